Background: an optimization exercise with open tools, aiming at small area. Do not read the settings as production practice.
Only simulation tests tie the RTL to the original design; equivalence was not proved.
Order is by start time. A run may have started before the one above it ended, and the first run may already hold edits.
The series may have gaps, and a smaller design here may also do less where the tests do not look.
Power is estimated from default activity; no workload was simulated.

==> flow/design.v <==
module fenping(
input clk_50M,
input rst,
output reg clk_1Hz
);
reg [31:0] time_count;
always@(posedge clk_50M)
	if(rst)begin
		time_count<=32'd0;
		clk_1Hz<=0;
		end
	else if(time_count==32'd1000)begin
		time_count<=32'd0;
		clk_1Hz<=1;
		end
	else begin
		time_count<=time_count+32'd1;
		clk_1Hz<=0;
		end
endmodule
module set_mode(
input clk_50M,
input rst,
input alarm_SW,
input MODE_SW,
output reg [3:0] led_mode,
output [3:0] state_mode
);
reg [3:0] mode_state;
always@(posedge clk_50M)
	if(rst)
		mode_state<=4'd0;
	else
	case({alarm_SW,MODE_SW})
		2'b00:mode_state<=4'd0;
		2'b01:mode_state<=4'd1;
		2'b10:mode_state<=4'd2;
		2'b11:mode_state<=4'd3;
		default:;
	endcase
always@(posedge clk_50M)
	case(mode_state)
		4'd0:led_mode<=4'b0001;
		4'd1:led_mode<=4'b0010;
		4'd2:led_mode<=4'b0100;
		4'd3:led_mode<=4'b1000;
		default:;
	endcase
assign state_mode=mode_state;
endmodule
module jishi(
input clk_50M,
input rst,
input clk_1Hz,
input [3:0] state_mode,
input AH_key,
input AM_key,
output [3:0] week_day,
output [7:0] hour_time,
output [7:0] minute_time,
output [7:0] second_time
);
wire AH_key_negedge;
wire AM_key_negedge;
reg AH_key_buf0;
reg AH_key_buf1;
reg AM_key_buf0;
reg AM_key_buf1;
always@(posedge clk_50M)
if(rst)begin
	AH_key_buf0<=1'b0;
	AH_key_buf1<=1'b0;
end
else
begin
	AH_key_buf0<=AH_key;
	AH_key_buf1<=AH_key_buf0;
end
always@(posedge clk_50M)
if(rst)begin
	AM_key_buf0<=1'b0;
	AM_key_buf1<=1'b0;
end
else
begin
	AM_key_buf0<=AM_key;
	AM_key_buf1<=AM_key_buf0;
end
assign AH_key_negedge=~AH_key_buf0 & AH_key_buf1;
assign AM_key_negedge=~AM_key_buf0 & AM_key_buf1; 
reg [7:0] hour;
reg [7:0] minute;
reg [7:0] second;
reg [3:0] week;
always@(posedge clk_50M)
	if(rst)
		week<=4'd1;
	else
	case(state_mode)
		4'd0,4'd2,4'd3:
			if(clk_1Hz)
				if(hour==8'd23 && minute==8'd59 && second==8'd59)
					if(week==4'd7)
						week<=4'd1;
					else
						week<=week+4'd1;
				else
					week<=week;
		default:;
	endcase
assign week_day=week;						
always@(posedge clk_50M)
	if(rst)begin
		hour<=8'd12;
		minute<=8'd59;
		second<=8'd00;
		end
	else
	case(state_mode)
		4'd0,4'd2,4'd3:
			if(clk_1Hz)
				if(hour==8'd23 && minute==8'd59 && second==8'd59)begin
					hour<=8'd0;  
					minute<=8'd0;  
					second<=8'd0;
					end
				else if(minute==8'd59 && second==8'd59)begin  
				   hour<=hour+8'd1;
					minute<=8'd0;  
					second<=8'd0;				
					end
				else if(second==8'd59)begin  
				   hour<=hour;
					minute<=minute+8'd1;  
					second<=8'd0;				
					end	
				else begin  
				   hour<=hour;
					minute<=minute;  
					second<=second+8'd1;				
					end
		4'd1:begin
			if(AH_key_negedge)
				if(hour==8'd23)
					hour<=8'd0;
				else
					hour<=hour+8'd1;
			else
				;
			if(AM_key_negedge)
				if(minute==8'd59)
					minute<=8'd0;
				else
					minute<=minute+8'd1;
			else
				;
			end
		default:;
	endcase
assign hour_time=hour;
assign minute_time=minute;
assign second_time=second;
endmodule
module alarm_clock(
input clk_50M,
input rst,
input [3:0] state_mode,
input AH_key,
input AM_key,
output [7:0] alarm_hour_time,
output [7:0] alarm_minute_time,
output [7:0] alarm_second_time
);
wire AH_key_negedge;
wire AM_key_negedge;
reg AH_key_buf0;
reg AH_key_buf1;
reg AM_key_buf0;
reg AM_key_buf1;
always@(posedge clk_50M)
if(rst)begin
	AH_key_buf0<=1'b0;
	AH_key_buf1<=1'b0;
end
else
begin
	AH_key_buf0<=AH_key;
	AH_key_buf1<=AH_key_buf0;
end
always@(posedge clk_50M)
if(rst)begin
	AM_key_buf0<=1'b0;
	AM_key_buf1<=1'b0;
end
else
begin
	AM_key_buf0<=AM_key;
	AM_key_buf1<=AM_key_buf0;
end
assign AH_key_negedge=~AH_key_buf0 & AH_key_buf1;
assign AM_key_negedge=~AM_key_buf0 & AM_key_buf1;
reg [7:0] hour;
reg [7:0] minute;
wire [7:0] second=8'd00;
always@(posedge clk_50M)
	if(rst)begin
		hour<=8'd21;
		minute<=8'd59;
		end
	else if(state_mode==4'd3)begin	
			if(AH_key_negedge)
				if(hour==8'd23)
					hour<=8'd0;
				else
					hour<=hour+8'd1;
			else
				hour<=hour;
			if(AM_key_negedge)
				if(minute==8'd59)
					minute<=8'd0;
				else
					minute<=minute+8'd1;
			else
				minute<=minute;
		end
assign alarm_hour_time=hour;
assign alarm_minute_time=minute;
assign alarm_second_time=second;
endmodule
module Bell(
input clk_50M,
input rst,
input [7:0] alarm_hour_time,
input [7:0] alarm_minute_time,
input [7:0] alarm_second_time,
input [7:0] hour_time,
input [7:0] minute_time,
input [7:0] second_time,
output bell_out
);
reg alarm_bell;
always@(posedge clk_50M)
	if(rst)
		alarm_bell<=0;
	else if(alarm_hour_time==hour_time && alarm_minute_time==minute_time && second_time<8'd6)
		alarm_bell<=1;
	else if(minute_time==8'd0 && second_time<8'd6)
		alarm_bell<=1;
	else	
		alarm_bell<=0;
assign bell_out=alarm_bell;
endmodule
module display(
	input clk,
	input rst,
	input SW_hour,
	input bell_en,
	input [3:0] state_mode,
	input [7:0] alarm_hour_time,
   input [7:0] alarm_minute_time,
   input [7:0] alarm_second_time,
	input [7:0] hour_time,
	input [7:0] minute_time,
	input [7:0] second_time,
	input [3:0] week_day,
	output  reg [7:0] HEX0,
	output  reg [7:0] HEX1,
	output  reg [7:0] HEX2,
	output  reg [7:0] HEX3,
	output  reg [7:0] HEX4,
	output  reg [7:0] HEX5,
	output  reg [7:0] HEX6 
);
reg [7:0] display_hour_time;
reg [7:0] display_minute_time;
reg [7:0] display_second_time;
always@(posedge clk)
	case(state_mode)
		4'd0,4'd1:
			if(SW_hour==1)
				begin
					if(hour_time>=12)
						display_hour_time<=hour_time-12;
					else
						display_hour_time<=hour_time;
				display_minute_time<=minute_time;
				display_second_time<=second_time;		
				end
			else
				begin
				display_hour_time<=hour_time;
				display_minute_time<=minute_time;
				display_second_time<=second_time;
				end
		4'd2,4'd3:
			begin
			display_hour_time<=alarm_hour_time;
			display_minute_time<=alarm_minute_time;
			display_second_time<=alarm_second_time;
			end
	default:;
endcase
reg [3:0] second_time_one;
reg [3:0] second_time_ten;
reg [3:0] minute_time_one;
reg [3:0] minute_time_ten;
reg [3:0] hour_time_one;
reg [3:0] hour_time_ten;
always @(posedge clk ) 
begin
		second_time_one <= display_second_time %8'd10;
		second_time_ten <= display_second_time /8'd10;
		minute_time_one <= display_minute_time %8'd10;
		minute_time_ten <= display_minute_time /8'd10;
		hour_time_one <= display_hour_time %8'd10;
		hour_time_ten <= display_hour_time /8'd10;
end
reg [31:0] time_count;
reg clk_bell;
always@(posedge clk)
	if(rst)begin
		time_count<=32'd0;
		clk_bell<=0;
		end
	else if(time_count==32'd250)begin
		time_count<=32'd0;
		clk_bell<=~clk_bell;
		end
	else begin
		time_count<=time_count+32'd1;
		end
always @(posedge clk)
begin
	if(bell_en==1 && clk_bell)
		HEX0<= 8'b1111_1111;
	else
		case (second_time_one)  
		8'd0: HEX0<= 8'b1100_0000;
		8'd1: HEX0<= 8'b1111_1001;
		8'd2: HEX0<= 8'b1010_0100;
		8'd3: HEX0<= 8'b1011_0000;
		8'd4: HEX0<= 8'b1001_1001;
		8'd5: HEX0<= 8'b1001_0010;
		8'd6: HEX0<= 8'b1000_0010;
		8'd7: HEX0<= 8'b1111_1000;
		8'd8: HEX0<= 8'b1000_0000;
		8'd9: HEX0<= 8'b1001_0000;
		default:;
		endcase
end
always @(posedge clk)
begin
	if(bell_en==1 && clk_bell)
		HEX1<= 8'b1111_1111;
	else
		case (second_time_ten)  
		8'd0: HEX1<= 8'b1100_0000;
		8'd1: HEX1<= 8'b1111_1001;
		8'd2: HEX1<= 8'b1010_0100;
		8'd3: HEX1<= 8'b1011_0000;
		8'd4: HEX1<= 8'b1001_1001;
		8'd5: HEX1<= 8'b1001_0010;
		8'd6: HEX1<= 8'b1000_0010;
		8'd7: HEX1<= 8'b1111_1000;
		8'd8: HEX1<= 8'b1000_0000;
		8'd9: HEX1<= 8'b1001_0000;
		default:;
		endcase
end
always @(posedge clk)
begin
	if(bell_en==1 && clk_bell)
		HEX2<= 8'b1111_1111;
	else
		case (minute_time_one)  
		8'd0: HEX2<= 8'b1100_0000;
		8'd1: HEX2<= 8'b1111_1001;
		8'd2: HEX2<= 8'b1010_0100;
		8'd3: HEX2<= 8'b1011_0000;
		8'd4: HEX2<= 8'b1001_1001;
		8'd5: HEX2<= 8'b1001_0010;
		8'd6: HEX2<= 8'b1000_0010;
		8'd7: HEX2<= 8'b1111_1000;
		8'd8: HEX2<= 8'b1000_0000;
		8'd9: HEX2<= 8'b1001_0000;
		default:;
		endcase
end
always @(posedge clk)
begin
	if(bell_en==1 && clk_bell)
		HEX3<= 8'b1111_1111;
	else
		case (minute_time_ten)  
		8'd0: HEX3<= 8'b1100_0000;
		8'd1: HEX3<= 8'b1111_1001;
		8'd2: HEX3<= 8'b1010_0100;
		8'd3: HEX3<= 8'b1011_0000;
		8'd4: HEX3<= 8'b1001_1001;
		8'd5: HEX3<= 8'b1001_0010;
		8'd6: HEX3<= 8'b1000_0010;
		8'd7: HEX3<= 8'b1111_1000;
		8'd8: HEX3<= 8'b1000_0000;
		8'd9: HEX3<= 8'b1001_0000;
		default:;
		endcase
end
always @(posedge clk)
begin
	if(bell_en==1 && clk_bell)
		HEX4<= 8'b1111_1111;
	else
		case (hour_time_one)  
		8'd0: HEX4<= 8'b1100_0000;
		8'd1: HEX4<= 8'b1111_1001;
		8'd2: HEX4<= 8'b1010_0100;
		8'd3: HEX4<= 8'b1011_0000;
		8'd4: HEX4<= 8'b1001_1001;
		8'd5: HEX4<= 8'b1001_0010;
		8'd6: HEX4<= 8'b1000_0010;
		8'd7: HEX4<= 8'b1111_1000;
		8'd8: HEX4<= 8'b1000_0000;
		8'd9: HEX4<= 8'b1001_0000;
		default:;
		endcase
end
always @(posedge clk)
begin
	if(bell_en==1 && clk_bell)
		HEX5<= 8'b1111_1111;
	else
		case (hour_time_ten)
		8'd0: HEX5<= 8'b1100_0000;
		8'd1: HEX5<= 8'b1111_1001;
		8'd2: HEX5<= 8'b1010_0100;
		8'd3: HEX5<= 8'b1011_0000;
		8'd4: HEX5<= 8'b1001_1001;
		8'd5: HEX5<= 8'b1001_0010;
		8'd6: HEX5<= 8'b1000_0010;
		8'd7: HEX5<= 8'b1111_1000;
		8'd8: HEX5<= 8'b1000_0000;
		8'd9: HEX5<= 8'b1001_0000;
		default:;
		endcase
end
always @(posedge clk)
begin
		case (week_day)  
		8'd0: HEX6<= 8'b1100_0000;
		8'd1: HEX6<= 8'b1111_1001;
		8'd2: HEX6<= 8'b1010_0100;
		8'd3: HEX6<= 8'b1011_0000;
		8'd4: HEX6<= 8'b1001_1001;
		8'd5: HEX6<= 8'b1001_0010;
		8'd6: HEX6<= 8'b1000_0010;
		8'd7: HEX6<= 8'b1111_1000;
		8'd8: HEX6<= 8'b1000_0000;
		8'd9: HEX6<= 8'b1001_0000;
		default:;
		endcase
end
endmodule
module Digital_clock(
input clk_50M,
input rst,
input alarm_SW,
input MODE_SW,
input AH_key,
input AM_key,
input SW_hour,
output [3:0] led_mode,
output  [7:0] HEX0,
output  [7:0] HEX1,
output  [7:0] HEX2,
output  [7:0] HEX3,
output  [7:0] HEX4,
output  [7:0] HEX5,
output  [7:0] HEX6
);
wire [3:0] state_mode;
wire [7:0] hour_time;
wire [7:0] minute_time;
wire [7:0] second_time;
wire [7:0] alarm_hour_time;
wire [7:0] alarm_minute_time;
wire [7:0] alarm_second_time;
wire clk_1Hz;
wire bell_out;
wire [3:0] week_day;
fenping fenping_Hz(
. clk_50M(clk_50M),
. rst(rst),
. clk_1Hz(clk_1Hz)
);
set_mode i_set_mode(
. clk_50M(clk_50M),
. rst(rst),
. alarm_SW(alarm_SW),
. MODE_SW(MODE_SW),
. led_mode(led_mode),
. state_mode(state_mode)
);
jishi i_jishi(
. clk_50M(clk_50M),
. rst(rst),
. clk_1Hz(clk_1Hz),
. state_mode(state_mode),
. AH_key(AH_key),
. AM_key(AM_key),
. week_day(week_day),
. hour_time(hour_time),
. minute_time(minute_time),
. second_time(second_time)
);
alarm_clock i_alarm_clock(
. clk_50M(clk_50M),
. rst(rst),
. state_mode(state_mode),
. AH_key(AH_key),
. AM_key(AM_key),
. alarm_hour_time(alarm_hour_time),
. alarm_minute_time(alarm_minute_time),
. alarm_second_time(alarm_second_time)
);
Bell i_Bell(
. clk_50M(clk_50M),
. rst(rst),
. alarm_hour_time(alarm_hour_time),
. alarm_minute_time(alarm_minute_time),
. alarm_second_time(alarm_second_time),
. hour_time(hour_time),
. minute_time(minute_time),
. second_time(second_time),
. bell_out(bell_out)
);
display i_display(
. clk(clk_50M),
. rst(rst),
. SW_hour(SW_hour),
. state_mode(state_mode),
. bell_en(bell_out),
. week_day(week_day),
. hour_time(hour_time),
. minute_time(minute_time),
. second_time(second_time),
. alarm_hour_time(alarm_hour_time),
. alarm_minute_time(alarm_minute_time),
. alarm_second_time(alarm_second_time),
. HEX0(HEX0),
. HEX1(HEX1),
. HEX2(HEX2),
. HEX3(HEX3),
. HEX4(HEX4),
. HEX5(HEX5),
. HEX6(HEX6) 
);
endmodule
==> flow/run.sh <==
#!/bin/bash
# synth_recipe.tcl (not shown) runs the flow's synth.tcl, then flattens the netlist and writes it again
# the make line also repeats each setting of config.mk as NAME=value (left out here)
make -C /OpenROAD-flow-scripts/flow DESIGN_CONFIG=/design/flow/config.mk WORK_HOME=/design/flow/orfs CLKGATE_MAP_FILE= SYNTH_SCRIPT=/design/flow/synth_recipe.tcl finish
==> flow/constraint.sdc <==
create_clock -name core_clock -period 10.0 [get_ports {clk_50M}]
set_input_delay 2.0000 -clock core_clock [delete_from_list [all_inputs] [get_ports {clk_50M}]]
set_output_delay 2.0000 -clock core_clock [all_outputs]
set_load 0.01 [all_outputs]
==> flow/config.mk <==
export PLATFORM = sky130hd
export DESIGN_NAME = Digital_clock
export DESIGN_NICKNAME = Digital_clock
export VERILOG_FILES = /design/flow/design.v
export SDC_FILE = /design/flow/constraint.sdc
export NUM_CORES = 4
export LEC_CHECK = 0
export CAP_MARGIN = 20
export CORE_MARGIN = 2
export CORE_UTILIZATION = 40
export PLACE_DENSITY = 0.6
export SLEW_MARGIN = 20
==> results of run 1 <==
## layout by cell type, fill, tap and decap left out, types with 26 or more instances in the layout
| cell | n |
|---|---|
| a21oi_1 | 65 |
| nand2_1 | 120 |
| clkbuf_16 | 28 |
| xnor2_1 | 48 |
| clkdlybuf4s50_1 | 59 |
| nand3_1 | 59 |
| nor2_1 | 123 |
| xor2_1 | 78 |
| dfxtp_1 | 187 |
| nor2b_1 | 26 |
| inv_1 | 35 |
| o21ai_0 | 82 |
| edfxtp_1 | 31 |
## power by group
part	switching (mW)	internal [mW]
Sequential	0.149	1.01
Combinational	0.231	0.312
Clock	0.354	0.558
Total	0.733	1.88
## worst max path at each step
stage | slack, ns | to | start
after floorplan | 7.22 | i_display.display_hour_time[7] | SW_hour
after global placement | 6.30 | i_display.time_count[28] | rst
after detailed placement | 6.28 | i_display.time_count[13] | rst
after CTS | 6.52 | HEX2[2] | i_display.HEX2[2]
after global routing | 6.52 | HEX2[2] | i_display.HEX2[2]
final | 6.57 | HEX2[2] | i_display.HEX2[2]
## cells by family (layout without fill, tap and decap cells)
group                    count (synthesis)  count (layout)  share of synthesized area [%]
AND/OR/NAND/NOR                        532             532                           24.5
AO/OA/AOI/OAI                          261             261                           14.9
XOR/XNOR                               126             126                           9.85
buffers and inverters                  124             145                           4.53
flip-flops                             218             218                           41.7
adder cells (fa/ha/maj)                 25              25                           2.74
other                                    1               7                         0.0335
multiplexers                            18              18                           1.75
## metrics by stage
step,setup WS [ns],instance area (µm²)
global placement,6.30,11900
detailed placement,6.28,11900
CTS,6.52,12800
finish,6.57,12800
floorplan,7.22,11200
global route,6.52,12800
## synthesized netlist by cell type, drive strengths merged, types with 22 or more instances
| master | count |
|---|---|
| a21oi | 67 |
| and3 | 23 |
| clkbuf | 67 |
| dfxtp | 187 |
| edfxtp | 31 |
| ha | 22 |
| inv | 36 |
| nand2 | 120 |
| nand3 | 59 |
| nand4 | 22 |
| nor2 | 124 |
| nor2b | 26 |
| o21ai | 84 |
| xnor2 | 48 |
| xor2 | 78 |
## cell type report
cell class	count	area, µm²	share of cell area, %
Clock buffer	42	783	6.13
Clock inverter	6	51.3	0.401
Inverter	36	135	1.06
Multi-Input combinational cell	969	6060	47.4
Sequential cell	218	4670	36.6
Tap cell	378	473	3.70
Timing Repair Buffer	61	606	4.74
## registers in the layout, summed over array words and instances, names as in the netlist, 7 cells and up
name and count:
fenping_Hz.time_count 32, i_display.time_count 32, i_alarm_clock.hour 8, i_alarm_clock.minute 8, i_display.display_hour_time 8, i_display.display_minute_time 8
i_display.display_second_time 8, i_jishi.hour 8, i_jishi.minute 8, i_jishi.second 8, i_display.HEX0 7, i_display.HEX1 7
i_display.HEX2 7, i_display.HEX3 7, i_display.HEX4 7, i_display.HEX5 7, i_display.HEX6 7
## layer usage
| metal | part of all wire (%) | routed length, µm | GRT usage [%] | vias up |
|---|---|---|---|---|
| met5 | 0 | 0 | 0 | - |
| met4 | 2.0 | 445 | 3.46 | 0 |
| met3 | 3.8 | 865 | 2.21 | 30 |
| met2 | 42 | 9530 | 23.5 | 145 |
| met1 | 52 | 11800 | 22.6 | 4066 |
| li1 | - | - | - | 4590 |
==> summary.md, run 1 <==
| Metric | Value |
|---|---|
| Wire per inst | `around 13 µm` |
| Syn_area_per_cell | `8.58 µm²` |
| Endpoints failing setup | `0` |
| Rows | `approximately 60` |
| Crit. End Element | `primary output` |
| Remaining global-route overflow | `0` |
| Yosys top cell by area | `dfxtp_1` |
| CP max-delay cell | `clkdlybuf4s50_1` |
| Die Footprint | `approximately 30,000 µm²` |
| Root buffer cell | `clkbuf_16` |
| Fill cell count | `about 2,700` |
| Synth-to-Final Area Change | `14.1%` |
| Iter 0 DRT Violations | `approximately 620` |
| Non-filler instance count after layout | `between 1,500 and 2,000` |
| Worst R2R Path Depth | `9` |
| Crit-path cells | `clkdlybuf4s50_1` |
| Layout cells sized above 1 | `around 5.3%` |
| Crit path buf inv count | `1` |
| Origin of the critical flop-to-flop path | `i_display.display_second_time[5]` |
| Async SR Flop Fraction | `0%` |
| Leakage | `approximately 4.7 nW` |
| PD cells | `204 nW/µm²` |
| Routed vias | `approximately 9,000` |
| WP depth | `1` |
| Clk sinks | `around 220` |
| Max FO, Critical Path | `2` |
| I/O pins | `67` |
| DRC viols | `0` |
| Relative slew margins | `30.3%` |
| Vias in the first global route | `between 7,000 and 8,000` |
| Initial antenna violation count | `0` |
| Synth unique cells | `75` |
| Main area contributors after synthesis | `dfxtp_1 (33%), edfxtp_1 (8.3%), xor2_1 (6.1%)` |
| Drt first pass iters | `4` |
| Worst-case clock buffer depth | `3` |
| Largest net degree at the start of global routing | `42` |
| Cells after DPL | `about 1,700` |
| First-pass GRT wire length | `38.4 mm` |
| Final wirelength | `22.6 mm` |
| Top-area cell type share of the netlist area | `between 30% and 40%` |
| H-Tree Depth | `1` |
| Buffers on Ports | `59` |
| Highest clock rate | `between 0.2 and 0.3 GHz` |
| Skew final | `approximately 0.014 ns` |
| Peak per-stage delay on the critical path | `between 0.5 and 0.6 ns` |
| Gpl congestion | `0.787` |
| Worst slew pin tran | `between 1 and 1.5 ns` |
| Post-route minimum period | `3.43 ns` |
| CTS tree | `done` |
| Min-Delay Path Class | `flip-flop to flip-flop` |
| Final Cycle Share | `roughly a third` |
| Hold Path Cell Cnt | `0` |
| Post-CTS sizing | `0` |
| Worst Hold End | `i_display.hour_time_one[0]` |
| YS warnings | `6` |
| Reg2Reg Setup Slack | `approximately 7.0 ns` |
| CP startpoint kind | `flip-flop` |
| DIE WIDTH | `171 µm` |
| RSZ-0062 raised after global routing | `no` |
| Register area share after synthesis | `between 40% and 50%` |
| Chip height | `171 µm` |
| Post-CTS setup buffers | `0` |
| Final hold slack | `0.340 ns` |
| Drt via density | `5.16` |
| Worst Path Required | `8.00 ns` |
| Total Power | `2.61 mW` |
| Slew Limit Fails | `0` |
| Max_cap viols | `0` |
| Status | `no timing/DRC/antenna violations` |
| Final Core Density | `46.1%` |
| Initial Utilization | `around 40%` |
| Post-cts hold buffer count | `0` |
| Min-delay src | `i_display.display_hour_time[0]` |
| Critical path type | `flip-flop to primary output` |
| Final Hold Viols | `0` |
| Reg clk slew, reported paths | `approximately 0.060 ns` |
| Mapped Cells | `around 1,300` |
| Top delay family on crit path | `buffers and inverters` |
| Layout Nets | `1,341` |
| Syn Std Cell Area | `~11,000 µm²` |
| Synthesized flop and latch total | `between 200 and 250` |
| Core area | `roughly 28,000 µm²` |
| Maximum vdd drop | `119 µV` |
| Reg2reg end | `i_display.second_time_one[1]` |
| CP Data Arrival Time | `between 1 and 1.5 ns` |
| Post-synth EDFFs | `31` |
| Detailed-placement wirelength estimate | `roughly 15 mm` |
| Tot GR Track Use | `between 10% and 20%` |
| Diode count | `0` |
| DRT antenna net count | `0` |
| Setup_tns | `0 ns` |
| CTS buffer count | `26` |
| Ys flop type | `dfxtp_1` |
| Worst-skew pair later-pin latency | `around 0.52 ns` |
==> run 2: changes to the inputs <==
==> flow/design.v (replaced) <==
module seg4(
	input [3:0] D,
	output [6:0] S
);
assign S[0] = (~D[3] & ~D[2] & ~D[1] & D[0]) | (D[2] & ~D[1] & ~D[0]);
assign S[1] = (D[2] & D[1] & ~D[0]) | (D[2] & ~D[1] & D[0]);
assign S[2] = (~D[2] & D[1] & ~D[0]);
assign S[3] = (D[2] & ~D[1] & ~D[0]) | (~D[3] & ~D[2] & ~D[1] & D[0]) | (D[2] & D[1] & D[0]);
assign S[4] = (D[2] & ~D[1]) | (D[0]);
assign S[5] = (~D[2] & D[1]) | (~D[3] & ~D[2] & D[0]) | (D[1] & D[0]);
assign S[6] = (~D[3] & ~D[2] & ~D[1]) | (D[2] & D[1] & D[0]);
endmodule
module seg3(
	input [2:0] D,
	output [6:0] S
);
assign S[0] = (~D[2] & ~D[1] & D[0]) | (D[2] & ~D[0]);
assign S[1] = (D[2] & D[0]);
assign S[2] = (D[1] & ~D[0]);
assign S[3] = (~D[2] & ~D[1] & D[0]) | (D[2] & ~D[0]);
assign S[4] = (D[0]) | (D[2]);
assign S[5] = (~D[2] & D[0]) | (D[1]);
assign S[6] = (~D[2] & ~D[1]);
endmodule
module seg2(
	input [1:0] D,
	output [6:0] S
);
assign S[0] = (D[0]);
assign S[1] = 1'b0;
assign S[2] = (D[1]);
assign S[3] = (D[0]);
assign S[4] = (D[0]);
assign S[5] = (D[0]) | (D[1]);
assign S[6] = (~D[1]);
endmodule
module segw(
	input [2:0] D,
	output [6:0] S
);
assign S[0] = (~D[2] & ~D[1]) | (~D[1] & ~D[0]);
assign S[1] = (D[2] & ~D[1] & D[0]) | (D[2] & D[1] & ~D[0]);
assign S[2] = (~D[2] & ~D[0]);
assign S[3] = (~D[2] & ~D[1]) | (D[2] & D[1] & D[0]) | (~D[1] & ~D[0]);
assign S[4] = (D[0]) | (~D[1]);
assign S[5] = (~D[2]) | (D[1] & D[0]);
assign S[6] = (~D[2] & ~D[1]) | (D[2] & D[1] & D[0]);
endmodule
module Digital_clock(
input clk_50M,
input rst,
input alarm_SW,
input MODE_SW,
input AH_key,
input AM_key,
input SW_hour,
output [3:0] led_mode,
output  [7:0] HEX0,
output  [7:0] HEX1,
output  [7:0] HEX2,
output  [7:0] HEX3,
output  [7:0] HEX4,
output  [7:0] HEX5,
output  [7:0] HEX6
);
reg [9:0] cnt;
always @(posedge clk_50M)
	if (rst)
		cnt <= 10'd0;
	else if (cnt == 10'd1005)
		cnt <= 10'd5;
	else
		cnt <= cnt + 10'd1;
wire hold  = (cnt < 10'd5);
wire tick3 = (cnt == 10'd1004);	 
wire tick1 = (cnt == 10'd1002);	 
reg [1:0] m0, m1, m2, m3;
always @(posedge clk_50M) begin
	if (rst)
		m0 <= 2'd0;
	else
		m0 <= {alarm_SW, MODE_SW};
	m1 <= m0;
	m2 <= m1;
	m3 <= m2;
end
assign led_mode = {m1 == 2'd3, m1 == 2'd2, m1 == 2'd1, m1 == 2'd0};
reg [4:0] kh, km;
reg [2:0] sw;
always @(posedge clk_50M) begin
	kh <= {kh[3:0], AH_key};
	km <= {km[3:0], AM_key};
	sw <= {sw[1:0], SW_hour};
end
wire eh3 = ~kh[3] & kh[4];
wire em3 = ~km[3] & km[4];
wire eh2 = ~kh[2] & kh[3];
wire em2 = ~km[2] & km[3];
reg [3:0] s_o, m_o, h_o, am_o, ah_o;
reg [2:0] s_t, m_t;
reg [1:0] h_t, ah_t;
reg [2:0] am_t;
wire run  = tick3 & (m3 != 2'd1);
wire sett = (m3 == 2'd1);
wire seta = (m3 == 2'd3);
wire s59 = (s_t == 3'd5) & (s_o == 4'd9);
wire m59 = (m_t == 3'd5) & (m_o == 4'd9);
wire h23 = (h_t == 2'd2) & (h_o == 4'd3);
wire am59 = (am_t == 3'd5) & (am_o == 4'd9);
wire ah23 = (ah_t == 2'd2) & (ah_o == 4'd3);
wire s_inc = run;
wire m_inc = (run & s59) | (sett & em3);
wire h_inc = (run & s59 & m59) | (sett & eh3);
wire am_inc = seta & em3;
wire ah_inc = seta & eh3;
reg [3:0] ns_o, nm_o, nh_o, nam_o, nah_o;
reg [2:0] ns_t, nm_t, nam_t;
reg [1:0] nh_t, nah_t;
always @* begin
	ns_o = s_o; ns_t = s_t;
	if (s_inc) begin
		if (s_o == 4'd9) begin
			ns_o = 4'd0;
			ns_t = (s_t == 3'd5) ? 3'd0 : s_t + 3'd1;
		end else
			ns_o = s_o + 4'd1;
	end
	nm_o = m_o; nm_t = m_t;
	if (m_inc) begin
		if (m_o == 4'd9) begin
			nm_o = 4'd0;
			nm_t = (m_t == 3'd5) ? 3'd0 : m_t + 3'd1;
		end else
			nm_o = m_o + 4'd1;
	end
	nh_o = h_o; nh_t = h_t;
	if (h_inc) begin
		if (h23) begin
			nh_o = 4'd0; nh_t = 2'd0;
		end else if (h_o == 4'd9) begin
			nh_o = 4'd0; nh_t = h_t + 2'd1;
		end else
			nh_o = h_o + 4'd1;
	end
	nam_o = am_o; nam_t = am_t;
	if (am_inc) begin
		if (am_o == 4'd9) begin
			nam_o = 4'd0;
			nam_t = (am_t == 3'd5) ? 3'd0 : am_t + 3'd1;
		end else
			nam_o = am_o + 4'd1;
	end
	nah_o = ah_o; nah_t = ah_t;
	if (ah_inc) begin
		if (ah23) begin
			nah_o = 4'd0; nah_t = 2'd0;
		end else if (ah_o == 4'd9) begin
			nah_o = 4'd0; nah_t = ah_t + 2'd1;
		end else
			nah_o = ah_o + 4'd1;
	end
	if (hold) begin
		ns_o = 4'd0; ns_t = 3'd0;
		nm_o = 4'd9; nm_t = 3'd5;
		nh_o = 4'd2; nh_t = 2'd1;
		nam_o = 4'd9; nam_t = 3'd5;
		nah_o = 4'd1; nah_t = 2'd2;
	end
end
always @(posedge clk_50M) begin
	s_o <= ns_o; s_t <= ns_t;
	m_o <= nm_o; m_t <= nm_t;
	h_o <= nh_o; h_t <= nh_t;
	am_o <= nam_o; am_t <= nam_t;
	ah_o <= nah_o; ah_t <= nah_t;
end
wire ih = ((m3 == 2'd1) & eh3) | ((m2 == 2'd1) & eh2);
wire im = ((m3 == 2'd1) & em3) | ((m2 == 2'd1) & em2);
wire m58 = (m_t == 3'd5) & (m_o == 4'd8);
wire h22 = (h_t == 2'd2) & (h_o == 4'd2);
wire mok = im ? m58 : m59;
wire hok = ih ? h22 : h23;
wire wcarry = tick1 & (m1 != 2'd1) & s59 & mok & hok;
reg [2:0] wk;
always @(posedge clk_50M)
	if (hold)
		wk <= 3'd1;
	else if (wcarry)
		wk <= (wk == 3'd7) ? 3'd1 : wk + 3'd1;
reg [7:0] bc;
reg bl;
always @(posedge clk_50M)
	if (rst) begin
		bc <= 8'd0;
		bl <= 1'b0;
	end else if (bc == 8'd251) begin
		bc <= 8'd1;
		bl <= ~bl;
	end else
		bc <= bc + 8'd1;
wire ns_lt6 = (ns_t == 3'd0) & (ns_o < 4'd6);
wire nm0 = (nm_t == 3'd0) & (nm_o == 4'd0);
wire nal = (nah_t == nh_t) & (nah_o == nh_o) & (nam_t == nm_t) & (nam_o == nm_o);
wire blank = bl & ns_lt6 & (nal | nm0);
wire show_alarm = m3[1];
wire h12 = sw[2] & ((h_t == 2'd2) | ((h_t == 2'd1) & (h_o >= 4'd2)));
reg [3:0] dh_o;
reg [1:0] dh_t;
always @* begin
	if (show_alarm) begin
		dh_o = ah_o; dh_t = ah_t;
	end else if (h12) begin
		if (h_t == 2'd1) begin
			dh_o = h_o - 4'd2; dh_t = 2'd0;
		end else if (h_o >= 4'd2) begin
			dh_o = h_o - 4'd2; dh_t = 2'd1;
		end else begin
			dh_o = h_o + 4'd8; dh_t = 2'd0;
		end
	end else begin
		dh_o = h_o; dh_t = h_t;
	end
end
wire [3:0] d0 = show_alarm ? 4'd0 : s_o;
wire [3:0] d1 = show_alarm ? 4'd0 : {1'b0, s_t};
wire [3:0] d2 = show_alarm ? am_o : m_o;
wire [3:0] d3 = {1'b0, show_alarm ? am_t : m_t};
wire [3:0] d4 = dh_o;
wire [3:0] d5 = {2'b00, dh_t};
wire [6:0] g0, g1, g2, g3, g4, g5, g6;
seg4 u_g0(.D(d0), .S(g0));
seg3 u_g1(.D(d1[2:0]), .S(g1));
seg4 u_g2(.D(d2), .S(g2));
seg3 u_g3(.D(d3[2:0]), .S(g3));
seg4 u_g4(.D(d4), .S(g4));
seg2 u_g5(.D(d5[1:0]), .S(g5));
segw u_g6(.D(wk), .S(g6));
assign HEX0 = {1'b1, g0 | {7{blank}}};
assign HEX1 = {1'b1, g1 | {7{blank}}};
assign HEX2 = {1'b1, g2 | {7{blank}}};
assign HEX3 = {1'b1, g3 | {7{blank}}};
assign HEX4 = {1'b1, g4 | {7{blank}}};
assign HEX5 = {1'b1, g5 | {7{blank}}};
assign HEX6 = {1'b1, g6};
endmodule
--- a/flow/config.mk
+++ b/flow/config.mk
@@ -7,6 +7,7 @@
 export LEC_CHECK = 0
+export ABC_AREA = 1
 export CAP_MARGIN = 20
 export CORE_MARGIN = 2
-export CORE_UTILIZATION = 40
-export PLACE_DENSITY = 0.6
+export CORE_UTILIZATION = 70
+export PLACE_DENSITY = 0.8
 export SLEW_MARGIN = 20
==> run 2 against run 1 <==
Effect of this change: count of clock-buffer cells in the layout down 32; clock skew down 0.00081 ns; core utilization up 37 points; first-iteration DRC count down 52%; combinational power down 89%; cell count down 47%; synthesized cell count down 42%; critical endpoint is now HEX5[3]; global-route usage up 16 points; cell area down 56%; sequential cell count down 142; sequential share of layout area down 9.7 points; highest routed layer unchanged; setup slack worse by 2.8 ns; still clean.
==> summary.md, run 2 <==
| Metric | Value |
|---|---|
| Commonest non-fill, non-tap cells in the layout | `nand2_1 (191), inv_1 (126), dfxtp_1 (76), nor2_1 (73), clkdlybuf4s50_1 (59) (was dfxtp_1 (187), nor2_1 (123), nand2_1 (120), o21ai_0 (82), xor2_1 (78))` |
| Max reg flops | `10` |
| Post-synth EDFFs | `0 (was 31)` |
| Sw Pwr | `0.162 mW (was 0.733 mW)` |
| Seq pwr share | `51.2% (was 44.3%)` |
| Gpl congestion | `0.969 (was 0.787)` |
| Wire per inst | `12.7 µm (was 13.2 µm)` |
| Place WS | `4.20 ns (was 6.28 ns)` |
| CTS tree | `done (unchanged)` |
| Largest net degree at the start of global routing | `39 (was 42)` |
| YS warnings | `1 (was 6)` |
| Root buffer cell | `clkbuf_8 (was clkbuf_16)` |
| Worst slew pin tran | `1.07 ns (was 1.04 ns)` |
| Drt first pass iters | `5 (was 4)` |
| PD cells | `109 nW/µm² (was 204 nW/µm²)` |
| I/O pins | `67 (unchanged)` |
| CP startpoint kind | `flip-flop (unchanged)` |
| Syn_area_per_cell | `6.45 µm² (was 8.58 µm²)` |
| Max_cap viols | `0 (unchanged)` |
| Total Power | `0.616 mW (was 2.61 mW)` |
| Main area contributors after synthesis | `dfxtp_1 (31%), nand2_1 (15%), inv_1 (9.7%) (was dfxtp_1 (33%), edfxtp_1 (8.3%), xor2_1 (6.1%))` |
| RSZ-0062 raised after global routing | `no (unchanged)` |
| Worst R2R Path Depth | `11 (was 9)` |
| Rows | `30 (was 61)` |
| Async SR Flop Fraction | `0% (unchanged)` |
| Die Footprint | `7670 µm² (was 29,400 µm²)` |
| Ys flop type | `dfxtp_1 (unchanged)` |
| Clk sinks | `76 (was 218)` |
| Register area share after synthesis | `31.1% (was 41.7%)` |
| Most frequent cell after synthesis | `nand2_1 (was dfxtp_1)` |
| Leakage | `2.86 nW (was 4.74 nW)` |
| Final wirelength | `11.6 mm (was 22.6 mm)` |
| Endpoints failing setup | `0 (unchanged)` |
| Final Cycle Share | `62.7% (was 34.3%)` |
| Detailed-placement wirelength estimate | `9.09 mm (was 15.4 mm)` |
| Slew Limit Fails | `0 (unchanged)` |
| Setup_tns | `0 ns (unchanged)` |
| Post-route minimum period | `6.27 ns (was 3.43 ns)` |
| Synthesized flop and latch total | `76 (was 218)` |
| Post-route worst setup slack | `3.73 ns (was 6.57 ns)` |
| Logic pwr share | `9.8% (was 20.8%)` |
| Initial antenna violation count | `0 (unchanged)` |
| DRC viols | `0 (unchanged)` |
| Iter 0 DRT Violations | `300 (was 622)` |
| Post-synth top cells | `nand2_1 (191), inv_1 (126), dfxtp_1 (76), nor2_1 (73), nand3_1 (58) (was dfxtp_1 (187), nor2_1 (124), nand2_1 (120), o21ai_0 (82), xor2_1 (78))` |
| Reg clk slew, reported paths | `0.09 ns (was 0.06 ns)` |
| Net Sw Frac | `26.4% (was 28.1%)` |
| DRT antenna net count | `0 (unchanged)` |
| Top flop regs | `cnt x10, bc x8 (was fenping_Hz.time_count x32, i_display.time_count x32)` |
| Initial Utilization | `72.0% (was 40.4%)` |
| Vias in the first global route | `4,540 (was 7,905)` |
| Fill cell count | `470 (was 2,714)` |
| Clk pwr share | `39.0% (was 34.9%)` |
| Skew final | `0.0131 ns (was 0.0139 ns)` |
| Max FO, Critical Path | `38 (was 2)` |
| CTS buffer count | `9 (was 26)` |
| Worst-case clock buffer depth | `2 (was 3)` |
| Worst-skew pair later-pin latency | `0.36 ns (was 0.52 ns)` |
| Reg2Reg Setup Slack | `7.30 ns (was 7.00 ns)` |
| Routed vias | `4,942 (was 8,831)` |
| CP Data Arrival Time | `4.27 ns (was 1.43 ns)` |
| Maximum vdd drop | `173 µV (was 119 µV)` |
| Internal | `0.453 mW (was 1.88 mW)` |
| Drt via density | `5.41 (was 5.16)` |
| Chip height | `87.6 µm (was 171 µm)` |
| Synth unique cells | `45 (was 75)` |
| Mapped Cells | `758 (was 1,305)` |
| Critical Path End | `HEX5[3] (was HEX2[2])` |
| Final Hold Viols | `0 (unchanged)` |
| Synth-to-Final Area Change | `15.9% (was 14.1%)` |
| Highest clock rate | `0.159 GHz (was 0.291 GHz)` |
| DIE WIDTH | `87.6 µm (was 171 µm)` |
| Buffers on Ports | `59 (unchanged)` |
| Diode count | `0 (unchanged)` |
| Worst Setup SP | `m3[1] (was i_display.HEX2[2])` |
| Critical path type | `flip-flop to primary output (unchanged)` |
| Most common cell after layout, fill and taps aside | `nand2_1 (was dfxtp_1)` |
| Worst Path Required | `8.00 ns (about the same)` |
| Yosys top cell by area | `dfxtp_1 (unchanged)` |
| H-Tree Depth | `3 (was 1)` |
| Crit. End Element | `primary output (unchanged)` |
| Post-CTS sizing | `0 (unchanged)` |
| Post-cts hold buffer count | `0 (unchanged)` |
| Tot GR Track Use | `31.3% (was 15.3%)` |
| Remaining global-route overflow | `0 (unchanged)` |
| Min-Delay Path Class | `flip-flop to flip-flop (unchanged)` |
| Status | `no timing/DRC/antenna violations (unchanged)` |
| Top-area cell type share of the netlist area | `31.1% (was 33.4%)` |
| Top reg by flops | `cnt` |
| Post-CTS setup buffers | `0 (unchanged)` |
| Origin of the critical flop-to-flop path | `m3[1] (was i_display.display_second_time[5])` |
| Syn Std Cell Area | `4890 µm² (was 11,200 µm²)` |
| Layout cells sized above 1 | `8.20% (was 5.33%)` |
| Reg2reg end | `wk[0] (was i_display.second_time_one[1])` |
| Relative slew margins | `28.8% (was 30.3%)` |
| Layout Nets | `842 (was 1,341)` |
| First-pass GRT wire length | `19.3 mm (was 38.4 mm)` |
| Core area | `6790 µm² (was 27,700 µm²)` |
run 2: cell types whose count changed in the layout (fill, tap and decap cells not counted), sizes merged, moves of 47 or more:
cell,delta
dfxtp,-111
inv,+107
nand2,+83
o21ai,-49
xnor2,-47
xor2,-69
run 2: power groups by stage:
stage | Combinational (mW) | Clock [mW] | Sequential, mW
floorplan | 0.0403 | 0 | 0.319
global placement | 0.0581 | 0 | 0.321
detailed placement | 0.0601 | 0 | 0.322
CTS | 0.0605 | 0.239 | 0.315
global route | 0.0676 | 0.253 | 0.316
finish | 0.0604 | 0.240 | 0.315
run 2: metrics by stage:
stage,instances,hold slack [ns],utilization (%),cell area [µm²]
final,913,0.329,83.5,5670
after global routing,913,0.334,83.5,5670
after CTS,913,0.328,83.5,5670
after detailed placement,897,0.312,80.6,5470
after floorplan,764,0.310,-,4910
after global placement,897,0.310,80.6,5470
run 2: worst min path at each step:
stage	slack, ns	depth (start not counted)	from	endpoint
2_1_floorplan	0.31	0	kh[0]	kh[1]
5_1_grt	0.33	0	m0[0]	m1[0]
4_1_cts	0.33	0	km[0]	km[1]
3_3_place_gp	0.31	0	sw[1]	sw[2]
3_5_place_dp	0.31	0	km[0]	km[1]
6_report	0.33	0	km[0]	km[1]
run 2: kinds of logic after synthesis:
kind of cell	after synthesis	share of synthesized area, %
other	1	0.0767
adder cells (fa/ha/maj)	23	5.88
AND/OR/NAND/NOR	397	37.1
XOR/XNOR	10	1.79
AO/OA/AOI/OAI	84	9.69
buffers and inverters	167	14.4
flip-flops	76	31.1
run 2: final cells by class:
type	count	area (µm²)	area share, %
Clock inverter	6	71.3	1.26
Sequential cell	76	1520	26.8
Multi-Input combinational cell	521	2690	47.4
Tap cell	96	120	2.12
Inverter	143	537	9.46
Clock buffer	10	128	2.25
Timing Repair Buffer	61	606	10.7
run 2: metal layers:
| layer | up-vias | share of wire (%) | track usage [%] |
|---|---|---|---|
| met3 | 34 | 5.8 | 5.18 |
| met2 | 192 | 49 | 55.8 |
| met4 | 0 | 2.4 | 13.3 |
| met5 | - | 0 | 0 |
| li1 | 2471 | - | - |
| met1 | 2245 | 43 | 37.0 |
run 2: worst max-delay path: stages (launching register included):
cell and delay, ns:
dfxtp_1 1.03, inv_2 0.25, nand2_2 0.18, nand3_2 0.11, nor2_4 0.17, inv_2 0.07, nor2_2 0.16, nand2_1 0.14
nand2_1 0.10, inv_2 0.04, o21ai_0 0.11, nand3_1 0.13, nor4_1 0.36, nand2_1 0.10, buf_4 0.27, nand2_1 0.14
clkdlybuf4s50_1 0.54
==> run 3: changes to the inputs <==
--- a/flow/config.mk
+++ b/flow/config.mk
@@ -11,2 +11,4 @@
 export CORE_UTILIZATION = 70
+export CTS_BUF_LIST = sky130_fd_sc_hd__clkbuf_4 sky130_fd_sc_hd__clkbuf_8
+export CTS_CLUSTER_SIZE = 30
 export PLACE_DENSITY = 0.8
==> run 3 against run 2 <==
Effect of this change: combinational power barely moved; largest cell class unchanged; non-clock buffer count unchanged; sequential share of layout area barely moved; via count shrank 0.22%; critical endpoint unchanged; sequential power about the same; power rose by 0.57%; synthesized cell count unchanged; count of clock-buffer cells in the layout unchanged; sequential cell count unchanged; hold slack got worse by 0.0055 ns; die area did not move; clock power hardly changed; largest power group unchanged.
==> summary.md, run 3 <==
| Metric | Value |
|---|---|
| Status | `no timing/DRC/antenna violations (unchanged)` |
| Cells after DPL | `897 (unchanged)` |
| Commonest non-fill, non-tap cells in the layout | `nand2_1 (191), inv_1 (126), dfxtp_1 (76), nor2_1 (73), clkdlybuf4s50_1 (59) (unchanged)` |
| Synth unique cells | `45 (unchanged)` |
| Die Footprint | `7670 µm² (unchanged)` |
| Worst Path Required | `8.00 ns (about the same)` |
| CTS tree | `done (unchanged)` |
| Critical path type | `flip-flop to primary output (unchanged)` |
| Max_cap viols | `0 (unchanged)` |
| Async SR Flop Fraction | `0% (unchanged)` |
| Final Hold Viols | `0 (unchanged)` |
| Syn Std Cell Area | `4890 µm² (unchanged)` |
| RSZ-0062 raised after global routing | `no (unchanged)` |
| Layout cells sized above 1 | `8.32% (was 8.20%)` |
| Leakage | `2.86 nW (about the same)` |
| Final Core Density | `83.5% (about the same)` |
| Main area contributors after synthesis | `dfxtp_1 (31%), nand2_1 (15%), inv_1 (9.7%) (unchanged)` |
| DRC viols | `0 (unchanged)` |
| Ys flop type | `dfxtp_1 (unchanged)` |
| Post-CTS setup buffers | `0 (unchanged)` |
| Yosys top cell by area | `dfxtp_1 (unchanged)` |
| Worst-case clock buffer depth | `2 (unchanged)` |
| Layout Nets | `842 (unchanged)` |
| Final wirelength | `11.7 mm (was 11.6 mm)` |
| Crit. End Element | `primary output (unchanged)` |
| Synth-to-Final Area Change | `16.0% (was 15.9%)` |
| Crit path buf inv count | `5 (unchanged)` |
| Min-Delay Path Class | `flip-flop to flip-flop (unchanged)` |
| Core area | `6790 µm² (unchanged)` |
| Drt first pass iters | `6 (was 5)` |
| Detailed-placement wirelength estimate | `9.09 mm (unchanged)` |
| PD cells | `109 nW/µm² (about the same)` |
| CP startpoint kind | `flip-flop (unchanged)` |
| Slew Limit Fails | `0 (unchanged)` |
| Diode count | `0 (unchanged)` |
| Largest net degree at the start of global routing | `39 (unchanged)` |
| Post-synth top cells | `nand2_1 (191), inv_1 (126), dfxtp_1 (76), nor2_1 (73), nand3_1 (58) (unchanged)` |
| Initial Utilization | `72.0% (unchanged)` |
| CTS buffer count | `9 (unchanged)` |
| Endpoints failing setup | `0 (unchanged)` |
| Max FO, Critical Path | `38 (unchanged)` |
| Reg2Reg Setup Slack | `7.29 ns (was 7.30 ns)` |
| YS warnings | `1 (unchanged)` |
| DIE WIDTH | `87.6 µm (unchanged)` |
| Peak per-stage delay on the critical path | `1.04 ns (was 1.03 ns)` |
| Maximum vdd drop | `172 µV (was 173 µV)` |
| Reg clk slew, reported paths | `0.09 ns (about the same)` |
| Worst slew pin tran | `1.08 ns (was 1.07 ns)` |
| Post-route cell area | `5680 µm² (was 5670 µm²)` |
| Place WS | `4.20 ns (unchanged)` |
| Most common cell after layout, fill and taps aside | `nand2_1 (unchanged)` |
| Synthesized flop and latch total | `76 (unchanged)` |
| Final Cycle Share | `62.6% (was 62.7%)` |
| Post-route minimum period | `6.26 ns (was 6.27 ns)` |
| Max reg flops | `10 (unchanged)` |
| Register area share after synthesis | `31.1% (unchanged)` |
| Skew final | `0.0177 ns (was 0.0131 ns)` |
| Remaining global-route overflow | `0 (unchanged)` |
| Highest clock rate | `0.160 GHz (was 0.159 GHz)` |
| Routed vias | `4,931 (was 4,942)` |
| Mapped Cells | `758 (unchanged)` |
| Tot GR Track Use | `31.3% (about the same)` |
| Post-cts hold buffer count | `0 (unchanged)` |
| CP Data Arrival Time | `4.26 ns (was 4.27 ns)` |
| Chip height | `87.6 µm (unchanged)` |
| First-pass GRT wire length | `19.3 mm (about the same)` |
| H-Tree Depth | `3 (unchanged)` |
| Placement Cell Area | `5470 µm² (unchanged)` |
| Iter 0 DRT Violations | `296 (was 300)` |
| Top-area cell type share of the netlist area | `31.1% (unchanged)` |
| Rows | `30 (unchanged)` |
| Drt via density | `5.40 (was 5.41)` |
| Post-CTS sizing | `0 (unchanged)` |
| DRT antenna net count | `0 (unchanged)` |
| Wire per inst | `12.8 µm (was 12.7 µm)` |
| Fill cell count | `468 (was 470)` |
| Initial antenna violation count | `0 (unchanged)` |
| Most frequent cell after synthesis | `nand2_1 (unchanged)` |
| Relative slew margins | `27.9% (was 28.8%)` |
| Gpl congestion | `0.969 (unchanged)` |
| Non-filler instance count after layout | `913 (unchanged)` |
| Setup_tns | `0 ns (unchanged)` |
| Worst-skew pair later-pin latency | `0.36 ns (about the same)` |
| Top reg by flops | `cnt (unchanged)` |
| Total Power | `0.619 mW (was 0.616 mW)` |
| CP dominant cell by count | `nand2_1 (unchanged)` |
| Top flop regs | `cnt x10, bc x8 (unchanged)` |
| I/O pins | `67 (unchanged)` |
| Vias in the first global route | `4,537 (was 4,540)` |
| Clk sinks | `76 (unchanged)` |
| Syn_area_per_cell | `6.45 µm² (unchanged)` |
| Buffers on Ports | `59 (unchanged)` |
| CP max-delay cell | `dfxtp_1 (unchanged)` |
| Root buffer cell | `clkbuf_8 (unchanged)` |
| Final hold slack | `0.323 ns (was 0.329 ns)` |
| Post-route worst setup slack | `3.74 ns (was 3.73 ns)` |
| Top delay family on crit path | `simple AND/OR/NAND/NOR gates (unchanged)` |
| Crit-path cells | `inv_2, nand2_2, nand3_2, nor2_4, inv_2, nor2_2, nand2_1, nand2_1, inv_2, o21ai_0, nand3_1, nor4_1, nand2_1, buf_4, nand2_1, clkdlybuf4s50_1 (unchanged)` |
| Post-synth EDFFs | `0 (unchanged)` |
run 3: path summary, 6_finish.rpt:
kind / start / endpoint / cells past startpoint
worst max-delay path: m3[1] / HEX5[3] / 16
worst min-delay path: km[0] / km[1] / 0
worst max register to register: m3[1] / wk[2] / 10
worst min register to register: km[0] / km[1] / 0
run 3: worst reg2reg max path: stages, from the launching register on:
cell     delay [ns]
dfxtp_1        1.04
inv_2          0.25
nand2_2        0.18
inv_2          0.06
nand3_1        0.27
o31ai_1        0.17
o21ai_0        0.19
nand3_1        0.15
inv_1          0.13
o21ai_0        0.08
a21oi_1        0.13
run 3: logic make-up (layout without fill, tap and decap cells):
group                      after synthesis  count (layout)  share of synthesized area [%]
other                                    1               7                         0.0767
adders and majority gates               23              23                           5.88
DFF                                     76              76                           31.1
and+or+nand+nor                        397             397                           37.1
buffers and inverters                  167             220                           14.4
AOI/OAI and AO/OA                       84              84                           9.69
xor gates and xnor gates                10              10                           1.79
run 3: cell type report:
class	instances	area [µm²]	area share [%]
multi-input combinational	521	2690	47.4
sequential	76	1520	26.8
timing repair buffer	61	606	10.7
inverter	143	537	9.46
clock buffer	10	131	2.31
tap	96	120	2.12
clock inverter	6	71.3	1.26
run 3: report_power, final:
part	internal (mW)	total, mW	switching, mW	leakage (nW)
Combinational	0.0267	0.0606	0.0339	2.15
Clock	0.120	0.243	0.123	0.0969
Sequential	0.309	0.315	0.00603	0.621
run 3: per-layer routing:
metal	global-route usage [%]	vias to the layer above	wire length, µm
met2	56.1	192	5710
met5	0	-	0
li1	-	2472	-
met1	36.9	2234	4990
met3	5.18	33	687
met4	13.4	0	266
==> run 4: changes to the inputs <==
==> flow/flow/run.sh (new file) <==
#!/bin/bash
# Own layout flow: the standard synthesis, then its combinational logic
# re-mapped for area (registers, their names and cell types unchanged), then
# the standard ORFS layout from floorplan on.
set -euo pipefail
here=$(pwd)
R=$here/orfs/results/$FLOW_PLATFORM/Digital_clock/base

# 1. standard synthesis
bash standard.sh synth > "$here/log_synth.txt" 2>&1

# 2. area re-mapping of the combinational logic
cp "$R/1_2_yosys.v" "$here/std_1_2_yosys.v"
RS_KEEP=$(grep -oE 'sky130_fd_sc_hd__(df|edf|sdf|dl)[a-z0-9_]*' "$here/std_1_2_yosys.v" | sort -u | tr '\n' ' ') \
RS_DONTUSE="$here/flow/dont_use.txt" RS_IN="$here/std_1_2_yosys.v" RS_OUT="$here/resynth.v" RS_TOP="$FLOW_TOP" \
RS_SCRIPT="$here/flow/area.abc" \
  yosys -c "$here/flow/resynth.tcl" > "$here/log_resynth.txt" 2>&1
cp "$here/resynth.v" "$R/1_2_yosys.v"
rm -f "$R/1_synth.odb" "$R/1_synth.sdc"

# 3. the rest of the standard flow, with small port buffers and a clock tree
#    of small buffers
bash standard.sh finish \
  "BUFFER_PORTS_ARGS=-buffer_cell sky130_fd_sc_hd__buf_1" \
  > "$here/log_layout.txt" 2>&1
==> flow/flow/area.abc (new file) <==
strash
&get -n
&deepsyn -J 100
&put
strash
&get -n
&dch -f
&nf -R 1000
&put
==> flow/flow/dont_use.txt (new file) <==
sky130_fd_sc_hd__lpflow_bleeder_1
sky130_fd_sc_hd__lpflow_clkbufkapwr_1
sky130_fd_sc_hd__lpflow_clkbufkapwr_16
sky130_fd_sc_hd__lpflow_clkbufkapwr_2
sky130_fd_sc_hd__lpflow_clkbufkapwr_4
sky130_fd_sc_hd__lpflow_clkbufkapwr_8
sky130_fd_sc_hd__lpflow_clkinvkapwr_1
sky130_fd_sc_hd__lpflow_clkinvkapwr_16
sky130_fd_sc_hd__lpflow_clkinvkapwr_2
sky130_fd_sc_hd__lpflow_clkinvkapwr_4
sky130_fd_sc_hd__lpflow_clkinvkapwr_8
sky130_fd_sc_hd__lpflow_decapkapwr_12
sky130_fd_sc_hd__lpflow_decapkapwr_3
sky130_fd_sc_hd__lpflow_decapkapwr_4
sky130_fd_sc_hd__lpflow_decapkapwr_6
sky130_fd_sc_hd__lpflow_decapkapwr_8
sky130_fd_sc_hd__lpflow_inputiso0n_1
sky130_fd_sc_hd__lpflow_inputiso0p_1
sky130_fd_sc_hd__lpflow_inputiso1n_1
sky130_fd_sc_hd__lpflow_inputiso1p_1
sky130_fd_sc_hd__lpflow_inputisolatch_1
sky130_fd_sc_hd__lpflow_isobufsrc_1
sky130_fd_sc_hd__lpflow_isobufsrc_16
sky130_fd_sc_hd__lpflow_isobufsrc_2
sky130_fd_sc_hd__lpflow_isobufsrc_4
sky130_fd_sc_hd__lpflow_isobufsrc_8
sky130_fd_sc_hd__lpflow_isobufsrckapwr_16
sky130_fd_sc_hd__lpflow_lsbuf_lh_hl_isowell_tap_1
sky130_fd_sc_hd__lpflow_lsbuf_lh_hl_isowell_tap_2
sky130_fd_sc_hd__lpflow_lsbuf_lh_hl_isowell_tap_4
sky130_fd_sc_hd__lpflow_lsbuf_lh_isowell_4
sky130_fd_sc_hd__lpflow_lsbuf_lh_isowell_tap_1
sky130_fd_sc_hd__lpflow_lsbuf_lh_isowell_tap_2
sky130_fd_sc_hd__lpflow_lsbuf_lh_isowell_tap_4
sky130_fd_sc_hd__probe_p_8
sky130_fd_sc_hd__probec_p_8
==> flow/flow/resynth.tcl (new file) <==
# Re-map the combinational logic of the standard synthesis for area.
# The flip-flops stay the cells (and names) the standard synthesis gave them.
yosys -import
set lib $::env(FLOW_HOME)/platforms/sky130hd/lib/sky130_fd_sc_hd__tt_025C_1v80.lib
read_liberty -overwrite -setattr liberty_cell -ignore_miss_func $lib
read_verilog $::env(RS_IN)
hierarchy -top $::env(RS_TOP)
setattr -mod -set keep_hierarchy 1 {*}$::env(RS_KEEP)
flatten
opt_clean -purge
set du {}
set f [open $::env(RS_DONTUSE)]
foreach c [split [string trim [read $f]] "\n"] { lappend du -dont_use $c }
close $f
abc -script $::env(RS_SCRIPT) -liberty $lib {*}$du
opt_clean -purge
hilomap -hicell sky130_fd_sc_hd__conb_1 HI -locell sky130_fd_sc_hd__conb_1 LO
splitnets
opt_clean -purge
insbuf -buf sky130_fd_sc_hd__buf_1 A X
check
stat -liberty $lib
blackbox =A:liberty_cell
write_verilog -noattr -nohex -nodec $::env(RS_OUT)
==> flow/standard.sh (new file) <==
#!/bin/bash
# synth_recipe.tcl (not shown) runs the flow's synth.tcl, then flattens the netlist and writes it again
# the make line also repeats each setting of config.mk as NAME=value (left out here)
make -C /OpenROAD-flow-scripts/flow DESIGN_CONFIG=/design/flow/config.mk WORK_HOME=/design/flow/orfs CLKGATE_MAP_FILE= SYNTH_SCRIPT=/design/flow/synth_recipe.tcl "${@:-finish}"
--- a/flow/config.mk
+++ b/flow/config.mk
@@ -11,4 +11,2 @@
 export CORE_UTILIZATION = 70
-export CTS_BUF_LIST = sky130_fd_sc_hd__clkbuf_4 sky130_fd_sc_hd__clkbuf_8
-export CTS_CLUSTER_SIZE = 30
 export PLACE_DENSITY = 0.8
removed: flow/run.sh
==> run 4 against run 3 <==
Effect of this change: first-iteration DRC count increased by 5.7%; critical path depth is 5 higher; hold slack improved by 0.010 ns; synthesized cell count down 40%; sequential power is essentially flat.
==> summary.md, run 4 <==
| Metric | Value |
|---|---|
| Min-Delay Path Class | `flip-flop to flip-flop (unchanged)` |
| Relative slew margins | `40.6% (was 27.9%)` |
| Reg clk slew, reported paths | `0.07 ns (was 0.09 ns)` |
| Layout cells sized above 1 | `3.24% (was 8.32%)` |
| Clk sinks | `76 (unchanged)` |
| Rows | `26 (was 30)` |
| CP Data Arrival Time | `5.57 ns (was 4.26 ns)` |
| DR WL met2 | `4.33 mm (was 5.71 mm)` |
| Layout Nets | `526 (was 842)` |
| Initial antenna violation count | `0 (unchanged)` |
| Fill cell count | `344 (was 468)` |
| CP startpoint kind | `flip-flop (unchanged)` |
| Gpl congestion | `0.883 (was 0.969)` |
| I/O pins | `67 (unchanged)` |
| Final Hold Viols | `0 (unchanged)` |
| Max reg flops | `10 (unchanged)` |
| Top Metal Used | `met4 (unchanged)` |
| Crit. End Element | `primary output (unchanged)` |
| Vias in the first global route | `3,154 (was 4,537)` |
| Post-route cell area | `4150 µm² (was 5680 µm²)` |
| Placement Cell Area | `3940 µm² (was 5470 µm²)` |
| Buffers on Ports | `59 (unchanged)` |
| Storage element area | `1520 µm² (unchanged)` |
| Worst-skew pair later-pin latency | `0.35 ns (was 0.36 ns)` |
| Mapped Cells | `452 (was 758)` |
| YS warnings | `1 (unchanged)` |
| Max_cap viols | `0 (unchanged)` |
| Post-CTS setup buffers | `0 (unchanged)` |
| Setup_tns | `0 ns (unchanged)` |
| Iter 0 DRT Violations | `313 (was 296)` |
| Non-filler instance count after layout | `594 (was 913)` |
| Highest clock rate | `0.132 GHz (was 0.160 GHz)` |
| Detailed-placement wirelength estimate | `6.15 mm (was 9.09 mm)` |
| Status | `no timing/DRC/antenna violations (unchanged)` |
| Leakage | `1.54 nW (was 2.86 nW)` |
| Synth-to-Final Area Change | `14.0% (was 16.0%)` |
| Root buffer cell | `clkbuf_8 (unchanged)` |
| Tot GR Track Use | `30.1% (was 31.3%)` |
| Routed vias | `3,500 (was 4,931)` |
| Endpoints failing setup | `0 (unchanged)` |
| Initial Utilization | `71.7% (was 72.0%)` |
| Final Cycle Share | `75.7% (was 62.6%)` |
| Top reg by flops | `cnt (unchanged)` |
| CTS buffer count | `9 (unchanged)` |
| Post-CTS sizing | `0 (unchanged)` |
| Largest net degree at the start of global routing | `34 (was 39)` |
| RSZ-0062 raised after global routing | `no (unchanged)` |
| Top flop regs | `cnt x10, bc x8 (unchanged)` |
| Peak per-stage delay on the critical path | `0.66 ns (was 1.04 ns)` |
| Worst slew pin tran | `0.888 ns (was 1.08 ns)` |
| PD cells | `140 nW/µm² (was 109 nW/µm²)` |
| H-Tree Depth | `3 (unchanged)` |
| WL met3 | `400 µm (was 687 µm)` |
| Chip height | `76.1 µm (was 87.6 µm)` |
| Wire per inst | `14.3 µm (was 12.8 µm)` |
| Met1 wire length | `3.58 mm (was 4.99 mm)` |
| DRC viols | `0 (unchanged)` |
| Slew Limit Fails | `0 (unchanged)` |
| Area of the multi-input gates | `2040 µm² (was 2690 µm²)` |
| Final wirelength | `8.48 mm (was 11.7 mm)` |
| Skew final | `0.00702 ns (was 0.0177 ns)` |
| Syn Std Cell Area | `3640 µm² (was 4890 µm²)` |
| Syn_area_per_cell | `8.05 µm² (was 6.45 µm²)` |
| Drt first pass iters | `5 (was 6)` |
| Cells after DPL | `578 (was 897)` |
| Post-route minimum period | `7.57 ns (was 6.26 ns)` |
| Die Footprint | `5790 µm² (was 7670 µm²)` |
| Max FO, Critical Path | `33 (was 38)` |
| Worst-case clock buffer depth | `2 (unchanged)` |
| CP max-delay cell | `nor4_2 (was dfxtp_1)` |
| Critical path type | `flip-flop to primary output (unchanged)` |
| Commonest non-fill, non-tap cells in the layout | `dfxtp_1 (76), buf_1 (59), nand2_1 (57), nor2_1 (51), a21oi_1 (23) (was nand2_1 (191), inv_1 (126), dfxtp_1 (76), nor2_1 (73), clkdlybuf4s50_1 (59))` |
| Remaining global-route overflow | `0 (unchanged)` |
| Post-cts hold buffer count | `0 (unchanged)` |
| Core area | `5070 µm² (was 6790 µm²)` |
| Crit-path cells | `buf_4, nor2b_1, nor4_2, a41oi_1, nor2b_1, a21oi_1, nor2_1, a21boi_0, nand2_1, o22ai_1, a211oi_1, nand4_1, a21oi_1, o2111ai_1, o31ai_1, nand3_1, clkinv_1, nor2_1, o31ai_1, o21bai_1, buf_1 (was inv_2, nand2_2, nand3_2, nor2_4, inv_2, nor2_2, nand2_1, nand2_1, inv_2, o21ai_0, nand3_1, nor4_1, nand2_1, buf_4, nand2_1, clkdlybuf4s50_1)` |
| Most common cell after layout, fill and taps aside | `dfxtp_1 (was nand2_1)` |
| DRT antenna net count | `0 (unchanged)` |
| DIE WIDTH | `76.1 µm (was 87.6 µm)` |
| Drt via density | `5.89 (was 5.40)` |
| CTS tree | `done (unchanged)` |
| Worst Path Required | `8.00 ns (about the same)` |
| Maximum vdd drop | `125 µV (was 172 µV)` |
| First-pass GRT wire length | `14.2 mm (was 19.3 mm)` |
| Diode count | `0 (unchanged)` |
[run 4: metal layers]
metal	vias up	global-route usage [%]
met5	-	0
met4	0	10.7
met3	18	5.69
met2	118	53.4
met1	1655	36.6
li1	1709	-
[run 4: worst paths after layout]
check	startpoint	end	slack [ns]	cells past startpoint
worst max-delay path	m3[1]	HEX0[3]	2.43	21
worst min-delay path	kh[0]	kh[1]	0.33	0
worst max register to register	m3[1]	m_o[1]	6.95	8
worst min register to register	kh[0]	kh[1]	0.33	0
[run 4: critical path: cells and delay by family (launching register included)]
kind | cells | cell delay [ns]
DFF | 1 | 0.32
and+or+nand+nor | 8 | 2.46
buffers and inverters | 3 | 0.97
AOI/OAI and AO/OA | 10 | 1.46
[run 4: layout make-up]
| cell class | instances | area share [%] |
|---|---|---|
| inverter | 18 | 1.63 |
| timing repair buffer | 60 | 5.52 |
| clock inverter | 4 | 1.15 |
| sequential | 76 | 36.7 |
| tap | 70 | 2.11 |
| multi-input combinational | 354 | 49.2 |
| clock buffer | 12 | 3.74 |
[run 4: stage by stage]
step | util, % | total power [mW] | worst slack (ns) | hold WS (ns)
2_1_floorplan | - | 0.341 | 3.28 | 0.310
4_1_cts | 81.6 | 0.583 | 2.09 | 0.337
3_5_place_dp | 77.6 | 0.351 | 2.48 | 0.314
5_1_grt | 81.7 | 0.601 | 1.80 | 0.341
6_report | 81.7 | 0.582 | 2.43 | 0.333
3_3_place_gp | 77.6 | 0.350 | 2.84 | 0.310
[run 4: where the power goes]
part / switching [mW] / internal (mW) / leakage, nW
registers: 0.00509 / 0.309 / 0.621
logic: 0.0200 / 0.0110 / 0.819
clock network: 0.109 / 0.128 / 0.102
==> run 5: changes to the inputs <==
==> flow/design.v (replaced) <==
module seg4(
	input [3:0] D,
	output [6:0] S
);
assign S[0] = (~D[3] & ~D[2] & ~D[1] & D[0]) | (D[2] & ~D[1] & ~D[0]);
assign S[1] = (D[2] & D[1] & ~D[0]) | (D[2] & ~D[1] & D[0]);
assign S[2] = (~D[2] & D[1] & ~D[0]);
assign S[3] = (D[2] & ~D[1] & ~D[0]) | (~D[3] & ~D[2] & ~D[1] & D[0]) | (D[2] & D[1] & D[0]);
assign S[4] = (D[2] & ~D[1]) | (D[0]);
assign S[5] = (~D[2] & D[1]) | (~D[3] & ~D[2] & D[0]) | (D[1] & D[0]);
assign S[6] = (~D[3] & ~D[2] & ~D[1]) | (D[2] & D[1] & D[0]);
endmodule
module seg3(
	input [2:0] D,
	output [6:0] S
);
assign S[0] = (~D[2] & ~D[1] & D[0]) | (D[2] & ~D[0]);
assign S[1] = (D[2] & D[0]);
assign S[2] = (D[1] & ~D[0]);
assign S[3] = (~D[2] & ~D[1] & D[0]) | (D[2] & ~D[0]);
assign S[4] = (D[0]) | (D[2]);
assign S[5] = (~D[2] & D[0]) | (D[1]);
assign S[6] = (~D[2] & ~D[1]);
endmodule
module seg2(
	input [1:0] D,
	output [6:0] S
);
assign S[0] = (D[0]);
assign S[1] = 1'b0;
assign S[2] = (D[1]);
assign S[3] = (D[0]);
assign S[4] = (D[0]);
assign S[5] = (D[0]) | (D[1]);
assign S[6] = (~D[1]);
endmodule
module segw(
	input [2:0] D,
	output [6:0] S
);
assign S[0] = (~D[2] & ~D[1]) | (~D[1] & ~D[0]);
assign S[1] = (D[2] & ~D[1] & D[0]) | (D[2] & D[1] & ~D[0]);
assign S[2] = (~D[2] & ~D[0]);
assign S[3] = (~D[2] & ~D[1]) | (D[2] & D[1] & D[0]) | (~D[1] & ~D[0]);
assign S[4] = (D[0]) | (~D[1]);
assign S[5] = (~D[2]) | (D[1] & D[0]);
assign S[6] = (~D[2] & ~D[1]) | (D[2] & D[1] & D[0]);
endmodule
module hour12(
	input [5:0] D,
	output [4:0] C
);
assign C[0] = (D[0]);
assign C[1] = (D[4] & D[3]) | (~D[5] & ~D[4] & D[1]) | (D[4] & D[2] & ~D[1]);
assign C[2] = (D[2] & D[1]) | (D[4] & D[3]) | (~D[4] & D[2]);
assign C[3] = (D[5] & ~D[1]) | (~D[4] & D[3]);
assign C[4] = (D[5] & D[1]) | (D[4] & ~D[3] & ~D[2] & ~D[1]);
endmodule
module inc10(
	input [3:0] D,
	output [3:0] N
);
assign N[0] = ~D[0];
assign N[1] = (D[1] ^ D[0]) & ~D[3];
assign N[2] = D[2] ^ (D[1] & D[0]);
assign N[3] = (D[3] & ~D[0]) | (D[2] & D[1] & D[0]);
endmodule
module inc6(
	input [2:0] D,
	output [2:0] N
);
assign N[0] = ~D[0];
assign N[1] = (D[1] ^ D[0]) & ~D[2];
assign N[2] = (D[2] & ~D[0]) | (D[1] & D[0]);
endmodule
module Digital_clock(
input clk_50M,
input rst,
input alarm_SW,
input MODE_SW,
input AH_key,
input AM_key,
input SW_hour,
output [3:0] led_mode,
output  [7:0] HEX0,
output  [7:0] HEX1,
output  [7:0] HEX2,
output  [7:0] HEX3,
output  [7:0] HEX4,
output  [7:0] HEX5,
output  [7:0] HEX6
);
reg [9:0] cnt;
wire [10:0] cnt_inc = {1'b0, cnt} + 11'd1;
always @(posedge clk_50M)
	if (rst)
		cnt <= 10'd0;
	else
		cnt <= cnt_inc[9:0] | {5'd0, cnt_inc[10], 1'b0, {3{cnt_inc[10]}}};
wire hold  = (cnt[9:3] == 7'd0) & ~(cnt[2] & (cnt[1] | cnt[0]));
wire tick3 = (cnt == 10'd1004);	 
wire tick1 = (cnt == 10'd1002);	 
reg [1:0] m0, m1, m2, m3;
always @(posedge clk_50M) begin
	if (rst)
		m0 <= 2'd0;
	else
		m0 <= {alarm_SW, MODE_SW};
	m1 <= m0;
	m2 <= m1;
	m3 <= m2;
end
assign led_mode = {m1[1] & m1[0], m1[1] & ~m1[0], ~m1[1] & m1[0], ~m1[1] & ~m1[0]};
reg [4:0] kh, km;
reg [2:0] sw;
always @(posedge clk_50M) begin
	kh <= {kh[3:0], AH_key};
	km <= {km[3:0], AM_key};
	sw <= {sw[1:0], SW_hour};
end
wire eh3 = ~kh[3] & kh[4];	 
wire em3 = ~km[3] & km[4];
wire eh2 = ~kh[2] & kh[3];	 
wire em2 = ~km[2] & km[3];
reg [3:0] s_o, m_o, h_o, am_o, ah_o;
reg [2:0] s_t, m_t, am_t;
reg [1:0] h_t, ah_t;
wire set3 = ~m3[1] & m3[0];	 
wire run  = tick3 & ~set3;
wire seta = m3[1] & m3[0];	 
wire s9   = s_o[3] & s_o[0];
wire s59  = s9 & s_t[2] & s_t[0];
wire m9   = m_o[3] & m_o[0];
wire m59  = m9 & m_t[2] & m_t[0];
wire h23  = h_t[1] & h_o[1] & h_o[0];
wire am9  = am_o[3] & am_o[0];
wire ah23 = ah_t[1] & ah_o[1] & ah_o[0];
wire s_inc  = run;
wire m_inc  = (run & s59) | (set3 & em3);
wire h_inc  = (run & s59 & m59) | (set3 & eh3);
wire am_inc = seta & em3;
wire ah_inc = seta & eh3;
wire [3:0] s_o1, m_o1, h_o1, am_o1, ah_o1;
wire [2:0] s_t1, m_t1, am_t1;
inc10 u_is(.D(s_o), .N(s_o1));
inc6  u_its(.D(s_t), .N(s_t1));
inc10 u_im(.D(m_o), .N(m_o1));
inc6  u_itm(.D(m_t), .N(m_t1));
inc10 u_ih(.D(h_o), .N(h_o1));
inc10 u_iam(.D(am_o), .N(am_o1));
inc6  u_itam(.D(am_t), .N(am_t1));
inc10 u_iah(.D(ah_o), .N(ah_o1));
reg [3:0] ns_o, nm_o, nh_o, nam_o, nah_o;
reg [2:0] ns_t, nm_t, nam_t;
reg [1:0] nh_t, nah_t;
always @* begin
	ns_o = s_inc ? s_o1 : s_o;
	ns_t = (s_inc & s9) ? s_t1 : s_t;
	nm_o = m_inc ? m_o1 : m_o;
	nm_t = (m_inc & m9) ? m_t1 : m_t;
	nh_o = h_inc ? (h23 ? 4'd0 : h_o1) : h_o;
	nh_t = h_inc ? (h23 ? 2'd0 : ((h_o[3] & h_o[0]) ? {h_t[0], ~h_t[0]} : h_t)) : h_t;
	nam_o = am_inc ? am_o1 : am_o;
	nam_t = (am_inc & am9) ? am_t1 : am_t;
	nah_o = ah_inc ? (ah23 ? 4'd0 : ah_o1) : ah_o;
	nah_t = ah_inc ? (ah23 ? 2'd0 : ((ah_o[3] & ah_o[0]) ? {ah_t[0], ~ah_t[0]} : ah_t)) : ah_t;
	if (hold) begin
		ns_o = 4'd0; ns_t = 3'd0;
		nm_o = 4'd9; nm_t = 3'd5;
		nh_o = 4'd2; nh_t = 2'd1;
		nam_o = 4'd9; nam_t = 3'd5;
		nah_o = 4'd1; nah_t = 2'd2;
	end
end
always @(posedge clk_50M) begin
	s_o <= ns_o; s_t <= ns_t;
	m_o <= nm_o; m_t <= nm_t;
	h_o <= nh_o; h_t <= nh_t;
	am_o <= nam_o; am_t <= nam_t;
	ah_o <= nah_o; ah_t <= nah_t;
end
wire ih = (set3 & eh3) | (~m2[1] & m2[0] & eh2);
wire im = (set3 & em3) | (~m2[1] & m2[0] & em2);
wire m58 = m_t[2] & m_t[0] & m_o[3] & ~m_o[0];
wire h22 = h_t[1] & h_o[1] & ~h_o[0];
wire mok = im ? m58 : m59;
wire hok = ih ? h22 : h23;
wire wcarry = tick1 & ~(~m1[1] & m1[0]) & s59 & mok & hok;
reg [2:0] wk;
always @(posedge clk_50M)
	if (hold)
		wk <= 3'd1;
	else if (wcarry)
		wk <= (wk == 3'd7) ? 3'd1 : wk + 3'd1;
reg [7:0] bc;
reg bl;
wire bwrap = (bc[7:2] == 6'b111110) & bc[1] & bc[0];	 
always @(posedge clk_50M)
	if (rst) begin
		bc <= 8'd0;
		bl <= 1'b0;
	end else if (bwrap) begin
		bc <= 8'd1;
		bl <= ~bl;
	end else
		bc <= bc + 8'd1;
wire ns_lt6 = (ns_t == 3'd0) & ~ns_o[3] & ~(ns_o[2] & ns_o[1]);
wire nm0 = (nm_t == 3'd0) & (nm_o == 4'd0);
wire nal = (nah_t == nh_t) & (nah_o == nh_o) & (nam_t == nm_t) & (nam_o == nm_o);
wire blank = bl & ns_lt6 & (nal | nm0);
wire show_alarm = m3[1];
wire [4:0] h12;
hour12 u_h12(.D({h_t, h_o}), .C(h12));
wire [5:0] th = sw[2] ? {1'b0, h12} : {h_t, h_o};
wire [3:0] d0 = show_alarm ? 4'd0 : s_o;
wire [2:0] d1 = show_alarm ? 3'd0 : s_t;
wire [3:0] d2 = show_alarm ? am_o : m_o;
wire [2:0] d3 = show_alarm ? am_t : m_t;
wire [3:0] d4 = show_alarm ? ah_o : th[3:0];
wire [1:0] d5 = show_alarm ? ah_t : th[5:4];
wire [6:0] g0, g1, g2, g3, g4, g5, g6;
seg4 u_g0(.D(d0), .S(g0));
seg3 u_g1(.D(d1), .S(g1));
seg4 u_g2(.D(d2), .S(g2));
seg3 u_g3(.D(d3), .S(g3));
seg4 u_g4(.D(d4), .S(g4));
seg2 u_g5(.D(d5), .S(g5));
segw u_g6(.D(wk), .S(g6));
assign HEX0 = {1'b1, g0 | {7{blank}}};
assign HEX1 = {1'b1, g1 | {7{blank}}};
assign HEX2 = {1'b1, g2 | {7{blank}}};
assign HEX3 = {1'b1, g3 | {7{blank}}};
assign HEX4 = {1'b1, g4 | {7{blank}}};
assign HEX5 = {1'b1, g5 | {7{blank}}};
assign HEX6 = {1'b1, g6};
endmodule
==> run 5 against run 4 <==
Effect of this change: maximum frequency decreased by 12%; sequential power about the same; core utilization increased by 1.8 points; synthesized cell count decreased by 6.2%; clock skew increased by 0.0042 ns; count of clock-buffer cells in the layout increased by 1; hold slack got worse by 0.0024 ns; sequential share of layout area increased by 1.6 points; wire length decreased by 5.6%; non-clock buffer count increased by 1; setup slack got worse by 1.0 ns.
==> summary.md, run 5 <==
| Metric | Value |
|---|---|
| Root buffer cell | `clkbuf_8 (unchanged)` |
| Post-route minimum period | `8.62 ns (was 7.57 ns)` |
| WL met3 | `528 µm (was 400 µm)` |
| PD cells | `142 nW/µm² (was 140 nW/µm²)` |
| Iter 0 DRT Violations | `298 (was 313)` |
| Rows | `25 (was 26)` |
| YS warnings | `1 (unchanged)` |
| Top reg by flops | `cnt (unchanged)` |
| Final Cycle Share | `86.2% (was 75.7%)` |
| DRC viols | `0 (unchanged)` |
| Highest clock rate | `0.116 GHz (was 0.132 GHz)` |
| Endpoints failing setup | `0 (unchanged)` |
| Internal | `0.430 mW (was 0.448 mW)` |
| Chip height | `74.5 µm (was 76.1 µm)` |
| Maximum vdd drop | `136 µV (was 125 µV)` |
| Final Hold Viols | `0 (unchanged)` |
| Skew final | `0.0113 ns (was 0.00702 ns)` |
| Drt via density | `5.96 (was 5.89)` |
| Detailed-placement wirelength estimate | `5.70 mm (was 6.15 mm)` |
| Critical path type | `flip-flop to primary output (unchanged)` |
| Routed vias | `3,362 (was 3,500)` |
| Layout cells sized above 1 | `3.42% (was 3.24%)` |
| Largest net degree at the start of global routing | `27 (was 34)` |
| Remaining global-route overflow | `0 (unchanged)` |
| RSZ-0062 raised after global routing | `no (unchanged)` |
| Gpl congestion | `0.950 (was 0.883)` |
| Met1 wire length | `3.40 mm (was 3.58 mm)` |
| Mapped Cells | `424 (was 452)` |
| Worst slew pin tran | `0.971 ns (was 0.888 ns)` |
| Slew Limit Fails | `0 (unchanged)` |
| Most common cell after layout, fill and taps aside | `dfxtp_1 (unchanged)` |
| Min-delay src | `km[1] (was kh[0])` |
| Max reg flops | `10 (unchanged)` |
| Placement Cell Area | `3780 µm² (was 3940 µm²)` |
| Tot GR Track Use | `30.1% (about the same)` |
| Crit. End Element | `primary output (unchanged)` |
| Top flop regs | `cnt x10, bc x8 (unchanged)` |
| Diode count | `0 (unchanged)` |
| Fill cell count | `336 (was 344)` |
| Worst-skew pair later-pin latency | `0.35 ns (about the same)` |
| Initial Utilization | `73.1% (was 71.7%)` |
| First-pass GRT wire length | `12.7 mm (was 14.2 mm)` |
| Die Footprint | `5550 µm² (was 5790 µm²)` |
| Commonest non-fill, non-tap cells in the layout | `dfxtp_1 (76), buf_1 (59), nand2_1 (44), nor2_1 (40), o21ai_0 (32) (was dfxtp_1 (76), buf_1 (59), nand2_1 (57), nor2_1 (51), a21oi_1 (23))` |
| Clk pwr share | `39.2% (was 40.7%)` |
| Worst-case clock buffer depth | `2 (unchanged)` |
| Syn_area_per_cell | `8.20 µm² (was 8.05 µm²)` |
| Worst Setup SP | `m3[1] (unchanged)` |
| DR WL met2 | `3.92 mm (was 4.33 mm)` |
| Buffers on Ports | `59 (unchanged)` |
| Vias in the first global route | `2,842 (was 3,154)` |
| CTS buffer count | `9 (unchanged)` |
| Min-Delay Path Class | `flip-flop to flip-flop (unchanged)` |
| Leakage | `1.51 nW (was 1.54 nW)` |
| Drt first pass iters | `5 (unchanged)` |
| Layout Nets | `499 (was 526)` |
| DIE WIDTH | `74.5 µm (was 76.1 µm)` |
| Core area | `4750 µm² (was 5070 µm²)` |
| Reg2Reg Setup Slack | `5.68 ns (was 6.95 ns)` |
| Post-CTS sizing | `0 (unchanged)` |
| Status | `no timing/DRC/antenna violations (unchanged)` |
| Wire per inst | `14.2 µm (was 14.3 µm)` |
| DRT antenna net count | `0 (unchanged)` |
| Max_cap viols | `0 (unchanged)` |
| Syn Std Cell Area | `3480 µm² (was 3640 µm²)` |
| Relative slew margins | `35.2% (was 40.6%)` |
| Final wirelength | `8.00 mm (was 8.48 mm)` |
| Post-CTS setup buffers | `0 (unchanged)` |
| Synth-to-Final Area Change | `14.2% (was 14.0%)` |
| Net Sw Frac | `23.9% (was 23.0%)` |
| CTS tree | `done (unchanged)` |
| Reg clk slew, reported paths | `0.07 ns (about the same)` |
| Max FO, Critical Path | `26 (was 33)` |
| Clk sinks | `76 (unchanged)` |
| Setup_tns | `0 ns (unchanged)` |
| Post-cts hold buffer count | `0 (unchanged)` |
| CP startpoint kind | `flip-flop (unchanged)` |
| Logic pwr share | `4.9% (was 5.3%)` |
| Worst Path Required | `8.00 ns (about the same)` |
| Post-route cell area | `3970 µm² (was 4150 µm²)` |
| Initial antenna violation count | `0 (unchanged)` |
| Origin of the critical flop-to-flop path | `m3[1] (unchanged)` |
| Top Metal Used | `met4 (unchanged)` |
| Seq pwr share | `55.9% (was 53.9%)` |
| H-Tree Depth | `3 (unchanged)` |
| Sw Pwr | `0.135 mW (was 0.134 mW)` |
| CP Data Arrival Time | `6.62 ns (was 5.57 ns)` |
| I/O pins | `67 (unchanged)` |
## run 5: power groups by stage
stage                     combinational, mW  clock (mW)  sequential, mW
after floorplan                      0.0195           0           0.321
after global placement               0.0266           0           0.322
after detailed placement             0.0272           0           0.322
after CTS                            0.0275       0.222           0.315
after global routing                 0.0311       0.235           0.316
final                                0.0277       0.221           0.316
## run 5: cell type report
cell class | instances | area [µm²] | share of cell area (%)
Clock buffer | 13 | 169 | 4.25
Clock inverter | 3 | 20.0 | 0.504
Inverter | 14 | 52.6 | 1.32
Multi-Input combinational cell | 330 | 1890 | 47.5
Sequential cell | 76 | 1520 | 38.3
Tap cell | 67 | 83.8 | 2.11
Timing Repair Buffer | 61 | 236 | 5.96
## run 5: critical path, stage by stage (launching register included)
cell and delay (ns):
dfxtp_1 0.96, clkinv_1 0.55, nand2_1 0.23, nand2_1 0.07, nor4_1 0.58, and2_0 0.31
and3_1 0.28, a21o_1 0.26, and2_0 0.28, nor2_1 0.06, a2111oi_0 0.59, xor2_1 0.13
a2111oi_0 0.33, o211ai_1 0.16, nor4_1 0.36, o211ai_1 0.13, buf_4 0.27, clkinv_1 0.16
nor2_1 0.08, o21ai_0 0.17, o21a_1 0.16, buf_1 0.16
## run 5: worst paths after layout
path,to,cells past startpoint
setup reg to reg,m_o[1],10
hold / removal,km[2],0
hold reg to reg,km[2],0
setup / recovery,HEX1[3],21
## run 5: layer usage
metal	vias up	global-route usage, %
met5	-	0
met4	0	11.9
met3	15	6.23
met2	138	51.8
met1	1558	36.8
li1	1651	-
## run 5: stage by stage
step           utilization [%]  cells  power (mW)  setup slack [ns]  hold slack, ns
3_5_place_dp              79.5    548       0.350              1.95           0.312
3_3_place_gp              79.5    548       0.348              2.40           0.311
6_report                  83.5    564       0.564              1.38           0.331
4_1_cts                   83.5    564       0.565              1.54           0.328
5_1_grt                   83.5    564       0.582             0.697           0.338
2_1_floorplan                -    424       0.340              2.23           0.310
==> run 6: changes to the inputs <==
--- a/flow/design.v
+++ b/flow/design.v
@@ -196,12 +196,11 @@
 reg bl;
-wire bwrap = (bc[7:2] == 6'b111110) & bc[1] & bc[0];	 
+wire [8:0] bc_inc = {1'b0, bc} + 9'd1;
 always @(posedge clk_50M)
 	if (rst) begin
-		bc <= 8'd0;
+		bc <= 8'd4;
 		bl <= 1'b0;
-	end else if (bwrap) begin
-		bc <= 8'd1;
-		bl <= ~bl;
-	end else
-		bc <= bc + 8'd1;
+	end else begin
+		bc <= bc_inc[7:0] | {5'd0, bc_inc[8], 1'b0, bc_inc[8]};
+		bl <= bl ^ bc_inc[8];
+	end
 wire ns_lt6 = (ns_t == 3'd0) & ~ns_o[3] & ~(ns_o[2] & ns_o[1]);
--- a/flow/flow/run.sh
+++ b/flow/flow/run.sh
@@ -24,2 +24,3 @@
   "BUFFER_PORTS_ARGS=-buffer_cell sky130_fd_sc_hd__buf_1" \
+  "CTS_ARGS=-sink_clustering_enable -repair_clock_nets -dont_use_dummy_load -buf_list sky130_fd_sc_hd__clkbuf_4 -sink_clustering_size 20" \
   > "$here/log_layout.txt" 2>&1
--- a/flow/config.mk
+++ b/flow/config.mk
@@ -10,4 +10,4 @@
 export CORE_MARGIN = 2
-export CORE_UTILIZATION = 70
-export PLACE_DENSITY = 0.8
+export CORE_UTILIZATION = 80
+export PLACE_DENSITY = 0.85
 export SLEW_MARGIN = 20
==> run 6 against run 5 <==
Effect of this change: die area shrank 11%; maximum frequency shrank 2.6%; power shrank 15%; first-iteration DRC count grew 62%; critical endpoint is now HEX4[5]; global-route usage grew 6.7 points; combinational power grew 6%; highest routed layer unchanged; critical path depth is the same; wire length grew 10%; clock power shrank about 40%; still clean; count of clock-buffer cells in the layout shrank 4; sequential cell count is the same.
==> summary.md, run 6 <==
| Metric | Value |
|---|---|
| PD cells | `124 nW/µm² (was 142 nW/µm²)` |
| Final wirelength | `8.84 mm (was 8.00 mm)` |
| Wire per inst | `16.0 µm (was 14.2 µm)` |
| Die Footprint | `4930 µm² (was 5550 µm²)` |
| CTS buffer count | `9 (unchanged)` |
| Leakage | `1.49 nW (was 1.51 nW)` |
| Worst slew pin tran | `1.01 ns (was 0.971 ns)` |
| Clk sinks | `76 (unchanged)` |
| Post-cts hold buffer count | `0 (unchanged)` |
| CP max-delay cell | `dfxtp_1 (unchanged)` |
| Rows | `24 (was 25)` |
| Crit-path cells | `clkinv_1, nand2_1, nand3_1, nor3_1, a31oi_1, nor2b_1, nand2_1, nor2_1, o21ai_0, a31oi_1, xor2_1, a2111oi_0, o221ai_1, o22ai_1, nand4bb_1, clkinv_1, nor2_1, a22oi_1, a21oi_1, o22ai_1, buf_1 (was clkinv_1, nand2_1, nand2_1, nor4_1, and2_0, and3_1, a21o_1, and2_0, nor2_1, a2111oi_0, xor2_1, a2111oi_0, o211ai_1, nor4_1, o211ai_1, buf_4, clkinv_1, nor2_1, o21ai_0, o21a_1, buf_1)` |
| Peak per-stage delay on the critical path | `0.86 ns (was 0.96 ns)` |
| Initial Utilization | `81.6% (was 73.1%)` |
| Relative slew margins | `32.2% (was 35.2%)` |
| Syn Std Cell Area | `3510 µm² (was 3480 µm²)` |
| Remaining global-route overflow | `0 (unchanged)` |
| Status | `no timing/DRC/antenna violations (unchanged)` |
| Iter 0 DRT Violations | `482 (was 298)` |
| Cells after DPL | `544 (was 548)` |
| Post-route minimum period | `8.85 ns (was 8.62 ns)` |
| Worst-case clock buffer depth | `2 (unchanged)` |
| Commonest non-fill, non-tap cells in the layout | `dfxtp_1 (76), buf_1 (59), nand2_1 (58), nor2_1 (37), a21oi_1 (32) (was dfxtp_1 (76), buf_1 (59), nand2_1 (44), nor2_1 (40), o21ai_0 (32))` |
| Final Hold Viols | `0 (unchanged)` |
| CP startpoint kind | `flip-flop (unchanged)` |
| Gpl congestion | `1.02 (was 0.950)` |
| Non-filler instance count after layout | `553 (was 564)` |
| H-Tree Depth | `3 (unchanged)` |
| Max reg flops | `10 (unchanged)` |
| Worst-skew pair later-pin latency | `0.44 ns (was 0.35 ns)` |
| Synth-to-Final Area Change | `9.89% (was 14.2%)` |
| Detailed-placement wirelength estimate | `6.59 mm (was 5.70 mm)` |
| Largest net degree at the start of global routing | `25 (was 27)` |
| Tot GR Track Use | `36.8% (was 30.1%)` |
| Chip height | `70.2 µm (was 74.5 µm)` |
| Critical path type | `flip-flop to primary output (unchanged)` |
| DRC viols | `0 (unchanged)` |
| RSZ-0062 raised after global routing | `no (unchanged)` |
| Worst Path Required | `8.00 ns (about the same)` |
| YS warnings | `1 (unchanged)` |
| Mapped Cells | `436 (was 424)` |
| Vias in the first global route | `3,239 (was 2,842)` |
| Post-CTS sizing | `0 (unchanged)` |
| Min-Delay Path Class | `flip-flop to flip-flop (unchanged)` |
| Core area | `4290 µm² (was 4750 µm²)` |
| Area of the multi-input gates | `1880 µm² (was 1890 µm²)` |
| Buffers on Ports | `59 (unchanged)` |
| First-pass GRT wire length | `14.3 mm (was 12.7 mm)` |
| Slew Limit Fails | `0 (unchanged)` |
| Initial antenna violation count | `0 (unchanged)` |
| Post-CTS setup buffers | `0 (unchanged)` |
| Syn_area_per_cell | `8.04 µm² (was 8.20 µm²)` |
| Final Cycle Share | `88.5% (was 86.2%)` |
| CTS tree | `done (unchanged)` |
| Storage element area | `1520 µm² (unchanged)` |
| Crit. End Element | `primary output (unchanged)` |
| Routed vias | `3,496 (was 3,362)` |
| DRT antenna net count | `0 (unchanged)` |
| Layout cells sized above 1 | `2.00% (was 3.42%)` |
| Root buffer cell | `clkbuf_4 (was clkbuf_8)` |
| CP Data Arrival Time | `6.85 ns (was 6.62 ns)` |
| DIE WIDTH | `70.2 µm (was 74.5 µm)` |
| Max FO, Critical Path | `24 (was 26)` |
| Drt first pass iters | `6 (was 5)` |
| Layout Nets | `510 (was 499)` |
| Highest clock rate | `0.113 GHz (was 0.116 GHz)` |
| Diode count | `0 (unchanged)` |
| Skew final | `0.0306 ns (was 0.0113 ns)` |
| Drt via density | `6.32 (was 5.96)` |
| Setup_tns | `0 ns (unchanged)` |
| Max_cap viols | `0 (unchanged)` |
| Most common cell after layout, fill and taps aside | `dfxtp_1 (unchanged)` |
| Endpoints failing setup | `0 (unchanged)` |
| Reg clk slew, reported paths | `0.12 ns (was 0.07 ns)` |
| I/O pins | `67 (unchanged)` |
| Top reg by flops | `cnt (unchanged)` |
| Fill cell count | `222 (was 336)` |
| Maximum vdd drop | `119 µV (was 136 µV)` |
| Top flop regs | `cnt x10, bc x8 (unchanged)` |
run 6: final timing paths:
| kind | start | to | slack, ns | depth (start not counted) |
|---|---|---|---|---|
| worst min-delay path | kh[1] | kh[2] | 0.32 | 0 |
| worst min register to register | kh[1] | kh[2] | 0.32 | 0 |
| worst max register to register | m3[1] | m_t[1] | 6.37 | 11 |
| worst max-delay path | m3[1] | HEX4[5] | 1.15 | 21 |
run 6: layer usage:
layer	up-vias	part of all wire (%)	track usage (%)
met2	203	50	63.1
met4	0	4.0	21.4
met5	-	0	0
li1	1668	-	-
met1	1583	39	41.9
met3	42	7.0	8.23
run 6: stage by stage:
stage | power [mW] | utilization (%) | hold WS [ns] | worst slack (ns) | area, µm²
2_1_floorplan | 0.341 | - | 0.310 | 3.10 | 3510
3_3_place_gp | 0.349 | 88.1 | 0.310 | 2.43 | 3780
3_5_place_dp | 0.351 | 88.1 | 0.314 | 1.88 | 3780
4_1_cts | 0.474 | 89.7 | 0.321 | 1.44 | 3850
5_1_grt | 0.492 | 89.7 | 0.314 | 0.572 | 3850
6_report | 0.478 | 89.7 | 0.322 | 1.15 | 3850
run 6: area by class of cell:
cell class | count | share of cell area, %
multi-input combinational | 333 | 48.9
sequential | 76 | 39.5
inverter | 23 | 2.24
tap | 52 | 1.69
clock buffer | 9 | 1.75
timing repair buffer | 60 | 5.94
run 6: report_power, final:
group | switching [mW] | internal, mW
registers | 0.00643 | 0.309
logic | 0.0187 | 0.0106
clock network | 0.0908 | 0.0418
total | 0.116 | 0.362
run 6: critical path, delay by kind of cell (launching register included):
family          cells  cell delay (ns)
simple gates        8             2.47
compound gates      9             1.88
buf+inv             3             1.14
flops               1             0.86
xor+xnor            1             0.09
==> run 7: changes to the inputs <==
--- a/flow/flow/run.sh
+++ b/flow/flow/run.sh
@@ -24,3 +24,2 @@
   "BUFFER_PORTS_ARGS=-buffer_cell sky130_fd_sc_hd__buf_1" \
-  "CTS_ARGS=-sink_clustering_enable -repair_clock_nets -dont_use_dummy_load -buf_list sky130_fd_sc_hd__clkbuf_4 -sink_clustering_size 20" \
   > "$here/log_layout.txt" 2>&1
--- a/flow/config.mk
+++ b/flow/config.mk
@@ -10,4 +10,4 @@
 export CORE_MARGIN = 2
-export CORE_UTILIZATION = 80
-export PLACE_DENSITY = 0.85
+export CORE_UTILIZATION = 70
+export PLACE_DENSITY = 0.8
 export SLEW_MARGIN = 20
==> run 7 against run 6 <==
Effect of this change: synthesized area unchanged; critical path depth is 2 higher; cell count is 3.8% higher; clock skew down 0.021 ns; synthesized cell count unchanged; combinational power barely moved; register-to-register slack worse by 0.13 ns; largest cell class unchanged; highest routed layer unchanged.
==> summary.md, run 7 <==
| Metric | Value |
|---|---|
| DRT antenna net count | `0 (unchanged)` |
| Gpl congestion | `0.929 (was 1.02)` |
| Status | `no timing/DRC/antenna violations (unchanged)` |
| Syn_area_per_cell | `8.04 µm² (unchanged)` |
| Fill cell count | `308 (was 222)` |
| Syn Std Cell Area | `3510 µm² (unchanged)` |
| Buffers on Ports | `59 (unchanged)` |
| Endpoints failing setup | `0 (unchanged)` |
| Initial antenna violation count | `0 (unchanged)` |
| Worst R2R Path Depth | `11 (unchanged)` |
| Reg clk slew, reported paths | `0.07 ns (was 0.12 ns)` |
| Rows | `25 (was 24)` |
| Largest net degree at the start of global routing | `25 (unchanged)` |
| Initial Utilization | `73.3% (was 81.6%)` |
| Clk sinks | `76 (unchanged)` |
| Critical Path End | `HEX4[5] (unchanged)` |
| Sw Pwr | `0.134 mW (was 0.116 mW)` |
| Worst slew pin tran | `0.819 ns (was 1.01 ns)` |
| Synth-to-Final Area Change | `15.0% (was 9.89%)` |
| Remaining global-route overflow | `0 (unchanged)` |
| RSZ-0062 raised after global routing | `no (unchanged)` |
| Core area | `4790 µm² (was 4290 µm²)` |
| Max FO, Critical Path | `19 (was 24)` |
| Final wirelength | `8.45 mm (was 8.84 mm)` |
| Top reg by flops | `cnt (unchanged)` |
| Drt first pass iters | `8 (was 6)` |
| CTS buffer count | `9 (unchanged)` |
| Drt via density | `6.03 (was 6.32)` |
| DIE WIDTH | `74.8 µm (was 70.2 µm)` |
| First-pass GRT wire length | `13.5 mm (was 14.3 mm)` |
| Worst-case clock buffer depth | `2 (unchanged)` |
| Origin of the critical flop-to-flop path | `m3[1] (unchanged)` |
| Worst Path Required | `8.00 ns (about the same)` |
| Die Footprint | `5590 µm² (was 4930 µm²)` |
| Setup_tns | `0 ns (unchanged)` |
| Min-Delay Path Class | `flip-flop to flip-flop (unchanged)` |
| Post-route minimum period | `8.42 ns (was 8.85 ns)` |
| I/O pins | `67 (unchanged)` |
| Reg2Reg Setup Slack | `6.24 ns (was 6.37 ns)` |
| Clk pwr share | `43.2% (was 27.8%)` |
| CP Data Arrival Time | `6.42 ns (was 6.85 ns)` |
| Iter 0 DRT Violations | `385 (was 482)` |
| Seq pwr share | `52.0% (was 66.1%)` |
| Wire per inst | `14.7 µm (was 16.0 µm)` |
| Worst-skew pair later-pin latency | `0.35 ns (was 0.44 ns)` |
| Final Cycle Share | `84.2% (was 88.5%)` |
| Layout Nets | `510 (unchanged)` |
| Net Sw Frac | `22.1% (was 24.3%)` |
| Most common cell after layout, fill and taps aside | `dfxtp_1 (unchanged)` |
| Detailed-placement wirelength estimate | `6.04 mm (was 6.59 mm)` |
| Highest clock rate | `0.119 GHz (was 0.113 GHz)` |
| Chip height | `74.8 µm (was 70.2 µm)` |
| Crit. End Element | `primary output (unchanged)` |
| Slew Limit Fails | `0 (unchanged)` |
| Mapped Cells | `436 (unchanged)` |
| Worst Setup SP | `m3[1] (unchanged)` |
| Diode count | `0 (unchanged)` |
| Post-cts hold buffer count | `0 (unchanged)` |
| Relative slew margins | `44.0% (was 32.2%)` |
| Post-route worst setup slack | `1.58 ns (was 1.15 ns)` |
| PD cells | `150 nW/µm² (was 124 nW/µm²)` |
| Vias in the first global route | `2,999 (was 3,239)` |
| Maximum vdd drop | `139 µV (was 119 µV)` |
| Post-CTS setup buffers | `0 (unchanged)` |
| Root buffer cell | `clkbuf_8 (was clkbuf_4)` |
| Critical path type | `flip-flop to primary output (unchanged)` |
| Logic pwr share | `4.8% (was 6.1%)` |
| Layout cells sized above 1 | `3.16% (was 2.00%)` |
| Tot GR Track Use | `31.5% (was 36.8%)` |
| Place WS | `1.85 ns (was 1.88 ns)` |
| Commonest non-fill, non-tap cells in the layout | `dfxtp_1 (76), buf_1 (59), nand2_1 (58), nor2_1 (37), a21oi_1 (32) (unchanged)` |
| Skew final | `0.00945 ns (was 0.0306 ns)` |
| Hold Path Cell Cnt | `0 (unchanged)` |
| Final hold slack | `0.329 ns (was 0.322 ns)` |
| Final Core Density | `84.2% (was 89.7%)` |
| Reg2reg end | `m_t[1] (unchanged)` |
| Max_cap viols | `0 (unchanged)` |
| Top flop regs | `cnt x10, bc x8 (unchanged)` |
| Routed vias | `3,463 (was 3,496)` |
| CP startpoint kind | `flip-flop (unchanged)` |
| Leakage | `1.56 nW (was 1.49 nW)` |
| DRC viols | `0 (unchanged)` |
| YS warnings | `1 (unchanged)` |
| Internal | `0.472 mW (was 0.362 mW)` |
| Max reg flops | `10 (unchanged)` |
| Final Hold Viols | `0 (unchanged)` |
| H-Tree Depth | `3 (unchanged)` |
| Post-CTS sizing | `0 (unchanged)` |
| CTS tree | `done (unchanged)` |
-- run 7: critical path, stage by stage (launching register included) --
cell and delay (ns):
dfxtp_1 0.86, clkinv_1 0.54, nand2_1 0.26, nand3_1 0.13, nor2_1 0.17, and2_0 0.35
a21oi_1 0.19, nor2b_1 0.33, and2_0 0.25, a21oi_1 0.05, o21ai_0 0.18, nor3_1 0.10
a21oi_1 0.18, nand4_1 0.11, a2111oi_0 0.48, nand2_1 0.11, o22ai_1 0.14, nand4bb_1 0.54
clkinv_1 0.35, nor2_1 0.12, a22oi_1 0.24, a21oi_1 0.10, o22ai_1 0.12, buf_1 0.16
-- run 7: cell type report --
class	count	area (µm²)	share of cell area, %
Clock buffer	11	151	3.76
Inverter	23	86.3	2.14
Tap cell	67	83.8	2.08
Sequential cell	76	1520	37.7
Clock inverter	4	72.6	1.80
Multi-Input combinational cell	333	1880	46.7
Timing Repair Buffer	60	233	5.77
-- run 7: worst min path at each step --
stage,endpoint,from
after floorplan,kh[1],kh[0]
after global placement,kh[1],kh[0]
after detailed placement,km[1],km[0]
after CTS,km[1],km[0]
after global routing,m1[0],m0[0]
final,km[1],km[0]
-- run 7: per-layer routing --
layer  track usage (%)  up-vias  routed length, µm
li1                  -     1670                  -
met1              39.5     1578               3480
met4              18.1        0                342
met5                 0        -                  0
met3              5.09       39                645
met2              51.6      176               3980
-- run 7: power groups by stage --
stage	logic [mW]	registers (mW)	clock network, mW
CTS	0.0287	0.315	0.262
global placement	0.0276	0.322	0
finish	0.0291	0.315	0.262
global route	0.0324	0.316	0.274
detailed placement	0.0285	0.322	0
floorplan	0.0205	0.320	0
-- run 7: per-stage QoR --
stage	instance area, µm²	power (mW)	std cells
after global routing	4030	0.622	574
final	4030	0.606	574
after CTS	4020	0.606	573
after detailed placement	3800	0.351	558
after floorplan	3510	0.341	436
after global placement	3800	0.349	558
==> run 8: changes to the inputs <==
--- a/flow/design.v
+++ b/flow/design.v
@@ -49,10 +49,20 @@
 module hour12(
-	input [5:0] D,
-	output [4:0] C
-);
-assign C[0] = (D[0]);
-assign C[1] = (D[4] & D[3]) | (~D[5] & ~D[4] & D[1]) | (D[4] & D[2] & ~D[1]);
-assign C[2] = (D[2] & D[1]) | (D[4] & D[3]) | (~D[4] & D[2]);
-assign C[3] = (D[5] & ~D[1]) | (~D[4] & D[3]);
-assign C[4] = (D[5] & D[1]) | (D[4] & ~D[3] & ~D[2] & ~D[1]);
+	input [4:0] D,
+	output [3:0] T
+);
+assign T[0] = (D[0]);
+assign T[1] = (D[1]);
+assign T[2] = (D[4] & ~D[2]) | (~D[4] & ~D[3] & D[2]);
+assign T[3] = (D[4] & D[2]) | (D[3] & ~D[2]);
+endmodule
+module hourbcd(
+	input [4:0] D,
+	output [5:0] B
+);
+assign B[0] = (D[0]);
+assign B[1] = (D[3] & D[2] & ~D[1]) | (~D[4] & ~D[3] & D[1]) | (D[4] & ~D[2] & ~D[1]) | (D[4] & D[2] & D[1]);
+assign B[2] = (~D[4] & ~D[3] & D[2]) | (D[4] & ~D[2] & ~D[1]) | (~D[4] & D[2] & D[1]);
+assign B[3] = (D[4] & ~D[2] & D[1]) | (D[3] & ~D[2] & ~D[1]);
+assign B[4] = (D[3] & D[1]) | (D[4] & ~D[2]) | (D[3] & D[2]);
+assign B[5] = (D[4] & D[2]);
 endmodule
@@ -124,5 +134,5 @@
 wire em2 = ~km[2] & km[3];
-reg [3:0] s_o, m_o, h_o, am_o, ah_o;
+reg [3:0] s_o, m_o, am_o;
 reg [2:0] s_t, m_t, am_t;
-reg [1:0] h_t, ah_t;
+reg [4:0] h, ah;
 wire set3 = ~m3[1] & m3[0];	 
@@ -134,5 +144,5 @@
 wire m59  = m9 & m_t[2] & m_t[0];
-wire h23  = h_t[1] & h_o[1] & h_o[0];
+wire h23  = h[4] & h[2] & h[1] & h[0];
 wire am9  = am_o[3] & am_o[0];
-wire ah23 = ah_t[1] & ah_o[1] & ah_o[0];
+wire ah23 = ah[4] & ah[2] & ah[1] & ah[0];
 wire s_inc  = run;
@@ -142,3 +152,3 @@
 wire ah_inc = seta & eh3;
-wire [3:0] s_o1, m_o1, h_o1, am_o1, ah_o1;
+wire [3:0] s_o1, m_o1, am_o1;
 wire [2:0] s_t1, m_t1, am_t1;
@@ -148,9 +158,7 @@
 inc6  u_itm(.D(m_t), .N(m_t1));
-inc10 u_ih(.D(h_o), .N(h_o1));
 inc10 u_iam(.D(am_o), .N(am_o1));
 inc6  u_itam(.D(am_t), .N(am_t1));
-inc10 u_iah(.D(ah_o), .N(ah_o1));
-reg [3:0] ns_o, nm_o, nh_o, nam_o, nah_o;
+reg [3:0] ns_o, nm_o, nam_o;
 reg [2:0] ns_t, nm_t, nam_t;
-reg [1:0] nh_t, nah_t;
+reg [4:0] nh, nah;
 always @* begin
@@ -160,8 +168,6 @@
 	nm_t = (m_inc & m9) ? m_t1 : m_t;
-	nh_o = h_inc ? (h23 ? 4'd0 : h_o1) : h_o;
-	nh_t = h_inc ? (h23 ? 2'd0 : ((h_o[3] & h_o[0]) ? {h_t[0], ~h_t[0]} : h_t)) : h_t;
+	nh = h_inc ? (h23 ? 5'd0 : h + 5'd1) : h;
 	nam_o = am_inc ? am_o1 : am_o;
 	nam_t = (am_inc & am9) ? am_t1 : am_t;
-	nah_o = ah_inc ? (ah23 ? 4'd0 : ah_o1) : ah_o;
-	nah_t = ah_inc ? (ah23 ? 2'd0 : ((ah_o[3] & ah_o[0]) ? {ah_t[0], ~ah_t[0]} : ah_t)) : ah_t;
+	nah = ah_inc ? (ah23 ? 5'd0 : ah + 5'd1) : ah;
 	if (hold) begin
@@ -169,5 +175,5 @@
 		nm_o = 4'd9; nm_t = 3'd5;
-		nh_o = 4'd2; nh_t = 2'd1;
+		nh = 5'd12;
 		nam_o = 4'd9; nam_t = 3'd5;
-		nah_o = 4'd1; nah_t = 2'd2;
+		nah = 5'd21;
 	end
@@ -177,5 +183,5 @@
 	m_o <= nm_o; m_t <= nm_t;
-	h_o <= nh_o; h_t <= nh_t;
+	h <= nh;
 	am_o <= nam_o; am_t <= nam_t;
-	ah_o <= nah_o; ah_t <= nah_t;
+	ah <= nah;
 end
@@ -184,3 +190,3 @@
 wire m58 = m_t[2] & m_t[0] & m_o[3] & ~m_o[0];
-wire h22 = h_t[1] & h_o[1] & ~h_o[0];
+wire h22 = h[4] & h[2] & h[1] & ~h[0];
 wire mok = im ? m58 : m59;
@@ -207,8 +213,10 @@
 wire nm0 = (nm_t == 3'd0) & (nm_o == 4'd0);
-wire nal = (nah_t == nh_t) & (nah_o == nh_o) & (nam_t == nm_t) & (nam_o == nm_o);
+wire nal = (nah == nh) & (nam_t == nm_t) & (nam_o == nm_o);
 wire blank = bl & ns_lt6 & (nal | nm0);
 wire show_alarm = m3[1];
-wire [4:0] h12;
-hour12 u_h12(.D({h_t, h_o}), .C(h12));
-wire [5:0] th = sw[2] ? {1'b0, h12} : {h_t, h_o};
+wire [3:0] h12;
+hour12 u_h12(.D(h), .T(h12));
+wire [4:0] dh = show_alarm ? ah : (sw[2] ? {1'b0, h12} : h);
+wire [5:0] bh;
+hourbcd u_bh(.D(dh), .B(bh));
 wire [3:0] d0 = show_alarm ? 4'd0 : s_o;
@@ -217,4 +225,4 @@
 wire [2:0] d3 = show_alarm ? am_t : m_t;
-wire [3:0] d4 = show_alarm ? ah_o : th[3:0];
-wire [1:0] d5 = show_alarm ? ah_t : th[5:4];
+wire [3:0] d4 = bh[3:0];
+wire [1:0] d5 = bh[5:4];
 wire [6:0] g0, g1, g2, g3, g4, g5, g6;
--- a/flow/flow/run.sh
+++ b/flow/flow/run.sh
@@ -24,2 +24,3 @@
   "BUFFER_PORTS_ARGS=-buffer_cell sky130_fd_sc_hd__buf_1" \
+  "CTS_ARGS=-sink_clustering_enable -repair_clock_nets -dont_use_dummy_load -buf_list sky130_fd_sc_hd__clkbuf_4 -sink_clustering_size 20" \
   > "$here/log_layout.txt" 2>&1
--- a/flow/config.mk
+++ b/flow/config.mk
@@ -10,4 +10,4 @@
 export CORE_MARGIN = 2
-export CORE_UTILIZATION = 70
-export PLACE_DENSITY = 0.8
+export CORE_UTILIZATION = 80
+export PLACE_DENSITY = 0.85
 export SLEW_MARGIN = 20
==> run 8 against run 7 <==
Effect of this change: sequential share of layout area is 0.50 points higher; count of clock-buffer cells in the layout down 2; sequential cell count fell by 2; critical path type unchanged; core utilization grew 6.0 points; clock power down about 50%; still clean; highest routed layer unchanged; synthesized cell count grew 2.5%; die area down 11%; hold slack improved by 0.0060 ns; register-to-register slack got worse by 0.03 ns; cell area fell by 3.9%; power fell by 21%; largest cell class unchanged; largest power group unchanged; sequential power is 2% lower.
==> summary.md, run 8 <==
| Metric | Value |
|---|---|
| Worst Hold End | `sw[1] (was km[1])` |
| Crit path buf inv count | `2 (was 3)` |
| Die Footprint | `4960 µm² (was 5590 µm²)` |
| Max_cap viols | `0 (unchanged)` |
| Reg2reg end | `m_t[1] (unchanged)` |
| Reg clk slew, reported paths | `0.11 ns (was 0.07 ns)` |
| CTS tree | `done (unchanged)` |
| Drt via density | `6.47 (was 6.03)` |
| Tot GR Track Use | `38.9% (was 31.5%)` |
| Final wirelength | `9.49 mm (was 8.45 mm)` |
| Initial antenna violation count | `0 (unchanged)` |
| Slew Limit Fails | `0 (unchanged)` |
| Min-Delay Path Class | `flip-flop to flip-flop (unchanged)` |
| Leakage | `1.43 nW (was 1.56 nW)` |
| CTS buffer count | `9 (unchanged)` |
| Cells after DPL | `555 (was 558)` |
| Gpl congestion | `0.943 (was 0.929)` |
| Origin of the critical flop-to-flop path | `m3[1] (unchanged)` |
| Layout cells sized above 1 | `1.95% (was 3.16%)` |
| Final Cycle Share | `80.7% (was 84.2%)` |
| Hold Path Cell Cnt | `0 (unchanged)` |
| Final hold slack | `0.335 ns (was 0.329 ns)` |
| Peak per-stage delay on the critical path | `0.96 ns (was 0.86 ns)` |
| Syn_area_per_cell | `7.89 µm² (was 8.04 µm²)` |
| I/O pins | `67 (unchanged)` |
| Post-route cell area | `3870 µm² (was 4030 µm²)` |
| Worst slew pin tran | `0.955 ns (was 0.819 ns)` |
| CP max-delay cell | `dfxtp_1 (unchanged)` |
| Worst R2R Path Depth | `10 (was 11)` |
| Post-cts hold buffer count | `0 (unchanged)` |
| YS warnings | `1 (unchanged)` |
| Top delay family on crit path | `simple AND/OR/NAND/NOR gates (unchanged)` |
| CP dominant cell by count | `nand2b_1 (was a21oi_1)` |
| Placement Cell Area | `3810 µm² (was 3800 µm²)` |
| Synth-to-Final Area Change | `9.83% (was 15.0%)` |
| Maximum vdd drop | `118 µV (was 139 µV)` |
| Layout Nets | `521 (was 510)` |
| DIE WIDTH | `70.4 µm (was 74.8 µm)` |
| Core area | `4290 µm² (was 4790 µm²)` |
| Chip height | `70.4 µm (was 74.8 µm)` |
| Syn Std Cell Area | `3530 µm² (was 3510 µm²)` |
| Final Core Density | `90.2% (was 84.2%)` |
| Crit. End Element | `primary output (unchanged)` |
| Root buffer cell | `clkbuf_4 (was clkbuf_8)` |
| Setup_tns | `0 ns (unchanged)` |
| PD cells | `123 nW/µm² (was 150 nW/µm²)` |
| Highest clock rate | `0.124 GHz (was 0.119 GHz)` |
| Vias in the first global route | `3,458 (was 2,999)` |
| CP Data Arrival Time | `6.07 ns (was 6.42 ns)` |
| Worst-skew pair later-pin latency | `0.43 ns (was 0.35 ns)` |
| Iter 0 DRT Violations | `478 (was 385)` |
| Detailed-placement wirelength estimate | `6.68 mm (was 6.04 mm)` |
| Crit-path cells | `nand2b_1, and4_1, and2_0, and3_1, a21oi_1, nor2b_1, and2_0, a21oi_1, o21ai_0, xor2_1, nor4_1, nand4_1, nor4_1, o21ai_1, buf_4, nand2b_1, nand2b_1, a21boi_0, nand2b_1, nand2_1, a31oi_1, buf_1 (was clkinv_1, nand2_1, nand3_1, nor2_1, and2_0, a21oi_1, nor2b_1, and2_0, a21oi_1, o21ai_0, nor3_1, a21oi_1, nand4_1, a2111oi_0, nand2_1, o22ai_1, nand4bb_1, clkinv_1, nor2_1, a22oi_1, a21oi_1, o22ai_1, buf_1)` |
| Non-filler instance count after layout | `564 (was 574)` |
| Largest net degree at the start of global routing | `27 (was 25)` |
| Post-CTS sizing | `0 (unchanged)` |
| Status | `no timing/DRC/antenna violations (unchanged)` |
| Most common cell after layout, fill and taps aside | `dfxtp_1 (unchanged)` |
| Clk sinks | `74 (was 76)` |
| Post-CTS setup buffers | `0 (unchanged)` |
| H-Tree Depth | `3 (unchanged)` |
| Post-route worst setup slack | `1.93 ns (was 1.58 ns)` |
| Routed vias | `3,650 (was 3,463)` |
| DRT antenna net count | `0 (unchanged)` |
| Max FO, Critical Path | `26 (was 19)` |
| Critical path type | `flip-flop to primary output (unchanged)` |
| Commonest non-fill, non-tap cells in the layout | `dfxtp_1 (74), buf_1 (59), nand2_1 (53), nor2_1 (48), a21oi_1 (32) (was dfxtp_1 (76), buf_1 (59), nand2_1 (58), nor2_1 (37), a21oi_1 (32))` |
| Final Hold Viols | `0 (unchanged)` |
| Fill cell count | `209 (was 308)` |
| DRC viols | `0 (unchanged)` |
| Endpoints failing setup | `0 (unchanged)` |
| Total Power | `0.477 mW (was 0.606 mW)` |
| Rows | `24 (was 25)` |
| Skew final | `0.0225 ns (was 0.00945 ns)` |
| Diode count | `0 (unchanged)` |
| Top flop regs | `cnt x10, bc x8 (unchanged)` |
| Remaining global-route overflow | `0 (unchanged)` |
| Top reg by flops | `cnt (unchanged)` |
| Worst-case clock buffer depth | `2 (unchanged)` |
| First-pass GRT wire length | `15.4 mm (was 13.5 mm)` |
| Max reg flops | `10 (unchanged)` |
| Relative slew margins | `36.2% (was 44.0%)` |
| Mapped Cells | `447 (was 436)` |
| Wire per inst | `16.8 µm (was 14.7 µm)` |
| Place WS | `2.66 ns (was 1.85 ns)` |
| Buffers on Ports | `59 (unchanged)` |
| CP startpoint kind | `flip-flop (unchanged)` |
| Initial Utilization | `82.1% (was 73.3%)` |
| RSZ-0062 raised after global routing | `no (unchanged)` |
| Drt first pass iters | `6 (was 8)` |
| Worst Path Required | `8.00 ns (about the same)` |
| Reg2Reg Setup Slack | `6.21 ns (was 6.24 ns)` |
| Post-route minimum period | `8.07 ns (was 8.42 ns)` |
| Min-delay src | `sw[0] (was km[0])` |
==> run 8: worst max-delay path by stage <==
stage | from | end | cells past startpoint
6_report | m3[1] | HEX2[2] | 22
5_1_grt | m3[1] | HEX2[2] | 22
4_1_cts | m3[1] | HEX2[2] | 22
3_5_place_dp | m3[1] | HEX2[2] | 22
3_3_place_gp | m3[1] | HEX2[2] | 22
2_1_floorplan | m3[1] | HEX2[2] | 20
==> run 8: power breakdown <==
part	leakage [nW]	total, mW	internal, mW	switching (mW)
sequential	0.605	0.308	0.301	0.00624
clock	0.0414	0.131	0.0418	0.0895
combinational	0.785	0.0381	0.0133	0.0249
==> run 8: layout make-up <==
| type | count | area [µm²] | share of cell area [%] |
|---|---|---|---|
| tap | 52 | 65.1 | 1.68 |
| sequential | 74 | 1480 | 38.2 |
| inverter | 13 | 48.8 | 1.26 |
| clock buffer | 9 | 67.6 | 1.74 |
| multi-input combinational | 356 | 1980 | 51.2 |
| timing repair buffer | 60 | 229 | 5.91 |
==> run 8: routing by layer <==
metal  up-vias  share of wire, %  global-route usage [%]  wire length (µm)
met5         -                 0                       0                 0
met4         0               5.4                    19.9               511
met3        75               8.8                    8.66               833
met2       246                50                    71.2              4740
met1      1637                36                    41.4              3410
li1       1692                 -                       -                 -
==> run 9: changes to the inputs <==
--- a/flow/flow/run.sh
+++ b/flow/flow/run.sh
@@ -11,9 +11,20 @@
 
-# 2. area re-mapping of the combinational logic
+# 2. area re-mapping of the combinational logic: ABC's deep synthesis with
+#    eight seeds, four at a time; the smallest netlist is kept.
 cp "$R/1_2_yosys.v" "$here/std_1_2_yosys.v"
-RS_KEEP=$(grep -oE 'sky130_fd_sc_hd__(df|edf|sdf|dl)[a-z0-9_]*' "$here/std_1_2_yosys.v" | sort -u | tr '\n' ' ') \
-RS_DONTUSE="$here/flow/dont_use.txt" RS_IN="$here/std_1_2_yosys.v" RS_OUT="$here/resynth.v" RS_TOP="$FLOW_TOP" \
-RS_SCRIPT="$here/flow/area.abc" \
-  yosys -c "$here/flow/resynth.tcl" > "$here/log_resynth.txt" 2>&1
-cp "$here/resynth.v" "$R/1_2_yosys.v"
+keep=$(grep -oE 'sky130_fd_sc_hd__(df|edf|sdf|dl)[a-z0-9_]*' "$here/std_1_2_yosys.v" | sort -u | tr '\n' ' ')
+remap() {
+  sed "s/&deepsyn -J 100/\&deepsyn -J 100 -S $1/" "$here/flow/area.abc" > "$here/area_$1.abc"
+  RS_KEEP="$keep" RS_DONTUSE="$here/flow/dont_use.txt" RS_IN="$here/std_1_2_yosys.v" \
+  RS_OUT="$here/resynth_$1.v" RS_TOP="$FLOW_TOP" RS_SCRIPT="$here/area_$1.abc" \
+    yosys -c "$here/flow/resynth.tcl" > "$here/log_resynth_$1.txt" 2>&1
+}
+for s in 0 1 2 3; do remap $s & done; wait
+for s in 4 5 6 7; do remap $s & done; wait
+best=$(for s in 0 1 2 3 4 5 6 7; do
+  a=$(grep 'Chip area for top module' "$here/log_resynth_$s.txt" | tail -1 | awk '{print $NF}')
+  if [ -n "$a" ]; then echo "$a $s"; fi
+done | sort -g | head -1 | awk '{print $2}')
+echo "seed $best" > "$here/resynth_choice.txt"
+cp "$here/resynth_$best.v" "$R/1_2_yosys.v"
 rm -f "$R/1_synth.odb" "$R/1_synth.sdc"
@@ -21,3 +32,3 @@
 # 3. the rest of the standard flow, with small port buffers and a clock tree
-#    of small buffers
+#    of small buffers without dummy loads
 bash standard.sh finish \
==> run 9 against run 8 <==
Effect of this change: the flow now stops in global placement (3_3_place_gp); synthesized cell count fell by 4.3%; synthesized area decreased by 3.7%.
==> summary.md, run 9 <==
| Metric | Value |
|---|---|
| I/O pins | `67 (unchanged)` |
| Rows | `23 (was 24)` |
| YS warnings | `1 (unchanged)` |
| Buffers on Ports | `59 (unchanged)` |
| Syn_area_per_cell | `7.94 µm² (was 7.89 µm²)` |
| Mapped Cells | `428 (was 447)` |
| Chip height | `69.2 µm (was 70.4 µm)` |
| Tool error | `[ERROR GPL-0301] Utilization 101.118 % exceeds 100%.` |
| Syn Std Cell Area | `3400 µm² (was 3530 µm²)` |
| Status | `stopped before the end (was no timing/DRC/antenna violations)` |
| Stopped at | `global placement (3_3_place_gp)` |
| Initial Utilization | `83.7% (was 82.1%)` |
| DIE WIDTH | `69.2 µm (was 70.4 µm)` |
==> run 10: changes to the inputs <==
--- a/flow/design.v
+++ b/flow/design.v
@@ -114,6 +114,4 @@
 always @(posedge clk_50M) begin
-	if (rst)
-		m0 <= 2'd0;
-	else
-		m0 <= {alarm_SW, MODE_SW};
+	m0[1] <= alarm_SW & ~rst;
+	m0[0] <= MODE_SW;
 	m1 <= m0;
--- a/flow/config.mk
+++ b/flow/config.mk
@@ -10,3 +10,3 @@
 export CORE_MARGIN = 2
-export CORE_UTILIZATION = 80
+export CORE_UTILIZATION = 75
 export PLACE_DENSITY = 0.85
==> run 10 against run 9 <==
Effect of this change: synthesized area down 0.18%; now clean on timing, DRC and antenna; synthesized cell count down 2.6%.
==> summary.md, run 10 <==
| Metric | Value |
|---|---|
| Mapped Cells | `417 (was 428)` |
| Remaining global-route overflow | `0` |
| Reg2reg end | `m_t[1]` |
| CP max-delay cell | `dfxtp_2` |
| Setup_tns | `0 ns` |
| Post-cts hold buffer count | `0` |
| Max FO, Critical Path | `32` |
| Post-CTS sizing | `0` |
| Core area | `4350 µm²` |
| Iter 0 DRT Violations | `around 190` |
| Maximum vdd drop | `129 µV` |
| Worst Setup SP | `m3[1]` |
| Vias in the first global route | `3,023` |
| YS warnings | `1 (unchanged)` |
| CTS buffer count | `9` |
| Worst slew pin tran | `approximately 0.9 ns` |
| DRT antenna net count | `0` |
| Post-CTS setup buffers | `0` |
| Crit-path cells | `nand2b_1, and4_1, a31o_1, and2_0, nand2_1, nor2_1, a211oi_1, o21ai_0, o22ai_1, a311oi_1, nand4_1, nor4_1, o211ai_1, buf_4, clkinv_1, a21oi_1, a21boi_0, nand2b_1, buf_1` |
| Layout cells sized above 1 | `2.28%` |
| Min-Delay Path Class | `flip-flop to flip-flop` |
| Rows | `24 (was 23)` |
| Max reg flops | `10` |
| First-pass GRT wire length | `13.4 mm` |
| Top reg by flops | `cnt` |
| Detailed-placement wirelength estimate | `between 5 and 6 mm` |
| Syn_area_per_cell | `8.13 µm² (was 7.94 µm²)` |
| Synth-to-Final Area Change | `10.3%` |
| Skew final | `~0.048 ns` |
| DRC viols | `0` |
| Tot GR Track Use | `between 30% and 40%` |
| Slew Limit Fails | `0` |
| I/O pins | `67 (unchanged)` |
| Chip height | `71.2 µm (was 69.2 µm)` |
| Storage element area | `1480 µm²` |
| Leakage | `1.42 nW` |
| Reg2Reg Setup Slack | `~7 ns` |
| Status | `no timing/DRC/antenna violations (was stopped before the end)` |
| Worst R2R Path Depth | `9` |
| Top flop regs | `cnt x10, bc x8` |
| Initial Utilization | `77.9% (was 83.7%)` |
| Initial antenna violation count | `0` |
| Peak per-stage delay on the critical path | `a little over 0.7 ns` |
| CP startpoint kind | `flip-flop` |
| DIE WIDTH | `71.2 µm (was 69.2 µm)` |
| Largest net degree at the start of global routing | `33` |
| Routed vias | `between 3,000 and 4,000` |
| Most common cell after layout, fill and taps aside | `dfxtp_1` |
| Fill cell count | `roughly 270` |
| RSZ-0062 raised after global routing | `no` |
| Worst-skew pair later-pin latency | `roughly 0.41 ns` |
| Buffers on Ports | `59 (unchanged)` |
| Area of the multi-input gates | `1830 µm²` |
| Post-route minimum period | `around 6.6 ns` |
| Critical path type | `flip-flop to primary output` |
| Drt first pass iters | `5` |
| Wire per inst | `~15 µm` |
| Worst Path Required | `8.00 ns` |
| Highest clock rate | `~0.15 GHz` |
| Commonest non-fill, non-tap cells in the layout | `dfxtp_1 (73), buf_1 (59), nand2_1 (43), nor2_1 (43), a21oi_1 (37)` |
| CP dominant cell by count | `nand2b_1` |
| Crit. End Element | `primary output` |
| Origin of the critical flop-to-flop path | `m3[1]` |
| Reg clk slew, reported paths | `~0.12 ns` |
| Final Hold Viols | `0` |
| Clk sinks | `between 70 and 80` |
| CP Data Arrival Time | `~4.6 ns` |
| Max_cap viols | `0` |
| Final Core Density | `a little under nine tenths` |
| Die Footprint | `5080 µm²` |
| Cells after DPL | `525` |
| H-Tree Depth | `3` |
| Final Cycle Share | `approximately 66%` |
| Diode count | `0` |
| PD cells | `between 100 and 150 nW/µm²` |
| Final wirelength | `~8.1 mm` |
| Relative slew margins | `39.9%` |
| Root buffer cell | `clkbuf_4` |
| Total Power | `between 0.4 and 0.5 mW` |
| Worst Hold End | `km[1]` |
| CTS tree | `done` |
| Layout Nets | `just under 500` |
| Worst-case clock buffer depth | `2` |
| Non-filler instance count after layout | `534` |
| Drt via density | `6.17` |
| Syn Std Cell Area | `3390 µm² (was 3400 µm²)` |
| Endpoints failing setup | `0` |
| Min-delay src | `km[0]` |
| Hold Path Cell Cnt | `0` |
| Gpl congestion | `around 0.90` |
==> run 10: stage by stage <==
| step | setup WS, ns | instance area, µm² | hold WS (ns) |
|---|---|---|---|
| 3_5_place_dp | 3.51 | 3670 | 0.315 |
| 5_1_grt | 2.87 | 3740 | 0.333 |
| 2_1_floorplan | 3.33 | 3390 | 0.310 |
| 3_3_place_gp | 3.73 | 3670 | 0.310 |
| 4_1_cts | 3.04 | 3740 | 0.333 |
| 6_report | 3.36 | 3740 | 0.332 |
==> run 10: how the worst max path moves through the flow <==
stage,end,cells past startpoint
finish,HEX2[3],19
global route,HEX1[3],19
CTS,HEX2[3],19
detailed placement,HEX2[3],19
global placement,HEX2[3],19
floorplan,HEX1[3],15
==> run 10: power by group <==
| group | internal [mW] | switching [mW] | total (mW) | leakage, nW |
|---|---|---|---|---|
| clock | 0.0418 | 0.0862 | 0.128 | 0.0414 |
| combinational | 0.0141 | 0.0239 | 0.0380 | 0.772 |
| sequential | 0.301 | 0.00759 | 0.309 | 0.606 |
| total | 0.357 | 0.118 | 0.475 | 1.42 |
==> run 10: final cells by class <==
cell class                      count  share of cell area (%)
Tap cell                           52                    1.74
Inverter                           16                    1.61
Clock buffer                        9                    1.81
Timing Repair Buffer               60                    6.12
Multi-Input combinational cell    323                    49.1
Sequential cell                    74                    39.7
==> run 10: layer usage <==
layer  global-route usage [%]  part of all wire (%)
met1                     38.3                    41
met4                     13.8                   2.0
met5                        0                     0
met3                     7.88                   6.3
met2                     59.0                    51
==> run 10: critical path: cells and delay by family (launching register included) <==
kind / cells / cell delay, ns
buffers and inverters: 3 / 0.52
and+or+nand+nor: 8 / 1.71
DFF: 1 / 0.72
AOI/OAI and AO/OA: 8 / 1.28
==> run 11: changes to the inputs <==
--- a/flow/design.v
+++ b/flow/design.v
@@ -103,11 +103,22 @@
 reg [9:0] cnt;
-wire [10:0] cnt_inc = {1'b0, cnt} + 11'd1;
+wire tick3 = (cnt == 10'd814);	 
+wire tick1 = (cnt == 10'd971);	 
 always @(posedge clk_50M)
 	if (rst)
-		cnt <= 10'd0;
+		cnt <= 10'd421;
 	else
-		cnt <= cnt_inc[9:0] | {5'd0, cnt_inc[10], 1'b0, {3{cnt_inc[10]}}};
-wire hold  = (cnt[9:3] == 7'd0) & ~(cnt[2] & (cnt[1] | cnt[0]));
-wire tick3 = (cnt == 10'd1004);	 
-wire tick1 = (cnt == 10'd1002);	 
+		cnt <= {cnt[8:0], ~(cnt[9] ^ cnt[6] ^ tick3)};
+reg [7:0] bc;
+reg bl;
+wire [8:0] bc_inc = {1'b0, bc} + 9'd1;
+wire bwrap = (bc == 8'd251);
+wire hold = (bc[7:3] == 5'd0) & ~(bc[2] & (bc[1] | bc[0]));
+always @(posedge clk_50M)
+	if (rst) begin
+		bc <= 8'd0;
+		bl <= 1'b0;
+	end else begin
+		bc <= bc_inc[7:0] | {5'd0, bc_inc[8], 1'b0, bc_inc[8]};
+		bl <= bl ^ bwrap;
+	end
 reg [1:0] m0, m1, m2, m3;
@@ -198,13 +209,2 @@
 		wk <= (wk == 3'd7) ? 3'd1 : wk + 3'd1;
-reg [7:0] bc;
-reg bl;
-wire [8:0] bc_inc = {1'b0, bc} + 9'd1;
-always @(posedge clk_50M)
-	if (rst) begin
-		bc <= 8'd4;
-		bl <= 1'b0;
-	end else begin
-		bc <= bc_inc[7:0] | {5'd0, bc_inc[8], 1'b0, bc_inc[8]};
-		bl <= bl ^ bc_inc[8];
-	end
 wire ns_lt6 = (ns_t == 3'd0) & ~ns_o[3] & ~(ns_o[2] & ns_o[1]);
--- a/flow/flow/run.sh
+++ b/flow/flow/run.sh
@@ -12,3 +12,3 @@
 # 2. area re-mapping of the combinational logic: ABC's deep synthesis with
-#    eight seeds, four at a time; the smallest netlist is kept.
+#    twelve seeds, four at a time; the smallest netlist is kept.
 cp "$R/1_2_yosys.v" "$here/std_1_2_yosys.v"
@@ -23,3 +23,4 @@
 for s in 4 5 6 7; do remap $s & done; wait
-best=$(for s in 0 1 2 3 4 5 6 7; do
+for s in 8 9 10 11; do remap $s & done; wait
+best=$(for s in 0 1 2 3 4 5 6 7 8 9 10 11; do
   a=$(grep 'Chip area for top module' "$here/log_resynth_$s.txt" | tail -1 | awk '{print $NF}')
==> run 11 against run 10 <==
Effect of this change: maximum frequency decreased by 21%; wire length decreased by 5.3%; non-clock buffer count decreased by 1; sequential share of layout area increased by 0.34 points; critical path type unchanged; die area decreased by 0.74%; via count decreased by 1.2%; clock power about the same; sequential power about the same; synthesized cell count decreased by 0.24%; first-iteration DRC count increased by 67%; global-route usage decreased by 0.98 points; critical endpoint is now HEX0[3].
==> summary.md, run 11 <==
| Metric | Value |
|---|---|
| Status | `no timing/DRC/antenna violations (unchanged)` |
| Chip height | `71.0 µm (was 71.2 µm)` |
| Gpl congestion | `0.923 (was 0.900)` |
| DRC viols | `0 (unchanged)` |
| Non-filler instance count after layout | `532 (was 534)` |
| Highest clock rate | `0.118 GHz (was 0.151 GHz)` |
| Largest net degree at the start of global routing | `29 (was 33)` |
| CP max-delay cell | `dfxtp_1 (was dfxtp_2)` |
| Max FO, Critical Path | `28 (was 32)` |
| First-pass GRT wire length | `13.0 mm (was 13.4 mm)` |
| Skew final | `0.0488 ns (was 0.0483 ns)` |
| CP dominant cell by count | `a21oi_1 (was nand2b_1)` |
| Worst slew pin tran | `1.00 ns (was 0.879 ns)` |
| Critical path type | `flip-flop to primary output (unchanged)` |
| Reg2Reg Setup Slack | `6.13 ns (was 7.17 ns)` |
| Initial antenna violation count | `0 (unchanged)` |
| Layout cells sized above 1 | `1.88% (was 2.28%)` |
| I/O pins | `67 (unchanged)` |
| Peak per-stage delay on the critical path | `1.00 ns (was 0.72 ns)` |
| Worst-case clock buffer depth | `2 (unchanged)` |
| Most common cell after layout, fill and taps aside | `dfxtp_1 (unchanged)` |
| DR WL met2 | `3.55 mm (was 4.12 mm)` |
| Top flop regs | `cnt x10, bc x8 (unchanged)` |
| CP startpoint kind | `flip-flop (unchanged)` |
| Vias in the first global route | `2,905 (was 3,023)` |
| Reg clk slew, reported paths | `0.12 ns (about the same)` |
| Max_cap viols | `0 (unchanged)` |
| Final Core Density | `85.6% (was 85.9%)` |
| Drt first pass iters | `7 (was 5)` |
| Syn Std Cell Area | `3360 µm² (was 3390 µm²)` |
| Clk sinks | `74 (unchanged)` |
| Min-Delay Path Class | `flip-flop to flip-flop (unchanged)` |
| Diode count | `0 (unchanged)` |
| Drt via density | `6.12 (was 6.17)` |
| H-Tree Depth | `3 (unchanged)` |
| Routed vias | `3,258 (was 3,297)` |
| Final hold slack | `0.315 ns (was 0.332 ns)` |
| Maximum vdd drop | `124 µV (was 129 µV)` |
| Crit-path cells | `clkinv_1, a21oi_1, and2_0, and3_1, a21oi_1, nor2b_1, and2_0, a21oi_1, o21ai_0, xnor2_1, nand4_1, nor4_1, o311ai_0, o41ai_1, nand3_1, clkinv_1, nor2_1, o21ai_0, nand2b_1, buf_1 (was nand2b_1, and4_1, a31o_1, and2_0, nand2_1, nor2_1, a211oi_1, o21ai_0, o22ai_1, a311oi_1, nand4_1, nor4_1, o211ai_1, buf_4, clkinv_1, a21oi_1, a21boi_0, nand2b_1, buf_1)` |
| PD cells | `129 nW/µm² (was 127 nW/µm²)` |
| Buffers on Ports | `59 (unchanged)` |
| Max reg flops | `10 (unchanged)` |
| DRT antenna net count | `0 (unchanged)` |
| Final Hold Viols | `0 (unchanged)` |
| Root buffer cell | `clkbuf_4 (unchanged)` |
| RSZ-0062 raised after global routing | `no (unchanged)` |
| Layout Nets | `489 (was 491)` |
| Crit. End Element | `primary output (unchanged)` |
| CTS buffer count | `9 (unchanged)` |
| Area of the multi-input gates | `1820 µm² (was 1830 µm²)` |
| Die Footprint | `5040 µm² (was 5080 µm²)` |
| Wire per inst | `14.4 µm (was 15.2 µm)` |
| Post-CTS setup buffers | `0 (unchanged)` |
| Core area | `4320 µm² (was 4350 µm²)` |
| Fill cell count | `269 (was 273)` |
| CTS tree | `done (unchanged)` |
| Leakage | `1.40 nW (was 1.42 nW)` |
| Met1 wire length | `3.32 mm (was 3.30 mm)` |
| WL met3 | `544 µm (was 510 µm)` |
| Commonest non-fill, non-tap cells in the layout | `dfxtp_1 (74), buf_1 (59), nand2_1 (52), nor2_1 (43), a21oi_1 (33) (was dfxtp_1 (73), buf_1 (59), nand2_1 (43), nor2_1 (43), a21oi_1 (37))` |
| Mapped Cells | `416 (was 417)` |
| Post-route minimum period | `8.44 ns (was 6.64 ns)` |
| Post-CTS sizing | `0 (unchanged)` |
| Tot GR Track Use | `32.2% (was 33.2%)` |
| Final wirelength | `7.67 mm (was 8.10 mm)` |
| Relative slew margins | `33.0% (was 39.9%)` |
| Synth-to-Final Area Change | `10.1% (was 10.3%)` |
| Iter 0 DRT Violations | `310 (was 186)` |
| CP Data Arrival Time | `6.44 ns (was 4.64 ns)` |
| Top Metal Used | `met4 (unchanged)` |
| Post-cts hold buffer count | `0 (unchanged)` |
| Initial Utilization | `77.8% (was 77.9%)` |
| Slew Limit Fails | `0 (unchanged)` |
| Worst Path Required | `8.00 ns (about the same)` |
| Storage element area | `1480 µm² (about the same)` |
| YS warnings | `1 (unchanged)` |
| Top reg by flops | `cnt (unchanged)` |
| Worst-skew pair later-pin latency | `0.44 ns (was 0.41 ns)` |
| Setup_tns | `0 ns (unchanged)` |
| DIE WIDTH | `71.0 µm (was 71.2 µm)` |
| Final Cycle Share | `84.4% (was 66.4%)` |
| Remaining global-route overflow | `0 (unchanged)` |
| Rows | `24 (unchanged)` |
| Syn_area_per_cell | `8.09 µm² (was 8.13 µm²)` |
| Endpoints failing setup | `0 (unchanged)` |
| Detailed-placement wirelength estimate | `5.63 mm (was 5.80 mm)` |
| Cells after DPL | `523 (was 525)` |
==> run 11: path summary, 6_finish.rpt <==
check	cells past startpoint	to	from
setup / recovery	20	HEX0[3]	m3[1]
hold / removal	0	km[2]	km[1]
setup reg to reg	9	m_t[2]	m3[1]
hold reg to reg	0	km[2]	km[1]
==> run 11: per-layer routing <==
metal  up-vias  track usage, %
met2       151            51.7
li1       1602               -
met3        27            8.69
met1      1478            40.7
met5         -               0
met4         0            14.9
==> run 11: final cells by class <==
class                           instances  share of cell area, %
Multi-Input combinational cell        326                   49.2
Sequential cell                        74                   40.0
Timing Repair Buffer                   59                   5.98
Clock buffer                            9                   1.82
Tap cell                               52                   1.76
Inverter                               12                   1.22
==> run 11: where the power goes <==
part	internal (mW)	leakage, nW	switching, mW
registers	0.303	0.608	0.00764
logic	0.0138	0.748	0.0240
clock network	0.0417	0.0414	0.0865
total	0.359	1.40	0.118
==> run 11: worst max-delay path: cells and delay by family, from the launching register on <==
kind	cells	cell delay (ns)
AOI/OAI and AO/OA	7	1.25
xor gates and xnor gates	1	0.17
buffers and inverters	3	1.07
DFF	1	1.00
and+or+nand+nor	9	2.53
==> run 11: stage by stage <==
| step | area (µm²) | total power [mW] | worst slack, ns |
|---|---|---|---|
| finish | 3700 | 0.477 | 1.56 |
| global route | 3700 | 0.494 | 0.967 |
| CTS | 3700 | 0.477 | 1.73 |
| detailed placement | 3640 | 0.354 | 2.22 |
| global placement | 3640 | 0.353 | 2.65 |
| floorplan | 3360 | 0.342 | 3.39 |
==> run 12: changes to the inputs <==
--- a/flow/flow/run.sh
+++ b/flow/flow/run.sh
@@ -36,3 +36,3 @@
   "BUFFER_PORTS_ARGS=-buffer_cell sky130_fd_sc_hd__buf_1" \
-  "CTS_ARGS=-sink_clustering_enable -repair_clock_nets -dont_use_dummy_load -buf_list sky130_fd_sc_hd__clkbuf_4 -sink_clustering_size 20" \
+  "CTS_ARGS=-sink_clustering_enable -repair_clock_nets -dont_use_dummy_load -buf_list sky130_fd_sc_hd__clkbuf_4 -sink_clustering_size 14" \
   > "$here/log_layout.txt" 2>&1
==> run 12 against run 11 <==
Effect of this change: cell count unchanged; largest power group unchanged; combinational power about the same; core utilization unchanged; sequential power about the same.
==> summary.md, run 12 <==
| Metric | Value |
|---|---|
| Status | `no timing/DRC/antenna violations (unchanged)` |
| Highest clock rate | `0.118 GHz (unchanged)` |
| Post-CTS setup buffers | `0 (unchanged)` |
| Vias in the first global route | `2,905 (unchanged)` |
| Maximum vdd drop | `124 µV (unchanged)` |
| Critical path type | `flip-flop to primary output (unchanged)` |
| Fill cell count | `269 (unchanged)` |
| Mapped Cells | `416 (unchanged)` |
| Final Cycle Share | `84.4% (unchanged)` |
| CP dominant cell by count | `a21oi_1 (unchanged)` |
| Die Footprint | `5040 µm² (unchanged)` |
| Origin of the critical flop-to-flop path | `m3[1] (unchanged)` |
| Syn Std Cell Area | `3360 µm² (unchanged)` |
| Post-cts hold buffer count | `0 (unchanged)` |
| Diode count | `0 (unchanged)` |
| Core area | `4320 µm² (unchanged)` |
| H-Tree Depth | `3 (unchanged)` |
| YS warnings | `1 (unchanged)` |
| Largest net degree at the start of global routing | `29 (unchanged)` |
| Drt first pass iters | `7 (unchanged)` |
| Crit-path cells | `clkinv_1, a21oi_1, and2_0, and3_1, a21oi_1, nor2b_1, and2_0, a21oi_1, o21ai_0, xnor2_1, nand4_1, nor4_1, o311ai_0, o41ai_1, nand3_1, clkinv_1, nor2_1, o21ai_0, nand2b_1, buf_1 (unchanged)` |
| Reg clk slew, reported paths | `0.12 ns (about the same)` |
| Reg2Reg Setup Slack | `6.13 ns (about the same)` |
| I/O pins | `67 (unchanged)` |
| PD cells | `129 nW/µm² (unchanged)` |
| Gpl congestion | `0.923 (unchanged)` |
| Final wirelength | `7.67 mm (unchanged)` |
| Top reg by flops | `cnt (unchanged)` |
| Layout Nets | `489 (unchanged)` |
| Detailed-placement wirelength estimate | `5.63 mm (unchanged)` |
| Worst-skew pair later-pin latency | `0.44 ns (about the same)` |
| Iter 0 DRT Violations | `310 (unchanged)` |
| CP startpoint kind | `flip-flop (unchanged)` |
| Rows | `24 (unchanged)` |
| First-pass GRT wire length | `13.0 mm (unchanged)` |
| Tot GR Track Use | `32.2% (unchanged)` |
| Skew final | `0.0488 ns (unchanged)` |
| Worst slew pin tran | `1.00 ns (unchanged)` |
| Commonest non-fill, non-tap cells in the layout | `dfxtp_1 (74), buf_1 (59), nand2_1 (52), nor2_1 (43), a21oi_1 (33) (unchanged)` |
| Buffers on Ports | `59 (unchanged)` |
| DIE WIDTH | `71.0 µm (unchanged)` |
| Max reg flops | `10 (unchanged)` |
| Min-Delay Path Class | `flip-flop to flip-flop (unchanged)` |
| DRT antenna net count | `0 (unchanged)` |
| Worst Hold End | `km[2] (unchanged)` |
| Wire per inst | `14.4 µm (unchanged)` |
| DRC viols | `0 (unchanged)` |
| Chip height | `71.0 µm (unchanged)` |
| Top flop regs | `cnt x10, bc x8 (unchanged)` |
| Slew Limit Fails | `0 (unchanged)` |
| Routed vias | `3,258 (unchanged)` |
| Leakage | `1.40 nW (unchanged)` |
| Most common cell after layout, fill and taps aside | `dfxtp_1 (unchanged)` |
| Total Power | `0.477 mW (unchanged)` |
| Initial antenna violation count | `0 (unchanged)` |
| Relative slew margins | `33.0% (unchanged)` |
| Worst Path Required | `8.00 ns (about the same)` |
| Layout cells sized above 1 | `1.88% (unchanged)` |
| CP max-delay cell | `dfxtp_1 (unchanged)` |
| Min-delay src | `km[1] (unchanged)` |
| Final Hold Viols | `0 (unchanged)` |
| Synth-to-Final Area Change | `10.1% (unchanged)` |
| Syn_area_per_cell | `8.09 µm² (unchanged)` |
| Worst R2R Path Depth | `9 (unchanged)` |
| Setup_tns | `0 ns (unchanged)` |
| Endpoints failing setup | `0 (unchanged)` |
| Peak per-stage delay on the critical path | `1.00 ns (about the same)` |
| Root buffer cell | `clkbuf_4 (unchanged)` |
| Area of the multi-input gates | `1820 µm² (unchanged)` |
| CP Data Arrival Time | `6.44 ns (about the same)` |
| Clk sinks | `74 (unchanged)` |
| RSZ-0062 raised after global routing | `no (unchanged)` |
| Storage element area | `1480 µm² (unchanged)` |
| CTS tree | `done (unchanged)` |
| Post-CTS sizing | `0 (unchanged)` |
| Hold Path Cell Cnt | `0 (unchanged)` |
| Max_cap viols | `0 (unchanged)` |
| Reg2reg end | `m_t[2] (unchanged)` |
| Remaining global-route overflow | `0 (unchanged)` |
| Worst-case clock buffer depth | `2 (unchanged)` |
| Initial Utilization | `77.8% (unchanged)` |
| Post-route minimum period | `8.44 ns (unchanged)` |
| CTS buffer count | `9 (unchanged)` |
| Drt via density | `6.12 (unchanged)` |
| Max FO, Critical Path | `28 (unchanged)` |
| Crit. End Element | `primary output (unchanged)` |
run 12: cell counts in the layout (fill, tap and decap cells not counted):
Identical to the previous run, type by type.
run 12: worst max-delay path by stage:
stage                      from  cells after the start      end  slack, ns
final                     m3[1]                     20  HEX0[3]       1.56
after global routing      m3[1]                     20  HEX0[3]       0.97
after CTS                 m3[1]                     20  HEX0[3]       1.73
after detailed placement  m3[1]                     20  HEX0[3]       2.22
after global placement    m3[1]                     20  HEX0[3]       2.65
after floorplan           m3[1]                     18  HEX3[3]       3.39
run 12: power by group:
part | total, mW | internal, mW | switching [mW]
logic | 0.0378 | 0.0138 | 0.0240
clock network | 0.128 | 0.0417 | 0.0865
registers | 0.311 | 0.303 | 0.00764
total | 0.477 | 0.359 | 0.118
run 12: worst max-delay path, delay by kind of cell, from the launching register on:
kind / cells / cell delay, ns
compound gates: 7 / 1.25
buf+inv: 3 / 1.07
flops: 1 / 1.00
xor+xnor: 1 / 0.17
simple gates: 9 / 2.53
run 12: cell type report:
class                           instances  area share (%)
Tap cell                               52            1.76
Sequential cell                        74            40.0
Clock buffer                            9            1.82
Timing Repair Buffer                   59            5.98
Multi-Input combinational cell        326            49.2
Inverter                               12            1.22
run 12: metal layers:
layer,part of all wire (%),routed length (µm),vias to the layer above,global-route usage [%]
li1,-,-,1602,-
met1,43,3320,1478,40.7
met2,46,3550,151,51.7
met3,7.1,544,27,8.69
met4,3.4,260,0,14.9
met5,0,0,-,0
run 12: metrics by stage:
stage | instances | hold WS (ns) | area (µm²) | util, % | setup WS [ns]
after floorplan | 416 | 0.310 | 3360 | - | 3.39
after CTS | 532 | 0.318 | 3700 | 85.6 | 1.73
after global placement | 523 | 0.310 | 3640 | 84.1 | 2.65
after detailed placement | 523 | 0.313 | 3640 | 84.1 | 2.22
final | 532 | 0.315 | 3700 | 85.6 | 1.56
after global routing | 532 | 0.315 | 3700 | 85.6 | 0.967
==> run 13: changes to the inputs <==
--- a/flow/flow/run.sh
+++ b/flow/flow/run.sh
@@ -36,3 +36,3 @@
   "BUFFER_PORTS_ARGS=-buffer_cell sky130_fd_sc_hd__buf_1" \
-  "CTS_ARGS=-sink_clustering_enable -repair_clock_nets -dont_use_dummy_load -buf_list sky130_fd_sc_hd__clkbuf_4 -sink_clustering_size 14" \
+  "CTS_ARGS=-sink_clustering_enable -repair_clock_nets -dont_use_dummy_load -buf_list sky130_fd_sc_hd__clkbuf_4 -sink_clustering_size 20 -sink_clustering_max_diameter 30" \
   > "$here/log_layout.txt" 2>&1
==> run 13 against run 12 <==
Effect of this change: register-to-register slack barely moved; sequential power barely moved; still clean; cell area did not move; maximum frequency did not move; core utilization did not move.
==> summary.md, run 13 <==
| Metric | Value |
|---|---|
| Max FO, Critical Path | `28 (unchanged)` |
| Post-CTS sizing | `0 (unchanged)` |
| Drt via density | `6.12 (unchanged)` |
| Most common cell after layout, fill and taps aside | `dfxtp_1 (unchanged)` |
| Final Cycle Share | `84.4% (unchanged)` |
| Top reg by flops | `cnt (unchanged)` |
| Drt first pass iters | `7 (unchanged)` |
| Final Hold Viols | `0 (unchanged)` |
| Status | `no timing/DRC/antenna violations (unchanged)` |
| Routed vias | `3,258 (unchanged)` |
| Maximum vdd drop | `124 µV (unchanged)` |
| CTS buffer count | `9 (unchanged)` |
| Final wirelength | `7.67 mm (unchanged)` |
| Max reg flops | `10 (unchanged)` |
| Top flop regs | `cnt x10, bc x8 (unchanged)` |
| Tot GR Track Use | `32.2% (unchanged)` |
| YS warnings | `1 (unchanged)` |
| Gpl congestion | `0.923 (unchanged)` |
| Placement Cell Area | `3640 µm² (unchanged)` |
| Detailed-placement wirelength estimate | `5.63 mm (unchanged)` |
| Total Power | `0.477 mW (unchanged)` |
| Skew final | `0.0488 ns (unchanged)` |
| CP Data Arrival Time | `6.44 ns (about the same)` |
| Worst slew pin tran | `1.00 ns (unchanged)` |
| Iter 0 DRT Violations | `310 (unchanged)` |
| Chip height | `71.0 µm (unchanged)` |
| DIE WIDTH | `71.0 µm (unchanged)` |
| Diode count | `0 (unchanged)` |
| CP startpoint kind | `flip-flop (unchanged)` |
| Worst-case clock buffer depth | `2 (unchanged)` |
| Post-route cell area | `3700 µm² (unchanged)` |
| Highest clock rate | `0.118 GHz (unchanged)` |
| Syn Std Cell Area | `3360 µm² (unchanged)` |
| Wire per inst | `14.4 µm (unchanged)` |
| Remaining global-route overflow | `0 (unchanged)` |
| Critical path type | `flip-flop to primary output (unchanged)` |
| RSZ-0062 raised after global routing | `no (unchanged)` |
| Vias in the first global route | `2,905 (unchanged)` |
| H-Tree Depth | `3 (unchanged)` |
| Worst-skew pair later-pin latency | `0.44 ns (about the same)` |
| Worst Path Required | `8.00 ns (about the same)` |
| Die Footprint | `5040 µm² (unchanged)` |
| Post-CTS setup buffers | `0 (unchanged)` |
| Root buffer cell | `clkbuf_4 (unchanged)` |
| Buffers on Ports | `59 (unchanged)` |
| Setup_tns | `0 ns (unchanged)` |
| Initial antenna violation count | `0 (unchanged)` |
| Post-cts hold buffer count | `0 (unchanged)` |
| PD cells | `129 nW/µm² (unchanged)` |
| Crit. End Element | `primary output (unchanged)` |
| Rows | `24 (unchanged)` |
| Commonest non-fill, non-tap cells in the layout | `dfxtp_1 (74), buf_1 (59), nand2_1 (52), nor2_1 (43), a21oi_1 (33) (unchanged)` |
| DRT antenna net count | `0 (unchanged)` |
| I/O pins | `67 (unchanged)` |
| Max_cap viols | `0 (unchanged)` |
| Slew Limit Fails | `0 (unchanged)` |
| Mapped Cells | `416 (unchanged)` |
| Layout Nets | `489 (unchanged)` |
| Largest net degree at the start of global routing | `29 (unchanged)` |
| Synth-to-Final Area Change | `10.1% (unchanged)` |
| Final hold slack | `0.315 ns (unchanged)` |
| Layout cells sized above 1 | `1.88% (unchanged)` |
| Endpoints failing setup | `0 (unchanged)` |
| First-pass GRT wire length | `13.0 mm (unchanged)` |
| Relative slew margins | `33.0% (unchanged)` |
| Post-route minimum period | `8.44 ns (unchanged)` |
| CTS tree | `done (unchanged)` |
| Syn_area_per_cell | `8.09 µm² (unchanged)` |
| Min-Delay Path Class | `flip-flop to flip-flop (unchanged)` |
| Reg clk slew, reported paths | `0.12 ns (about the same)` |
| Leakage | `1.40 nW (unchanged)` |
| DRC viols | `0 (unchanged)` |
| Initial Utilization | `77.8% (unchanged)` |
| Core area | `4320 µm² (unchanged)` |
| Clk sinks | `74 (unchanged)` |
-- run 13: worst max-delay path, stage by stage, from the launching register on --
cell and delay (ns):
dfxtp_1 1.00, clkinv_1 0.49, a21oi_1 0.38, and2_0 0.47
and3_1 0.27, a21oi_1 0.13, nor2b_1 0.35, and2_0 0.28
a21oi_1 0.11, o21ai_0 0.20, xnor2_1 0.17, nand4_1 0.10
nor4_1 0.20, o311ai_0 0.21, o41ai_1 0.12, nand3_1 0.63
clkinv_1 0.43, nor2_1 0.10, o21ai_0 0.10, nand2b_1 0.13
buf_1 0.15
-- run 13: power by group --
part	total, mW	internal (mW)	switching, mW
logic	0.0378	0.0138	0.0240
registers	0.311	0.303	0.00764
clock network	0.128	0.0417	0.0865
total	0.477	0.359	0.118
-- run 13: per-stage QoR --
stage	cells	setup slack (ns)	utilization, %
after floorplan	416	3.39	-
after global placement	523	2.65	84.1
after detailed placement	523	2.22	84.1
after CTS	532	1.73	85.6
after global routing	532	0.967	85.6
final	532	1.56	85.6
-- run 13: worst paths after layout --
check | end | depth (start not counted) | start | slack (ns)
worst min-delay path | km[2] | 0 | km[1] | 0.31
worst max-delay path | HEX0[3] | 20 | m3[1] | 1.56
worst max register to register | m_t[2] | 9 | m3[1] | 6.13
worst min register to register | km[2] | 0 | km[1] | 0.31
-- run 13: layout make-up --
type	instances	area [µm²]
Fill cell	269	621
Timing Repair Buffer	59	221
Sequential cell	74	1480
Clock buffer	9	67.6
Tap cell	52	65.1
Multi-Input combinational cell	326	1820
Inverter	12	45.0
-- run 13: layer usage --
layer	vias to the layer above	GRT usage, %	wire length (µm)
met1	1478	40.7	3320
met3	27	8.69	544
met5	-	0	0
li1	1602	-	-
met2	151	51.7	3550
met4	0	14.9	260
==> run 14: changes to the inputs <==
--- a/flow/flow/run.sh
+++ b/flow/flow/run.sh
@@ -36,3 +36,3 @@
   "BUFFER_PORTS_ARGS=-buffer_cell sky130_fd_sc_hd__buf_1" \
-  "CTS_ARGS=-sink_clustering_enable -repair_clock_nets -dont_use_dummy_load -buf_list sky130_fd_sc_hd__clkbuf_4 -sink_clustering_size 20 -sink_clustering_max_diameter 30" \
+  "CTS_ARGS=-sink_clustering_enable -repair_clock_nets -dont_use_dummy_load -buf_list sky130_fd_sc_hd__clkbuf_4 -sink_clustering_size 20 -sink_buffer_max_cap_derate 0.8" \
   > "$here/log_layout.txt" 2>&1
==> run 14 against run 13 <==
Effect of this change: still clean on timing, DRC and antenna; setup slack is the same; non-clock buffer count did not move; synthesized cell count stayed put; global-route usage unchanged; die area is the same; power unchanged; maximum frequency unchanged; cell area stayed put; critical path type unchanged; largest power group unchanged.
==> summary.md, run 14 <==
| Metric | Value |
|---|---|
| Reg clk slew, reported paths | `0.12 ns (about the same)` |
| Post-route minimum period | `8.44 ns (unchanged)` |
| Crit-path cells | `clkinv_1, a21oi_1, and2_0, and3_1, a21oi_1, nor2b_1, and2_0, a21oi_1, o21ai_0, xnor2_1, nand4_1, nor4_1, o311ai_0, o41ai_1, nand3_1, clkinv_1, nor2_1, o21ai_0, nand2b_1, buf_1 (unchanged)` |
| Max reg flops | `10 (unchanged)` |
| Slew Limit Fails | `0 (unchanged)` |
| Post-cts hold buffer count | `0 (unchanged)` |
| Post-route cell area | `3700 µm² (unchanged)` |
| Max_cap viols | `0 (unchanged)` |
| Grt met1 use | `40.7% (unchanged)` |
| Remaining global-route overflow | `0 (unchanged)` |
| Met3 Use GR | `8.69% (unchanged)` |
| Rows | `24 (unchanged)` |
| Worst Setup SP | `m3[1] (unchanged)` |
| CTS buffer count | `9 (unchanged)` |
| Reg2Reg Setup Slack | `6.13 ns (about the same)` |
| Skew final | `0.0488 ns (unchanged)` |
| Origin of the critical flop-to-flop path | `m3[1] (unchanged)` |
| Crit path buf inv count | `3 (unchanged)` |
| Min-delay src | `km[1] (unchanged)` |
| Most common cell after layout, fill and taps aside | `dfxtp_1 (unchanged)` |
| Final wirelength | `7.67 mm (unchanged)` |
| Relative slew margins | `33.0% (unchanged)` |
| M2 GR Usage | `51.7% (unchanged)` |
| Initial Utilization | `77.8% (unchanged)` |
| CP max-delay cell | `dfxtp_1 (unchanged)` |
| GRT busiest layer | `met2 (unchanged)` |
| First-pass GRT wire length | `13.0 mm (unchanged)` |
| DRC viols | `0 (unchanged)` |
| Detailed-placement wirelength estimate | `5.63 mm (unchanged)` |
| CP Data Arrival Time | `6.44 ns (about the same)` |
| Total Power | `0.477 mW (unchanged)` |
| Die Footprint | `5040 µm² (unchanged)` |
| Setup_tns | `0 ns (unchanged)` |
| Mapped Cells | `416 (unchanged)` |
| CP dominant cell by count | `a21oi_1 (unchanged)` |
| Crit. End Element | `primary output (unchanged)` |
| I/O pins | `67 (unchanged)` |
| Syn_area_per_cell | `8.09 µm² (unchanged)` |
| Maximum vdd drop | `124 µV (unchanged)` |
| Min-Delay Path Class | `flip-flop to flip-flop (unchanged)` |
| Final Hold Viols | `0 (unchanged)` |
| Syn Std Cell Area | `3360 µm² (unchanged)` |
| Critical path type | `flip-flop to primary output (unchanged)` |
| Gpl congestion | `0.923 (unchanged)` |
| Highest clock rate | `0.118 GHz (unchanged)` |
| Layout cells sized above 1 | `1.88% (unchanged)` |
| RSZ-0062 raised after global routing | `no (unchanged)` |
| DRT antenna net count | `0 (unchanged)` |
| Endpoints failing setup | `0 (unchanged)` |
| Chip height | `71.0 µm (unchanged)` |
| Iter 0 DRT Violations | `310 (unchanged)` |
| DIE WIDTH | `71.0 µm (unchanged)` |
| Peak per-stage delay on the critical path | `1.00 ns (about the same)` |
| Critical Path End | `HEX0[3] (unchanged)` |
| Largest net degree at the start of global routing | `29 (unchanged)` |
| Post-CTS sizing | `0 (unchanged)` |
| Worst slew pin tran | `1.00 ns (unchanged)` |
| Cells after DPL | `523 (unchanged)` |
| Wire per inst | `14.4 µm (unchanged)` |
| CP startpoint kind | `flip-flop (unchanged)` |
| Top delay family on crit path | `simple AND/OR/NAND/NOR gates (unchanged)` |
| Worst Path Required | `8.00 ns (about the same)` |
| Worst-skew pair later-pin latency | `0.44 ns (about the same)` |
| Routed vias | `3,258 (unchanged)` |
| Tot GR Track Use | `32.2% (unchanged)` |
| Top reg by flops | `cnt (unchanged)` |
| Diode count | `0 (unchanged)` |
| Synth-to-Final Area Change | `10.1% (unchanged)` |
| Root buffer cell | `clkbuf_4 (unchanged)` |
| Core area | `4320 µm² (unchanged)` |
| Buffers on Ports | `59 (unchanged)` |
| CTS tree | `done (unchanged)` |
| Layout Nets | `489 (unchanged)` |
| Worst R2R Path Depth | `9 (unchanged)` |
| YS warnings | `1 (unchanged)` |
| Non-filler instance count after layout | `532 (unchanged)` |
| PD cells | `129 nW/µm² (unchanged)` |
| Final Cycle Share | `84.4% (unchanged)` |
| Max FO, Critical Path | `28 (unchanged)` |
| Storage element area | `1480 µm² (unchanged)` |
| Clk sinks | `74 (unchanged)` |
| Initial antenna violation count | `0 (unchanged)` |
| Vias in the first global route | `2,905 (unchanged)` |
| Worst-case clock buffer depth | `2 (unchanged)` |
| Commonest non-fill, non-tap cells in the layout | `dfxtp_1 (74), buf_1 (59), nand2_1 (52), nor2_1 (43), a21oi_1 (33) (unchanged)` |
| Area of the multi-input gates | `1820 µm² (unchanged)` |
| Drt via density | `6.12 (unchanged)` |
| Placement Cell Area | `3640 µm² (unchanged)` |
| Reg2reg end | `m_t[2] (unchanged)` |
| H-Tree Depth | `3 (unchanged)` |
| Drt first pass iters | `7 (unchanged)` |
| Status | `no timing/DRC/antenna violations (unchanged)` |
| Leakage | `1.40 nW (unchanged)` |
| WP depth | `20 (unchanged)` |
| Post-CTS setup buffers | `0 (unchanged)` |
| Fill cell count | `269 (unchanged)` |
| Top flop regs | `cnt x10, bc x8 (unchanged)` |
[run 14: final cells by class]
type | count | area share [%]
Multi-Input combinational cell | 326 | 49.2
Inverter | 12 | 1.22
Timing Repair Buffer | 59 | 5.98
Tap cell | 52 | 1.76
Sequential cell | 74 | 40.0
Clock buffer | 9 | 1.82
[run 14: worst min-delay path by stage]
| stage | to | cells after the start |
|---|---|---|
| 2_1_floorplan | kh[1] | 0 |
| 3_3_place_gp | sw[1] | 0 |
| 3_5_place_dp | sw[1] | 0 |
| 4_1_cts | km[2] | 0 |
| 5_1_grt | km[2] | 0 |
| 6_report | km[2] | 0 |
[run 14: through the flow]
stage / utilization, % / setup WS (ns) / hold WS, ns
2_1_floorplan: - / 3.39 / 0.310
4_1_cts: 85.6 / 1.73 / 0.318
3_5_place_dp: 84.1 / 2.22 / 0.313
6_report: 85.6 / 1.56 / 0.315
3_3_place_gp: 84.1 / 2.65 / 0.310
5_1_grt: 85.6 / 0.967 / 0.315
[run 14: where the power goes]
group          internal (mW)  switching [mW]  leakage, nW
Sequential             0.303         0.00764        0.608
Clock                 0.0417          0.0865       0.0414
Combinational         0.0138          0.0240        0.748
Total                  0.359           0.118         1.40
[run 14: worst register-to-register path, stage by stage (launching register included)]
cell and delay, ns:
dfxtp_1 1.00, clkinv_1 0.50, a21oi_1 0.38, and2_0 0.47
and3_1 0.27, a21oi_1 0.13, nor2b_1 0.35, nand3_1 0.20
a21oi_1 0.32, clkinv_1 0.10
[run 14: per-layer routing]
layer  wire length, µm  vias up
li1                  -     1602
met1              3320     1478
met2              3550      151
met3               544       27
met4               260        0
met5                 0        -
==> run 15: changes to the inputs <==
--- a/flow/flow/run.sh
+++ b/flow/flow/run.sh
@@ -36,3 +36,3 @@
   "BUFFER_PORTS_ARGS=-buffer_cell sky130_fd_sc_hd__buf_1" \
-  "CTS_ARGS=-sink_clustering_enable -repair_clock_nets -dont_use_dummy_load -buf_list sky130_fd_sc_hd__clkbuf_4 -sink_clustering_size 20 -sink_buffer_max_cap_derate 0.8" \
+  "CTS_ARGS=-sink_clustering_enable -repair_clock_nets -dont_use_dummy_load -buf_list {sky130_fd_sc_hd__clkbuf_4 sky130_fd_sc_hd__clkbuf_8} -sink_clustering_size 20" \
   > "$here/log_layout.txt" 2>&1
==> run 15 against run 14 <==
Effect of this change: wire length is 6.4% higher; cell count is the same; critical path type unchanged; sequential power is essentially flat; sequential cell count did not move; synthesized area stayed put.
==> summary.md, run 15 <==
| Metric | Value |
|---|---|
| Status | `no timing/DRC/antenna violations (unchanged)` |
| Syn_area_per_cell | `8.09 µm² (unchanged)` |
| Rows | `24 (unchanged)` |
| Wire per inst | `15.3 µm (was 14.4 µm)` |
| H-Tree Depth | `3 (unchanged)` |
| Non-filler instance count after layout | `532 (unchanged)` |
| Top flop regs | `cnt x10, bc x8 (unchanged)` |
| Buffers on Ports | `59 (unchanged)` |
| Initial Utilization | `77.8% (unchanged)` |
| Critical path type | `flip-flop to primary output (unchanged)` |
| CP Data Arrival Time | `6.40 ns (was 6.44 ns)` |
| Reg clk slew, reported paths | `0.08 ns (was 0.12 ns)` |
| Remaining global-route overflow | `0 (unchanged)` |
| Final hold slack | `0.319 ns (was 0.315 ns)` |
| Post-route cell area | `3760 µm² (was 3700 µm²)` |
| Initial antenna violation count | `0 (unchanged)` |
| YS warnings | `1 (unchanged)` |
| Worst-case clock buffer depth | `2 (unchanged)` |
| CTS buffer count | `9 (unchanged)` |
| Largest net degree at the start of global routing | `29 (unchanged)` |
| Relative slew margins | `32.1% (was 33.0%)` |
| Layout Nets | `489 (unchanged)` |
| Post-cts hold buffer count | `0 (unchanged)` |
| Diode count | `0 (unchanged)` |
| Slew Limit Fails | `0 (unchanged)` |
| Core area | `4320 µm² (unchanged)` |
| Worst slew pin tran | `1.02 ns (was 1.00 ns)` |
| Tot GR Track Use | `33.1% (was 32.2%)` |
| CP startpoint kind | `flip-flop (unchanged)` |
| Min-Delay Path Class | `flip-flop to flip-flop (unchanged)` |
| RSZ-0062 raised after global routing | `no (unchanged)` |
| I/O pins | `67 (unchanged)` |
| Fill cell count | `255 (was 269)` |
| Post-CTS sizing | `0 (unchanged)` |
| Endpoints failing setup | `0 (unchanged)` |
| Worst Setup SP | `m3[1] (unchanged)` |
| Root buffer cell | `clkbuf_8 (was clkbuf_4)` |
| Routed vias | `3,283 (was 3,258)` |
| Syn Std Cell Area | `3360 µm² (unchanged)` |
| Worst-skew pair later-pin latency | `0.36 ns (was 0.44 ns)` |
| Worst Path Required | `8.00 ns (about the same)` |
| Leakage | `1.42 nW (was 1.40 nW)` |
| Setup_tns | `0 ns (unchanged)` |
| PD cells | `139 nW/µm² (was 129 nW/µm²)` |
| Maximum vdd drop | `149 µV (was 124 µV)` |
| Max FO, Critical Path | `28 (unchanged)` |
| CTS tree | `done (unchanged)` |
| DIE WIDTH | `71.0 µm (unchanged)` |
| Highest clock rate | `0.119 GHz (was 0.118 GHz)` |
| Post-CTS setup buffers | `0 (unchanged)` |
| Max reg flops | `10 (unchanged)` |
| Die Footprint | `5040 µm² (unchanged)` |
| Iter 0 DRT Violations | `407 (was 310)` |
| Final wirelength | `8.16 mm (was 7.67 mm)` |
| Gpl congestion | `0.923 (unchanged)` |
| Cells after DPL | `523 (unchanged)` |
| Origin of the critical flop-to-flop path | `m3[1] (unchanged)` |
| Detailed-placement wirelength estimate | `5.63 mm (unchanged)` |
| DRT antenna net count | `0 (unchanged)` |
| Clk sinks | `74 (unchanged)` |
| Final Cycle Share | `84.0% (was 84.4%)` |
| Most common cell after layout, fill and taps aside | `dfxtp_1 (unchanged)` |
| Crit. End Element | `primary output (unchanged)` |
| Placement Cell Area | `3640 µm² (unchanged)` |
| Commonest non-fill, non-tap cells in the layout | `dfxtp_1 (74), buf_1 (59), nand2_1 (52), nor2_1 (43), a21oi_1 (33) (unchanged)` |
| Max_cap viols | `0 (unchanged)` |
| Post-route minimum period | `8.40 ns (was 8.44 ns)` |
| Drt first pass iters | `5 (was 7)` |
| Final Hold Viols | `0 (unchanged)` |
| Mapped Cells | `416 (unchanged)` |
| First-pass GRT wire length | `13.2 mm (was 13.0 mm)` |
| Synth-to-Final Area Change | `11.8% (was 10.1%)` |
| DRC viols | `0 (unchanged)` |
| Layout cells sized above 1 | `1.88% (unchanged)` |
| Drt via density | `6.17 (was 6.12)` |
| Chip height | `71.0 µm (unchanged)` |
| Top reg by flops | `cnt (unchanged)` |
| Skew final | `0.0310 ns (was 0.0488 ns)` |
| Min-delay src | `kh[0] (was km[1])` |
| Vias in the first global route | `2,940 (was 2,905)` |
run 15: layer usage:
layer | track usage [%] | up-vias | wire, µm
met2 | 54.8 | 156 | 3840
met5 | 0 | - | 0
li1 | - | 1591 | -
met1 | 40.6 | 1509 | 3420
met4 | 15.7 | 0 | 259
met3 | 8.12 | 27 | 636
run 15: power by group:
group          internal, mW  switching [mW]
clock network        0.0801          0.0933
registers             0.303         0.00756
logic                0.0138          0.0244
total                 0.397           0.125
run 15: final timing paths:
path,to,slack [ns],cells after the start
worst min register to register,kh[1],0.32,0
worst max register to register,m_o[1],6.14,10
worst max-delay path,HEX0[3],1.60,20
worst min-delay path,kh[1],0.32,0
run 15: layout make-up:
class	instances	area, µm²	area share [%]
multi-input combinational	326	1820	48.5
sequential	74	1480	39.4
timing repair buffer	59	221	5.89
clock buffer	9	124	3.29
tap	52	65.1	1.73
inverter	12	45.0	1.20
run 15: worst max-delay path: stages, from the launching register on:
cell	delay, ns
dfxtp_1	0.99
clkinv_1	0.51
a21oi_1	0.38
and2_0	0.46
and3_1	0.27
a21oi_1	0.12
nor2b_1	0.33
and2_0	0.27
a21oi_1	0.11
o21ai_0	0.20
xnor2_1	0.18
nand4_1	0.11
nor4_1	0.21
o311ai_0	0.23
o41ai_1	0.13
nand3_1	0.63
clkinv_1	0.42
nor2_1	0.10
o21ai_0	0.10
nand2b_1	0.13
buf_1	0.15
run 15: stage by stage:
stage	util, %	power [mW]	setup slack, ns
after global placement	84.1	0.353	2.65
after detailed placement	84.1	0.354	2.22
after floorplan	-	0.342	3.39
after CTS	87.0	0.521	1.76
after global routing	87.0	0.537	1.05
final	87.0	0.522	1.60
==> run 16: changes to the inputs <==
--- a/flow/design.v
+++ b/flow/design.v
@@ -12,14 +12,2 @@
 endmodule
-module seg3(
-	input [2:0] D,
-	output [6:0] S
-);
-assign S[0] = (~D[2] & ~D[1] & D[0]) | (D[2] & ~D[0]);
-assign S[1] = (D[2] & D[0]);
-assign S[2] = (D[1] & ~D[0]);
-assign S[3] = (~D[2] & ~D[1] & D[0]) | (D[2] & ~D[0]);
-assign S[4] = (D[0]) | (D[2]);
-assign S[5] = (~D[2] & D[0]) | (D[1]);
-assign S[6] = (~D[2] & ~D[1]);
-endmodule
 module seg2(
@@ -36,14 +24,2 @@
 endmodule
-module segw(
-	input [2:0] D,
-	output [6:0] S
-);
-assign S[0] = (~D[2] & ~D[1]) | (~D[1] & ~D[0]);
-assign S[1] = (D[2] & ~D[1] & D[0]) | (D[2] & D[1] & ~D[0]);
-assign S[2] = (~D[2] & ~D[0]);
-assign S[3] = (~D[2] & ~D[1]) | (D[2] & D[1] & D[0]) | (~D[1] & ~D[0]);
-assign S[4] = (D[0]) | (~D[1]);
-assign S[5] = (~D[2]) | (D[1] & D[0]);
-assign S[6] = (~D[2] & ~D[1]) | (D[2] & D[1] & D[0]);
-endmodule
 module hour12(
@@ -68,18 +44,52 @@
 endmodule
-module inc10(
-	input [3:0] D,
-	output [3:0] N
-);
-assign N[0] = ~D[0];
-assign N[1] = (D[1] ^ D[0]) & ~D[3];
-assign N[2] = D[2] ^ (D[1] & D[0]);
-assign N[3] = (D[3] & ~D[0]) | (D[2] & D[1] & D[0]);
-endmodule
-module inc6(
+module seg3j(
 	input [2:0] D,
-	output [2:0] N
-);
-assign N[0] = ~D[0];
-assign N[1] = (D[1] ^ D[0]) & ~D[2];
-assign N[2] = (D[2] & ~D[0]) | (D[1] & D[0]);
+	output [6:0] S
+);
+assign S[0] = (D[1] & ~D[0]) | (~D[1] & D[0]);
+assign S[1] = (D[2] & ~D[1]);
+assign S[2] = (~D[2] & D[1]);
+assign S[3] = (D[1] & ~D[0]) | (~D[1] & D[0]);
+assign S[4] = (~D[1] & D[0]) | (D[2]);
+assign S[5] = (D[0]);
+assign S[6] = (~D[2] & ~D[1]);
+endmodule
+module seg4n(
+	input [3:0] D,
+	output [6:0] S
+);
+assign S[0] = (D[3] & D[0]);
+assign S[1] = (~D[3] & ~D[0]);
+assign S[2] = (D[3] & D[1] & ~D[0]);
+assign S[3] = (D[3] & ~D[2]) | (D[3] & D[0]);
+assign S[4] = (~D[2] & D[1]) | (D[3] & D[0]) | (D[3] & ~D[1]);
+assign S[5] = (D[3] & D[1]) | (D[3] & ~D[0]);
+assign S[6] = (D[2] & D[0]) | (~D[2] & ~D[1] & ~D[0]);
+endmodule
+module onesfb(
+	input [3:0] D,
+	output [0:0] F
+);
+assign F[0] = (D[3] & ~D[1] & ~D[0]) | (~D[3] & D[0]);
+endmodule
+module onesflags(
+	input [3:0] D,
+	output [3:0] F
+);
+assign F[0] = (~D[2] & D[1] & D[0]);
+assign F[1] = (~D[3] & D[2] & D[1]);
+assign F[2] = (~D[3] & ~D[2] & ~D[1]);
+assign F[3] = (D[2] & D[0]) | (D[1] & ~D[0]) | (D[3] & D[0]) | (D[3] & D[2]);
+endmodule
+module segwl(
+	input [2:0] D,
+	output [6:0] S
+);
+assign S[0] = (~D[2] & D[0]);
+assign S[1] = (D[2] & D[1]);
+assign S[2] = (~D[2] & ~D[0]);
+assign S[3] = (~D[2] & D[0]) | (~D[1] & ~D[0]);
+assign S[4] = (D[0]) | (~D[1]);
+assign S[5] = (~D[2] & ~D[0]) | (~D[1]);
+assign S[6] = (~D[2] & ~D[1]) | (~D[1] & ~D[0]);
 endmodule
@@ -149,8 +159,12 @@
 wire seta = m3[1] & m3[0];	 
-wire s9   = s_o[3] & s_o[0];
-wire s59  = s9 & s_t[2] & s_t[0];
-wire m9   = m_o[3] & m_o[0];
-wire m59  = m9 & m_t[2] & m_t[0];
+wire [3:0] sf, mf, amf;
+onesflags u_fs(.D(s_o), .F(sf));
+onesflags u_fm(.D(m_o), .F(mf));
+onesflags u_fam(.D(am_o), .F(amf));
+wire s9   = sf[0];
+wire s59  = s9 & s_t[2] & ~s_t[1];
+wire m9   = mf[0];
+wire m59  = m9 & m_t[2] & ~m_t[1];
 wire h23  = h[4] & h[2] & h[1] & h[0];
-wire am9  = am_o[3] & am_o[0];
+wire am9  = amf[0];
 wire ah23 = ah[4] & ah[2] & ah[1] & ah[0];
@@ -161,10 +175,12 @@
 wire ah_inc = seta & eh3;
-wire [3:0] s_o1, m_o1, am_o1;
-wire [2:0] s_t1, m_t1, am_t1;
-inc10 u_is(.D(s_o), .N(s_o1));
-inc6  u_its(.D(s_t), .N(s_t1));
-inc10 u_im(.D(m_o), .N(m_o1));
-inc6  u_itm(.D(m_t), .N(m_t1));
-inc10 u_iam(.D(am_o), .N(am_o1));
-inc6  u_itam(.D(am_t), .N(am_t1));
+wire s_f, m_f, am_f;
+onesfb u_is(.D(s_o), .F(s_f));
+onesfb u_im(.D(m_o), .F(m_f));
+onesfb u_iam(.D(am_o), .F(am_f));
+wire [3:0] s_o1 = {s_o[2:0], s_f};
+wire [3:0] m_o1 = {m_o[2:0], m_f};
+wire [3:0] am_o1 = {am_o[2:0], am_f};
+wire [2:0] s_t1 = {s_t[1:0], ~s_t[2]};
+wire [2:0] m_t1 = {m_t[1:0], ~m_t[2]};
+wire [2:0] am_t1 = {am_t[1:0], ~am_t[2]};
 reg [3:0] ns_o, nm_o, nam_o;
@@ -182,6 +198,6 @@
 	if (hold) begin
-		ns_o = 4'd0; ns_t = 3'd0;
-		nm_o = 4'd9; nm_t = 3'd5;
+		ns_o = 4'd7; ns_t = 3'd0;
+		nm_o = 4'd3; nm_t = 3'b100;
 		nh = 5'd12;
-		nam_o = 4'd9; nam_t = 3'd5;
+		nam_o = 4'd3; nam_t = 3'b100;
 		nah = 5'd21;
@@ -198,3 +214,3 @@
 wire im = (set3 & em3) | (~m2[1] & m2[0] & em2);
-wire m58 = m_t[2] & m_t[0] & m_o[3] & ~m_o[0];
+wire m58 = m_t[2] & ~m_t[1] & mf[2];
 wire h22 = h[4] & h[2] & h[1] & ~h[0];
@@ -208,5 +224,8 @@
 	else if (wcarry)
-		wk <= (wk == 3'd7) ? 3'd1 : wk + 3'd1;
-wire ns_lt6 = (ns_t == 3'd0) & ~ns_o[3] & ~(ns_o[2] & ns_o[1]);
-wire nm0 = (nm_t == 3'd0) & (nm_o == 4'd0);
+		wk <= {wk[1:0], wk[2] ^ wk[1]};
+wire [3:0] nsf, nmf;
+onesflags u_fns(.D(ns_o), .F(nsf));
+onesflags u_fnm(.D(nm_o), .F(nmf));
+wire ns_lt6 = ~ns_t[2] & ~ns_t[0] & nsf[3];
+wire nm0 = ~nm_t[2] & ~nm_t[0] & nmf[1];
 wire nal = (nah == nh) & (nam_t == nm_t) & (nam_o == nm_o);
@@ -219,3 +238,3 @@
 hourbcd u_bh(.D(dh), .B(bh));
-wire [3:0] d0 = show_alarm ? 4'd0 : s_o;
+wire [3:0] d0 = show_alarm ? 4'd7 : s_o;
 wire [2:0] d1 = show_alarm ? 3'd0 : s_t;
@@ -226,9 +245,9 @@
 wire [6:0] g0, g1, g2, g3, g4, g5, g6;
-seg4 u_g0(.D(d0), .S(g0));
-seg3 u_g1(.D(d1), .S(g1));
-seg4 u_g2(.D(d2), .S(g2));
-seg3 u_g3(.D(d3), .S(g3));
+seg4n u_g0(.D(d0), .S(g0));
+seg3j u_g1(.D(d1), .S(g1));
+seg4n u_g2(.D(d2), .S(g2));
+seg3j u_g3(.D(d3), .S(g3));
 seg4 u_g4(.D(d4), .S(g4));
 seg2 u_g5(.D(d5), .S(g5));
-segw u_g6(.D(wk), .S(g6));
+segwl u_g6(.D(wk), .S(g6));
 assign HEX0 = {1'b1, g0 | {7{blank}}};
--- a/flow/flow/run.sh
+++ b/flow/flow/run.sh
@@ -36,3 +36,3 @@
   "BUFFER_PORTS_ARGS=-buffer_cell sky130_fd_sc_hd__buf_1" \
-  "CTS_ARGS=-sink_clustering_enable -repair_clock_nets -dont_use_dummy_load -buf_list {sky130_fd_sc_hd__clkbuf_4 sky130_fd_sc_hd__clkbuf_8} -sink_clustering_size 20" \
+  "CTS_ARGS=-sink_clustering_enable -repair_clock_nets -dont_use_dummy_load -buf_list sky130_fd_sc_hd__clkbuf_4 -sink_clustering_size 20" \
   > "$here/log_layout.txt" 2>&1
==> run 16 against run 15 <==
Effect of this change: largest cell class unchanged; hold slack gained 0.0050 ns; synthesized cell count down 4.3%; still clean; highest routed layer unchanged; core utilization down 2.1 points; first-iteration DRC count down 42%; maximum frequency rose by 12%; non-clock buffer count grew 1; register-to-register slack better by 1.2 ns; power shrank 9.1%; largest power group unchanged; sequential cell count unchanged.
==> summary.md, run 16 <==
| Metric | Value |
|---|---|
| Worst Setup SP | `cnt[3] (was m3[1])` |
| Gpl congestion | `0.915 (was 0.923)` |
| Detailed-placement wirelength estimate | `5.67 mm (was 5.63 mm)` |
| Maximum vdd drop | `120 µV (was 149 µV)` |
| Fill cell count | `264 (was 255)` |
| Slew Limit Fails | `0 (unchanged)` |
| H-Tree Depth | `3 (unchanged)` |
| Die Footprint | `4910 µm² (was 5040 µm²)` |
| Syn Std Cell Area | `3270 µm² (was 3360 µm²)` |
| Highest clock rate | `0.134 GHz (was 0.119 GHz)` |
| I/O pins | `67 (unchanged)` |
| Worst slew pin tran | `0.874 ns (was 1.02 ns)` |
| Worst R2R Path Depth | `8 (was 10)` |
| Setup_tns | `0 ns (unchanged)` |
| CP dominant cell by count | `a31oi_1 (was a21oi_1)` |
| Worst-case clock buffer depth | `2 (unchanged)` |
| WL met3 | `610 µm (was 636 µm)` |
| Crit. End Element | `primary output (unchanged)` |
| Iter 0 DRT Violations | `238 (was 407)` |
| DR WL met2 | `3.75 mm (was 3.84 mm)` |
| Initial antenna violation count | `0 (unchanged)` |
| DIE WIDTH | `70.1 µm (was 71.0 µm)` |
| Status | `no timing/DRC/antenna violations (unchanged)` |
| Critical path type | `flip-flop to primary output (unchanged)` |
| Most common cell after layout, fill and taps aside | `dfxtp_1 (unchanged)` |
| Root buffer cell | `clkbuf_4 (was clkbuf_8)` |
| Reg clk slew, reported paths | `0.12 ns (was 0.08 ns)` |
| Chip height | `70.1 µm (was 71.0 µm)` |
| CP Data Arrival Time | `5.48 ns (was 6.40 ns)` |
| Max FO, Critical Path | `31 (was 28)` |
| Final wirelength | `7.58 mm (was 8.16 mm)` |
| Origin of the critical flop-to-flop path | `cnt[3] (was m3[1])` |
| Crit-path cells | `nand4_1, nor4_1, nand2_1, nor2_1, a31oi_1, nor3_1, o21ai_0, a21oi_1, xnor2_1, nand4_1, a2111oi_0, a31oi_1, or4_1, clkinv_1, a31oi_1, o21ai_0, buf_1 (was clkinv_1, a21oi_1, and2_0, and3_1, a21oi_1, nor2b_1, and2_0, a21oi_1, o21ai_0, xnor2_1, nand4_1, nor4_1, o311ai_0, o41ai_1, nand3_1, clkinv_1, nor2_1, o21ai_0, nand2b_1, buf_1)` |
| Post-cts hold buffer count | `0 (unchanged)` |
| Drt first pass iters | `4 (was 5)` |
| Relative slew margins | `41.7% (was 32.1%)` |
| Top flop regs | `cnt x10, bc x8 (unchanged)` |
| Final Cycle Share | `74.8% (was 84.0%)` |
| Post-CTS setup buffers | `0 (unchanged)` |
| Remaining global-route overflow | `0 (unchanged)` |
| Min-Delay Path Class | `flip-flop to flip-flop (unchanged)` |
| Reg2reg end | `m_t[0] (was m_o[1])` |
| RSZ-0062 raised after global routing | `no (unchanged)` |
| CP max-delay cell | `or4_1 (was dfxtp_1)` |
| Commonest non-fill, non-tap cells in the layout | `dfxtp_1 (74), buf_1 (59), nand2_1 (56), nor2_1 (47), o21ai_0 (34) (was dfxtp_1 (74), buf_1 (59), nand2_1 (52), nor2_1 (43), a21oi_1 (33))` |
| Syn_area_per_cell | `8.22 µm² (was 8.09 µm²)` |
| CTS buffer count | `9 (unchanged)` |
| Diode count | `0 (unchanged)` |
| DRC viols | `0 (unchanged)` |
| Rows | `24 (unchanged)` |
| First-pass GRT wire length | `12.4 mm (was 13.2 mm)` |
| Worst-skew pair later-pin latency | `0.41 ns (was 0.36 ns)` |
| Top Metal Used | `met4 (unchanged)` |
| CP startpoint kind | `flip-flop (unchanged)` |
| Wire per inst | `14.7 µm (was 15.3 µm)` |
| Max reg flops | `10 (unchanged)` |
| Met1 wire length | `3.04 mm (was 3.42 mm)` |
| Place WS | `3.09 ns (was 2.22 ns)` |
| Worst Path Required | `8.00 ns (about the same)` |
| Peak per-stage delay on the critical path | `0.97 ns (was 0.99 ns)` |
| Tot GR Track Use | `31.8% (was 33.1%)` |
| DRT antenna net count | `0 (unchanged)` |
| CTS tree | `done (unchanged)` |
| Drt via density | `5.92 (was 6.17)` |
| Post-CTS sizing | `0 (unchanged)` |
| Vias in the first global route | `2,814 (was 2,940)` |
| Total Power | `0.475 mW (was 0.522 mW)` |
| Max_cap viols | `0 (unchanged)` |
| YS warnings | `1 (unchanged)` |
| Hold Path Cell Cnt | `0 (unchanged)` |
| Layout Nets | `472 (was 489)` |
| Post-route minimum period | `7.48 ns (was 8.40 ns)` |
| Largest net degree at the start of global routing | `32 (was 29)` |
| Skew final | `0.0288 ns (was 0.0310 ns)` |
| Endpoints failing setup | `0 (unchanged)` |
| PD cells | `131 nW/µm² (was 139 nW/µm²)` |
| Post-route worst setup slack | `2.52 ns (was 1.60 ns)` |
| Top reg by flops | `cnt (unchanged)` |
| Routed vias | `3,048 (was 3,283)` |
| Core area | `4260 µm² (was 4320 µm²)` |
| Layout cells sized above 1 | `2.16% (was 1.88%)` |
| Clk sinks | `74 (unchanged)` |
| Critical Path End | `HEX1[3] (was HEX0[3])` |
| Buffers on Ports | `59 (unchanged)` |
| Final Hold Viols | `0 (unchanged)` |
| Leakage | `1.38 nW (was 1.42 nW)` |
| Initial Utilization | `76.8% (was 77.8%)` |
| Reg2Reg Setup Slack | `7.31 ns (was 6.14 ns)` |
| Mapped Cells | `398 (was 416)` |
| Synth-to-Final Area Change | `10.6% (was 11.8%)` |
[run 16: final cells by class]
| class | instances | area (µm²) | share of cell area (%) |
|---|---|---|---|
| Clock buffer | 9 | 67.6 | 1.87 |
| Inverter | 20 | 75.1 | 2.07 |
| Multi-Input combinational cell | 300 | 1700 | 47.0 |
| Sequential cell | 74 | 1480 | 40.9 |
| Tap cell | 52 | 65.1 | 1.80 |
| Timing Repair Buffer | 60 | 229 | 6.33 |
[run 16: power breakdown]
part           internal, mW  switching, mW  total (mW)
clock                0.0419         0.0849       0.127
sequential            0.303        0.00545       0.309
combinational        0.0144         0.0253      0.0397
total                 0.359          0.116       0.475
[run 16: metrics by stage]
stage	area [µm²]	utilization (%)	instances	hold slack, ns
after detailed placement	3550	83.3	506	0.316
after global placement	3550	83.3	506	0.310
after floorplan	3270	-	398	0.310
final	3620	84.9	515	0.324
after CTS	3620	84.9	515	0.327
after global routing	3620	84.9	515	0.323
[run 16: worst min path at each step]
| stage | endpoint | slack, ns | from |
|---|---|---|---|
| 4_1_cts | kh[1] | 0.33 | kh[0] |
| 3_3_place_gp | sw[1] | 0.31 | sw[0] |
| 6_report | kh[1] | 0.32 | kh[0] |
| 5_1_grt | kh[1] | 0.32 | kh[0] |
| 2_1_floorplan | kh[1] | 0.31 | kh[0] |
| 3_5_place_dp | km[2] | 0.32 | km[1] |
[run 16: layer usage]
layer,track usage (%),up-vias
met5,0,-
met4,16.5,0
met3,5.92,18
met2,54.4,131
met1,38.0,1395
li1,-,1504
[run 16: worst max-delay path: cells and delay by family, from the launching register on]
family,cells,cell delay (ns)
AND/OR/NAND/NOR,7,2.62
flip-flops,1,0.36
XOR/XNOR,1,0.15
AO/OA/AOI/OAI,7,1.52
buffers and inverters,2,0.42
==> run 17: changes to the inputs <==
--- a/flow/flow/run.sh
+++ b/flow/flow/run.sh
@@ -36,3 +36,3 @@
   "BUFFER_PORTS_ARGS=-buffer_cell sky130_fd_sc_hd__buf_1" \
-  "CTS_ARGS=-sink_clustering_enable -repair_clock_nets -dont_use_dummy_load -buf_list sky130_fd_sc_hd__clkbuf_4 -sink_clustering_size 20" \
+  "CTS_ARGS=-sink_clustering_enable -repair_clock_nets -dont_use_dummy_load -buf_list sky130_fd_sc_hd__clkbuf_4 -sink_clustering_size 20 -sink_buffer_max_cap_derate 0.5" \
   > "$here/log_layout.txt" 2>&1
==> run 17 against run 16 <==
Effect of this change: synthesized cell count unchanged; wire length unchanged; sequential power about the same; sequential cell count unchanged; sequential share of layout area unchanged; synthesized area unchanged; largest power group unchanged; global-route usage unchanged; still clean; core utilization unchanged; via count unchanged; largest cell class unchanged; hold slack unchanged; die area unchanged.
==> summary.md, run 17 <==
| Metric | Value |
|---|---|
| Largest net degree at the start of global routing | `32 (unchanged)` |
| Worst slew pin tran | `0.874 ns (unchanged)` |
| Final wirelength | `7.58 mm (unchanged)` |
| Layout cells sized above 1 | `2.16% (unchanged)` |
| Vias in the first global route | `2,814 (unchanged)` |
| DIE WIDTH | `70.1 µm (unchanged)` |
| Syn Std Cell Area | `3270 µm² (unchanged)` |
| Slew Limit Fails | `0 (unchanged)` |
| RSZ-0062 raised after global routing | `no (unchanged)` |
| Highest clock rate | `0.134 GHz (unchanged)` |
| Drt via density | `5.92 (unchanged)` |
| Relative slew margins | `41.7% (unchanged)` |
| Worst-case clock buffer depth | `2 (unchanged)` |
| Setup_tns | `0 ns (unchanged)` |
| Core area | `4260 µm² (unchanged)` |
| Gpl congestion | `0.915 (unchanged)` |
| Final Cycle Share | `74.8% (unchanged)` |
| Crit. End Element | `primary output (unchanged)` |
| Status | `no timing/DRC/antenna violations (unchanged)` |
| Wire per inst | `14.7 µm (unchanged)` |
| Non-filler instance count after layout | `515 (unchanged)` |
| Top reg by flops | `cnt (unchanged)` |
| Initial Utilization | `76.8% (unchanged)` |
| Iter 0 DRT Violations | `238 (unchanged)` |
| Worst Path Required | `8.00 ns (about the same)` |
| Worst R2R Path Depth | `8 (unchanged)` |
| Clk sinks | `74 (unchanged)` |
| Chip height | `70.1 µm (unchanged)` |
| Detailed-placement wirelength estimate | `5.67 mm (unchanged)` |
| Hold Path Cell Cnt | `0 (unchanged)` |
| YS warnings | `1 (unchanged)` |
| Critical path type | `flip-flop to primary output (unchanged)` |
| Post-cts hold buffer count | `0 (unchanged)` |
| Tot GR Track Use | `31.8% (unchanged)` |
| I/O pins | `67 (unchanged)` |
| Max FO, Critical Path | `31 (unchanged)` |
| Drt first pass iters | `4 (unchanged)` |
| Layout Nets | `472 (unchanged)` |
| Skew final | `0.0288 ns (unchanged)` |
| Final Hold Viols | `0 (unchanged)` |
| DRC viols | `0 (unchanged)` |
| Diode count | `0 (unchanged)` |
| Post-route cell area | `3620 µm² (unchanged)` |
| Cells after DPL | `506 (unchanged)` |
| Routed vias | `3,048 (unchanged)` |
| Synth-to-Final Area Change | `10.6% (unchanged)` |
| Mapped Cells | `398 (unchanged)` |
| Most common cell after layout, fill and taps aside | `dfxtp_1 (unchanged)` |
| Post-route minimum period | `7.48 ns (unchanged)` |
| Final Core Density | `84.9% (unchanged)` |
| CP startpoint kind | `flip-flop (unchanged)` |
| First-pass GRT wire length | `12.4 mm (unchanged)` |
| Top flop regs | `cnt x10, bc x8 (unchanged)` |
| Max_cap viols | `0 (unchanged)` |
| Syn_area_per_cell | `8.22 µm² (unchanged)` |
| Endpoints failing setup | `0 (unchanged)` |
| Maximum vdd drop | `120 µV (unchanged)` |
| Leakage | `1.38 nW (unchanged)` |
| Post-CTS sizing | `0 (unchanged)` |
| DRT antenna net count | `0 (unchanged)` |
| Initial antenna violation count | `0 (unchanged)` |
| Placement Cell Area | `3550 µm² (unchanged)` |
| Root buffer cell | `clkbuf_4 (unchanged)` |
| Rows | `24 (unchanged)` |
| Max reg flops | `10 (unchanged)` |
| Reg clk slew, reported paths | `0.12 ns (about the same)` |
| Worst-skew pair later-pin latency | `0.41 ns (about the same)` |
| CTS buffer count | `9 (unchanged)` |
| Remaining global-route overflow | `0 (unchanged)` |
| CP Data Arrival Time | `5.48 ns (about the same)` |
| Die Footprint | `4910 µm² (unchanged)` |
| CTS tree | `done (unchanged)` |
| PD cells | `131 nW/µm² (unchanged)` |
| Commonest non-fill, non-tap cells in the layout | `dfxtp_1 (74), buf_1 (59), nand2_1 (56), nor2_1 (47), o21ai_0 (34) (unchanged)` |
| Buffers on Ports | `59 (unchanged)` |
| Min-Delay Path Class | `flip-flop to flip-flop (unchanged)` |
| Post-CTS setup buffers | `0 (unchanged)` |
| H-Tree Depth | `3 (unchanged)` |
-- run 17: cell counts in the layout (fill, tap and decap cells not counted) --
Identical to the previous run, type by type.
-- run 17: area by class of cell --
cell class / count / area [µm²]
Clock buffer: 9 / 67.6
Fill cell: 264 / 644
Inverter: 20 / 75.1
Multi-Input combinational cell: 300 / 1700
Sequential cell: 74 / 1480
Tap cell: 52 / 65.1
Timing Repair Buffer: 60 / 229
-- run 17: routing by layer --
metal | track usage [%] | part of all wire (%)
met5 | 0 | 0
met2 | 54.4 | 50
met1 | 38.0 | 40
met4 | 16.5 | 2.3
met3 | 5.92 | 8.0
-- run 17: per-stage QoR --
stage | power (mW) | hold slack [ns] | worst slack, ns
after floorplan | 0.342 | 0.310 | 3.38
after CTS | 0.475 | 0.327 | 2.64
after global routing | 0.491 | 0.323 | 2.15
after detailed placement | 0.355 | 0.316 | 3.09
final | 0.475 | 0.324 | 2.52
after global placement | 0.352 | 0.310 | 3.61
-- run 17: path summary, 6_finish.rpt --
check                           startpoint  endpoint  slack, ns
worst min register to register       kh[0]     kh[1]       0.32
worst max-delay path                cnt[3]   HEX1[3]       2.52
worst max register to register      cnt[3]    m_t[0]       7.31
worst min-delay path                 kh[0]     kh[1]       0.32
-- run 17: critical path, stage by stage (launching register included) --
cell       delay [ns]
dfxtp_1          0.36
nand4_1          0.13
nor4_1           0.43
nand2_1          0.18
nor2_1           0.22
a31oi_1          0.24
nor3_1           0.57
o21ai_0          0.17
a21oi_1          0.27
xnor2_1          0.15
nand4_1          0.12
a2111oi_0        0.47
a31oi_1          0.18
or4_1            0.97
clkinv_1         0.24
a31oi_1          0.07
o21ai_0          0.12
buf_1            0.18
-- run 17: where the power goes --
group	internal, mW	switching, mW	leakage [nW]	total (mW)
Clock	0.0419	0.0849	0.0414	0.127
Sequential	0.303	0.00545	0.608	0.309
Combinational	0.0144	0.0253	0.735	0.0397
==> run 18: changes to the inputs <==
--- a/flow/flow/run.sh
+++ b/flow/flow/run.sh
@@ -36,3 +36,3 @@
   "BUFFER_PORTS_ARGS=-buffer_cell sky130_fd_sc_hd__buf_1" \
-  "CTS_ARGS=-sink_clustering_enable -repair_clock_nets -dont_use_dummy_load -buf_list sky130_fd_sc_hd__clkbuf_4 -sink_clustering_size 20 -sink_buffer_max_cap_derate 0.5" \
+  "CTS_ARGS=-sink_clustering_enable -repair_clock_nets -dont_use_dummy_load -buf_list {sky130_fd_sc_hd__clkbuf_4 sky130_fd_sc_hd__clkbuf_8} -sink_clustering_size 20" \
   > "$here/log_layout.txt" 2>&1
==> run 18 against run 17 <==
Effect of this change: sequential power about the same; power increased by 9.7%; cell area grew 1.6%; sequential share of layout area decreased by 0.63 points; synthesized area is the same; combinational power about the same; sequential cell count did not move; critical path type unchanged; largest power group unchanged; highest routed layer unchanged.
==> summary.md, run 18 <==
| Metric | Value |
|---|---|
| Top flop regs | `cnt x10, bc x8 (unchanged)` |
| Leakage | `1.41 nW (was 1.38 nW)` |
| Final Cycle Share | `74.3% (was 74.8%)` |
| Max FO, Critical Path | `31 (unchanged)` |
| Reg clk slew, reported paths | `0.08 ns (was 0.12 ns)` |
| Max_cap viols | `0 (unchanged)` |
| Drt first pass iters | `6 (was 4)` |
| I/O pins | `67 (unchanged)` |
| DRC viols | `0 (unchanged)` |
| DRT antenna net count | `0 (unchanged)` |
| Post-CTS sizing | `0 (unchanged)` |
| Post-cts hold buffer count | `0 (unchanged)` |
| CP startpoint kind | `flip-flop (unchanged)` |
| Vias in the first global route | `2,850 (was 2,814)` |
| Routed vias | `3,112 (was 3,048)` |
| Iter 0 DRT Violations | `287 (was 238)` |
| Maximum vdd drop | `149 µV (was 120 µV)` |
| Drt via density | `6.04 (was 5.92)` |
| Endpoints failing setup | `0 (unchanged)` |
| Chip height | `70.1 µm (unchanged)` |
| Most common cell after layout, fill and taps aside | `dfxtp_1 (unchanged)` |
| Worst-case clock buffer depth | `2 (unchanged)` |
| Setup_tns | `0 ns (unchanged)` |
| Storage element area | `1480 µm² (unchanged)` |
| Reg2reg end | `m_t[1] (was m_t[0])` |
| Min-Delay Path Class | `flip-flop to flip-flop (unchanged)` |
| Initial antenna violation count | `0 (unchanged)` |
| Post-CTS setup buffers | `0 (unchanged)` |
| Initial Utilization | `76.8% (unchanged)` |
| Area of the multi-input gates | `1700 µm² (unchanged)` |
| Reg2Reg Setup Slack | `7.33 ns (was 7.31 ns)` |
| Core area | `4260 µm² (unchanged)` |
| Die Footprint | `4910 µm² (unchanged)` |
| Place WS | `3.09 ns (unchanged)` |
| GRT busiest layer | `met2 (unchanged)` |
| Skew final | `0.0176 ns (was 0.0288 ns)` |
| Final Core Density | `86.2% (was 84.9%)` |
| Fill cell count | `249 (was 264)` |
| Met3 Use GR | `7.22% (was 5.92%)` |
| CTS tree | `done (unchanged)` |
| M2 GR Usage | `56.5% (was 54.4%)` |
| Rows | `24 (unchanged)` |
| Wire per inst | `15.1 µm (was 14.7 µm)` |
| Layout Nets | `472 (unchanged)` |
| Remaining global-route overflow | `0 (unchanged)` |
| Root buffer cell | `clkbuf_8 (was clkbuf_4)` |
| Crit. End Element | `primary output (unchanged)` |
| Diode count | `0 (unchanged)` |
| First-pass GRT wire length | `12.6 mm (was 12.4 mm)` |
| Post-route worst setup slack | `2.57 ns (was 2.52 ns)` |
| Top reg by flops | `cnt (unchanged)` |
| Worst slew pin tran | `0.869 ns (was 0.874 ns)` |
| Critical path type | `flip-flop to primary output (unchanged)` |
| Tot GR Track Use | `32.3% (was 31.8%)` |
| Buffers on Ports | `59 (unchanged)` |
| Synth-to-Final Area Change | `12.3% (was 10.6%)` |
| Relative slew margins | `42.1% (was 41.7%)` |
| Worst Path Required | `8.00 ns (about the same)` |
| Commonest non-fill, non-tap cells in the layout | `dfxtp_1 (74), buf_1 (59), nand2_1 (56), nor2_1 (47), o21ai_0 (34) (unchanged)` |
| Largest net degree at the start of global routing | `32 (unchanged)` |
| Status | `no timing/DRC/antenna violations (unchanged)` |
| H-Tree Depth | `3 (unchanged)` |
| CTS buffer count | `9 (unchanged)` |
| Final wirelength | `7.77 mm (was 7.58 mm)` |
| YS warnings | `1 (unchanged)` |
| PD cells | `142 nW/µm² (was 131 nW/µm²)` |
| Post-route minimum period | `7.43 ns (was 7.48 ns)` |
| Origin of the critical flop-to-flop path | `cnt[3] (unchanged)` |
| Worst-skew pair later-pin latency | `0.35 ns (was 0.41 ns)` |
| Slew Limit Fails | `0 (unchanged)` |
| RSZ-0062 raised after global routing | `no (unchanged)` |
| Layout cells sized above 1 | `2.16% (unchanged)` |
| Cells after DPL | `506 (unchanged)` |
| CP Data Arrival Time | `5.43 ns (was 5.48 ns)` |
| Worst Setup SP | `cnt[3] (unchanged)` |
| Critical Path End | `HEX1[3] (unchanged)` |
| Final hold slack | `0.332 ns (was 0.324 ns)` |
| Final Hold Viols | `0 (unchanged)` |
| Syn Std Cell Area | `3270 µm² (unchanged)` |
| Highest clock rate | `0.135 GHz (was 0.134 GHz)` |
| Mapped Cells | `398 (unchanged)` |
| Max reg flops | `10 (unchanged)` |
| DIE WIDTH | `70.1 µm (unchanged)` |
| Gpl congestion | `0.915 (unchanged)` |
| Detailed-placement wirelength estimate | `5.67 mm (unchanged)` |
| Worst R2R Path Depth | `8 (unchanged)` |
| Grt met1 use | `38.3% (was 38.0%)` |
| Non-filler instance count after layout | `515 (unchanged)` |
| Syn_area_per_cell | `8.22 µm² (unchanged)` |
| Clk sinks | `74 (unchanged)` |
## run 18: area by class of cell
type / instances / share of cell area, %
inverter: 20 / 2.04
timing repair buffer: 60 / 6.23
tap: 52 / 1.77
multi-input combinational: 300 / 46.3
clock buffer: 9 / 3.37
sequential: 74 / 40.3
## run 18: worst min path at each step
stage / start / endpoint / slack [ns] / cells past startpoint
global placement: sw[0] / sw[1] / 0.31 / 0
floorplan: kh[0] / kh[1] / 0.31 / 0
global route: kh[0] / kh[1] / 0.33 / 0
finish: km[1] / km[2] / 0.33 / 0
detailed placement: km[1] / km[2] / 0.32 / 0
CTS: km[1] / km[2] / 0.33 / 0
## run 18: power breakdown
group          switching (mW)  internal [mW]
clock                  0.0921         0.0802
combinational          0.0255         0.0144
sequential            0.00551          0.303
## run 18: worst max-delay path, cell delays in order (launching register included)
cell	delay [ns]
dfxtp_1	0.35
nand4_1	0.13
nor4_1	0.45
nand2_1	0.18
nor2_1	0.22
a31oi_1	0.24
nor3_1	0.57
o21ai_0	0.16
a21oi_1	0.26
xnor2_1	0.16
nand4_1	0.12
a2111oi_0	0.50
a31oi_1	0.17
or4_1	0.97
clkinv_1	0.24
a31oi_1	0.07
o21ai_0	0.13
buf_1	0.18
## run 18: through the flow
stage	power, mW	instance area, µm²
floorplan	0.342	3270
global placement	0.352	3550
detailed placement	0.355	3550
CTS	0.520	3680
global route	0.535	3680
finish	0.521	3680
## run 18: metal layers
metal | vias up | part of all wire (%) | routed length, µm
met5 | - | 0 | 0
met4 | 0 | 3.2 | 252
met3 | 34 | 6.9 | 536
met2 | 140 | 50 | 3860
met1 | 1435 | 40 | 3120
li1 | 1503 | - | -
==> run 19: changes to the inputs <==
--- a/flow/flow/run.sh
+++ b/flow/flow/run.sh
@@ -33,3 +33,3 @@
 # 3. the rest of the standard flow, with small port buffers and a clock tree
-#    of small buffers without dummy loads
+#    of small buffers (clkbuf_4 or clkbuf_8) without dummy loads
 bash standard.sh finish \
==> run 19 against run 18 <==
Effect of this change: via count unchanged; clock skew unchanged; clock power about the same; highest routed layer unchanged; cell count unchanged; critical path type unchanged; power unchanged; combinational power about the same; sequential cell count unchanged; cell area unchanged; register-to-register slack about the same.
==> summary.md, run 19 <==
| Metric | Value |
|---|---|
| Iter 0 DRT Violations | `287 (unchanged)` |
| Worst Path Required | `8.00 ns (about the same)` |
| RSZ-0062 raised after global routing | `no (unchanged)` |
| Skew final | `0.0176 ns (unchanged)` |
| Buffers on Ports | `59 (unchanged)` |
| CP startpoint kind | `flip-flop (unchanged)` |
| Max FO, Critical Path | `31 (unchanged)` |
| DIE WIDTH | `70.1 µm (unchanged)` |
| YS warnings | `1 (unchanged)` |
| Setup_tns | `0 ns (unchanged)` |
| I/O pins | `67 (unchanged)` |
| Critical path type | `flip-flop to primary output (unchanged)` |
| Peak per-stage delay on the critical path | `0.97 ns (about the same)` |
| Crit. End Element | `primary output (unchanged)` |
| Synth-to-Final Area Change | `12.3% (unchanged)` |
| Drt via density | `6.04 (unchanged)` |
| Final Hold Viols | `0 (unchanged)` |
| H-Tree Depth | `3 (unchanged)` |
| CTS tree | `done (unchanged)` |
| Place WS | `3.09 ns (unchanged)` |
| First-pass GRT wire length | `12.6 mm (unchanged)` |
| Clk sinks | `74 (unchanged)` |
| Wire per inst | `15.1 µm (unchanged)` |
| Endpoints failing setup | `0 (unchanged)` |
| Status | `no timing/DRC/antenna violations (unchanged)` |
| Post-route minimum period | `7.43 ns (unchanged)` |
| Core area | `4260 µm² (unchanged)` |
| Die Footprint | `4910 µm² (unchanged)` |
| Rows | `24 (unchanged)` |
| Placement Cell Area | `3550 µm² (unchanged)` |
| Highest clock rate | `0.135 GHz (unchanged)` |
| Post-CTS sizing | `0 (unchanged)` |
| Slew Limit Fails | `0 (unchanged)` |
| Vias in the first global route | `2,850 (unchanged)` |
| Worst slew pin tran | `0.869 ns (unchanged)` |
| Leakage | `1.41 nW (unchanged)` |
| Top reg by flops | `cnt (unchanged)` |
| Final wirelength | `7.77 mm (unchanged)` |
| Gpl congestion | `0.915 (unchanged)` |
| Initial antenna violation count | `0 (unchanged)` |
| Remaining global-route overflow | `0 (unchanged)` |
| Chip height | `70.1 µm (unchanged)` |
| Mapped Cells | `398 (unchanged)` |
| Drt first pass iters | `6 (unchanged)` |
| CP max-delay cell | `or4_1 (unchanged)` |
| Worst-case clock buffer depth | `2 (unchanged)` |
| Worst-skew pair later-pin latency | `0.35 ns (about the same)` |
| Post-cts hold buffer count | `0 (unchanged)` |
| Diode count | `0 (unchanged)` |
| Routed vias | `3,112 (unchanged)` |
| PD cells | `142 nW/µm² (unchanged)` |
| Root buffer cell | `clkbuf_8 (unchanged)` |
| Max_cap viols | `0 (unchanged)` |
| Largest net degree at the start of global routing | `32 (unchanged)` |
| CP dominant cell by count | `a31oi_1 (unchanged)` |
| Commonest non-fill, non-tap cells in the layout | `dfxtp_1 (74), buf_1 (59), nand2_1 (56), nor2_1 (47), o21ai_0 (34) (unchanged)` |
| Most common cell after layout, fill and taps aside | `dfxtp_1 (unchanged)` |
| DRC viols | `0 (unchanged)` |
| Top flop regs | `cnt x10, bc x8 (unchanged)` |
| Initial Utilization | `76.8% (unchanged)` |
| CP Data Arrival Time | `5.43 ns (about the same)` |
| Relative slew margins | `42.1% (unchanged)` |
| Reg clk slew, reported paths | `0.08 ns (about the same)` |
| DRT antenna net count | `0 (unchanged)` |
| Syn_area_per_cell | `8.22 µm² (unchanged)` |
| Detailed-placement wirelength estimate | `5.67 mm (unchanged)` |
| Final Cycle Share | `74.3% (unchanged)` |
| Layout Nets | `472 (unchanged)` |
| Maximum vdd drop | `149 µV (unchanged)` |
| Layout cells sized above 1 | `2.16% (unchanged)` |
| Total Power | `0.521 mW (unchanged)` |
| Min-Delay Path Class | `flip-flop to flip-flop (unchanged)` |
| Fill cell count | `249 (unchanged)` |
| Post-CTS setup buffers | `0 (unchanged)` |
| Max reg flops | `10 (unchanged)` |
| Post-route cell area | `3680 µm² (unchanged)` |
| Tot GR Track Use | `32.3% (unchanged)` |
| Crit-path cells | `nand4_1, nor4_1, nand2_1, nor2_1, a31oi_1, nor3_1, o21ai_0, a21oi_1, xnor2_1, nand4_1, a2111oi_0, a31oi_1, or4_1, clkinv_1, a31oi_1, o21ai_0, buf_1 (unchanged)` |
| CTS buffer count | `9 (unchanged)` |
| Syn Std Cell Area | `3270 µm² (unchanged)` |
| Post-route worst setup slack | `2.57 ns (unchanged)` |
==> run 19: routing by layer <==
layer  track usage [%]  wire [µm]  vias to the layer above
met5                 0          0                        -
met4              13.0        252                        0
met3              7.22        536                       34
met2              56.5       3860                      140
met1              38.3       3120                     1435
li1                  -          -                     1503
==> run 19: layout make-up <==
| cell class | instances | area [µm²] | share of cell area, % |
|---|---|---|---|
| Clock buffer | 9 | 124 | 3.37 |
| Inverter | 20 | 75.1 | 2.04 |
| Multi-Input combinational cell | 300 | 1700 | 46.3 |
| Tap cell | 52 | 65.1 | 1.77 |
| Sequential cell | 74 | 1480 | 40.3 |
| Timing Repair Buffer | 60 | 229 | 6.23 |
==> run 19: path summary, 6_finish.rpt <==
| check | start | end | slack [ns] | cells past startpoint |
|---|---|---|---|---|
| setup reg to reg | cnt[3] | m_t[1] | 7.33 | 8 |
| hold / removal | km[1] | km[2] | 0.33 | 0 |
| hold reg to reg | km[1] | km[2] | 0.33 | 0 |
| setup / recovery | cnt[3] | HEX1[3] | 2.57 | 17 |
==> run 19: per-stage QoR <==
step                cells  hold WS [ns]  utilization, %
global route          515         0.334            86.2
floorplan             398         0.310               -
CTS                   515         0.334            86.2
detailed placement    506         0.316            83.3
finish                515         0.332            86.2
global placement      506         0.310            83.3
==> run 19: power by group <==
group          switching [mW]  internal (mW)
combinational          0.0255         0.0144
clock                  0.0921         0.0802
sequential            0.00551          0.303
==> run 19: critical path: cells and delay by family (launching register included) <==
family	cells	cell delay, ns
AO/OA/AOI/OAI	7	1.53
AND/OR/NAND/NOR	7	2.64
flip-flops	1	0.35
XOR/XNOR	1	0.16
buffers and inverters	2	0.42

==> afterwards: timing with drivers on the ports <==
How much do the figures lean on ideal ports? The routed layouts below were timed once more, with nothing changed but the port constraints. Step 1: set_driving_cell puts a clkbuf_16 on clk_50M and a buf_2 on each other input, an assumption about the parent block. Step 2 adds t to the input delays and takes it off the output delays; t is the mean of the earliest and latest rising clock arrival at the registers after step 1. Input paths then give back, and output paths get back, about the clock's delay inside the block. a / b / c = ideal ports / drivers / drivers and shift; a / b = the first two.
run	shift t [ns]	setup WS [ns]	hold slack, ns
run 1	0.561	6.569 / 6.524 / 6.273	0.340 / 0.340 / 0.340
run 2	0.378	3.727 / 3.699 / 4.077	0.329 / 0.329 / 0.329
run 3	0.376	3.739 / 3.710 / 4.086	0.323 / 0.323 / 0.323
run 4	0.371	2.425 / 2.398 / 2.770	0.333 / 0.333 / 0.333
run 5	0.371	1.377 / 1.349 / 1.720	0.331 / 0.331 / 0.331
run 6	0.447	1.146 / 1.121 / 1.568	0.322 / 0.322 / 0.322
run 7	0.376	1.575 / 1.545 / 1.921	0.329 / 0.329 / 0.329
run 8	0.440	1.935 / 1.910 / 2.350	0.335 / 0.335 / 0.335
run 10	0.414	3.358 / 3.331 / 3.745	0.332 / 0.332 / 0.332
run 11	0.434	1.558 / 1.535 / 1.969	0.315 / 0.315 / 0.315
run 12	0.434	1.558 / 1.535 / 1.969	0.315 / 0.315 / 0.315
run 13	0.434	1.558 / 1.535 / 1.969	0.315 / 0.315 / 0.315
run 14	0.434	1.558 / 1.535 / 1.969	0.315 / 0.315 / 0.315
run 15	0.365	1.596 / 1.571 / 1.936	0.319 / 0.319 / 0.319
run 16	0.420	2.520 / 2.493 / 2.914	0.324 / 0.324 / 0.324
run 17	0.420	2.520 / 2.493 / 2.914	0.324 / 0.324 / 0.324
run 18	0.366	2.569 / 2.541 / 2.907	0.332 / 0.332 / 0.332
run 19	0.366	2.569 / 2.541 / 2.907	0.332 / 0.332 / 0.332
After both steps every run listed still meets setup and hold. The setup slack of run 1, which loses most, moves by -0.045 ns with the drivers and by -0.296 ns with both steps.
